Context: an optimization exercise on an open-source flow, tuned for small area. The choices shown serve that exercise and are no tape-out recipe.
At most, simulation tests tie the RTL to the original design; equivalence was not proved.
Order is by start time. A run may have started before the one above it ended, and the first run may already hold edits.
The series may have gaps, and a smaller design here may also do less where the tests do not look.
Function not checked in run 1: the RTL went through the layout flow alone.
The clock port is modelled as an ideal driver; clocking choices that lean on that would not hold on a real chip.

`flow/run.sh`:
```
#!/bin/bash
# synth_recipe.tcl (not shown) runs the flow's synth.tcl, then flattens the netlist and writes it again
# the make line also repeats each setting of config.mk as NAME=value (left out here)
make -C /OpenROAD-flow-scripts/flow DESIGN_CONFIG=/design/flow/config.mk WORK_HOME=/design/flow/orfs CLKGATE_MAP_FILE= SYNTH_SCRIPT=/design/flow/synth_recipe.tcl finish
```
`flow/config.mk`:
```
export PLATFORM = sky130hd
export DESIGN_NAME = camera_init
export DESIGN_NICKNAME = camera_init
export VERILOG_FILES = /design/flow/design.v
export SDC_FILE = /design/flow/constraint.sdc
export NUM_CORES = 4
export LEC_CHECK = 0
export CAP_MARGIN = 20
export CELL_PAD_IN_SITES_DETAIL_PLACEMENT = 1
export CORE_MARGIN = 2
export CORE_UTILIZATION = 30
export SLEW_MARGIN = 20
```
`flow/constraint.sdc`:
```
create_clock -name core_clock -period 10.0 [get_ports {clk}]
set_input_delay 2.0000 -clock core_clock [delete_from_list [all_inputs] [get_ports {clk}]]
set_output_delay 2.0000 -clock core_clock [all_outputs]
set_load 0.01 [all_outputs]
```
`flow/design.v`:
```
module i2c_module(
	input clk,  
	input reset_n,
	output reg sda_oe,
	input wire sda_in,
	output reg sda,
	output reg scl_out,
	input[7:0] writedata,
	input write,
	input[2:0] address,
	output reg ready,
	output reg success_out
);
reg[7:0] state_next;
localparam STATE_IDLE = 0;
localparam STATE_ADDRESS_START = 1;
localparam STATE_ADDRESS_START_2 = 111;
localparam STATE_ADDRESS_START_3 = 112;
localparam STATE_ADDRESS_BIT_1 = 2;
localparam STATE_ADDRESS_BIT_2 = 3;
localparam STATE_ADDRESS_BIT_3 = 4;
localparam STATE_ADDRESS_BIT_4 = 5;
localparam STATE_ADDRESS_BIT_5 = 6;
localparam STATE_ADDRESS_BIT_6 = 7;
localparam STATE_ADDRESS_BIT_7 = 8;
localparam STATE_ADDRESS_BIT_8 = 9;
localparam STATE_ADDRESS_ACK = 10;
localparam STATE_TRANSIT_1 =	102;
localparam STATE_REG_BIT_1 = 11;
localparam STATE_REG_BIT_2 = 12;
localparam STATE_REG_BIT_3 = 13;
localparam STATE_REG_BIT_4 = 14;
localparam STATE_REG_BIT_5 = 15;
localparam STATE_REG_BIT_6 = 16;
localparam STATE_REG_BIT_7 = 17;
localparam STATE_REG_BIT_8 = 18;
localparam STATE_REG_ACK = 19;
localparam STATE_TRANSIT_2 =	192;
localparam STATE_DATA_BIT_1 = 20;
localparam STATE_DATA_BIT_2 = 21;
localparam STATE_DATA_BIT_3 = 22;
localparam STATE_DATA_BIT_4 = 23;
localparam STATE_DATA_BIT_5 = 24;
localparam STATE_DATA_BIT_6 = 25;
localparam STATE_DATA_BIT_7 = 26;
localparam STATE_DATA_BIT_8 = 27;
localparam STATE_DATA_ACK = 28;
localparam STATE_STOP = 29;
localparam STATE_STOP_1 = 30;
localparam STATE_STOP_2 = 31;
reg clk_div;
reg[7:0] divider2;
wire div_rise = (divider2 == 8'd127);
wire div_fall = (divider2 == 8'd255);
always@(posedge clk)
begin
	if(reset_n == 0)
		clk_div <= 0;
	else if(div_rise)
		clk_div <= ~clk_div;
end
always@(posedge clk)
begin
	if(reset_n == 0)
		divider2 <= 0;
	else
		divider2 <= divider2 + 8'b1;
end
reg [7:0] control_reg;
reg [7:0] slave_address;
reg [7:0] slave_reg_address;
reg [7:0] slave_data_1;
reg [7:0] slave_data_2;
always@(posedge clk)
begin
	if(reset_n == 0)
	begin
		control_reg <= 0;
		slave_address <= 0;
		slave_reg_address <= 0;
		slave_data_1 <= 0;
		slave_data_2 <= 0;
	end
	else
	begin
		if(write == 1'b1)
		begin
			case(address)
				3'b000: control_reg <= writedata;
				3'b001:	slave_address <= writedata;
				3'b010:	slave_reg_address <= writedata;
				3'b011:	slave_data_1 <= writedata;
				3'b100:	slave_data_2 <= writedata;
			endcase
		end
		if(state_next != STATE_IDLE)
			control_reg <= 0;
	end
end
reg scl_output_enable;
reg scl_output_zero;
always@(posedge clk)
begin
	if(reset_n == 0)
		scl_out <= 1'b1;
	else if(div_rise)
	if(scl_output_enable == 1)
	begin
		scl_out <= ~scl_out;
	end
	else
	begin
			if(scl_output_zero == 0)
				scl_out <= 1'b1;
			else
				scl_out <= 1'b0;
	end
end
reg success;
reg ack_ok;
always@(posedge clk)
begin
	if(reset_n == 0)
		ack_ok <= 1'b0;
	else if(div_rise)
	if( (state_next == STATE_ADDRESS_ACK || state_next == STATE_REG_ACK || state_next == STATE_DATA_ACK) && sda_in == 1'b0 && clk_div == 1)
	begin	
		ack_ok <= 1'b1;
	end
		else
		ack_ok <= 1'b0;
end
always@(posedge clk)
begin
	if(reset_n == 0)
		success_out <= 1'b0;
	else if(div_fall)
	if(clk_div == 1)
	begin
		if(state_next == STATE_STOP && success == 1'b1)
			success_out <= 1'b1;
		else
			if(state_next == STATE_ADDRESS_START)
				success_out <= 1'b0;
	end
end
always@(posedge clk)
begin
	if(reset_n == 0)
	begin
	 state_next <= STATE_IDLE;
	end
	else if(div_fall)
	begin
		case(state_next)
			STATE_IDLE:
			begin
				if(control_reg[0] == 1'b1 )
				begin
					state_next <= STATE_ADDRESS_START;
				end
			end
			STATE_ADDRESS_START:
			begin
				if(clk_div == 0)
				begin
					state_next <= STATE_ADDRESS_START_2;
				end
			end
			STATE_ADDRESS_START_2:
			begin
				if(clk_div == 1)
				begin
					state_next <= STATE_ADDRESS_START_3;
				end
			end
			STATE_ADDRESS_START_3:
			begin
				if(clk_div == 0)
				begin
					state_next <= STATE_ADDRESS_BIT_1;
				end
			end
			STATE_ADDRESS_BIT_1:
			begin
				if(clk_div == 0)
				begin
					state_next <= STATE_ADDRESS_BIT_2;
				end
			end
			STATE_ADDRESS_BIT_2:
			begin
				if(clk_div == 0)
				begin
					state_next <= STATE_ADDRESS_BIT_3;
				end
			end
			STATE_ADDRESS_BIT_3:
			begin
				if(clk_div == 0)
				begin
					state_next <= STATE_ADDRESS_BIT_4;
				end
			end
			STATE_ADDRESS_BIT_4:
			begin
				if(clk_div == 0)
				begin
					state_next <= STATE_ADDRESS_BIT_5;
				end
			end
			STATE_ADDRESS_BIT_5:
			begin
				if(clk_div == 0)
				begin
					state_next <= STATE_ADDRESS_BIT_6;
				end
			end
			STATE_ADDRESS_BIT_6:
			begin
				if(clk_div == 0)
				begin
					state_next <= STATE_ADDRESS_BIT_7;
				end
			end
			STATE_ADDRESS_BIT_7:
			begin
				if(clk_div == 0)
				begin
					state_next <= STATE_ADDRESS_BIT_8;
				end
			end
			STATE_ADDRESS_BIT_8:
			begin
				if(clk_div == 0)
				begin
					state_next <= STATE_ADDRESS_ACK;
				end
			end
			STATE_ADDRESS_ACK:
			begin
			if(clk_div == 0)
				begin
				if(ack_ok == 1'b1)
					begin
						state_next <= STATE_TRANSIT_1;
					end
					else
					begin
						state_next <= STATE_STOP;
					end
				end
			end
			STATE_TRANSIT_1:
			begin
				if(clk_div == 0)
				begin
					state_next <= STATE_REG_BIT_1;
				end
			end
			STATE_REG_BIT_1:
			begin
				if(clk_div == 0)
				begin
					state_next <= STATE_REG_BIT_2;
				end
			end
			STATE_REG_BIT_2:
			begin
				if(clk_div == 0)
				begin
					state_next <= STATE_REG_BIT_3;
				end
			end
			STATE_REG_BIT_3:
			begin
				if(clk_div == 0)
				begin
					state_next <= STATE_REG_BIT_4;
				end
			end
			STATE_REG_BIT_4:
			begin
				if(clk_div == 0)
				begin
					state_next <= STATE_REG_BIT_5;
				end
			end
			STATE_REG_BIT_5:
			begin
				if(clk_div == 0)
				begin
					state_next <= STATE_REG_BIT_6;
				end
			end
			STATE_REG_BIT_6:
			begin
				if(clk_div == 0)
				begin
					state_next <= STATE_REG_BIT_7;
				end
			end
			STATE_REG_BIT_7:
			begin
				if(clk_div == 0)
				begin
					state_next <= STATE_REG_BIT_8;
				end
			end
			STATE_REG_BIT_8:
			begin
				if(clk_div == 0)
				begin
					state_next <= STATE_REG_ACK;
				end
			end
			STATE_REG_ACK:
			begin
				if(clk_div == 0)
				begin
					if(ack_ok == 1'b1)
					begin
						state_next <= STATE_TRANSIT_2;
					end
					else
					begin
						state_next <= STATE_STOP;
					end
				end
			end
			STATE_TRANSIT_2:
			begin
				if(clk_div == 0)
				begin
					state_next <= STATE_DATA_BIT_1;
				end
			end
			STATE_DATA_BIT_1:
			begin
				if(clk_div == 0)
				begin
					state_next <= STATE_DATA_BIT_2;
				end
			end
			STATE_DATA_BIT_2:
			begin
				if(clk_div == 0)
				begin
					state_next <= STATE_DATA_BIT_3;
				end
			end
			STATE_DATA_BIT_3:
			begin
				if(clk_div == 0)
				begin
					state_next <= STATE_DATA_BIT_4;
				end
			end
			STATE_DATA_BIT_4:
			begin
				if(clk_div == 0)
				begin
					state_next <= STATE_DATA_BIT_5;
				end
			end
			STATE_DATA_BIT_5:
			begin
				if(clk_div == 0)
				begin
					state_next <= STATE_DATA_BIT_6;
				end
			end
			STATE_DATA_BIT_6:
			begin
				if(clk_div == 0)
				begin
					state_next <= STATE_DATA_BIT_7;
				end
			end
			STATE_DATA_BIT_7:
			begin
				if(clk_div == 0)
				begin
					state_next <= STATE_DATA_BIT_8;
				end
			end
			STATE_DATA_BIT_8:
			begin
				if(clk_div == 0)
				begin
					state_next <= STATE_DATA_ACK;
				end
			end
			STATE_DATA_ACK:
			begin
				if(clk_div == 0)
				begin
					state_next <= STATE_STOP;
				end
			end
			STATE_STOP:
			begin
				if(clk_div == 1)
				begin
					state_next <= STATE_STOP_1;
				end
			end
			STATE_STOP_1:
			begin
				if(clk_div == 0)
				begin
					state_next <= STATE_IDLE;
				end
			end
			STATE_STOP_2:
			begin
				if(clk_div == 1)
				begin
					state_next <= STATE_IDLE;
				end
			end
		endcase
	end
end
always@(posedge clk)
begin
	if(reset_n == 1'b0)
	begin
		sda <= 1'b1;
		sda_oe <= 1'b1;
		scl_output_enable <= 1'b0;
		scl_output_zero <= 1'b0;
		ready <= 1;
		success <= 0;
	end
	else if(div_fall)
	begin
		case(state_next)
			STATE_IDLE:
			begin
				sda <= 1'b1;
				sda_oe <= 1'b1;
				scl_output_enable <= 1'b0;
				ready <= 1;
				success <= 0;
				scl_output_zero <= 0;
			end
			STATE_ADDRESS_START:
			begin
				if(clk_div == 0)
				begin
					scl_output_zero <= 0;
					scl_output_enable <= 0;
					sda_oe <= 1;
					sda <= 0;
					ready <= 0;
					success <= 0;
				end
			end
			STATE_ADDRESS_START_2:
			begin
				if(clk_div == 1)
				begin
					scl_output_zero <= 1;
					scl_output_enable <= 0;
					sda_oe <= 1;
					sda <= 0;
					ready <= 0;
					success <= 0;
				end
			end
			STATE_ADDRESS_START_3:
			begin
				if(clk_div == 0)
				begin
					scl_output_zero <= 0;
					scl_output_enable <= 1;
					sda_oe <= 1;
					sda <= slave_address[7];
					ready <= 0;
					success <= 0;
				end
			end
			STATE_ADDRESS_BIT_1:
			begin
				if(clk_div == 0)
				begin
					scl_output_zero <= 0;
					scl_output_enable <= 1;
					sda_oe <= 1;
					sda <= slave_address[6];
					ready <= 0;
					success <= 0;
				end
			end
			STATE_ADDRESS_BIT_2:
			begin
				if(clk_div == 0)
				begin
					scl_output_zero <= 0;
					scl_output_enable <= 1;
					sda_oe <= 1;
					sda <= slave_address[5];
					ready <= 0;
					success <= 0;	
				end
			end
			STATE_ADDRESS_BIT_3:
			begin
				if(clk_div == 0)
				begin
				scl_output_zero <= 0;
					scl_output_enable <= 1;
					sda_oe <= 1;
					sda <= slave_address[4];
					ready <= 0;
					success <= 0;	
				end
			end
			STATE_ADDRESS_BIT_4:
			begin
				if(clk_div == 0)
				begin
				scl_output_zero <= 0;
					scl_output_enable <= 1;
					sda_oe <= 1;
					sda <= slave_address[3];
					ready <= 0;
					success <= 0;	
				end
			end
			STATE_ADDRESS_BIT_5:
			begin
				if(clk_div == 0)
				begin
				scl_output_zero <= 0;
					scl_output_enable <= 1;
					sda_oe <= 1;
					sda <= slave_address[2];
					ready <= 0;
					success <= 0;	
				end
			end
			STATE_ADDRESS_BIT_6:
			begin
				if(clk_div == 0)
				begin
				scl_output_zero <= 0;
					scl_output_enable <= 1;
					sda_oe <= 1;
					sda <= slave_address[1];
					ready <= 0;
					success <= 0;	
				end
			end
			STATE_ADDRESS_BIT_7:
			begin
				if(clk_div == 0)
				begin
				scl_output_zero <= 0;
					scl_output_enable <= 1;
					sda_oe <= 1;
					sda <= slave_address[0];
					ready <= 0;
					success <= 0;
				end
			end
			STATE_ADDRESS_BIT_8:
			begin
				if(clk_div == 0)
				begin
				scl_output_zero <= 0;
					ready <= 0;
					scl_output_enable <= 1;
					sda_oe <= 0;
					sda <= 0;
					success <= 0;	
				end
			end
			STATE_ADDRESS_ACK:
			begin
				if(clk_div == 0)
				begin
					if(ack_ok == 1'b1)
					begin
						scl_output_zero <= 1;
						ready <= 0;
						sda_oe <= 1'b1;
						scl_output_enable <= 0;
						sda <= 0;
						success <= 0;
					end
					else
					begin
						sda_oe <= 1'b1;
						sda <= 1'b0;
						scl_output_enable <= 1'b0;
						ready <= 0;
						success <= 0;
						scl_output_zero <= 1;
					end
				end
			end
			STATE_TRANSIT_1:
			begin
				if(clk_div == 0)
				begin
					scl_output_zero <= 0;
					scl_output_enable <= 1;
					sda_oe <= 1;
					sda <= slave_reg_address[7];
					ready <= 0;
					success <= 0;
				end
			end
			STATE_REG_BIT_1:
			begin
				if(clk_div == 0)
				begin
					scl_output_zero <= 0;
					scl_output_enable <= 1;
					sda_oe <= 1;
					sda <= slave_reg_address[6];
					ready <= 0;
					success <= 0;
				end
			end
			STATE_REG_BIT_2:
			begin
				if(clk_div == 0)
				begin
				scl_output_zero <= 0;
					scl_output_enable <= 1;
					sda_oe <= 1;
					sda <= slave_reg_address[5];
					ready <= 0;
					success <= 0;
				end
			end
			STATE_REG_BIT_3:
			begin
				if(clk_div == 0)
				begin
					scl_output_enable <= 1;
					sda_oe <= 1;
					sda <= slave_reg_address[4];
					ready <= 0;
					success <= 0;
					scl_output_zero <= 0;
				end
			end
			STATE_REG_BIT_4:
			begin
				if(clk_div == 0)
				begin
					scl_output_enable <= 1;
					sda_oe <= 1;
					sda <= slave_reg_address[3];
					ready <= 0;
					success <= 0;
					scl_output_zero <= 0;
				end
			end
			STATE_REG_BIT_5:
			begin
				if(clk_div == 0)
				begin
					scl_output_enable <= 1;
					sda_oe <= 1;
					sda <= slave_reg_address[2];
					ready <= 0;
					success <= 0;
					scl_output_zero <= 0;
				end
			end
			STATE_REG_BIT_6:
			begin
				if(clk_div == 0)
				begin
					scl_output_enable <= 1;
					sda_oe <= 1;
					sda <= slave_reg_address[1];
					ready <= 0;
					success <= 0;
					scl_output_zero <= 0;
				end
			end
			STATE_REG_BIT_7:
			begin
				if(clk_div == 0)
				begin
					scl_output_enable <= 1;
					sda_oe <= 1;
					sda <= slave_reg_address[0];
					ready <= 0;
					success <= 0;
					scl_output_zero <= 0;
				end
			end
			STATE_REG_BIT_8:
			begin
				if(clk_div == 0)
				begin
					ready <= 0;
					scl_output_enable <= 1;
					sda_oe <= 0;
					sda <= 0;
					success <= 0;
					scl_output_zero <= 0;
				end
			end
			STATE_REG_ACK:
			begin
				if(clk_div == 0)
				begin
					if(ack_ok == 1'b1)
					begin
						ready <= 0;
						sda_oe <= 1'b1;
						scl_output_enable <= 0;
						sda <= 0;
						success <= 0;
						scl_output_zero <= 1;
					end
					else
					begin
						sda_oe <= 1'b1;
						sda <= 1'b0;
						scl_output_enable <= 1'b0;
						ready <= 0;
						success <= 0;
						scl_output_zero <= 1;
					end
				end
			end
			STATE_TRANSIT_2:
			begin
				if(clk_div == 0)
				begin
					scl_output_enable <= 1;
					sda_oe <= 1;
					sda <= slave_data_1[7];
					ready <= 0;
					success <= 0;
					scl_output_zero <= 0;
				end
			end
			STATE_DATA_BIT_1:
			begin
				if(clk_div == 0)
				begin
					scl_output_enable <= 1;
					sda_oe <= 1;
					sda <= slave_data_1[6];
					ready <= 0;
					success <= 0;
					scl_output_zero <= 0;
				end
			end
			STATE_DATA_BIT_2:
			begin
				if(clk_div == 0)
				begin
					scl_output_enable <= 1;
					sda_oe <= 1;
					sda <= slave_data_1[5];
					ready <= 0;
					success <= 0;
					scl_output_zero <= 0;
				end
			end
			STATE_DATA_BIT_3:
			begin
				if(clk_div == 0)
				begin
					scl_output_enable <= 1;
					sda_oe <= 1;
					sda <= slave_data_1[4];
					ready <= 0;
					success <= 0;
					scl_output_zero <= 0;
				end
			end
			STATE_DATA_BIT_4:
			begin
				if(clk_div == 0)
				begin
					scl_output_enable <= 1;
					sda_oe <= 1;
					sda <= slave_data_1[3];
					ready <= 0;
					success <= 0;
					scl_output_zero <= 0;
				end
			end
			STATE_DATA_BIT_5:
			begin
				if(clk_div == 0)
				begin
					scl_output_enable <= 1;
					sda_oe <= 1;
					sda <= slave_data_1[2];
					ready <= 0;
					success <= 0;
					scl_output_zero <= 0;
				end
			end
			STATE_DATA_BIT_6:
			begin
				if(clk_div == 0)
				begin
					scl_output_enable <= 1;
					sda_oe <= 1;
					sda <= slave_data_1[1];
					ready <= 0;
					success <= 0;
					scl_output_zero <= 0;
				end
			end
			STATE_DATA_BIT_7:
			begin
				if(clk_div == 0)
				begin
					scl_output_enable <= 1;
					sda_oe <= 1;
					sda <= slave_data_1[0];
					ready <= 0;
					success <= 0;
					scl_output_zero <= 0;
				end
			end
			STATE_DATA_BIT_8:
			begin
				if(clk_div == 0)
				begin
					ready <= 0;
					scl_output_enable <= 1;
					sda_oe <= 0;
					sda <= 0;
					success <= 0;
					scl_output_zero <= 0;
				end
			end
			STATE_DATA_ACK:
			begin
				if(clk_div == 0)
				begin
					if(ack_ok == 1'b1)
					begin
						sda_oe <= 1'b1;
						sda <= 1'b0;
						scl_output_enable <= 1'b1;
						ready <= 0;
						scl_output_zero <= 1;
						success <= 1;
					end
					else
					begin
						sda_oe <= 1'b1;
						sda <= 1'b0;
						scl_output_enable <= 1'b0;
						ready <= 0;
						success <= 0;
						scl_output_zero <= 1;
					end
				end
			end
			STATE_STOP:
			begin
				if(clk_div == 1)
				begin
					ready <= 0;
					sda_oe <= 1'b1;
					sda <= 1'b0;
					scl_output_enable <= 1'b0;
					success <= 0;
					scl_output_zero <= 0;
				end
			end
			STATE_STOP_1:
			begin
				if(clk_div == 0)
				begin
					ready <= 0;
					sda <= 1'b1;
					sda_oe <= 1'b1;
					scl_output_enable <= 1'b0;
					success <= 0;
					scl_output_zero <= 0;
				end
			end
			STATE_STOP_2:
				begin
					if(clk_div == 1)
					begin
					end
				end
			default:
			begin
				sda <= 1'b1;
				sda_oe <= 1'b1;
				scl_output_enable <= 1'b0;
				ready <= 1;
				scl_output_zero <= 0;
				success <= 0;
			end
		endcase
	end
end
endmodule
module camera_init (
	input clk,
	input reset_n,
	output reg ready,
	output wire sda_oe,
	output wire sda,
	input wire sda_in,
	output scl
);
parameter REGS_TO_INIT = 73;
localparam CAMERA_INIT_1 = 11;
localparam CAMERA_INIT_2 = 12;
localparam CAMERA_INIT_3 = 13;
localparam CAMERA_INIT_4 = 14;
localparam CAMERA_INIT_5 = 15;
localparam CAMERA_INIT_6 = 16;
localparam CAMERA_INIT_7 = 17;
localparam CAMERA_IDLE = 18;
localparam CONTROL_REG = 3'b000;
localparam SLAVE_ADDRESS = 3'b001;
localparam SLAVE_REG_ADDRESS = 3'b010;
localparam SLAVE_DATA_1 = 3'b011;
localparam SLAVE_DATA_2 = 3'b100;
reg[7:0] data_in_bus;
reg [2:0] reg_address;
reg bus_write;
wire ready_out;
wire success_out;
i2c_module i2c_write_module(.clk(clk), .reset_n(reset_n), .scl_out(scl), 
						.writedata(data_in_bus), .address(reg_address),
						.write(bus_write), .ready(ready_out), .success_out(success_out), .sda_in(sda_in), .sda(sda), .sda_oe(sda_oe)  );
wire[7:0] regs_addr;
wire[7:0] data_to_write;
reg[7:0] counter;
reg[7:0] state_next;
wire [15:0] regs_data = 
counter == 0 ? 16'h12_80 :  
counter == 1 ? 16'hFF_F0 :  
counter == 2 ? 16'h12_04 :  
counter == 3 ? 16'h11_80 :  
counter == 4 ? 16'h0C_00 :  
counter == 5 ? 16'h3E_00 :  
counter == 6 ? 16'h04_00 :  
counter == 7 ? 16'h40_d0 :  
counter == 8 ? 16'h3a_04 :  
counter == 9 ? 16'h14_18 :  
counter == 10 ? 16'h4F_B3 :  
counter == 11 ? 16'h50_B3 :  
counter == 12 ? 16'h51_00 :  
counter == 13 ? 16'h52_3d :  
counter == 14 ? 16'h53_A7 :  
counter == 15 ? 16'h54_E4 :  
counter == 16 ? 16'h58_9E :  
counter == 17 ? 16'h3D_C0 :  
counter == 18 ? 16'h17_14 :  
counter == 19 ? 16'h18_02 :  
counter == 20 ? 16'h32_80 :  
counter == 21 ? 16'h19_03 :  
counter == 22 ? 16'h1A_7B :  
counter == 23 ? 16'h03_0A :  
counter == 24 ? 16'h0F_41 :  
counter == 25 ? 16'h1E_00 :  
counter == 26 ? 16'h33_0B :  
counter == 27 ? 16'h3C_78 :  
counter == 28 ? 16'h69_00 :  
counter == 29 ? 16'h74_00 :  
counter == 30 ? 16'hB0_84 :  
counter == 31 ? 16'hB1_0c :  
counter == 32 ? 16'hB2_0e :  
counter == 33 ? 16'hB3_80 :  
counter == 34 ? 16'h70_3a :
counter == 35 ? 16'h71_35 :
counter == 36 ? 16'h72_11 :
counter == 37 ? 16'h73_f0 :
counter == 38 ? 16'ha2_02 :
counter == 39 ? 16'h7a_20 :
counter == 40 ? 16'h7b_10 :
counter == 41 ? 16'h7c_1e :
counter == 42 ? 16'h7d_35 :
counter == 43 ? 16'h7e_5a :
counter == 44 ? 16'h7f_69 :
counter == 45 ? 16'h80_76 :
counter == 46 ? 16'h81_80 :
counter == 47 ? 16'h82_88 :
counter == 48 ? 16'h83_8f :
counter == 49 ? 16'h84_96 :
counter == 50 ? 16'h85_a3 :
counter == 51 ? 16'h86_af :
counter == 52 ? 16'h87_c4 :
counter == 53 ? 16'h88_d7 :
counter == 54 ? 16'h89_e8 :
counter == 54 ? 16'h13_e0 :  
counter == 55 ? 16'h00_00 :  
counter == 56 ? 16'h10_00 :  
counter == 57 ? 16'h0d_40 :  
counter == 58 ? 16'h14_18 :  
counter == 59 ? 16'ha5_05 :  
counter == 60 ? 16'hab_07 :  
counter == 61 ? 16'h24_95 :  
counter == 62 ? 16'h25_33 :  
counter == 63 ? 16'h26_e3 :  
counter == 64 ? 16'h9f_78 :  
counter == 65 ? 16'ha0_68 :  
counter == 66 ? 16'ha1_03 :  
counter == 67 ? 16'ha6_d8 :  
counter == 68 ? 16'ha7_d8 :  
counter == 69 ? 16'ha8_f0 :  
counter == 70 ? 16'ha9_90 :  
counter == 71 ? 16'haa_94 :  
counter == 72 ? 16'h13_e5 :  
8'hFF;
assign regs_addr = 	counter == 0 ? 8'h12 :
							counter == 1 ? 8'h12 :
							counter == 2 ? 8'h12 :	
							counter == 3 ? 8'h40 :
							counter == 4 ? 8'h58 :
							counter == 5 ? 8'h1e :
							counter == 6 ? 8'h3c :
							8'hFF;
assign data_to_write = 	counter == 0 ? 8'h80 :
								counter == 1 ? 8'h04 :
								counter == 2 ? 8'h04 :	
								counter == 3 ? 8'hd0 :
								counter == 4 ? 8'h9e :
								counter == 5 ? 8'h01 :
								counter == 6 ? 8'h78 :
								8'hFF;
always@(posedge clk)
begin
		if(reset_n == 1'b0)
			ready <= 1'b0;
		else
		if(state_next == CAMERA_IDLE)
			ready <= 1'b1;
		else
			ready <= 1'b0;
end
always@(posedge clk)
begin
	if(reset_n == 1'b0)
	begin
		state_next <= CAMERA_INIT_1;	
	end
	else
	begin
		case(state_next)
			CAMERA_INIT_1:
				begin 
					state_next <= CAMERA_INIT_2;		
				end
			CAMERA_INIT_2:
				begin
						state_next <= CAMERA_INIT_3;
				end
			CAMERA_INIT_3:
				begin
					state_next <= CAMERA_INIT_4;
				end
			CAMERA_INIT_4:
				begin
					state_next <= CAMERA_INIT_7;
				end
			CAMERA_INIT_7:
			begin
				if(ready_out == 1'b0)
					state_next <= CAMERA_INIT_5;
			end
			CAMERA_INIT_5:
				begin
					if(ready_out == 1'b1)
					begin
						if(success_out == 1'b1)
						begin
							if(counter == REGS_TO_INIT - 1)
							begin
								state_next <= CAMERA_IDLE;
							end
							else
							state_next <= CAMERA_INIT_6;
						end
						else
						state_next <= CAMERA_INIT_2;
					end	
				end
			CAMERA_INIT_6:
				begin
					state_next <= CAMERA_INIT_2;
				end
			CAMERA_IDLE:
				begin
					state_next <= CAMERA_IDLE;
				end
		endcase
	end
end
always@(posedge clk)
begin
	if(reset_n == 1'b0)
	begin
		reg_address <= 0;
		data_in_bus <= 0;
		bus_write <= 1'b0;
		counter <= 0;
	end
	else
	begin
		case(state_next)
			CAMERA_INIT_1:
				begin
					reg_address <= SLAVE_ADDRESS;
					data_in_bus <= 8'h42;  
					bus_write <= 1'b1;
				end
			CAMERA_INIT_2:
				begin
					reg_address <= SLAVE_REG_ADDRESS;
					data_in_bus <= regs_data[15:8];
					bus_write <= 1'b1;	
				end
			CAMERA_INIT_3:
				begin
					reg_address <= SLAVE_DATA_1;
					data_in_bus <= regs_data[7:0];
					bus_write <= 1'b1;			
				end
			CAMERA_INIT_4:
				begin
					reg_address <= CONTROL_REG;
					data_in_bus <= 3'b001;
					bus_write <= 1'b1;
				end
			CAMERA_INIT_5:
				begin
					reg_address <= 0;
					data_in_bus <= 0;
					bus_write <= 1'b0;
				end
			CAMERA_INIT_6:
				begin
					bus_write <= 1'b0;
					reg_address <= 0;
					data_in_bus <= 0;
					counter <= counter + 1'b1;
				end
			CAMERA_INIT_7:
				begin
					reg_address <= 0;
					data_in_bus <= 0;
					bus_write <= 1'b0;
				end
			CAMERA_IDLE:
				begin
					reg_address <= 0;
					data_in_bus <= 0;
					bus_write <= 1'b0;
				end
			default:
				begin
					bus_write <= 1'b0;
					reg_address <= 3'd0;
					data_in_bus <= 8'd0;
				end
		endcase
	end
end
endmodule
```
==> impl_metrics.json, run 1 <==
{
  "clk_pin_slew_ns": 0.06,
  "slowest_delay_ns": 0.99,
  "drtAntennaViolNets": 0,
  "diodes": 0,
  "finalCritPeriodShare_pct": 40.6,
  "skew_ns": 0.00554,
  "postCtsHoldBufs": 0,
  "whs_path_depth": 2,
  "synth_cell_types": 81,
  "gp_congestion": 1.05,
  "seq_area_sq_mm": 0.00152,
  "synth_top_area_share_pct": 21.2,
  "cts_inserted_buffers": 9,
  "yosys_register_bits": 76,
  "tightestPinTransition_ns": 1.07,
  "antenna_found_initial": 0,
  "avgSynthCellArea_sq_um": 6.86,
  "start_kind": "input pin",
  "cp.arrival_ns": 4.32,
  "synth.cell_area_sq_mm": 0.00716,
  "outcome": "timing/DRC/antenna clean",
  "netlist_top_cells_area": "dfxtp_1 (21%), a21oi_1 (7.5%), o21ai_0 (6.5%)",
  "path_class": "in -> reg",
  "coreArea_sq_mm": 0.0235,
  "multi_input_area_sq_mm": 0.00514,
  "fin_setup_tns_ns": 0,
  "cp_slowest_cell": "clkdlybuf4s50_1",
  "cts-root-buf": "clkbuf_16",
  "synth-edff-count": 0,
  "cts_sinks": 76,
  "min_path_type": "reg -> reg",
  "die_area_sq_mm": 0.0251,
  "start_util_pct": 30.5,
  "max_cap_violations": 0,
  "post_drt_wl_per_cell_microns": 23.6,
  "drive_gt1_share_pct": 7.06,
  "grt_usage_pct": 24.1,
  "placedCellCount": 1282,
  "yosysWarningCount": 2,
  "fp.dieH_microns": 159,
  "setup_viol": 0,
  "crit_buf_inv": 3,
  "synth_nets": 1052,
  "worst_slack_ns": 5.94,
  "portBuffers": 6,
  "finalHoldViolations": 0,
  "final_cell_mix": "nor2_1 (119), a21oi_1 (108), o21ai_0 (93)",
  "synth_top_cell_by_area": "dfxtp_1",
  "io_pins": 7,
  "fin_nets": 982,
  "route.vias.total": 8497,
  "viasPerCell": 6.55,
  "drc": 0,
  "totalWireLength_mm": 30.6,
  "drt_first_pass_iters": 5,
  "die_x_microns": 159,
  "htreeDepth": 3,
  "grt_pass1_wl_mm": 47.7,
  "post-cts-setup-buffers": 0,
  "globalRouteOverflowTotal": 0,
  "fin_area_sq_mm": 0.00769,
  "clock_latency_ns": 0.34,
  "endpoint_kind": "register",
  "fin_cells": 1297,
  "fmax_mhz": 246,
  "crit_fanout": 55,
  "dp_slack_ns": 5.59,
  "period_minus_slack_ns": 4.06,
  "crit_required_ns": 10.27,
  "clockBufferDepth": 2,
  "area_growth_pct": 7.30,
  "fp-row-count": 56,
  "drt_iter0_drc": 1022,
  "hpwl_mm": 20.9,
  "nFillCells": 2948,
  "synth_cells": 1044,
  "path_cells": "clkdlybuf4s50_1 > clkinv_1 > buf_4 > or4b_1 > o21ai_0",
  "slew-limit-headroom_pct": 28.3,
  "ctsResizeCount": 0,
  "grt_max_degree": 57,
  "synth_seq_area_share_pct": 21.2,
  "critical-path-top-delay-family": "buffers and inverters",
  "slew_viol_final": 0,
  "synth_ff_type": "dfxtp_1",
  "ff2ff_path_depth": 8,
  "grt_pass1_vias": 8309,
  "synthArstFlopShare_pct": 0,
  "place_area_sq_mm": 0.00737,
  "tritoncts": "done",
  "final_common_cell": "nor2_1",
  "rsz0062_at_grt": "no",
  "worstSetupPathDepth": 5
}
==> worst reg2reg max path, stage by stage, from the launching register on <==
cell	delay, ns
dfxtp_2	0.72
buf_4	0.60
inv_1	0.61
nand2_1	0.52
nand2_1	0.19
a211oi_1	0.34
o221ai_1	0.21
a32oi_1	0.32
o221ai_1	0.14
==> path summary, 6_finish.rpt <==
check / startpoint / to / slack, ns
setup / recovery: reset_n / i2c_write_module.state_next[7] / 5.94
hold / removal: i2c_write_module.scl_output_zero / i2c_write_module.scl_output_zero / 0.46
setup reg to reg: counter[3] / data_in_bus[0] / 6.23
hold reg to reg: i2c_write_module.scl_output_zero / i2c_write_module.scl_output_zero / 0.46
==> through the flow <==
step                util (%)  hold WS (ns)
global route            32.8         0.493
CTS                     32.8         0.463
floorplan                  -         0.430
finish                  32.8         0.463
detailed placement      31.4         0.451
global placement        31.4         0.443
==> synthesized netlist by cell type, types with 12 or more instances <==
library cell and n:
inv_1 18, o21ai_0 93, clkbuf_1 86, a211oi_1 12
a31oi_1 19, nor2_1 119, nor3_1 25, nand2_1 73
o211ai_1 16, a21oi_1 108, nand2b_1 16, nand3_1 39
nor2b_1 22, mux2i_1 35, nand4_1 16, o22ai_1 16
buf_1 12, and2_1 12, dfxtp_1 76
==> kinds of logic after synthesis <==
kind of cell	synth area share (%)
muxes	5.36
DFF	21.2
buffers and inverters	7.58
and+or+nand+nor	27.8
adders and majority gates	0.873
xor gates and xnor gates	2.08
AOI/OAI and AO/OA	35.1
==> routing by layer <==
| layer | global-route usage, % | share of wire, % | up-vias |
|---|---|---|---|
| li1 | - | - | 3755 |
| met1 | 30.3 | 41 | 4064 |
| met2 | 37.9 | 44 | 534 |
| met3 | 5.53 | 9.2 | 144 |
| met4 | 14.0 | 5.9 | 0 |
| met5 | 0 | 0 | - |
==> layout make-up <==
class	instances	share of cell area, %
sequential	76	19.8
clock buffer	11	3.16
timing repair buffer	30	3.12
multi-input combinational	838	66.8
clock inverter	4	0.960
inverter	19	0.928
tap	319	5.19
Power of run 1 is not shown: the default activity estimate is doubtful for this run.
==> inputs of run 2 (changes only) <==
==> flow/design.v (replaced) <==
module i2c_module(
	input clk,
	input reset_n,
	output sda_oe,
	input  sda_in,
	output sda,
	output scl,
	input  data_bit,         
	output [1:0] pos_byte,   
	output [2:0] pos_bit,    
	input  last,             
	output inc,              
	output ready
);
localparam SP_I = 4'd0;
localparam SP_A = 4'd1;
localparam SP_S = 4'd2;
localparam SP_D = 4'd3;
reg [8:0] p;
reg [1:0] byte_r;
reg [3:0] slot;
reg ack;
wire ev     = &p;                        
wire ev_ack = p[8] & ~p[7] & (&p[6:0]);  
wire ev_rdy = p[8] & ~p[7] & (p[6:0] == 7'd1);  
wire special = (byte_r == 2'd3);
wire is_k = slot[3] & ~slot[0];
wire is_g = slot[3] & slot[0];
wire lastbyte = (byte_r == 2'd2);
assign inc = ev & is_g & lastbyte & ack & ~special;
assign pos_byte = byte_r;
assign pos_bit = slot[2:0];
assign ready = special & (slot == SP_D);
always @(posedge clk) begin
	if (!reset_n)
		p <= 9'd0;
	else
		p <= p + 9'd1;
end
always @(posedge clk) begin
	if (ev_ack && is_k)
		ack <= ~sda_in;
end
always @(posedge clk) begin
	if (!reset_n) begin
		byte_r <= 2'd3;
		slot <= SP_A;
	end else if (special) begin
		if (slot == SP_I) begin
			if (ev_rdy && last)
				slot <= SP_D;
			else if (ev)
				slot <= SP_A;
		end else if (ev) begin
			if (slot == SP_A)
				slot <= SP_S;
			else if (slot == SP_S) begin
				byte_r <= 2'd0;
				slot <= 4'd0;
			end
		end
	end else if (ev) begin
		if (is_g) begin
			if (ack && !lastbyte) begin
				byte_r <= byte_r + 2'd1;
				slot <= 4'd0;
			end else begin
				byte_r <= 2'd3;
				slot <= SP_I;
			end
		end else
			slot <= slot + 4'd1;
	end
end
wire cd = p[8] ^ p[7];
wire q3 = p[8] & p[7];
assign sda_oe = ~(is_k & ~special);
assign sda = special ? (slot != SP_S) :
             is_g ? 1'b0 :
             (byte_r == 2'd0) ? (slot[2:0] == 3'd1 || slot[2:0] == 3'd6) :
             data_bit;
assign scl = special ? ~((slot == SP_S) & q3) :
             is_g ? ((q3 & (~ack | lastbyte)) | (cd & ack & lastbyte)) :
             cd;
endmodule
module camera_init (
	input clk,
	input reset_n,
	output ready,
	output wire sda_oe,
	output wire sda,
	input wire sda_in,
	output scl
);
reg [6:0] counter;    
wire [1:0] pos_byte;
wire [2:0] pos_bit;
wire inc;
wire [15:0] entry;
assign entry =
	counter == 7'd0 ? 16'h1280 :
	counter == 7'd1 ? 16'hfff0 :
	counter == 7'd2 ? 16'h1204 :
	counter == 7'd3 ? 16'h1180 :
	counter == 7'd4 ? 16'h0c00 :
	counter == 7'd5 ? 16'h3e00 :
	counter == 7'd6 ? 16'h0400 :
	counter == 7'd7 ? 16'h40d0 :
	counter == 7'd8 ? 16'h3a04 :
	counter == 7'd9 ? 16'h1418 :
	counter == 7'd10 ? 16'h4fb3 :
	counter == 7'd11 ? 16'h50b3 :
	counter == 7'd12 ? 16'h5100 :
	counter == 7'd13 ? 16'h523d :
	counter == 7'd14 ? 16'h53a7 :
	counter == 7'd15 ? 16'h54e4 :
	counter == 7'd16 ? 16'h589e :
	counter == 7'd17 ? 16'h3dc0 :
	counter == 7'd18 ? 16'h1714 :
	counter == 7'd19 ? 16'h1802 :
	counter == 7'd20 ? 16'h3280 :
	counter == 7'd21 ? 16'h1903 :
	counter == 7'd22 ? 16'h1a7b :
	counter == 7'd23 ? 16'h030a :
	counter == 7'd24 ? 16'h0f41 :
	counter == 7'd25 ? 16'h1e00 :
	counter == 7'd26 ? 16'h330b :
	counter == 7'd27 ? 16'h3c78 :
	counter == 7'd28 ? 16'h6900 :
	counter == 7'd29 ? 16'h7400 :
	counter == 7'd30 ? 16'hb084 :
	counter == 7'd31 ? 16'hb10c :
	counter == 7'd32 ? 16'hb20e :
	counter == 7'd33 ? 16'hb380 :
	counter == 7'd34 ? 16'h703a :
	counter == 7'd35 ? 16'h7135 :
	counter == 7'd36 ? 16'h7211 :
	counter == 7'd37 ? 16'h73f0 :
	counter == 7'd38 ? 16'ha202 :
	counter == 7'd39 ? 16'h7a20 :
	counter == 7'd40 ? 16'h7b10 :
	counter == 7'd41 ? 16'h7c1e :
	counter == 7'd42 ? 16'h7d35 :
	counter == 7'd43 ? 16'h7e5a :
	counter == 7'd44 ? 16'h7f69 :
	counter == 7'd45 ? 16'h8076 :
	counter == 7'd46 ? 16'h8180 :
	counter == 7'd47 ? 16'h8288 :
	counter == 7'd48 ? 16'h838f :
	counter == 7'd49 ? 16'h8496 :
	counter == 7'd50 ? 16'h85a3 :
	counter == 7'd51 ? 16'h86af :
	counter == 7'd52 ? 16'h87c4 :
	counter == 7'd53 ? 16'h88d7 :
	counter == 7'd54 ? 16'h89e8 :
	counter == 7'd55 ? 16'h0000 :
	counter == 7'd56 ? 16'h1000 :
	counter == 7'd57 ? 16'h0d40 :
	counter == 7'd58 ? 16'h1418 :
	counter == 7'd59 ? 16'ha505 :
	counter == 7'd60 ? 16'hab07 :
	counter == 7'd61 ? 16'h2495 :
	counter == 7'd62 ? 16'h2533 :
	counter == 7'd63 ? 16'h26e3 :
	counter == 7'd64 ? 16'h9f78 :
	counter == 7'd65 ? 16'ha068 :
	counter == 7'd66 ? 16'ha103 :
	counter == 7'd67 ? 16'ha6d8 :
	counter == 7'd68 ? 16'ha7d8 :
	counter == 7'd69 ? 16'ha8f0 :
	counter == 7'd70 ? 16'ha990 :
	counter == 7'd71 ? 16'haa94 :
	counter == 7'd72 ? 16'h13e5 :
	16'h0000;
wire data_bit = entry[~{pos_byte[1], pos_bit}];
wire last = counter[6] & counter[3] & counter[0];
i2c_module i2c_write_module(.clk(clk), .reset_n(reset_n), .sda_oe(sda_oe),
	.sda_in(sda_in), .sda(sda), .scl(scl), .data_bit(data_bit),
	.pos_byte(pos_byte), .pos_bit(pos_bit), .last(last), .inc(inc),
	.ready(ready));
always @(posedge clk) begin
	if (!reset_n)
		counter <= 7'd0;
	else if (inc)
		counter <= counter + 7'd1;
end
endmodule
--- a/flow/config.mk
+++ b/flow/config.mk
@@ -7,2 +7,3 @@
 export LEC_CHECK = 0
+export ABC_AREA = 1
 export CAP_MARGIN = 20
==> run 2 against run 1 <==
- synthesized area down 48%
- synthesized cell count down 32%
- still clean on timing, DRC and antenna
- highest routed layer unchanged
- clock skew down 0.0023 ns
- cell area down 48%
- sequential share of layout area down 8.1 points
- fmax down 42%
- worst hold slack better by 0.032 ns
- worst setup slack worse by 2.9 ns
- wire length down 56%
==> impl_metrics.json, run 2 <==
{
  "skew_ns": 0.00324,
  "area_growth_pct": 8.06,
  "synth.cell_area_sq_mm": 0.00371,
  "synth_common_cells": "nor2_1 (137), nand2_1 (130), inv_1 (119)",
  "hold_ws_ns": 0.495,
  "antenna_found_initial": 0,
  "min_path_type": "reg -> reg",
  "post_drt_wl_per_cell_microns": 15.3,
  "critPathLaunch": "counter[0]",
  "netlist_top_cells_area": "nor2_1 (14%), nand2_1 (13%), inv_1 (12%)",
  "fmax_mhz": 143,
  "crit_fanout": 6,
  "setup_viol": 0,
  "synth_top_cell_by_area": "nor2_1",
  "reg_top3": "i2c_write_module.p (9), counter (7), i2c_write_module.slot (4)",
  "r2r_setup_slack_ns": 7.38,
  "finalHoldViolations": 0,
  "io_pins": 7,
  "whs_path_depth": 1,
  "clock_latency_ns": 0.26,
  "gp_congestion": 0.974,
  "htreeDepth": 1,
  "start_kind": "register",
  "path_class": "reg -> out",
  "post-cts-setup-buffers": 0,
  "synth_top_area_share_pct": 13.9,
  "die_x_microns": 115,
  "yosys_register_bits": 23,
  "grt_pass1_wl_mm": 22.5,
  "synth_ff_type": "dfxtp_1",
  "hpwl_mm": 10.9,
  "drc": 0,
  "fp.dieH_microns": 115,
  "largest_reg_flops": 9,
  "regMostFlops": "i2c_write_module.p",
  "ctsResizeCount": 0,
  "synth-edff-count": 1,
  "start_util_pct": 30.8,
  "synth_cell_types": 40,
  "worstHoldEndpoint": "i2c_write_module.p[0]",
  "grt_usage_pct": 20.7,
  "route.vias.total": 4710,
  "cp_slowest_cell": "clkdlybuf4s50_1",
  "synth_cells": 713,
  "tritoncts": "done",
  "fin_nets": 734,
  "diodes": 0,
  "finalCritPeriodShare_pct": 69.7,
  "clk_pin_slew_ns": 0.06,
  "max_cap_violations": 0,
  "fp-row-count": 40,
  "fin_setup_tns_ns": 0,
  "synth_seq_area_share_pct": 12.7,
  "tightestPinTransition_ns": 0.624,
  "drt_first_pass_iters": 5,
  "slew-limit-headroom_pct": 58.3,
  "cts_inserted_buffers": 3,
  "cts-root-buf": "clkbuf_16",
  "viasPerCell": 5.34,
  "cp.arrival_ns": 4.97,
  "drt_iter0_drc": 346,
  "slowest_delay_ns": 0.53,
  "totalWireLength_mm": 13.5,
  "grt_max_degree": 18,
  "synth_nets": 732,
  "drtAntennaViolNets": 0,
  "postCtsHoldBufs": 0,
  "die_area_sq_mm": 0.0133,
  "coreArea_sq_mm": 0.0121,
  "final_common_cell": "nor2_1",
  "clockBufferDepth": 2,
  "avgSynthCellArea_sq_um": 5.20,
  "slew_viol_final": 0,
  "synthArstFlopShare_pct": 0,
  "hp-start": "i2c_write_module.p[0]",
  "rsz0062_at_grt": "no",
  "period_minus_slack_ns": 6.97,
  "crit_required_ns": 8.00,
  "rr_startpoint": "i2c_write_module.p[0]",
  "globalRouteOverflowTotal": 0,
  "yosysWarningCount": 2,
  "drive_gt1_share_pct": 3.50,
  "r2r-end": "counter[6]",
  "final_cell_mix": "nor2_1 (137), nand2_1 (130), inv_1 (119)",
  "ff2ff_path_depth": 13,
  "yosys.cell_count.top_type": "nor2_1",
  "portBuffers": 6,
  "outcome": "timing/DRC/antenna clean",
  "nFillCells": 1727,
  "cp_common_cell": "nand2_1",
  "endpoint_kind": "output port",
  "grt_pass1_vias": 4724,
  "cts_sinks": 23
}
[run 2: worst max path at each step]
stage / slack (ns) / to / cells past startpoint
after global routing: 2.72 / sda / 51
after global placement: 3.54 / sda / 28
after detailed placement: 3.48 / sda / 28
after floorplan: 4.90 / sda / 32
after CTS: 3.17 / sda / 28
final: 3.03 / sda / 28
[run 2: stage by stage]
step	instances	cell area, sq um	setup slack (ns)	utilization, %
floorplan	713	3710	4.90	-
global placement	878	3930	3.54	32.6
detailed placement	878	3930	3.48	32.6
CTS	882	4010	3.17	33.2
global route	882	4010	2.72	33.2
finish	882	4010	3.03	33.2
[run 2: critical path: cells and delay by family, from the launching register on]
family | cells | cell delay (ns)
AO/OA/AOI/OAI | 11 | 1.97
AND/OR/NAND/NOR | 13 | 1.39
adder cells (fa/ha/maj) | 1 | 0.23
flip-flops | 1 | 0.38
buffers and inverters | 3 | 0.74
[run 2: layout make-up]
class	count	area, sq um	area share, %
Multi-Input combinational cell	550	2700	67.2
Inverter	131	494	12.3
Sequential cell	23	470	11.7
Tap cell	168	210	5.24
Clock buffer	4	78.8	1.97
Timing Repair Buffer	6	60.1	1.50
[run 2: metal layers]
metal  share of wire [%]  up-vias  wire length, microns  global-route usage [%]
li1                    -     2364                     -                       -
met1                  46     2194                  6220                    27.3
met2                  47      127                  6380                    36.0
met3                 4.5       25                   604                    1.42
met4                 1.9        0                   253                    6.18
met5                   0        -                     0                       0
[run 2: cells by family after synthesis]
kind of cell / share of synthesized area, %
adders and majority gates: 5.40
and+or+nand+nor: 44.1
buffers and inverters: 14.7
AOI/OAI and AO/OA: 23.1
DFF: 12.7
Power of run 2 is not shown: the default activity estimate is doubtful for this run.
==> inputs of run 3 (changes only) <==
--- a/flow/design.v
+++ b/flow/design.v
@@ -8,4 +8,3 @@
 	input  data_bit,         
-	output [1:0] pos_byte,   
-	output [2:0] pos_bit,    
+	output [3:0] bit_sel,    
 	input  last,             
@@ -14,6 +13,2 @@
 );
-localparam SP_I = 4'd0;
-localparam SP_A = 4'd1;
-localparam SP_S = 4'd2;
-localparam SP_D = 4'd3;
 reg [8:0] p;
@@ -22,13 +17,16 @@
 reg ack;
-wire ev     = &p;                        
-wire ev_ack = p[8] & ~p[7] & (&p[6:0]);  
-wire ev_rdy = p[8] & ~p[7] & (p[6:0] == 7'd1);  
-wire special = (byte_r == 2'd3);
-wire is_k = slot[3] & ~slot[0];
-wire is_g = slot[3] & slot[0];
-wire lastbyte = (byte_r == 2'd2);
-assign inc = ev & is_g & lastbyte & ack & ~special;
-assign pos_byte = byte_r;
-assign pos_bit = slot[2:0];
-assign ready = special & (slot == SP_D);
+wire ev     = &p;                                 
+wire ev_ack = p[8] & ~p[7] & (&p[6:0]);           
+wire ev_rdy = p[8] & ~p[7] & (p[6:0] == 7'd1);    
+wire special = &byte_r;
+wire s9 = slot[3] & slot[0];                      
+wire s8 = slot[3] & ~slot[0];
+wire is_k = s8 & ~special;
+wire is_g = s9 & ~special;
+wire is_i = special & (slot == 4'd7);
+wire done = special & slot[3] & slot[1];           
+wire lastbyte = byte_r[1] & ~byte_r[0];
+assign inc = ev & is_g & lastbyte & ack;
+assign bit_sel = {byte_r[1], slot[2:0]};
+assign ready = done;
 always @(posedge clk) begin
@@ -46,26 +44,12 @@
 		byte_r <= 2'd3;
-		slot <= SP_A;
-	end else if (special) begin
-		if (slot == SP_I) begin
-			if (ev_rdy && last)
-				slot <= SP_D;
-			else if (ev)
-				slot <= SP_A;
-		end else if (ev) begin
-			if (slot == SP_A)
-				slot <= SP_S;
-			else if (slot == SP_S) begin
-				byte_r <= 2'd0;
-				slot <= 4'd0;
-			end
-		end
-	end else if (ev) begin
-		if (is_g) begin
-			if (ack && !lastbyte) begin
-				byte_r <= byte_r + 2'd1;
-				slot <= 4'd0;
-			end else begin
-				byte_r <= 2'd3;
-				slot <= SP_I;
-			end
+		slot <= 4'd8;
+	end else if (is_i && ev_rdy && last) begin
+		slot <= 4'd10;
+	end else if (ev && !done) begin
+		if (is_g && (!ack || lastbyte)) begin
+			byte_r <= 2'd3;
+			slot <= 4'd7;
+		end else if (s9) begin
+			byte_r <= byte_r + 2'd1;
+			slot <= 4'd0;
 		end else
@@ -76,10 +60,9 @@
 wire q3 = p[8] & p[7];
-assign sda_oe = ~(is_k & ~special);
-assign sda = special ? (slot != SP_S) :
-             is_g ? 1'b0 :
-             (byte_r == 2'd0) ? (slot[2:0] == 3'd1 || slot[2:0] == 3'd6) :
-             data_bit;
-assign scl = special ? ~((slot == SP_S) & q3) :
-             is_g ? ((q3 & (~ack | lastbyte)) | (cd & ack & lastbyte)) :
-             cd;
+wire addr_bit = ~(slot[2] ^ slot[1]) & (slot[1] ^ slot[0]);    
+assign sda_oe = ~is_k;
+assign sda = s9 ? 1'b0 :
+             special ? 1'b1 :
+             (byte_r == 2'd0) ? addr_bit : data_bit;
+assign scl = s9 ? (special ? ~q3 : ((q3 & (~ack | lastbyte)) | (cd & ack & lastbyte))) :
+             special ? 1'b1 : cd;
 endmodule
@@ -95,7 +78,5 @@
 reg [6:0] counter;    
-wire [1:0] pos_byte;
-wire [2:0] pos_bit;
+wire [3:0] bit_sel;
 wire inc;
-wire [15:0] entry;
-assign entry =
+wire [15:0] entry =
 	counter == 7'd0 ? 16'h1280 :
@@ -174,3 +155,3 @@
 	16'h0000;
-wire data_bit = entry[~{pos_byte[1], pos_bit}];
+wire data_bit = entry[~bit_sel];
 wire last = counter[6] & counter[3] & counter[0];
@@ -178,4 +159,3 @@
 	.sda_in(sda_in), .sda(sda), .scl(scl), .data_bit(data_bit),
-	.pos_byte(pos_byte), .pos_bit(pos_bit), .last(last), .inc(inc),
-	.ready(ready));
+	.bit_sel(bit_sel), .last(last), .inc(inc), .ready(ready));
 always @(posedge clk) begin
==> flow/flow/run.sh (new file) <==
#!/bin/bash
# Layout flow: the standard synthesis, then the combinational logic of
# its netlist is re-mapped by ABC with an area-oriented script (the
# flip-flops are kept: same instances, names and cell types), then the standard flow's
# standard layout from floorplan to finish. Each tool writes its own log
# into the work folder.
set -euo pipefail
W=$PWD
R=$W/orfs/results/$FLOW_PLATFORM/camera_init/base
YOSYS=${YOSYS_EXE:-$FLOW_HOME/../tools/install/yosys/bin/yosys}

bash standard.sh synth > $W/log_1_standard_synth.log 2>&1

cp $R/1_2_yosys.v $W/standard_1_2_yosys.v
RS_LIB=$FLOW_HOME/platforms/$FLOW_PLATFORM/lib/sky130_fd_sc_hd__tt_025C_1v80.lib \
RS_IN=$W/standard_1_2_yosys.v RS_OUT=$W/resynth_1_2_yosys.v \
RS_SCRIPT=$W/flow/resynth.abc RS_TOP=$FLOW_TOP \
RS_STAT0=$W/resynth_stat_in.txt RS_STAT=$W/resynth_stat_out.txt \
RS_CONSTR=$W/flow/abc.constr \
  $YOSYS -c $W/flow/resynth.tcl > $W/log_2_resynth_yosys.log 2>&1
cp $W/resynth_1_2_yosys.v $R/1_2_yosys.v

bash standard.sh finish > $W/log_3_standard_finish.log 2>&1
==> flow/flow/abc.constr (new file) <==
set_driving_cell sky130_fd_sc_hd__buf_1
set_load 5
==> flow/flow/resynth.abc (new file) <==
strash
&get -n
&deepsyn -T 120
&put
dch -f
amap
==> flow/flow/resynth.tcl (new file) <==
# Re-map the combinational logic of the standard synthesis netlist with an
# area-oriented ABC script. Sequential cells (and tie cells) stay black
# boxes, so every flip-flop keeps its instance, name and cell type.
yosys -import
set lib $::env(RS_LIB)
read_liberty -ignore_miss_func $lib
foreach m {dfxtp_1 dfxtp_2 dfxtp_4 edfxtp_1 dfrtp_1 dfrtp_2 dfrtp_4 dfstp_1 dfstp_2 dfstp_4 dfxbp_1 dfxbp_2 dfrbp_1 dfrbp_2 dfbbn_1 dfbbp_1 dfsbp_1 dfsbp_2 edfxbp_1 conb_1} {
  catch { blackbox sky130_fd_sc_hd__$m }
}
read_verilog $::env(RS_IN)
hierarchy -top $::env(RS_TOP)
flatten
opt_clean -purge
tee -o $::env(RS_STAT0) stat -liberty $lib
set dont_use {}
foreach c {lpflow_bleeder_1 lpflow_clkbufkapwr_1 lpflow_clkbufkapwr_16 lpflow_clkbufkapwr_2 lpflow_clkbufkapwr_4 lpflow_clkbufkapwr_8 lpflow_clkinvkapwr_1 lpflow_clkinvkapwr_16 lpflow_clkinvkapwr_2 lpflow_clkinvkapwr_4 lpflow_clkinvkapwr_8 lpflow_decapkapwr_12 lpflow_decapkapwr_3 lpflow_decapkapwr_4 lpflow_decapkapwr_6 lpflow_decapkapwr_8 lpflow_inputiso0n_1 lpflow_inputiso0p_1 lpflow_inputiso1n_1 lpflow_inputiso1p_1 lpflow_inputisolatch_1 lpflow_isobufsrc_1 lpflow_isobufsrc_16 lpflow_isobufsrc_2 lpflow_isobufsrc_4 lpflow_isobufsrc_8 lpflow_isobufsrckapwr_16 lpflow_lsbuf_lh_hl_isowell_tap_1 lpflow_lsbuf_lh_hl_isowell_tap_2 lpflow_lsbuf_lh_hl_isowell_tap_4 lpflow_lsbuf_lh_isowell_4 lpflow_lsbuf_lh_isowell_tap_1 lpflow_lsbuf_lh_isowell_tap_2 lpflow_lsbuf_lh_isowell_tap_4 probe_p_8 probec_p_8} {
  lappend dont_use -dont_use sky130_fd_sc_hd__$c
}
abc -liberty $lib -script $::env(RS_SCRIPT) -constr $::env(RS_CONSTR) -D 10000 {*}$dont_use
opt_clean -purge
hilomap -singleton -hicell sky130_fd_sc_hd__conb_1 HI -locell sky130_fd_sc_hd__conb_1 LO
opt_clean -purge
# names left by flattening the library cells contain '.': make them private
yosys rename -hide w:*.*
read_liberty -lib -ignore_redef -ignore_miss_func $lib
tee -o $::env(RS_STAT) stat -liberty $lib
check -assert -mapped
write_verilog -noattr -nohex -nodec $::env(RS_OUT)
==> flow/standard.sh (new file) <==
#!/bin/bash
# synth_recipe.tcl (not shown) runs the flow's synth.tcl, then flattens the netlist and writes it again
# the make line also repeats each setting of config.mk as NAME=value (left out here)
make -C /OpenROAD-flow-scripts/flow DESIGN_CONFIG=/design/flow/config.mk WORK_HOME=/design/flow/orfs CLKGATE_MAP_FILE= SYNTH_SCRIPT=/design/flow/synth_recipe.tcl "${@:-finish}"
removed: flow/run.sh
==> run 3 against run 2 <==
- highest routed layer unchanged
- die area shrank 44%
- core utilization rose by 0.60 points
- synthesized area is 45% lower
- still clean on timing, DRC and antenna
- worst hold slack worse by 0.043 ns
- critical path type unchanged
- sequential share of layout area increased by 9.1 points
==> impl_metrics.json, run 3 <==
{
  "start_util_pct": 30.6,
  "final_common_cell": "nor2_1",
  "cts-root-buf": "clkbuf_8",
  "tightestPinTransition_ns": 0.924,
  "skew_ns": 0.00644,
  "hpwl_mm": 8.17,
  "drive_gt1_share_pct": 1.43,
  "die_x_microns": 86.6,
  "largest_reg_flops": 9,
  "grt_pass1_wl_mm": 15.5,
  "totalWireLength_mm": 10.0,
  "ctsResizeCount": 0,
  "drt_first_pass_iters": 5,
  "fp-row-count": 30,
  "regMostFlops": "i2c_write_module.p",
  "grt_max_degree": 15,
  "io_pins": 7,
  "route.vias.total": 2747,
  "hold_ws_ns": 0.452,
  "drt_iter0_drc": 208,
  "yosysWarningCount": 2,
  "cts_inserted_buffers": 3,
  "grt_usage_pct": 27.4,
  "drtAntennaViolNets": 0,
  "crit_fanout": 12,
  "cts_sinks": 23,
  "post_drt_wl_per_cell_microns": 23.4,
  "portBuffers": 6,
  "cp.arrival_ns": 5.63,
  "period_minus_slack_ns": 7.63,
  "coreArea_sq_mm": 0.00668,
  "finalHoldViolations": 0,
  "die_area_sq_mm": 0.00750,
  "clockBufferDepth": 2,
  "rsz0062_at_grt": "no",
  "min_path_type": "reg -> reg",
  "place_area_sq_mm": 0.00221,
  "tritoncts": "done",
  "grt_pass1_vias": 2816,
  "postLayoutCoreUtil_pct": 33.8,
  "gp_congestion": 1.01,
  "slew-limit-headroom_pct": 37.9,
  "final_cell_mix": "nor2_1 (88), clkinv_1 (44), nand2_1 (29)",
  "fin_area_sq_mm": 0.00226,
  "post-cts-setup-buffers": 0,
  "viasPerCell": 6.40,
  "antenna_found_initial": 0,
  "avgSynthCellArea_sq_um": 6.05,
  "start_kind": "register",
  "reg_top3": "i2c_write_module.p (9), counter (7), i2c_write_module.slot (4)",
  "path_class": "reg -> out",
  "clk_pin_slew_ns": 0.09,
  "max_cap_violations": 0,
  "synth_nets": 341,
  "synth_cells": 338,
  "crit_required_ns": 8.00,
  "fin_setup_tns_ns": 0,
  "setup_viol": 0,
  "area_growth_pct": 10.5,
  "synth.cell_area_sq_mm": 0.00205,
  "endpoint_kind": "output port",
  "globalRouteOverflowTotal": 0,
  "fin_nets": 353,
  "fmax_mhz": 131,
  "htreeDepth": 1,
  "slew_viol_final": 0,
  "finalCritPeriodShare_pct": 76.3,
  "postCtsHoldBufs": 0,
  "drc": 0,
  "outcome": "timing/DRC/antenna clean",
  "diodes": 0,
  "fp.dieH_microns": 86.6,
  "clock_latency_ns": 0.27
}
-- run 3: worst paths after layout --
kind	from	end	slack, ns	cells past startpoint
max	counter[1]	sda	2.37	21
min	i2c_write_module.p[0]	i2c_write_module.p[0]	0.45	1
max reg2reg	i2c_write_module.p[0]	counter[6]	6.93	13
min reg2reg	i2c_write_module.p[0]	i2c_write_module.p[0]	0.45	1
-- run 3: worst max-delay path: stages, from the launching register on --
cell	delay, ns
dfxtp_1	0.59
clkinv_1	0.43
nor2_1	0.48
nor2_1	0.15
o22ai_1	0.29
nand2_1	0.14
nor2_1	0.19
o21ai_0	0.21
o31ai_1	0.37
nor3_1	0.12
nand3_1	0.13
o21ai_0	0.19
a221oi_1	0.30
o31ai_1	0.14
or4_1	0.41
o21a_1	0.12
o32a_1	0.15
nor2_1	0.10
nor3_1	0.05
nand3b_1	0.15
nor2b_1	0.15
clkdlybuf4s50_1	0.50
-- run 3: area by class of cell --
cell class / instances / area, sq um
multi-input combinational: 271 / 1410
fill: 911 / 4420
tap: 80 / 100
clock buffer: 3 / 41.3
clock inverter: 1 / 6.26
inverter: 44 / 165
timing repair buffer: 7 / 67.6
sequential: 23 / 470
-- run 3: per-stage QoR --
step	setup slack (ns)	cells
after CTS	2.59	429
after floorplan	4.29	338
final	2.37	429
after global placement	2.99	425
after detailed placement	2.91	425
after global routing	2.02	429
-- run 3: layer usage --
| metal | global-route usage (%) | up-vias | part of all wire [%] |
|---|---|---|---|
| met2 | 47.2 | 157 | 47 |
| met1 | 31.9 | 1299 | 38 |
| met4 | 18.3 | 0 | 7.7 |
| met5 | 0 | - | 0 |
| met3 | 3.05 | 55 | 6.6 |
| li1 | - | 1236 | - |
Power of run 3 is not shown: the default activity estimate is doubtful for this run.
==> inputs of run 4 (changes only) <==
--- a/flow/flow/run.sh
+++ b/flow/flow/run.sh
@@ -22,2 +22,2 @@
 
-bash standard.sh finish > $W/log_3_standard_finish.log 2>&1
+bash standard.sh BUFFER_PORTS_ARGS="-buffer_cell sky130_fd_sc_hd__buf_1" finish > $W/log_3_standard_finish.log 2>&1
--- a/flow/config.mk
+++ b/flow/config.mk
@@ -12,2 +12,3 @@
 export CORE_UTILIZATION = 30
+export CTS_BUF_LIST = sky130_fd_sc_hd__clkbuf_2 sky130_fd_sc_hd__clkbuf_4
 export SLEW_MARGIN = 20
==> run 4 against run 3 <==
- synthesized area did not move
- non-clock buffer count fell by 1
- worst hold slack improved by 0.016 ns
- clock skew is 0.0038 ns lower
- final cell count shrank 0.23%
- global-route usage down 1.7 points
- clock-buffer cell count stayed put
- register-to-register slack gained 0.03 ns
- critical path depth is the same
- fmax increased by 7.8%
- die area is the same
- first-iteration DRC count increased by 30%
- critical path type unchanged
- critical endpoint unchanged
==> impl_metrics.json, run 4 <==
{
  "outcome": "timing/DRC/antenna clean",
  "final_common_cell": "nor2_1",
  "synth_nets": 341,
  "start_kind": "register",
  "gp_congestion": 1.06,
  "tightestPinTransition_ns": 0.914,
  "finalHoldViolations": 0,
  "multi_input_area_sq_mm": 0.00141,
  "tritoncts": "done",
  "path_class": "reg -> out",
  "cts_inserted_buffers": 3,
  "regMostFlops": "i2c_write_module.p",
  "grt_usage_pct": 25.7,
  "portBuffers": 6,
  "slowest_delay_ns": 0.59,
  "place_area_sq_mm": 0.00217,
  "slew_viol_final": 0,
  "hpwl_mm": 7.49,
  "fp-row-count": 30,
  "ctsResizeCount": 0,
  "finalCritPeriodShare_pct": 70.7,
  "cp_slowest_cell": "dfxtp_1",
  "totalWireLength_mm": 9.35,
  "cts_sinks": 23,
  "fin_nets": 352,
  "crit_fanout": 11,
  "cts-root-buf": "clkbuf_4",
  "post-cts-setup-buffers": 0,
  "postCtsHoldBufs": 0,
  "fp.dieH_microns": 86.6,
  "setup_viol": 0,
  "die_area_sq_mm": 0.00750,
  "drc": 0,
  "worst_slack_ns": 2.93,
  "drt_first_pass_iters": 5,
  "synth.cell_area_sq_mm": 0.00205,
  "coreArea_sq_mm": 0.00668,
  "synth_cells": 338,
  "avgSynthCellArea_sq_um": 6.05,
  "clockBufferDepth": 2,
  "drtAntennaViolNets": 0,
  "final_cell_mix": "nor2_1 (88), clkinv_1 (44), nand2_1 (29)",
  "post_drt_wl_per_cell_microns": 21.8,
  "min_path_type": "reg -> reg",
  "crit_buf_inv": 2,
  "clk_pin_slew_ns": 0.12,
  "max_cap_violations": 0,
  "yosysWarningCount": 2,
  "largest_reg_flops": 9,
  "fmax_mhz": 141,
  "htreeDepth": 1,
  "reg_top3": "i2c_write_module.p (9), counter (7), i2c_write_module.slot (4)",
  "die_x_microns": 86.6,
  "skew_ns": 0.00265,
  "crit_required_ns": 8.00,
  "drt_iter0_drc": 270,
  "path_cells": "clkinv_1 > nor2_1 > nor2_1 > o22ai_1 > nand2_1 > nor2_1 > o21ai_0 > o31ai_1 > nor3_1 > nand3_1 > o21ai_0 > a221oi_1 > o31ai_1 > or4_1 > o21a_1 > o32a_1 > nor2_1 > nor3_1 > nand3b_1 > nor2b_1 > buf_1",
  "rsz0062_at_grt": "no",
  "clock_latency_ns": 0.31,
  "viasPerCell": 6.56,
  "grt_max_degree": 15,
  "antenna_found_initial": 0,
  "postLayoutCoreUtil_pct": 32.9,
  "route.vias.total": 2806,
  "io_pins": 7,
  "nFillCells": 916,
  "endpoint_kind": "output port",
  "area_growth_pct": 7.34,
  "drive_gt1_share_pct": 1.15,
  "slew-limit-headroom_pct": 38.6,
  "critical-path-top-delay-family": "simple AND/OR/NAND/NOR gates",
  "start_util_pct": 30.6,
  "seq_area_sq_um": 470,
  "diodes": 0,
  "fin_area_sq_mm": 0.00220,
  "period_minus_slack_ns": 7.07,
  "fin_setup_tns_ns": 0,
  "cp.arrival_ns": 5.07,
  "grt_pass1_wl_mm": 14.9,
  "cp_common_cell": "nor2_1",
  "dp_slack_ns": 3.47,
  "globalRouteOverflowTotal": 0,
  "grt_pass1_vias": 2793
}
[run 4: through the flow]
stage / hold WS [ns] / instances
after detailed placement: 0.439 / 424
after global routing: 0.492 / 428
final: 0.468 / 428
after CTS: 0.469 / 428
after global placement: 0.428 / 424
after floorplan: 0.410 / 338
[run 4: area by class of cell]
class | instances | share of cell area, %
clock inverter | 1 | 0.228
sequential | 23 | 21.4
tap | 80 | 4.56
multi-input combinational | 271 | 64.2
inverter | 44 | 7.52
clock buffer | 3 | 1.03
timing repair buffer | 6 | 1.03
[run 4: worst reg2reg max path: cells and delay by family (launching register included)]
family,cells,cell delay (ns)
and+or+nand+nor,10,2.09
buffers and inverters,1,0.09
AOI/OAI and AO/OA,2,0.37
DFF,1,0.39
[run 4: path summary, 6_finish.rpt]
kind | startpoint | to | slack [ns] | cells past startpoint
max reg2reg | i2c_write_module.p[0] | counter[6] | 6.96 | 13
min reg2reg | i2c_write_module.p[0] | i2c_write_module.p[0] | 0.47 | 1
min | i2c_write_module.p[0] | i2c_write_module.p[0] | 0.47 | 1
max | counter[0] | sda | 2.93 | 21
[run 4: per-layer routing]
metal	wire [microns]	GRT usage, %	up-vias
li1	-	-	1253
met2	4330	42.2	164
met5	0	0	-
met3	652	2.95	63
met4	779	18.3	0
met1	3580	31.1	1326
Power of run 4 is not shown: the default activity estimate is doubtful for this run.
==> inputs of run 5 (changes only) <==
--- a/flow/config.mk
+++ b/flow/config.mk
@@ -12,3 +12,4 @@
 export CORE_UTILIZATION = 30
-export CTS_BUF_LIST = sky130_fd_sc_hd__clkbuf_2 sky130_fd_sc_hd__clkbuf_4
+export CTS_BUF_LIST = sky130_fd_sc_hd__clkbuf_4
+export CTS_CLUSTER_SIZE = 8
 export SLEW_MARGIN = 20
==> run 5 against run 4 <==
- global-route usage stayed put
- wire length stayed put
- first-iteration DRC count stayed put
- via count stayed put
- clock skew stayed put
- critical path depth stayed put
- synthesized area stayed put
- critical endpoint unchanged
- non-clock buffer count stayed put
==> impl_metrics.json, run 5 <==
{
  "outcome": "timing/DRC/antenna clean",
  "diodes": 0,
  "drt_iter0_drc": 270,
  "cp_common_cell": "nor2_1",
  "fp-row-count": 30,
  "drive_gt1_share_pct": 1.15,
  "finalCritPeriodShare_pct": 70.7,
  "placedCellCount": 424,
  "fin_nets": 352,
  "clockBufferDepth": 2,
  "viasPerCell": 6.56,
  "fin_cells": 428,
  "cp_slowest_cell": "dfxtp_1",
  "skew_ns": 0.00265,
  "start_util_pct": 30.6,
  "gp_congestion": 1.06,
  "grt_pass1_vias": 2793,
  "largest_reg_flops": 9,
  "cts_inserted_buffers": 3,
  "fp.dieH_microns": 86.6,
  "tightestPinTransition_ns": 0.914,
  "reg_top3": "i2c_write_module.p (9), counter (7), i2c_write_module.slot (4)",
  "fin_setup_tns_ns": 0,
  "grt_pass1_wl_mm": 14.9,
  "grt_max_degree": 15,
  "clock_latency_ns": 0.31,
  "rr_startpoint": "i2c_write_module.p[0]",
  "cts-root-buf": "clkbuf_4",
  "critPathLaunch": "counter[0]",
  "ctsResizeCount": 0,
  "crit_fanout": 11,
  "slew_viol_final": 0,
  "hp-start": "i2c_write_module.p[0]",
  "area_growth_pct": 7.34,
  "setup_viol": 0,
  "synth.cell_area_sq_mm": 0.00205,
  "drc": 0,
  "path_class": "reg -> out",
  "start_kind": "register",
  "drt_first_pass_iters": 5,
  "cts_sinks": 23,
  "coreArea_sq_mm": 0.00668,
  "route.vias.total": 2806,
  "clk_pin_slew_ns": 0.12,
  "place_area_sq_mm": 0.00217,
  "grt_usage_pct": 25.7,
  "htreeDepth": 1,
  "max_cap_violations": 0,
  "post-cts-setup-buffers": 0,
  "rsz0062_at_grt": "no",
  "portBuffers": 6,
  "slew-limit-headroom_pct": 38.6,
  "hpwl_mm": 7.49,
  "post_drt_wl_per_cell_microns": 21.8,
  "slowest_delay_ns": 0.59,
  "period_minus_slack_ns": 7.07,
  "io_pins": 7,
  "min_path_type": "reg -> reg",
  "path_cells": "clkinv_1 > nor2_1 > nor2_1 > o22ai_1 > nand2_1 > nor2_1 > o21ai_0 > o31ai_1 > nor3_1 > nand3_1 > o21ai_0 > a221oi_1 > o31ai_1 > or4_1 > o21a_1 > o32a_1 > nor2_1 > nor3_1 > nand3b_1 > nor2b_1 > buf_1",
  "synth_nets": 341,
  "finalHoldViolations": 0,
  "postCtsHoldBufs": 0,
  "totalWireLength_mm": 9.35,
  "die_area_sq_mm": 0.00750,
  "die_x_microns": 86.6,
  "fin_area_sq_mm": 0.00220,
  "antenna_found_initial": 0,
  "crit_required_ns": 8.00,
  "final_cell_mix": "nor2_1 (88), clkinv_1 (44), nand2_1 (29)",
  "tritoncts": "done",
  "endpoint_kind": "output port",
  "cp.arrival_ns": 5.07,
  "avgSynthCellArea_sq_um": 6.05,
  "drtAntennaViolNets": 0,
  "fmax_mhz": 141,
  "regMostFlops": "i2c_write_module.p",
  "globalRouteOverflowTotal": 0,
  "synth_cells": 338,
  "yosysWarningCount": 2,
  "final_common_cell": "nor2_1"
}
-- run 5: cell counts in the layout (fill, tap and decap cells not counted) --
Identical to the previous run, type by type.
-- run 5: routing by layer --
metal	share of wire, %	global-route usage (%)	vias to the layer above
met3	7.0	2.95	63
met5	0	0	-
met4	8.3	18.3	0
met1	38	31.1	1326
met2	46	42.2	164
li1	-	-	1253
-- run 5: path summary, 6_finish.rpt --
path | endpoint | slack [ns] | depth (start not counted)
max reg2reg | counter[6] | 6.96 | 13
min | i2c_write_module.p[0] | 0.47 | 1
max | sda | 2.93 | 21
min reg2reg | i2c_write_module.p[0] | 0.47 | 1
-- run 5: cell type report --
| class | count | area [sq um] |
|---|---|---|
| Fill cell | 916 | 4490 |
| Multi-Input combinational cell | 271 | 1410 |
| Sequential cell | 23 | 470 |
| Inverter | 44 | 165 |
| Tap cell | 80 | 100 |
| Clock buffer | 3 | 22.5 |
| Timing Repair Buffer | 6 | 22.5 |
| Clock inverter | 1 | 5.00 |
-- run 5: per-stage QoR --
step | hold slack (ns) | utilization [%] | setup slack [ns]
after floorplan | 0.410 | - | 4.29
after global routing | 0.492 | 32.9 | 2.50
after CTS | 0.469 | 32.9 | 3.06
after global placement | 0.428 | 32.5 | 3.51
final | 0.468 | 32.9 | 2.93
after detailed placement | 0.439 | 32.5 | 3.47
-- run 5: critical path: cells and delay by family, from the launching register on --
kind | cells | cell delay [ns]
buffers and inverters | 2 | 0.53
flip-flops | 1 | 0.59
AO/OA/AOI/OAI | 8 | 1.68
AND/OR/NAND/NOR | 11 | 1.96
Power of run 5 is not shown: the default activity estimate is doubtful for this run.
==> inputs of run 6 (changes only) <==
--- a/flow/config.mk
+++ b/flow/config.mk
@@ -11,5 +11,4 @@
 export CORE_MARGIN = 2
-export CORE_UTILIZATION = 30
+export CORE_UTILIZATION = 60
 export CTS_BUF_LIST = sky130_fd_sc_hd__clkbuf_4
-export CTS_CLUSTER_SIZE = 8
 export SLEW_MARGIN = 20
==> run 6 against run 5 <==
- the flow now stops in global routing (5_1_grt)
- synthesized cell count stayed put
- synthesized area unchanged
==> impl_metrics.json, run 6 <==
{
  "cts-root-buf": "clkbuf_4",
  "post-cts-setup-buffers": 0,
  "hpwl_mm": 8.31,
  "die_x_microns": 62.4,
  "htreeDepth": 1,
  "avgSynthCellArea_sq_um": 6.05,
  "stop_stage": "global routing (5_1_grt)",
  "portBuffers": 6,
  "fp-row-count": 21,
  "gp_congestion": 1.31,
  "error": "[ERROR GRT-0232] Routing congestion too high. Check the congestion heatmap in the GUI.",
  "ctsResizeCount": 0,
  "grt_max_degree": 15,
  "cts_inserted_buffers": 3,
  "start_util_pct": 61.8,
  "synth.cell_area_sq_mm": 0.00205,
  "fp.dieH_microns": 62.4,
  "outcome": "did not finish",
  "synth_nets": 341,
  "place_area_sq_mm": 0.00213,
  "yosysWarningCount": 2,
  "antenna_found_initial": 2,
  "io_pins": 7,
  "postCtsHoldBufs": 0,
  "clockBufferDepth": 2,
  "synth_cells": 338,
  "grt_usage_pct": 78.5,
  "globalRouteOverflowTotal": 46
}
==> run 6: per-layer routing <==
| metal | track usage [%] | overflow |
|---|---|---|
| met5 | 23.6 | 0 |
| met4 | 83.6 | 32 |
| met3 | 56.4 | 1 |
| met2 | 95.8 | 13 |
| met1 | 80.2 | 0 |
==> run 6: worst min-delay path by stage <==
stage | end | slack, ns
after floorplan | i2c_write_module.p[0] | 0.41
after global placement | i2c_write_module.p[0] | 0.42
after detailed placement | i2c_write_module.p[0] | 0.45
after CTS | i2c_write_module.p[0] | 0.49
==> run 6: metrics by stage <==
stage	setup slack [ns]	utilization (%)	instances
detailed placement	3.24	64.4	391
floorplan	4.29	-	338
CTS	2.42	65.3	395
global placement	3.66	64.4	391
==> inputs of run 7 (changes only) <==
--- a/flow/config.mk
+++ b/flow/config.mk
@@ -11,4 +11,4 @@
 export CORE_MARGIN = 2
-export CORE_UTILIZATION = 60
-export CTS_BUF_LIST = sky130_fd_sc_hd__clkbuf_4
+export CORE_UTILIZATION = 30
+export CTS_BUF_LIST = sky130_fd_sc_hd__clkbuf_2 sky130_fd_sc_hd__clkbuf_8
 export SLEW_MARGIN = 20
==> run 7 against run 6 <==
- now clean on timing, DRC and antenna
- synthesized cell count stayed put
- synthesized area stayed put
==> impl_metrics.json, run 7 <==
{
  "outcome": "timing/DRC/antenna clean",
  "drive_gt1_share_pct": 1.15,
  "clockBufferDepth": 2,
  "area_growth_pct": 8.26,
  "slew_viol_final": 0,
  "cts_inserted_buffers": 3,
  "start_util_pct": 30.6,
  "coreArea_sq_mm": 0.00668,
  "cp.arrival_ns": 5.05,
  "antenna_found_initial": 0,
  "skew_ns": 0.00211,
  "setup_viol": 0,
  "finalCritPeriodShare_pct": 70.5,
  "min_path_type": "reg -> reg",
  "path_class": "reg -> out",
  "endpoint_kind": "output port",
  "htreeDepth": 1,
  "final_common_cell": "nor2_1",
  "max_cap_violations": 0,
  "route.vias.total": 2775,
  "ctsResizeCount": 0,
  "period_minus_slack_ns": 7.05,
  "final_cell_mix": "nor2_1 (88), clkinv_1 (44), nand2_1 (29)",
  "crit_fanout": 11,
  "tightestPinTransition_ns": 0.872,
  "drt_iter0_drc": 263,
  "slew-limit-headroom_pct": 41.4,
  "postCtsHoldBufs": 0,
  "drt_first_pass_iters": 5,
  "grt_max_degree": 15,
  "hpwl_mm": 7.49,
  "globalRouteOverflowTotal": 0,
  "reg_top3": "i2c_write_module.p (9), counter (7), i2c_write_module.slot (4)",
  "fp.dieH_microns": 86.6,
  "post-cts-setup-buffers": 0,
  "clock_latency_ns": 0.26,
  "place_area_sq_mm": 0.00217,
  "clk_pin_slew_ns": 0.08,
  "drc": 0,
  "gp_congestion": 1.06,
  "finalHoldViolations": 0,
  "die_area_sq_mm": 0.00750,
  "cts-root-buf": "clkbuf_8",
  "nFillCells": 918,
  "synth.cell_area_sq_mm": 0.00205,
  "die_x_microns": 86.6,
  "tritoncts": "done",
  "start_kind": "register",
  "rsz0062_at_grt": "no",
  "diodes": 0,
  "synth_nets": 341,
  "synth_cells": 338,
  "largest_reg_flops": 9,
  "avgSynthCellArea_sq_um": 6.05,
  "grt_pass1_wl_mm": 14.9,
  "viasPerCell": 6.48,
  "yosysWarningCount": 2,
  "cts_sinks": 23,
  "regMostFlops": "i2c_write_module.p",
  "fmax_mhz": 142,
  "grt_pass1_vias": 2775,
  "fin_nets": 352,
  "crit_required_ns": 8.00,
  "drtAntennaViolNets": 0,
  "fin_setup_tns_ns": 0,
  "totalWireLength_mm": 9.42,
  "fp-row-count": 30,
  "io_pins": 7,
  "grt_usage_pct": 25.7,
  "post_drt_wl_per_cell_microns": 22.0,
  "fin_area_sq_mm": 0.00221,
  "portBuffers": 6
}
## run 7: worst max-delay path, stage by stage (launching register included)
cell and delay [ns]:
dfxtp_1 0.56, clkinv_1 0.39, nor2_1 0.46, nor2_1 0.14, o22ai_1 0.27, nand2_1 0.12, nor2_1 0.16, o21ai_0 0.20
o31ai_1 0.38, nor3_1 0.15, nand3_1 0.12, o21ai_0 0.16, a221oi_1 0.29, o31ai_1 0.13, or4_1 0.42, o21a_1 0.12
o32a_1 0.16, nor2_1 0.09, nor3_1 0.05, nand3b_1 0.15, nor2b_1 0.13, buf_1 0.13
## run 7: cell type report
type | count | area, sq um | share of cell area [%]
Sequential cell | 23 | 470 | 21.2
Clock buffer | 3 | 41.3 | 1.86
Timing Repair Buffer | 6 | 22.5 | 1.02
Multi-Input combinational cell | 271 | 1410 | 63.7
Inverter | 44 | 165 | 7.46
Clock inverter | 1 | 5.00 | 0.226
Tap cell | 80 | 100 | 4.52
## run 7: path summary, 6_finish.rpt
| check | startpoint | end | slack, ns | depth (start not counted) |
|---|---|---|---|---|
| worst max-delay path | counter[0] | sda | 2.95 | 21 |
| worst min-delay path | i2c_write_module.p[0] | i2c_write_module.p[0] | 0.46 | 1 |
| worst max register to register | i2c_write_module.p[0] | counter[6] | 6.95 | 13 |
| worst min register to register | i2c_write_module.p[0] | i2c_write_module.p[0] | 0.46 | 1 |
## run 7: metal layers
metal | global-route usage (%) | wire length (microns) | share of wire [%] | up-vias
met5 | 0 | 0 | 0 | -
met4 | 18.6 | 760 | 8.1 | 0
met3 | 2.57 | 627 | 6.7 | 61
met2 | 42.2 | 4350 | 46 | 169
met1 | 31.2 | 3680 | 39 | 1299
li1 | - | - | - | 1246
## run 7: stage by stage
step | cells | setup slack, ns | utilization [%] | hold slack, ns
final | 428 | 2.95 | 33.1 | 0.458
after global routing | 428 | 2.57 | 33.1 | 0.484
after CTS | 428 | 3.13 | 33.1 | 0.458
after detailed placement | 424 | 3.47 | 32.5 | 0.439
after global placement | 424 | 3.51 | 32.5 | 0.428
after floorplan | 338 | 4.29 | - | 0.410
Power of run 7 is not shown: the default activity estimate is doubtful for this run.
==> inputs of run 8 (changes only) <==
--- a/flow/config.mk
+++ b/flow/config.mk
@@ -11,4 +11,4 @@
 export CORE_MARGIN = 2
-export CORE_UTILIZATION = 30
-export CTS_BUF_LIST = sky130_fd_sc_hd__clkbuf_2 sky130_fd_sc_hd__clkbuf_8
+export CORE_UTILIZATION = 40
+export CTS_BUF_LIST = sky130_fd_sc_hd__clkbuf_4
 export SLEW_MARGIN = 20
==> run 8 against run 7 <==
- critical path depth did not move
- via count rose by 2.8%
- register-to-register slack got worse by 0.24 ns
==> impl_metrics.json, run 8 <==
{
  "synth_nets": 341,
  "grt_max_degree": 15,
  "skew_ns": 0.00266,
  "period_minus_slack_ns": 7.28,
  "slew_viol_final": 0,
  "gp_congestion": 1.07,
  "coreArea_sq_mm": 0.00501,
  "drt_iter0_drc": 340,
  "htreeDepth": 1,
  "r2r-end": "counter[6]",
  "fin_setup_tns_ns": 0,
  "crit_required_ns": 8.00,
  "grt_pass1_vias": 2954,
  "postCtsHoldBufs": 0,
  "outcome": "timing/DRC/antenna clean",
  "finalCritPeriodShare_pct": 72.8,
  "endpoint_kind": "output port",
  "clock_latency_ns": 0.31,
  "largest_reg_flops": 9,
  "io_pins": 7,
  "drive_gt1_share_pct": 1.43,
  "avgSynthCellArea_sq_um": 6.05,
  "cp.arrival_ns": 5.28,
  "path_class": "reg -> out",
  "yosysWarningCount": 2,
  "r2r_setup_slack_ns": 6.71,
  "die_x_microns": 75.5,
  "cts-root-buf": "clkbuf_4",
  "rr_startpoint": "i2c_write_module.p[0]",
  "clockBufferDepth": 2,
  "fp-row-count": 26,
  "ff2ff_path_depth": 13,
  "globalRouteOverflowTotal": 0,
  "rsz0062_at_grt": "no",
  "post-cts-setup-buffers": 0,
  "portBuffers": 6,
  "cts_inserted_buffers": 3,
  "ctsResizeCount": 0,
  "grt_usage_pct": 37.5,
  "whs_path_depth": 1,
  "finalHoldViolations": 0,
  "antenna_found_initial": 0,
  "totalWireLength_mm": 10.1,
  "crit_fanout": 12,
  "nFillCells": 697,
  "regMostFlops": "i2c_write_module.p",
  "tritoncts": "done",
  "fin_nets": 353,
  "fp.dieH_microns": 75.5,
  "clk_pin_slew_ns": 0.12,
  "min_path_type": "reg -> reg",
  "drtAntennaViolNets": 0,
  "drc": 0,
  "slew-limit-headroom_pct": 41.4,
  "max_cap_violations": 0,
  "hp-start": "i2c_write_module.p[0]",
  "start_util_pct": 40.8,
  "die_area_sq_mm": 0.00570,
  "area_growth_pct": 7.22,
  "final_common_cell": "nor2_1",
  "drt_first_pass_iters": 5,
  "synth_cells": 338,
  "post_drt_wl_per_cell_microns": 24.1,
  "cts_sinks": 23,
  "reg_top3": "i2c_write_module.p (9), counter (7), i2c_write_module.slot (4)",
  "fmax_mhz": 137,
  "diodes": 0,
  "final_cell_mix": "nor2_1 (88), clkinv_1 (44), nand2_1 (29)",
  "synth.cell_area_sq_mm": 0.00205,
  "start_kind": "register",
  "grt_pass1_wl_mm": 15.7,
  "tightestPinTransition_ns": 0.872,
  "hpwl_mm": 8.10,
  "critPathLaunch": "counter[1]",
  "worstHoldEndpoint": "i2c_write_module.p[0]",
  "viasPerCell": 6.81,
  "setup_viol": 0,
  "route.vias.total": 2853
}
-- run 8: cell types whose count changed in the layout (fill, tap and decap cells not counted) --
cell	change
buf_4	+1
clkbuf_4	+4
clkinv_2	-1
clkbuf_8	-3
-- run 8: stage by stage --
| step | utilization, % | instances | setup slack (ns) | hold WS (ns) | cell area, sq um |
|---|---|---|---|---|---|
| final | 43.8 | 419 | 2.72 | 0.464 | 2190 |
| after global placement | 43.2 | 415 | 3.46 | 0.426 | 2160 |
| after floorplan | - | 338 | 4.29 | 0.410 | 2050 |
| after global routing | 43.8 | 419 | 2.30 | 0.509 | 2190 |
| after CTS | 43.8 | 419 | 3.00 | 0.469 | 2190 |
| after detailed placement | 43.2 | 415 | 3.34 | 0.438 | 2160 |
-- run 8: final cells by class --
| type | count | area [sq um] | share of cell area [%] |
|---|---|---|---|
| clock buffer | 4 | 30.0 | 1.37 |
| timing repair buffer | 7 | 30.0 | 1.37 |
| tap | 70 | 87.6 | 3.99 |
| sequential | 23 | 470 | 21.4 |
| multi-input combinational | 271 | 1410 | 64.3 |
| inverter | 44 | 165 | 7.53 |
-- run 8: critical path, stage by stage, from the launching register on --
cell and delay (ns):
dfxtp_1 0.60, clkinv_1 0.40, nor2_1 0.47, nor2_1 0.15, o22ai_1 0.28, nand2_1 0.14
nor2_1 0.15, o21ai_0 0.23, o31ai_1 0.43, nor3_1 0.14, nand3_1 0.13, o21ai_0 0.16
a221oi_1 0.29, o31ai_1 0.14, or4_1 0.42, o21a_1 0.12, o32a_1 0.15, nor2_1 0.09
nor3_1 0.05, nand3b_1 0.16, nor2b_1 0.13, buf_1 0.14
-- run 8: worst max path at each step --
stage,to,cells past startpoint
after floorplan,sda,20
after global placement,sda,21
after detailed placement,sda,21
after CTS,sda,21
after global routing,sda,21
final,sda,21
-- run 8: routing by layer --
metal	global-route usage, %	vias up	part of all wire, %
li1	-	1251	-
met1	43.1	1316	35
met2	61.3	213	46
met3	5.03	73	9.3
met4	31.6	0	9.0
met5	0	-	0
Power of run 8 is not shown: the default activity estimate is doubtful for this run.
==> inputs of run 9 (changes only) <==
--- a/flow/config.mk
+++ b/flow/config.mk
@@ -11,4 +11,5 @@
 export CORE_MARGIN = 2
-export CORE_UTILIZATION = 40
+export CORE_UTILIZATION = 30
 export CTS_BUF_LIST = sky130_fd_sc_hd__clkbuf_4
+export CTS_CLUSTER_DIAMETER = 20
 export SLEW_MARGIN = 20
==> run 9 against run 8 <==
- synthesized cell count unchanged
- still clean
- first-iteration DRC count decreased by 21%
- critical endpoint unchanged
- sequential share of layout area about the same
- worst hold slack improved by 0.0040 ns
- non-clock buffer count decreased by 1
- fmax increased by 2.9%
- clock skew about the same
==> impl_metrics.json, run 9 <==
{
  "cp.arrival_ns": 5.07,
  "grt_max_degree": 15,
  "fmax_mhz": 141,
  "grt_usage_pct": 25.7,
  "finalCritPeriodShare_pct": 70.7,
  "diodes": 0,
  "grt_pass1_vias": 2793,
  "portBuffers": 6,
  "globalRouteOverflowTotal": 0,
  "route.vias.total": 2806,
  "path_cells": "clkinv_1 > nor2_1 > nor2_1 > o22ai_1 > nand2_1 > nor2_1 > o21ai_0 > o31ai_1 > nor3_1 > nand3_1 > o21ai_0 > a221oi_1 > o31ai_1 > or4_1 > o21a_1 > o32a_1 > nor2_1 > nor3_1 > nand3b_1 > nor2b_1 > buf_1",
  "critPathLaunch": "counter[0]",
  "viasPerCell": 6.56,
  "synth_cells": 338,
  "tritoncts": "done",
  "rsz0062_at_grt": "no",
  "cts_sinks": 23,
  "fp-row-count": 30,
  "antenna_found_initial": 0,
  "finalHoldViolations": 0,
  "clk_pin_slew_ns": 0.12,
  "worstSetupPathDepth": 21,
  "synth.cell_area_sq_mm": 0.00205,
  "clock_latency_ns": 0.31,
  "gp_congestion": 1.06,
  "drt_first_pass_iters": 5,
  "final_common_cell": "nor2_1",
  "post-cts-setup-buffers": 0,
  "fin_area_sq_mm": 0.00220,
  "fin_setup_tns_ns": 0,
  "grtUsageMet3_pct": 2.95,
  "drt_iter0_drc": 270,
  "post_drt_wl_per_cell_microns": 21.8,
  "start_kind": "register",
  "rr_startpoint": "i2c_write_module.p[0]",
  "synth_nets": 341,
  "path_class": "reg -> out",
  "slowest_delay_ns": 0.59,
  "htreeDepth": 1,
  "r2r-end": "counter[6]",
  "busiest_layer": "met2",
  "cp_common_cell": "nor2_1",
  "ff2ff_path_depth": 13,
  "endpoint_kind": "output port",
  "slew_viol_final": 0,
  "reg_top3": "i2c_write_module.p (9), counter (7), i2c_write_module.slot (4)",
  "die_area_sq_mm": 0.00750,
  "min_path_type": "reg -> reg",
  "ctsResizeCount": 0,
  "cts-root-buf": "clkbuf_4",
  "drc": 0,
  "crit_required_ns": 8.00,
  "outcome": "timing/DRC/antenna clean",
  "crit_buf_inv": 2,
  "final_cell_mix": "nor2_1 (88), clkinv_1 (44), nand2_1 (29)",
  "area_growth_pct": 7.34,
  "largest_reg_flops": 9,
  "hpwl_mm": 7.49,
  "worst_slack_ns": 2.93,
  "crit_fanout": 11,
  "yosysWarningCount": 2,
  "r2r_setup_slack_ns": 6.96,
  "cts_inserted_buffers": 3,
  "totalWireLength_mm": 9.35,
  "avgSynthCellArea_sq_um": 6.05,
  "placedCellCount": 424,
  "cp-endpoint": "sda",
  "start_util_pct": 30.6,
  "clockBufferDepth": 2,
  "setup_viol": 0,
  "coreArea_sq_mm": 0.00668,
  "place_area_sq_mm": 0.00217,
  "die_x_microns": 86.6,
  "dp_slack_ns": 3.47,
  "critical-path-top-delay-family": "simple AND/OR/NAND/NOR gates",
  "tightestPinTransition_ns": 0.914,
  "cp_slowest_cell": "dfxtp_1",
  "postCtsHoldBufs": 0,
  "skew_ns": 0.00265,
  "io_pins": 7,
  "grt_pass1_wl_mm": 14.9,
  "drive_gt1_share_pct": 1.15,
  "drtAntennaViolNets": 0,
  "use_met1_pct": 31.1,
  "fin_cells": 428,
  "fin_nets": 352,
  "nFillCells": 916,
  "gr-usage-met2_pct": 42.2,
  "max_cap_violations": 0,
  "period_minus_slack_ns": 7.07,
  "slew-limit-headroom_pct": 38.6,
  "fp.dieH_microns": 86.6,
  "regMostFlops": "i2c_write_module.p"
}
[run 9: layout make-up]
type	count	area (sq um)	area share, %
flip-flops and latches	23	470	21.4
inverters	44	165	7.52
clock buffers	3	22.5	1.03
well taps	80	100	4.56
repair buffers	6	22.5	1.03
multi-input cells	271	1410	64.2
clock inverters	1	5.00	0.228
[run 9: routing by layer]
metal | part of all wire [%] | up-vias | routed length (microns)
li1 | - | 1253 | -
met1 | 38 | 1326 | 3580
met2 | 46 | 164 | 4330
met3 | 7.0 | 63 | 652
met4 | 8.3 | 0 | 779
met5 | 0 | - | 0
[run 9: worst min path at each step]
stage | slack [ns] | endpoint | cells after the start | from
after floorplan | 0.41 | i2c_write_module.p[0] | 1 | i2c_write_module.p[0]
after global placement | 0.43 | i2c_write_module.p[0] | 1 | i2c_write_module.p[0]
after detailed placement | 0.44 | i2c_write_module.p[0] | 1 | i2c_write_module.p[0]
after CTS | 0.47 | i2c_write_module.p[0] | 1 | i2c_write_module.p[0]
after global routing | 0.49 | i2c_write_module.p[0] | 1 | i2c_write_module.p[0]
final | 0.47 | i2c_write_module.p[0] | 1 | i2c_write_module.p[0]
[run 9: stage by stage]
step                      util (%)  hold slack (ns)
final                         32.9            0.468
after global routing          32.9            0.492
after CTS                     32.9            0.469
after detailed placement      32.5            0.439
after global placement        32.5            0.428
after floorplan                  -            0.410
Power of run 9 is not shown: the default activity estimate is doubtful for this run.
==> inputs of run 10 (changes only) <==
--- a/flow/config.mk
+++ b/flow/config.mk
@@ -12,4 +12,3 @@
 export CORE_UTILIZATION = 30
-export CTS_BUF_LIST = sky130_fd_sc_hd__clkbuf_4
-export CTS_CLUSTER_DIAMETER = 20
+export CTS_BUF_LIST = sky130_fd_sc_hd__clkbuf_4 sky130_fd_sc_hd__clkbuf_8
 export SLEW_MARGIN = 20
==> run 10 against run 9 <==
- highest routed layer unchanged
- wire length rose by 0.76%
- via count fell by 1.1%
- critical endpoint unchanged
- still clean on timing, DRC and antenna
- non-clock buffer count did not move
- register-to-register slack barely moved
- clock skew fell by 0.00054 ns
==> impl_metrics.json, run 10 <==
{
  "outcome": "timing/DRC/antenna clean",
  "tightestPinTransition_ns": 0.872,
  "post_drt_wl_per_cell_microns": 22.0,
  "route.vias.total": 2775,
  "min_path_type": "reg -> reg",
  "rr_startpoint": "i2c_write_module.p[0]",
  "die_x_microns": 86.6,
  "antenna_found_initial": 0,
  "gp_congestion": 1.06,
  "setup_viol": 0,
  "r2r-end": "counter[6]",
  "final_cell_mix": "nor2_1 (88), clkinv_1 (44), nand2_1 (29)",
  "drt_iter0_drc": 263,
  "clockBufferDepth": 2,
  "totalWireLength_mm": 9.42,
  "finalCritPeriodShare_pct": 70.5,
  "synth_cells": 338,
  "diodes": 0,
  "largest_reg_flops": 9,
  "post-cts-setup-buffers": 0,
  "endpoint_kind": "output port",
  "avgSynthCellArea_sq_um": 6.05,
  "grt_pass1_vias": 2775,
  "portBuffers": 6,
  "reg_top3": "i2c_write_module.p (9), counter (7), i2c_write_module.slot (4)",
  "fmax_mhz": 142,
  "die_area_sq_mm": 0.00750,
  "regMostFlops": "i2c_write_module.p",
  "grt_usage_pct": 25.7,
  "io_pins": 7,
  "period_minus_slack_ns": 7.05,
  "placedCellCount": 424,
  "synth.cell_area_sq_mm": 0.00205,
  "postCtsHoldBufs": 0,
  "synth_nets": 341,
  "viasPerCell": 6.48,
  "worstHoldEndpoint": "i2c_write_module.p[0]",
  "fin_setup_tns_ns": 0,
  "grt_pass1_wl_mm": 14.9,
  "cp.arrival_ns": 5.05,
  "cts_inserted_buffers": 3,
  "finalHoldViolations": 0,
  "slew_viol_final": 0,
  "start_util_pct": 30.6,
  "hpwl_mm": 7.49,
  "whs_path_depth": 1,
  "drt_first_pass_iters": 5,
  "fp-row-count": 30,
  "yosysWarningCount": 2,
  "cts-root-buf": "clkbuf_8",
  "fin_cells": 428,
  "cts_sinks": 23,
  "fin_nets": 352,
  "ff2ff_path_depth": 13,
  "skew_ns": 0.00211,
  "ctsResizeCount": 0,
  "r2r_setup_slack_ns": 6.95,
  "clk_pin_slew_ns": 0.08,
  "htreeDepth": 1,
  "coreArea_sq_mm": 0.00668,
  "clock_latency_ns": 0.26,
  "crit_required_ns": 8.00,
  "drtAntennaViolNets": 0,
  "drive_gt1_share_pct": 1.15,
  "path_class": "reg -> out",
  "globalRouteOverflowTotal": 0,
  "start_kind": "register",
  "final_common_cell": "nor2_1",
  "grt_max_degree": 15,
  "drc": 0,
  "slew-limit-headroom_pct": 41.4,
  "area_growth_pct": 8.26,
  "rsz0062_at_grt": "no",
  "hp-start": "i2c_write_module.p[0]",
  "tritoncts": "done",
  "nFillCells": 918,
  "max_cap_violations": 0,
  "fp.dieH_microns": 86.6,
  "crit_fanout": 11
}
## run 10: how the worst max path moves through the flow
stage                           from   to  slack [ns]
final                     counter[0]  sda        2.95
after global routing      counter[0]  sda        2.57
after CTS                 counter[0]  sda        3.13
after detailed placement  counter[0]  sda        3.47
after global placement    counter[4]  sda        3.51
after floorplan           counter[1]  sda        4.29
## run 10: cell type report
class                           instances  area, sq um  area share, %
Clock buffer                            3         41.3           1.86
Clock inverter                          1         5.00          0.226
Inverter                               44          165           7.46
Multi-Input combinational cell        271         1410           63.7
Sequential cell                        23          470           21.2
Tap cell                               80          100           4.52
Timing Repair Buffer                    6         22.5           1.02
## run 10: layer usage
| metal | share of wire, % | vias to the layer above | track usage (%) |
|---|---|---|---|
| met3 | 6.7 | 61 | 2.57 |
| met2 | 46 | 169 | 42.2 |
| met1 | 39 | 1299 | 31.2 |
| met5 | 0 | - | 0 |
| met4 | 8.1 | 0 | 18.6 |
| li1 | - | 1246 | - |
## run 10: critical path, stage by stage (launching register included)
cell and delay (ns):
dfxtp_1 0.56, clkinv_1 0.39, nor2_1 0.46, nor2_1 0.14
o22ai_1 0.27, nand2_1 0.12, nor2_1 0.16, o21ai_0 0.20
o31ai_1 0.38, nor3_1 0.15, nand3_1 0.12, o21ai_0 0.16
a221oi_1 0.29, o31ai_1 0.13, or4_1 0.42, o21a_1 0.12
o32a_1 0.16, nor2_1 0.09, nor3_1 0.05, nand3b_1 0.15
nor2b_1 0.13, buf_1 0.13
## run 10: through the flow
| step | hold WS, ns | area (sq um) | utilization, % | worst slack [ns] |
|---|---|---|---|---|
| 3_3_place_gp | 0.428 | 2170 | 32.5 | 3.51 |
| 4_1_cts | 0.458 | 2210 | 33.1 | 3.13 |
| 6_report | 0.458 | 2210 | 33.1 | 2.95 |
| 2_1_floorplan | 0.410 | 2050 | - | 4.29 |
| 3_5_place_dp | 0.439 | 2170 | 32.5 | 3.47 |
| 5_1_grt | 0.484 | 2210 | 33.1 | 2.57 |
Power of run 10 is not shown: the default activity estimate is doubtful for this run.
==> inputs of run 11 (changes only) <==
--- a/flow/design.v
+++ b/flow/design.v
@@ -13,3 +13,8 @@
 );
-reg [8:0] p;
+localparam [6:0] POL = 7'b0101010;
+localparam [6:0] LFSR_T = 7'b1111111;    
+localparam [6:0] LFSR_R = 7'b1111110;    
+localparam [6:0] LFSR_1 = 7'b1111100;    
+reg [6:0] m;
+reg [1:0] q;
 reg [1:0] byte_r;
@@ -17,14 +22,17 @@
 reg ack;
-wire ev     = &p;                                 
-wire ev_ack = p[8] & ~p[7] & (&p[6:0]);           
-wire ev_rdy = p[8] & ~p[7] & (p[6:0] == 7'd1);    
-wire special = &byte_r;
-wire s9 = slot[3] & slot[0];                      
-wire s8 = slot[3] & ~slot[0];
+wire [6:0] lfsr = m ^ POL;
+wire fb = lfsr[6] ^ lfsr[5] ^ (lfsr[5:0] == 6'd0);
+wire q_end = (lfsr == LFSR_T);
+wire ev     = q_end & q[1] & q[0];                
+wire ev_ack = q_end & q[1] & ~q[0];               
+wire ev_rdy = (lfsr == LFSR_1) & q[1] & ~q[0];    
+wire special  = byte_r[1] & byte_r[0];
+wire lastbyte = byte_r[1] & ~byte_r[0];
+wire s9   = slot[3] & slot[0];                    
+wire s8   = slot[3] & ~slot[0];                   
 wire is_k = s8 & ~special;
 wire is_g = s9 & ~special;
-wire is_i = special & (slot == 4'd7);
-wire done = special & slot[3] & slot[1];           
-wire lastbyte = byte_r[1] & ~byte_r[0];
-assign inc = ev & is_g & lastbyte & ack;
+wire is_i = special & ~slot[3];
+wire done = special & slot[3] & slot[1];
+assign inc = ev & s9 & lastbyte & ack;
 assign bit_sel = {byte_r[1], slot[2:0]};
@@ -32,9 +40,13 @@
 always @(posedge clk) begin
-	if (!reset_n)
-		p <= 9'd0;
-	else
-		p <= p + 9'd1;
+	if (!reset_n) begin
+		m <= LFSR_R ^ POL;
+		q <= 2'd0;
+	end else begin
+		m <= {lfsr[5:0], fb} ^ POL;
+		if (q_end)
+			q <= q + 2'd1;
+	end
 end
 always @(posedge clk) begin
-	if (ev_ack && is_k)
+	if (ev_ack && s8)
 		ack <= ~sda_in;
@@ -55,7 +67,7 @@
 		end else
-			slot <= slot + 4'd1;
+			slot <= {slot[3] | (&slot[2:0]), slot[2] ^ (&slot[1:0]), slot[1] ^ slot[0], ~slot[0]};
 	end
 end
-wire cd = p[8] ^ p[7];
-wire q3 = p[8] & p[7];
+wire cd = q[1] ^ q[0];
+wire q3 = q[1] & q[0];
 wire addr_bit = ~(slot[2] ^ slot[1]) & (slot[1] ^ slot[0]);    
==> flow/flow/run.sh (replaced) <==
#!/bin/bash
# Layout flow: the standard synthesis, then the combinational logic of
# its netlist is re-mapped by ABC with an area-oriented script (the
# flip-flops are kept: same instances, names and cell types), then the standard flow's
# standard layout from floorplan to finish. The re-mapping is run with a few
# random seeds in parallel and the smallest result is used. Each tool
# writes its own log into the work folder.
set -euo pipefail
W=$PWD
R=$W/orfs/results/$FLOW_PLATFORM/camera_init/base
YOSYS=${YOSYS_EXE:-$FLOW_HOME/../tools/install/yosys/bin/yosys}
LIB=$FLOW_HOME/platforms/$FLOW_PLATFORM/lib/sky130_fd_sc_hd__tt_025C_1v80.lib

bash standard.sh synth > $W/log_1_standard_synth.log 2>&1
cp $R/1_2_yosys.v $W/standard_1_2_yosys.v

SEEDS="1 2 3 4"
for s in $SEEDS; do
  printf 'strash\n&get -n\n&deepsyn -T 120 -S %s\n&put\ndch -f\namap -F 3 -A 10\n' $s > $W/resynth_$s.abc
  RS_LIB=$LIB RS_IN=$W/standard_1_2_yosys.v RS_OUT=$W/resynth_$s.v \
  RS_SCRIPT=$W/resynth_$s.abc RS_TOP=$FLOW_TOP \
  RS_STAT0=$W/resynth_stat_in.txt RS_STAT=$W/resynth_stat_$s.txt \
  RS_CONSTR=$W/flow/abc.constr \
    $YOSYS -c $W/flow/resynth.tcl > $W/log_2_resynth_yosys_$s.log 2>&1 &
done
wait
best=""; best_area=""
for s in $SEEDS; do
  a=$(awk '/Chip area/ {print $NF}' $W/resynth_stat_$s.txt 2>/dev/null || true)
  if [[ -n "$a" ]] && { [[ -z "$best" ]] || awk -v a="$a" -v b="$best_area" 'BEGIN {exit !(a < b)}'; }; then
    best=$s; best_area=$a
  fi
done
echo "resynth: seed $best, area $best_area" > $W/resynth_choice.txt
cp $W/resynth_$best.v $R/1_2_yosys.v

bash standard.sh BUFFER_PORTS_ARGS="-buffer_cell sky130_fd_sc_hd__buf_1" finish > $W/log_3_standard_finish.log 2>&1
removed: flow/flow/resynth.abc
==> run 11 against run 10 <==
- cell area is 0.85% lower
- largest cell class unchanged
- core utilization is 0.85 points higher
- highest routed layer unchanged
- non-clock buffer count stayed put
==> impl_metrics.json, run 11 <==
{
  "die_x_microns": 86.3,
  "critical-path-top-delay-family": "compound AO/OA/AOI/OAI gates",
  "slowest_delay_ns": 0.73,
  "drt_first_pass_iters": 5,
  "tritoncts": "done",
  "tightestPinTransition_ns": 0.816,
  "area_growth_pct": 8.20,
  "cts_inserted_buffers": 3,
  "hp-start": "i2c_write_module.m[3]",
  "grt_pass1_vias": 2732,
  "cp_common_cell": "nor2_1",
  "clockBufferDepth": 2,
  "globalRouteOverflowTotal": 0,
  "fmax_mhz": 147,
  "start_util_pct": 31.4,
  "slew_viol_final": 0,
  "viasPerCell": 6.58,
  "synth_cells": 335,
  "setup_viol": 0,
  "path_cells": "clkinv_1 > nor2_1 > nor2_1 > clkinv_1 > o21ai_0 > a211oi_1 > nor2_1 > nor2_1 > clkinv_1 > o21ai_0 > a41oi_1 > a311oi_1 > a21oi_1 > nor2_1 > nor2_1 > nor3_1 > nor2_1 > buf_1",
  "die_area_sq_mm": 0.00744,
  "portBuffers": 6,
  "rr_startpoint": "i2c_write_module.slot[0]",
  "gp_congestion": 1.15,
  "r2r_setup_slack_ns": 6.62,
  "rsz0062_at_grt": "no",
  "endpoint_kind": "output port",
  "outcome": "timing/DRC/antenna clean",
  "ff2ff_path_depth": 16,
  "final_cell_mix": "nor2_1 (90), clkinv_1 (50), o21ai_0 (30)",
  "avgSynthCellArea_sq_um": 6.06,
  "grt_max_degree": 20,
  "crit_buf_inv": 4,
  "slew-limit-headroom_pct": 45.3,
  "postCtsHoldBufs": 0,
  "post_drt_wl_per_cell_microns": 20.9,
  "post-cts-setup-buffers": 0,
  "coreArea_sq_mm": 0.00646,
  "min_path_type": "reg -> reg",
  "drc": 0,
  "synth.cell_area_sq_mm": 0.00203,
  "finalHoldViolations": 0,
  "skew_ns": 0.00372,
  "antenna_found_initial": 0,
  "r2r-end": "counter[6]",
  "start_kind": "register",
  "cp.arrival_ns": 4.79,
  "worstHoldEndpoint": "i2c_write_module.m[4]",
  "max_cap_violations": 0,
  "diodes": 0,
  "fp-row-count": 29,
  "reg_top3": "counter (7), i2c_write_module.m (7), i2c_write_module.slot (4)",
  "route.vias.total": 2778,
  "io_pins": 7,
  "cts_sinks": 23,
  "crit_required_ns": 8.00,
  "whs_path_depth": 1,
  "totalWireLength_mm": 8.83,
  "htreeDepth": 1,
  "fin_nets": 349,
  "cts-root-buf": "clkbuf_8",
  "period_minus_slack_ns": 6.79,
  "clk_pin_slew_ns": 0.08,
  "synth_nets": 338,
  "drtAntennaViolNets": 0,
  "final_common_cell": "nor2_1",
  "fin_setup_tns_ns": 0,
  "crit_fanout": 14,
  "clock_latency_ns": 0.27,
  "hpwl_mm": 7.03,
  "fp.dieH_microns": 86.3,
  "ctsResizeCount": 0,
  "yosysWarningCount": 2,
  "finalCritPeriodShare_pct": 67.9,
  "cp_slowest_cell": "a211oi_1",
  "path_class": "reg -> out",
  "drive_gt1_share_pct": 1.16,
  "grt_usage_pct": 24.2,
  "drt_iter0_drc": 396,
  "grt_pass1_wl_mm": 14.2
}
run 11: worst max-delay path by stage:
stage | start | endpoint | slack (ns) | cells past startpoint
2_1_floorplan | counter[1] | sda | 4.81 | 19
3_3_place_gp | counter[1] | sda | 3.60 | 18
3_5_place_dp | counter[4] | sda | 3.73 | 19
4_1_cts | counter[4] | sda | 3.40 | 19
5_1_grt | counter[1] | sda | 2.80 | 20
6_report | counter[1] | sda | 3.21 | 18
run 11: area by class of cell:
type                       count  area [sq um]
inverter                      50           188
timing repair buffer           6          22.5
multi-input combinational    262          1370
sequential                    23           470
fill                         879          4260
clock buffer                   3          41.3
tap                           77          96.3
clock inverter                 1          6.26
run 11: routing by layer:
metal | track usage [%] | share of wire (%) | up-vias
met5 | 0 | 0 | -
met4 | 10.8 | 5.1 | 0
met3 | 3.43 | 8.5 | 58
met2 | 39.3 | 45 | 184
met1 | 31.9 | 42 | 1299
li1 | - | - | 1237
run 11: per-stage QoR:
step | instance area, sq um | setup WS, ns | hold WS, ns | instances | util (%)
floorplan | 2030 | 4.81 | 0.369 | 335 | -
global placement | 2150 | 3.60 | 0.377 | 418 | 33.3
detailed placement | 2150 | 3.73 | 0.383 | 418 | 33.3
CTS | 2200 | 3.40 | 0.406 | 422 | 34.0
global route | 2200 | 2.80 | 0.419 | 422 | 34.0
finish | 2200 | 3.21 | 0.407 | 422 | 34.0
Power of run 11 is not shown: the default activity estimate is doubtful for this run.
==> inputs of run 12 (changes only) <==
--- a/flow/design.v
+++ b/flow/design.v
@@ -21,3 +21,2 @@
 reg [3:0] slot;
-reg ack;
 wire [6:0] lfsr = m ^ POL;
@@ -32,2 +31,3 @@
 wire s8   = slot[3] & ~slot[0];                   
+wire ack  = ~slot[2];                             
 wire is_k = s8 & ~special;
@@ -50,6 +50,2 @@
 always @(posedge clk) begin
-	if (ev_ack && s8)
-		ack <= ~sda_in;
-end
-always @(posedge clk) begin
 	if (!reset_n) begin
@@ -59,2 +55,4 @@
 		slot <= 4'd10;
+	end else if (is_k && ev_ack) begin
+		slot[2] <= sda_in;
 	end else if (ev && !done) begin
==> flow/flow/run.sh (replaced) <==
#!/bin/bash
# Layout flow: the standard synthesis, then the combinational logic of
# its netlist is re-mapped by ABC with area-oriented scripts (the
# flip-flops are kept: same instances, names and cell types), then the standard flow's
# standard layout from floorplan to finish. The re-mapping is tried with
# several random seeds and mappers, four at a time, and the smallest result
# is used. Each tool writes its own log into the work folder.
set -euo pipefail
W=$PWD
R=$W/orfs/results/$FLOW_PLATFORM/camera_init/base
YOSYS=${YOSYS_EXE:-$FLOW_HOME/../tools/install/yosys/bin/yosys}
LIB=$FLOW_HOME/platforms/$FLOW_PLATFORM/lib/sky130_fd_sc_hd__tt_025C_1v80.lib
JOBS=${NUM_CORES:-4}

bash standard.sh synth > $W/log_1_standard_synth.log 2>&1
cp $R/1_2_yosys.v $W/standard_1_2_yosys.v

resynth() {  # resynth NAME : ABC script in $W/resynth_NAME.abc
  RS_LIB=$LIB RS_IN=$W/standard_1_2_yosys.v RS_OUT=$W/resynth_$1.v \
  RS_SCRIPT=$W/resynth_$1.abc RS_TOP=$FLOW_TOP \
  RS_STAT0=$W/resynth_stat_in.txt RS_STAT=$W/resynth_stat_$1.txt \
  RS_CONSTR=$W/flow/abc.constr \
    $YOSYS -c $W/flow/resynth.tcl > $W/log_2_resynth_yosys_$1.log 2>&1 || true
}

NAMES=""
for s in 1 2 3 4 5 6 7 8; do
  printf 'strash\n&get -n\n&deepsyn -T 75 -S %s\n&put\ndch -f\namap -F 3 -A 10\n' $s > $W/resynth_a$s.abc
  NAMES="$NAMES a$s"
done
n=0
for name in $NAMES; do
  resynth $name &
  n=$((n + 1))
  if (( n % JOBS == 0 )); then wait; fi
done
wait

best=""; best_area=""
for name in $NAMES; do
  a=$(awk '/Chip area/ {print $NF}' $W/resynth_stat_$name.txt 2>/dev/null || true)
  echo "$name ${a:-failed}" >> $W/resynth_choice.txt
  if [[ -n "$a" ]] && { [[ -z "$best" ]] || awk -v a="$a" -v b="$best_area" 'BEGIN {exit !(a < b)}'; }; then
    best=$name; best_area=$a
  fi
done
echo "chosen: $best, area $best_area" >> $W/resynth_choice.txt
cp $W/resynth_$best.v $R/1_2_yosys.v

bash standard.sh BUFFER_PORTS_ARGS="-buffer_cell sky130_fd_sc_hd__buf_1" finish > $W/log_3_standard_finish.log 2>&1
==> run 12 against run 11 <==
- still clean on timing, DRC and antenna
- global-route usage increased by 0.48 points
- wire length hardly changed
- worst setup slack worse by 0.14 ns
- sequential share of layout area is 1.0 points lower
- non-clock buffer count stayed put
- die area down 2.2%
- cell area down 1.8%
- critical endpoint unchanged
- highest routed layer unchanged
==> impl_metrics.json, run 12 <==
{
  "outcome": "timing/DRC/antenna clean",
  "fin_setup_tns_ns": 0,
  "path_class": "reg -> out",
  "grt_usage_pct": 24.7,
  "fmax_mhz": 144,
  "cts-root-buf": "clkbuf_8",
  "postCtsHoldBufs": 0,
  "drt_iter0_drc": 469,
  "hpwl_mm": 6.83,
  "post_drt_wl_per_cell_microns": 21.3,
  "tightestPinTransition_ns": 0.724,
  "synth_cells": 327,
  "cp_common_cell": "nor2_1",
  "io_pins": 7,
  "portBuffers": 6,
  "min_path_type": "reg -> reg",
  "rsz0062_at_grt": "no",
  "place_area_sq_mm": 0.00210,
  "antenna_found_initial": 0,
  "period_minus_slack_ns": 6.94,
  "clock_latency_ns": 0.26,
  "final_cell_mix": "nor2_1 (73), clkinv_1 (41), o21ai_0 (32)",
  "ctsResizeCount": 0,
  "die_x_microns": 85.3,
  "area_growth_pct": 8.77,
  "skew_ns": 0.00464,
  "maxUsedRoutingLayer": "met4",
  "gp_congestion": 1.10,
  "setup_viol": 0,
  "drc": 0,
  "final_common_cell": "nor2_1",
  "grt_pass1_wl_mm": 14.3,
  "crit_buf_inv": 4,
  "grt_pass1_vias": 2714,
  "finalHoldViolations": 0,
  "fp-row-count": 29,
  "post-cts-setup-buffers": 0,
  "fin_area_sq_mm": 0.00216,
  "clk_pin_slew_ns": 0.08,
  "drt_first_pass_iters": 5,
  "crit_required_ns": 8.00,
  "fin_nets": 341,
  "slowest_delay_ns": 0.64,
  "die_area_sq_mm": 0.00728,
  "wl_met2_mm": 3.88,
  "start_kind": "register",
  "route.vias.total": 2757,
  "finalCritPeriodShare_pct": 69.4,
  "postLayoutCoreUtil_pct": 33.8,
  "diodes": 0,
  "clockBufferDepth": 2,
  "totalWireLength_mm": 8.83,
  "critical-path-top-delay-family": "compound AO/OA/AOI/OAI gates",
  "drtAntennaViolNets": 0,
  "cts_inserted_buffers": 3,
  "synth_nets": 330,
  "avgSynthCellArea_sq_um": 6.06,
  "drive_gt1_share_pct": 1.19,
  "cts_sinks": 22,
  "tritoncts": "done",
  "start_util_pct": 31.1,
  "coreArea_sq_mm": 0.00639,
  "path_cells": "clkinv_1 > nor2_1 > clkinv_1 > o21ai_0 > clkinv_1 > a22oi_1 > nand2_1 > o2111ai_1 > nand3_1 > nand2_1 > nor4_1 > a31oi_1 > nor2_1 > a31oi_1 > nor2_1 > a211oi_1 > nor3_1 > o21ai_0 > o31a_1 > nor2_1 > nor2_1 > buf_1",
  "yosysWarningCount": 2,
  "crit_fanout": 11,
  "max_cap_violations": 0,
  "met3WireLength_microns": 766,
  "reg_top3": "counter (7), i2c_write_module.m (7), i2c_write_module.slot (4)",
  "slew_viol_final": 0,
  "globalRouteOverflowTotal": 0,
  "fp.dieH_microns": 85.3,
  "drt-met1-wl_mm": 3.57,
  "viasPerCell": 6.66,
  "slew-limit-headroom_pct": 51.6,
  "synth.cell_area_sq_mm": 0.00198,
  "grt_max_degree": 19,
  "cp.arrival_ns": 4.94,
  "htreeDepth": 1,
  "endpoint_kind": "output port",
  "cp_slowest_cell": "nor2_1"
}
## run 12: final timing paths
kind                          from  slack [ns]               endpoint  cells past startpoint
min          i2c_write_module.m[1]        0.40  i2c_write_module.m[2]                      1
max                     counter[5]        3.06                    sda                     22
min reg2reg  i2c_write_module.m[1]        0.40  i2c_write_module.m[2]                      1
max reg2reg  i2c_write_module.m[2]        6.63             counter[6]                     14
## run 12: metal layers
metal	vias up	GRT usage [%]
met4	0	15.6
li1	1222	-
met3	55	3.21
met5	-	0
met2	203	39.3
met1	1277	31.3
## run 12: layout make-up
class | instances | area, sq um
clock buffers | 4 | 55.1
fillers | 853 | 4230
inverters | 41 | 154
multi-input cells | 264 | 1390
flip-flops and latches | 22 | 440
well taps | 77 | 96.3
repair buffers | 6 | 22.5
## run 12: stage by stage
step / instances / hold slack [ns] / worst slack (ns)
2_1_floorplan: 327 / 0.369 / 4.80
3_3_place_gp: 410 / 0.375 / 3.51
3_5_place_dp: 410 / 0.385 / 3.63
4_1_cts: 414 / 0.407 / 3.35
5_1_grt: 414 / 0.413 / 2.78
6_report: 414 / 0.401 / 3.06
Power of run 12 is not shown: the default activity estimate is doubtful for this run.
==> inputs of run 13 (changes only) <==
--- a/flow/flow/run.sh
+++ b/flow/flow/run.sh
@@ -26,5 +26,6 @@
 NAMES=""
-for s in 1 2 3 4 5 6 7 8; do
+for s in 1 2 3 4 5 6 7 8 9 10 11 12; do
   printf 'strash\n&get -n\n&deepsyn -T 75 -S %s\n&put\ndch -f\namap -F 3 -A 10\n' $s > $W/resynth_a$s.abc
-  NAMES="$NAMES a$s"
+  printf 'strash\n&get -n\n&deepsyn -T 75 -S %s\n&dch -f\n&nf -a -p -R 1000\n&put\n' $((s + 50)) > $W/resynth_n$s.abc
+  NAMES="$NAMES a$s n$s"
 done
==> run 13 against run 12 <==
- worst setup slack improved by 0.42 ns
- sequential share of layout area about the same
- wire length is 2.8% lower
- first-iteration DRC count fell by 44%
- cell area about the same
==> impl_metrics.json, run 13 <==
{
  "outcome": "timing/DRC/antenna clean",
  "io_pins": 7,
  "htreeDepth": 1,
  "clock_latency_ns": 0.26,
  "worst_slack_ns": 3.48,
  "cts_sinks": 22,
  "route.vias.total": 2712,
  "cp.arrival_ns": 4.52,
  "synth_nets": 336,
  "start_util_pct": 31.0,
  "drtAntennaViolNets": 0,
  "finalHoldViolations": 0,
  "fin_setup_tns_ns": 0,
  "setup_viol": 0,
  "fin_nets": 347,
  "path_class": "reg -> out",
  "rr_startpoint": "i2c_write_module.slot[0]",
  "avgSynthCellArea_sq_um": 5.91,
  "tightestPinTransition_ns": 0.932,
  "fmax_mhz": 153,
  "endpoint_kind": "output port",
  "max_cap_violations": 0,
  "skew_ns": 0.00289,
  "grt_pass1_wl_mm": 14.4,
  "slew-limit-headroom_pct": 37.4,
  "yosysWarningCount": 2,
  "cts-root-buf": "clkbuf_8",
  "cp_slowest_cell": "dfxtp_1",
  "rsz0062_at_grt": "no",
  "crit_fanout": 16,
  "synth_cells": 333,
  "path_cells": "clkinv_1 > nor2_1 > clkinv_1 > o311ai_0 > o21ai_0 > nor4b_1 > o32a_1 > o311a_1 > o41ai_1 > nor2_1 > buf_1",
  "gp_congestion": 1.08,
  "drc": 0,
  "drt_first_pass_iters": 5,
  "synth.cell_area_sq_mm": 0.00197,
  "grt_pass1_vias": 2746,
  "post_drt_wl_per_cell_microns": 20.4,
  "reg_top3": "counter (7), i2c_write_module.m (7), i2c_write_module.slot (4)",
  "area_growth_pct": 9.66,
  "busiest_layer": "met2",
  "slew_viol_final": 0,
  "dp_slack_ns": 3.87,
  "grt_usage_pct": 24.8,
  "finalCritPeriodShare_pct": 65.2,
  "slowest_delay_ns": 0.74,
  "postLayoutCoreUtil_pct": 34.0,
  "clk_pin_slew_ns": 0.08,
  "tritoncts": "done",
  "coreArea_sq_mm": 0.00635,
  "drt_iter0_drc": 261,
  "crit_required_ns": 8.00,
  "fp.dieH_microns": 85.0,
  "hpwl_mm": 6.77,
  "ctsResizeCount": 0,
  "portBuffers": 6,
  "globalRouteOverflowTotal": 0,
  "period_minus_slack_ns": 6.52,
  "final_common_cell": "nor2_1",
  "totalWireLength_mm": 8.58,
  "grtUsageMet3_pct": 2.53,
  "postCtsHoldBufs": 0,
  "placedCellCount": 416,
  "fp-row-count": 29,
  "cts_inserted_buffers": 3,
  "r2r_setup_slack_ns": 6.62,
  "antenna_found_initial": 0,
  "min_path_type": "reg -> reg",
  "viasPerCell": 6.46,
  "grt_max_degree": 19,
  "ff2ff_path_depth": 9,
  "drive_gt1_share_pct": 1.17,
  "die_area_sq_mm": 0.00722,
  "r2r-end": "counter[6]",
  "critPathLaunch": "counter[0]",
  "use_met1_pct": 30.7,
  "final_cell_mix": "nor2_1 (94), clkinv_1 (48), nor3_1 (28)",
  "clockBufferDepth": 2,
  "diodes": 0,
  "gr-usage-met2_pct": 41.3,
  "post-cts-setup-buffers": 0,
  "cp-endpoint": "sda",
  "fin_cells": 420,
  "start_kind": "register",
  "die_x_microns": 85.0
}
==> run 13: layout make-up <==
type	instances	area [sq um]
inverter	48	180
timing repair buffer	6	22.5
fill	855	4190
multi-input combinational	263	1350
sequential	22	440
clock buffer	3	41.3
clock inverter	1	30.0
tap	77	96.3
==> run 13: worst min path at each step <==
stage                          start                    end  slack, ns  cells past startpoint
2_1_floorplan  i2c_write_module.m[3]  i2c_write_module.m[4]       0.37                      1
3_3_place_gp   i2c_write_module.m[3]  i2c_write_module.m[4]       0.38                      1
3_5_place_dp   i2c_write_module.m[3]  i2c_write_module.m[4]       0.39                      1
4_1_cts        i2c_write_module.m[3]  i2c_write_module.m[4]       0.41                      1
5_1_grt        i2c_write_module.m[3]  i2c_write_module.m[4]       0.43                      1
6_report       i2c_write_module.m[3]  i2c_write_module.m[4]       0.41                      1
==> run 13: routing by layer <==
metal  wire length (microns)  vias up
met2                    4040      152
met3                     501       38
li1                        -     1225
met1                    3490     1297
met5                       0        -
met4                     549        0
==> run 13: worst max-delay path, delay by kind of cell (launching register included) <==
family                 cells  cell delay [ns]
AO/OA/AOI/OAI              5             1.92
AND/OR/NAND/NOR            3             0.81
buffers and inverters      3             0.80
flip-flops                 1             0.74
==> run 13: stage by stage <==
step,hold WS (ns),cell area [sq um]
6_report,0.408,2160
5_1_grt,0.429,2160
4_1_cts,0.414,2160
3_5_place_dp,0.394,2090
3_3_place_gp,0.382,2090
2_1_floorplan,0.369,1970
Power of run 13 is not shown: the default activity estimate is doubtful for this run.
==> inputs of run 14 (changes only) <==
--- a/flow/flow/run.sh
+++ b/flow/flow/run.sh
@@ -4,5 +4,6 @@
 # flip-flops are kept: same instances, names and cell types), then the standard flow's
-# standard layout from floorplan to finish. The re-mapping is tried with
-# several random seeds and mappers, four at a time, and the smallest result
-# is used. Each tool writes its own log into the work folder.
+# standard layout from floorplan to finish (port buffers of the smallest
+# buffer cell; clock tree of clkbuf_8 without dummy loads). The re-mapping (flow/resynth.tcl) is run
+# with several random seeds, four at a time, and the smallest result is
+# used. Each tool writes its own log into the work folder.
 set -euo pipefail
@@ -17,7 +18,6 @@
 
-resynth() {  # resynth NAME : ABC script in $W/resynth_NAME.abc
+resynth() {  # resynth SEED
   RS_LIB=$LIB RS_IN=$W/standard_1_2_yosys.v RS_OUT=$W/resynth_$1.v \
-  RS_SCRIPT=$W/resynth_$1.abc RS_TOP=$FLOW_TOP \
+  RS_SEED=$1 RS_TIME=75 RS_TMP=$W/resynth_tmp_$1 RS_TOP=$FLOW_TOP \
   RS_STAT0=$W/resynth_stat_in.txt RS_STAT=$W/resynth_stat_$1.txt \
-  RS_CONSTR=$W/flow/abc.constr \
     $YOSYS -c $W/flow/resynth.tcl > $W/log_2_resynth_yosys_$1.log 2>&1 || true
@@ -25,8 +25,3 @@
 
-NAMES=""
-for s in 1 2 3 4 5 6 7 8 9 10 11 12; do
-  printf 'strash\n&get -n\n&deepsyn -T 75 -S %s\n&put\ndch -f\namap -F 3 -A 10\n' $s > $W/resynth_a$s.abc
-  printf 'strash\n&get -n\n&deepsyn -T 75 -S %s\n&dch -f\n&nf -a -p -R 1000\n&put\n' $((s + 50)) > $W/resynth_n$s.abc
-  NAMES="$NAMES a$s n$s"
-done
+NAMES="1 2 3 4 5 6 7 8 9 10 11 12"
 n=0
@@ -50,2 +45,3 @@
 
-bash standard.sh BUFFER_PORTS_ARGS="-buffer_cell sky130_fd_sc_hd__buf_1" finish > $W/log_3_standard_finish.log 2>&1
+CTS="-sink_clustering_enable -repair_clock_nets -buf_list sky130_fd_sc_hd__clkbuf_8 -dont_use_dummy_load"
+bash standard.sh BUFFER_PORTS_ARGS="-buffer_cell sky130_fd_sc_hd__buf_1" CTS_ARGS="$CTS" finish > $W/log_3_standard_finish.log 2>&1
--- a/flow/flow/resynth.tcl
+++ b/flow/flow/resynth.tcl
@@ -1,6 +1,11 @@
-# Re-map the combinational logic of the standard synthesis netlist with an
-# area-oriented ABC script. Sequential cells (and tie cells) stay black
-# boxes, so every flip-flop keeps its instance, name and cell type.
+# Re-map the combinational logic of the standard synthesis netlist for
+# area. Sequential cells (and tie cells) stay black boxes, so every
+# flip-flop keeps its instance, name and cell type.
+# Step 1: ABC's deepsyn restructures the logic (seed RS_SEED), kept as
+# simple gates. Step 2: several mapping scripts to the cell library are
+# tried on that logic and the smallest result is kept.
 yosys -import
 set lib $::env(RS_LIB)
+set seed $::env(RS_SEED)
+set tmp $::env(RS_TMP)
 read_liberty -ignore_miss_func $lib
@@ -18,4 +23,53 @@
 }
-abc -liberty $lib -script $::env(RS_SCRIPT) -constr $::env(RS_CONSTR) -D 10000 {*}$dont_use
+
+proc write_script {name text} {
+  set f [open $name w]
+  puts $f $text
+  close $f
+}
+
+# step 1
+write_script $tmp.ds.abc "strash\n&get -n\n&deepsyn -T $::env(RS_TIME) -S $seed\n&put\nmap"
+abc -script $tmp.ds.abc -g AND
 opt_clean -purge
+design -save ds
+
+# step 2
+set maps {
+  "strash\ndch -f\namap -F 3 -A 10"
+  "strash\ndch -f\namap -F 5 -A 20"
+  "strash\ndch\namap -F 3 -A 10"
+  "strash\n&get -n\n&dc2\n&put\ndch -f\namap -F 3 -A 10"
+  "strash\n&get -n\n&dc2 -l\n&put\ndch -f\namap -F 3 -A 10"
+  "strash\n&get -n\n&b\n&put\ndch -f\namap -F 3 -A 10"
+  "strash\n&get -n\n&dch -f\n&put\ndch -f\namap -F 3 -A 10"
+  "strash\ndc2\ndch -f\namap -F 3 -A 10"
+  "strash\n&get -n\n&dch -f\n&nf -a -p -R 1000\n&put"
+  "strash\n&get -n\n&dc2\n&dch -f\n&nf -a -p -R 1000\n&put"
+}
+set best ""
+set best_area 0
+set i 0
+foreach m $maps {
+  incr i
+  design -load ds
+  write_script $tmp.map$i.abc [subst -nocommands -novariables $m]
+  abc -liberty $lib -script $tmp.map$i.abc {*}$dont_use
+  opt_clean -purge
+  tee -q -o $tmp.stat$i stat -liberty $lib
+  set f [open $tmp.stat$i r]
+  set txt [read $f]
+  close $f
+  if {[regexp {Chip area for module[^:]*: ([0-9.]+)} $txt -> a]} {
+    puts "RESYNTH map $i area $a"
+    if {$best eq "" || $a < $best_area} {
+      set best $i
+      set best_area $a
+      design -save best
+    }
+  }
+}
+puts "RESYNTH chosen map $best area $best_area"
+design -load best
+
 hilomap -singleton -hicell sky130_fd_sc_hd__conb_1 HI -locell sky130_fd_sc_hd__conb_1 LO
removed: flow/flow/abc.constr
==> run 14 against run 13 <==
- synthesized cell count down 3.9%
- clock skew up 0.0051 ns
- critical path type unchanged
- worst setup slack better by 0.13 ns
- sequential share of layout area grew 0.35 points
- via count is 0.15% lower
- non-clock buffer count stayed put
- global-route usage rose by 1.6 points
- final cell count fell by 3.3%
- fmax increased by 2.1%
- cell area shrank 1.7%
- clock-buffer cell count stayed put
==> impl_metrics.json, run 14 <==
{
  "viasPerCell": 6.67,
  "gp_congestion": 1.08,
  "area_growth_pct": 8.16,
  "yosysWarningCount": 2,
  "final_common_cell": "nor2_1",
  "slowest_delay_ns": 0.79,
  "setup_viol": 0,
  "portBuffers": 6,
  "start_util_pct": 30.9,
  "hpwl_mm": 7.22,
  "slew_viol_final": 0,
  "critical-path-top-delay-family": "simple AND/OR/NAND/NOR gates",
  "ff2ff_path_depth": 14,
  "totalWireLength_mm": 9.35,
  "fin_setup_tns_ns": 0,
  "diodes": 0,
  "drt_iter0_drc": 354,
  "post-cts-setup-buffers": 0,
  "path_cells": "clkinv_1 > nor2_1 > clkinv_1 > nor4_1 > nor2_1 > o311a_1 > a21oi_1 > nor3_1 > o21ai_0 > nand3_1 > o311ai_0 > nand2_1 > nor2b_1 > buf_1",
  "worstSetupPathDepth": 14,
  "whs_path_depth": 1,
  "clockBufferDepth": 2,
  "start_kind": "register",
  "io_pins": 7,
  "grt_pass1_wl_mm": 14.9,
  "min_path_type": "reg -> reg",
  "die_x_microns": 84.9,
  "synth.cell_area_sq_mm": 0.00196,
  "postLayoutCoreUtil_pct": 33.4,
  "coreArea_sq_mm": 0.00635,
  "grt_max_degree": 17,
  "cts-root-buf": "clkbuf_8",
  "drt_first_pass_iters": 7,
  "nFillCells": 840,
  "fin_nets": 334,
  "endpoint_kind": "output port",
  "globalRouteOverflowTotal": 0,
  "finalHoldViolations": 0,
  "fp.dieH_microns": 84.9,
  "grt_pass1_vias": 2751,
  "skew_ns": 0.00799,
  "avgSynthCellArea_sq_um": 6.13,
  "crit_fanout": 14,
  "fp-row-count": 29,
  "postCtsHoldBufs": 0,
  "tritoncts": "done",
  "cts_sinks": 22,
  "grt_usage_pct": 26.4,
  "rsz0062_at_grt": "no",
  "finalCritPeriodShare_pct": 63.9,
  "crit_buf_inv": 3,
  "max_cap_violations": 0,
  "drtAntennaViolNets": 0,
  "drc": 0,
  "htreeDepth": 1,
  "antenna_found_initial": 0,
  "clock_latency_ns": 0.27,
  "outcome": "timing/DRC/antenna clean",
  "fmax_mhz": 157,
  "ctsResizeCount": 0,
  "clk_pin_slew_ns": 0.08,
  "path_class": "reg -> out",
  "cts_inserted_buffers": 3,
  "cp_slowest_cell": "nor4_1",
  "die_area_sq_mm": 0.00720,
  "tightestPinTransition_ns": 1.00,
  "cp.arrival_ns": 4.39,
  "period_minus_slack_ns": 6.39,
  "post_drt_wl_per_cell_microns": 23.0,
  "route.vias.total": 2708,
  "synth_nets": 323,
  "synth_cells": 320,
  "drive_gt1_share_pct": 0.912,
  "final_cell_mix": "nor2_1 (65), clkinv_1 (43), nand2_1 (39)",
  "reg_top3": "counter (7), i2c_write_module.m (7), i2c_write_module.slot (4)",
  "slew-limit-headroom_pct": 32.5,
  "crit_required_ns": 8.00
}
run 14: path summary, 6_finish.rpt:
| check | from | to | slack (ns) |
|---|---|---|---|
| hold reg to reg | i2c_write_module.m[3] | i2c_write_module.m[4] | 0.41 |
| hold / removal | i2c_write_module.m[3] | i2c_write_module.m[4] | 0.41 |
| setup / recovery | counter[2] | sda | 3.61 |
| setup reg to reg | i2c_write_module.m[3] | counter[5] | 6.80 |
run 14: final cells by class:
type,count,area (sq um),area share (%)
Timing Repair Buffer,6,22.5,1.06
Multi-Input combinational cell,255,1360,64.1
Sequential cell,22,440,20.8
Clock buffer,3,41.3,1.95
Inverter,43,161,7.61
Tap cell,77,96.3,4.54
run 14: layer usage:
metal  vias up  wire, microns  GRT usage [%]
li1       1201              -              -
met1      1254           3700           33.4
met2       190           4220           41.2
met3        63            831           5.16
met4         0            598           16.6
met5         -              0              0
run 14: per-stage QoR:
| step | hold WS, ns | cells | instance area [sq um] | setup slack, ns |
|---|---|---|---|---|
| 4_1_cts | 0.414 | 406 | 2120 | 3.83 |
| 5_1_grt | 0.425 | 406 | 2120 | 3.36 |
| 2_1_floorplan | 0.367 | 320 | 1960 | 5.34 |
| 3_3_place_gp | 0.381 | 403 | 2080 | 3.90 |
| 3_5_place_dp | 0.395 | 403 | 2080 | 4.15 |
| 6_report | 0.409 | 406 | 2120 | 3.61 |
Power of run 14 is not shown: the default activity estimate is doubtful for this run.
==> inputs of run 15 (changes only) <==
--- a/flow/flow/run.sh
+++ b/flow/flow/run.sh
@@ -5,3 +5,4 @@
 # standard layout from floorplan to finish (port buffers of the smallest
-# buffer cell; clock tree of clkbuf_8 without dummy loads). The re-mapping (flow/resynth.tcl) is run
+# buffer cell; clock tree of clkbuf_8 without dummy loads, then its root
+# buffer made a clkbuf_2 by flow/root_buf.tcl). The re-mapping (flow/resynth.tcl) is run
 # with several random seeds, four at a time, and the smallest result is
@@ -46,2 +47,4 @@
 CTS="-sink_clustering_enable -repair_clock_nets -buf_list sky130_fd_sc_hd__clkbuf_8 -dont_use_dummy_load"
-bash standard.sh BUFFER_PORTS_ARGS="-buffer_cell sky130_fd_sc_hd__buf_1" CTS_ARGS="$CTS" finish > $W/log_3_standard_finish.log 2>&1
+bash standard.sh BUFFER_PORTS_ARGS="-buffer_cell sky130_fd_sc_hd__buf_1" CTS_ARGS="$CTS" cts > $W/log_3_standard_cts.log 2>&1
+RB_DB=$R/4_cts.odb openroad -no_init -exit $W/flow/root_buf.tcl > $W/log_4_root_buf_openroad.log 2>&1
+bash standard.sh BUFFER_PORTS_ARGS="-buffer_cell sky130_fd_sc_hd__buf_1" CTS_ARGS="$CTS" finish > $W/log_5_standard_finish.log 2>&1
==> flow/flow/root_buf.tcl (new file) <==
# After clock tree synthesis: the root buffer of the clock tree only drives
# the inputs of the leaf buffers, so give it the small clkbuf_2 cell (the
# leaf buffers, which drive the flip-flops, keep clkbuf_8). The smaller
# cell fits in the place of the larger one, so placement stays legal.
read_db $::env(RB_DB)
set block [ord::get_db_block]
set inst [$block findInst clkbuf_0_clk]
if { $inst != "NULL" } {
  set old [[$inst getMaster] getName]
  $inst swapMaster [[ord::get_db] findMaster sky130_fd_sc_hd__clkbuf_2]
  puts "root clock buffer [$inst getName]: $old -> [[$inst getMaster] getName]"
} else {
  puts "no root clock buffer clkbuf_0_clk found; nothing changed"
}
write_db $::env(RB_DB)
--- a/flow/config.mk
+++ b/flow/config.mk
@@ -12,3 +12,3 @@
 export CORE_UTILIZATION = 30
-export CTS_BUF_LIST = sky130_fd_sc_hd__clkbuf_4 sky130_fd_sc_hd__clkbuf_8
+export GPL_TIMING_DRIVEN = 0
 export SLEW_MARGIN = 20
==> run 15 against run 14 <==
- first-iteration DRC count is 4.5% higher
- core utilization is 0.12 points lower
- critical path depth stayed put
- wire length is 9.5% lower
- global-route usage is 2.9 points lower
- worst setup slack worse by 0.82 ns
- clock skew is 0.0052 ns higher
- sequential share of layout area is 0.074 points higher
- cell area is 0.35% lower
- via count is 0.59% lower
- synthesized area hardly changed
- largest cell class unchanged
==> impl_metrics.json, run 15 <==
{
  "setup_viol": 0,
  "avgSynthCellArea_sq_um": 6.21,
  "drive_gt1_share_pct": 0.923,
  "finalCritPeriodShare_pct": 72.1,
  "critPathLaunch": "counter[5]",
  "fp-row-count": 29,
  "globalRouteOverflowTotal": 0,
  "cp_slowest_cell": "dfxtp_1",
  "start_util_pct": 30.9,
  "synth.cell_area_sq_mm": 0.00196,
  "antenna_found_initial": 0,
  "reg_top3": "counter (7), i2c_write_module.m (7), i2c_write_module.slot (4)",
  "yosysWarningCount": 2,
  "min_path_type": "reg -> reg",
  "gp_congestion": 1.12,
  "fp.dieH_microns": 84.9,
  "clockBufferDepth": 2,
  "endpoint_kind": "output port",
  "crit_fanout": 13,
  "ctsResizeCount": 0,
  "diodes": 0,
  "outcome": "timing/DRC/antenna clean",
  "hpwl_mm": 6.46,
  "post-cts-setup-buffers": 0,
  "clk_pin_slew_ns": 0.08,
  "cts_inserted_buffers": 3,
  "area_growth_pct": 7.71,
  "synth_cells": 316,
  "clock_latency_ns": 0.27,
  "slowest_delay_ns": 0.67,
  "fmax_mhz": 139,
  "start_kind": "register",
  "grt_usage_pct": 23.5,
  "portBuffers": 6,
  "die_area_sq_mm": 0.00721,
  "grt_pass1_wl_mm": 13.7,
  "max_cap_violations": 0,
  "period_minus_slack_ns": 7.21,
  "final_cell_mix": "nor2_1 (60), clkinv_1 (46), nand2_1 (30)",
  "route.vias.total": 2692,
  "fin_nets": 330,
  "path_class": "reg -> out",
  "io_pins": 7,
  "crit_required_ns": 8.00,
  "tightestPinTransition_ns": 0.744,
  "fin_area_sq_mm": 0.00211,
  "drc": 0,
  "cts_sinks": 22,
  "drt_iter0_drc": 370,
  "drt_first_pass_iters": 5,
  "post_drt_wl_per_cell_microns": 21.0,
  "coreArea_sq_mm": 0.00635,
  "cp.arrival_ns": 5.21,
  "grt_pass1_vias": 2755,
  "totalWireLength_mm": 8.46,
  "slew-limit-headroom_pct": 50.3,
  "die_x_microns": 84.9,
  "fin_cells": 402,
  "viasPerCell": 6.70,
  "slew_viol_final": 0,
  "fin_setup_tns_ns": 0,
  "final_common_cell": "nor2_1",
  "tritoncts": "done",
  "postCtsHoldBufs": 0,
  "place_area_sq_mm": 0.00208,
  "rr_startpoint": "i2c_write_module.slot[0]",
  "cts-root-buf": "clkbuf_8",
  "synth_nets": 319,
  "skew_ns": 0.0132,
  "grt_max_degree": 21,
  "finalHoldViolations": 0,
  "placedCellCount": 399,
  "hp-start": "i2c_write_module.m[5]",
  "htreeDepth": 1,
  "drtAntennaViolNets": 0,
  "path_cells": "clkinv_1 > nor2_1 > clkinv_1 > nor2_1 > nor2_1 > nor3_1 > clkinv_1 > nor3_1 > a211oi_1 > a21oi_1 > o32ai_1 > o311ai_0 > o311a_1 > buf_1",
  "rsz0062_at_grt": "no"
}
-- run 15: metal layers --
| metal | wire length, microns | part of all wire (%) | up-vias | GRT usage (%) |
|---|---|---|---|---|
| met2 | 3760 | 44 | 168 | 37.1 |
| met5 | 0 | 0 | - | 0 |
| li1 | - | - | 1207 | - |
| met3 | 750 | 8.9 | 56 | 2.43 |
| met4 | 482 | 5.7 | 0 | 13.3 |
| met1 | 3470 | 41 | 1261 | 31.4 |
-- run 15: worst paths after layout --
check | endpoint | slack, ns | cells after the start
worst max-delay path | sda | 2.79 | 14
worst min-delay path | i2c_write_module.m[6] | 0.41 | 1
worst max register to register | counter[5] | 6.49 | 12
worst min register to register | i2c_write_module.m[6] | 0.41 | 1
-- run 15: cell type report --
class	count	area (sq um)
fillers	844	4240
multi-input cells	248	1350
flip-flops and latches	22	440
inverters	46	173
well taps	77	96.3
clock buffers	3	32.5
repair buffers	6	22.5
-- run 15: metrics by stage --
| stage | setup WS (ns) | utilization (%) | hold slack [ns] |
|---|---|---|---|
| after floorplan | 4.98 | - | 0.367 |
| final | 2.79 | 33.3 | 0.412 |
| after detailed placement | 3.48 | 32.8 | 0.393 |
| after CTS | 3.16 | 33.4 | 0.413 |
| after global placement | 3.43 | 32.8 | 0.384 |
| after global routing | 2.73 | 33.3 | 0.442 |
-- run 15: critical path: cells and delay by family (launching register included) --
| family | cells | cell delay (ns) |
|---|---|---|
| flip-flops | 1 | 0.67 |
| buffers and inverters | 4 | 1.26 |
| AO/OA/AOI/OAI | 5 | 1.16 |
| AND/OR/NAND/NOR | 5 | 1.85 |
Power of run 15 is not shown: the default activity estimate is doubtful for this run.
==> inputs of run 16 (changes only) <==
--- a/flow/flow/run.sh
+++ b/flow/flow/run.sh
@@ -21,3 +21,3 @@
   RS_LIB=$LIB RS_IN=$W/standard_1_2_yosys.v RS_OUT=$W/resynth_$1.v \
-  RS_SEED=$1 RS_TIME=75 RS_TMP=$W/resynth_tmp_$1 RS_TOP=$FLOW_TOP \
+  RS_SEED=$1 RS_TIME=240 RS_TMP=$W/resynth_tmp_$1 RS_TOP=$FLOW_TOP \
   RS_STAT0=$W/resynth_stat_in.txt RS_STAT=$W/resynth_stat_$1.txt \
@@ -26,3 +26,3 @@
 
-NAMES="1 2 3 4 5 6 7 8 9 10 11 12"
+NAMES="1 2 3 4 5 6 7 8"
 n=0
==> run 16 against run 15 <==
- sequential cell count unchanged
- global-route usage about the same
- non-clock buffer count stayed put
- final cell count up 1.0%
- critical endpoint unchanged
- still clean on timing, DRC and antenna
- first-iteration DRC count is 14% lower
- synthesized cell count rose by 1.3%
- core utilization fell by 0.086 points
- register-to-register slack better by 0.54 ns
- critical path depth increased by 1
- critical path type unchanged
- worst setup slack gained 0.77 ns
- fmax is 12% higher
- synthesized area is 0.89% lower
==> impl_metrics.json, run 16 <==
{
  "outcome": "timing/DRC/antenna clean",
  "grt_usage_pct": 23.5,
  "grt_pass1_vias": 2536,
  "grt_pass1_wl_mm": 13.5,
  "synth_nets": 323,
  "postLayoutCoreUtil_pct": 33.2,
  "min_path_type": "reg -> reg",
  "avgSynthCellArea_sq_um": 6.08,
  "viasPerCell": 6.33,
  "slew-limit-headroom_pct": 38.6,
  "drt_first_pass_iters": 5,
  "start_kind": "register",
  "tightestPinTransition_ns": 0.913,
  "fp-row-count": 29,
  "post-cts-setup-buffers": 0,
  "worst_slack_ns": 3.56,
  "fmax_mhz": 155,
  "setup_viol": 0,
  "totalWireLength_mm": 8.21,
  "final_cell_mix": "nor2_1 (66), clkinv_1 (46), nand2_1 (29)",
  "route.vias.total": 2570,
  "maxUsedRoutingLayer": "met4",
  "fin_cells": 406,
  "finalCritPeriodShare_pct": 64.4,
  "antenna_found_initial": 0,
  "fp.dieH_microns": 84.5,
  "nFillCells": 859,
  "skew_ns": 0.0127,
  "coreArea_sq_mm": 0.00631,
  "max_cap_violations": 0,
  "post_drt_wl_per_cell_microns": 20.2,
  "drive_gt1_share_pct": 0.912,
  "path_class": "reg -> out",
  "crit_fanout": 8,
  "period_minus_slack_ns": 6.44,
  "io_pins": 7,
  "finalHoldViolations": 0,
  "tritoncts": "done",
  "endpoint_kind": "output port",
  "drt_iter0_drc": 319,
  "portBuffers": 6,
  "slew_viol_final": 0,
  "clock_latency_ns": 0.29,
  "die_area_sq_mm": 0.00715,
  "fin_nets": 334,
  "met3WireLength_microns": 501,
  "drt-met1-wl_mm": 3.56,
  "cp.arrival_ns": 4.44,
  "globalRouteOverflowTotal": 0,
  "yosysWarningCount": 2,
  "fin_setup_tns_ns": 0,
  "rsz0062_at_grt": "no",
  "grt_max_degree": 22,
  "cts_inserted_buffers": 3,
  "synth.cell_area_sq_mm": 0.00195,
  "die_x_microns": 84.5,
  "reg_top3": "counter (7), i2c_write_module.m (7), i2c_write_module.slot (4)",
  "hpwl_mm": 6.40,
  "final_common_cell": "nor2_1",
  "crit_required_ns": 8.00,
  "ctsResizeCount": 0,
  "placedCellCount": 403,
  "dp_slack_ns": 4.04,
  "gp_congestion": 0.968,
  "area_growth_pct": 7.78,
  "cts_sinks": 22,
  "drtAntennaViolNets": 0,
  "synth_cells": 320,
  "clockBufferDepth": 2,
  "diodes": 0,
  "postCtsHoldBufs": 0,
  "clk_pin_slew_ns": 0.08,
  "drc": 0,
  "cts-root-buf": "clkbuf_8",
  "htreeDepth": 1,
  "start_util_pct": 30.8,
  "wl_met2_mm": 3.76
}
## run 16: critical path: stages, from the launching register on
cell and delay (ns):
dfxtp_1 0.52, clkinv_1 0.30, nor4_1 0.85, clkinv_1 0.30, nor2_1 0.24, clkinv_1 0.18, o22ai_1 0.36, a21oi_1 0.12
o41ai_1 0.13, a311oi_1 0.09, a22oi_1 0.25, o221a_1 0.22, o32ai_1 0.07, a21boi_0 0.13, nor3b_1 0.21, buf_1 0.17
## run 16: routing by layer
layer	up-vias	GRT usage, %
met2	123	37.6
li1	1195	-
met5	-	0
met4	0	11.0
met1	1224	31.9
met3	28	2.36
## run 16: stage by stage
step	area [sq um]	hold slack [ns]
after floorplan	1950	0.367
after global placement	2060	0.383
after detailed placement	2060	0.389
after CTS	2110	0.406
after global routing	2100	0.414
final	2100	0.400
## run 16: cell type report
| type | instances | area, sq um | share of cell area [%] |
|---|---|---|---|
| timing repair buffer | 6 | 22.5 | 1.07 |
| inverter | 46 | 173 | 8.23 |
| tap | 77 | 96.3 | 4.59 |
| multi-input combinational | 252 | 1330 | 63.5 |
| sequential | 22 | 440 | 21.0 |
| clock buffer | 3 | 32.5 | 1.55 |
## run 16: path summary, 6_finish.rpt
check / slack [ns] / startpoint / to / cells after the start
max: 3.56 / counter[6] / sda / 15
min: 0.40 / i2c_write_module.m[5] / i2c_write_module.m[6] / 1
max reg2reg: 7.03 / i2c_write_module.slot[0] / counter[5] / 12
min reg2reg: 0.40 / i2c_write_module.m[5] / i2c_write_module.m[6] / 1
Power of run 16 is not shown: the default activity estimate is doubtful for this run.
==> inputs of run 17 (changes only) <==
--- a/flow/flow/run.sh
+++ b/flow/flow/run.sh
@@ -21,3 +21,3 @@
   RS_LIB=$LIB RS_IN=$W/standard_1_2_yosys.v RS_OUT=$W/resynth_$1.v \
-  RS_SEED=$1 RS_TIME=240 RS_TMP=$W/resynth_tmp_$1 RS_TOP=$FLOW_TOP \
+  RS_SEED=$1 RS_TIME=75 RS_TMP=$W/resynth_tmp_$1 RS_TOP=$FLOW_TOP \
   RS_STAT0=$W/resynth_stat_in.txt RS_STAT=$W/resynth_stat_$1.txt \
@@ -26,3 +26,3 @@
 
-NAMES="1 2 3 4 5 6 7 8"
+NAMES="1 2 3 4 5 6 7 8 9 10 11 12 13 14 15 16 17 18 19 20"
 n=0
==> run 17 against run 16 <==
- clock-buffer cell count stayed put
- largest cell class unchanged
- critical path depth rose by 4
- non-clock buffer count is the same
- critical endpoint unchanged
- still clean on timing, DRC and antenna
- fmax is 5.8% lower
==> impl_metrics.json, run 17 <==
{
  "rsz0062_at_grt": "no",
  "finalHoldViolations": 0,
  "synth_nets": 325,
  "portBuffers": 6,
  "drtAntennaViolNets": 0,
  "critPathLaunch": "counter[4]",
  "ctsResizeCount": 0,
  "fin_setup_tns_ns": 0,
  "cts_sinks": 22,
  "globalRouteOverflowTotal": 0,
  "path_class": "reg -> out",
  "use_met1_pct": 30.8,
  "slew_viol_final": 0,
  "clk_pin_slew_ns": 0.07,
  "grtUsageMet3_pct": 3.05,
  "fin_area_sq_mm": 0.00209,
  "max_cap_violations": 0,
  "totalWireLength_mm": 8.27,
  "drt_iter0_drc": 352,
  "slew-limit-headroom_pct": 30.4,
  "busiest_layer": "met2",
  "drt_first_pass_iters": 5,
  "drc": 0,
  "diodes": 0,
  "antenna_found_initial": 0,
  "io_pins": 7,
  "cts_inserted_buffers": 3,
  "coreArea_sq_mm": 0.00631,
  "clock_latency_ns": 0.30,
  "start_kind": "register",
  "area_growth_pct": 7.80,
  "grt_pass1_vias": 2677,
  "cp.arrival_ns": 4.83,
  "grt_usage_pct": 24.0,
  "synth.cell_area_sq_mm": 0.00194,
  "start_util_pct": 30.8,
  "final_cell_mix": "nor2_1 (81), clkinv_1 (41), o21ai_0 (30)",
  "gp_congestion": 1.05,
  "finalCritPeriodShare_pct": 68.3,
  "rr_startpoint": "i2c_write_module.slot[0]",
  "postCtsHoldBufs": 0,
  "die_area_sq_mm": 0.00713,
  "fmax_mhz": 146,
  "htreeDepth": 1,
  "hold_ws_ns": 0.391,
  "place_area_sq_mm": 0.00206,
  "grt_max_degree": 17,
  "crit_required_ns": 8.00,
  "die_x_microns": 84.5,
  "drive_gt1_share_pct": 0.906,
  "final_common_cell": "nor2_1",
  "route.vias.total": 2602,
  "fp-row-count": 29,
  "avgSynthCellArea_sq_um": 6.03,
  "hp-start": "i2c_write_module.m[1]",
  "grt_pass1_wl_mm": 13.8,
  "period_minus_slack_ns": 6.83,
  "viasPerCell": 6.38,
  "crit_fanout": 9,
  "cts-root-buf": "clkbuf_8",
  "synth_cells": 322,
  "min_path_type": "reg -> reg",
  "reg_top3": "counter (7), i2c_write_module.m (7), i2c_write_module.slot (4)",
  "clockBufferDepth": 2,
  "endpoint_kind": "output port",
  "tritoncts": "done",
  "skew_ns": 0.00661,
  "fin_nets": 336,
  "nFillCells": 888,
  "tightestPinTransition_ns": 1.04,
  "placedCellCount": 405,
  "post-cts-setup-buffers": 0,
  "outcome": "timing/DRC/antenna clean",
  "hpwl_mm": 6.44,
  "yosysWarningCount": 2,
  "gr-usage-met2_pct": 38.7,
  "setup_viol": 0,
  "fp.dieH_microns": 84.5,
  "fin_cells": 408,
  "post_drt_wl_per_cell_microns": 20.3
}
==> run 17: area by class of cell <==
class / count / area, sq um / area share, %
Multi-Input combinational cell: 259 / 1350 / 64.4
Sequential cell: 22 / 440 / 21.0
Inverter: 41 / 154 / 7.35
Tap cell: 77 / 96.3 / 4.60
Clock buffer: 3 / 32.5 / 1.55
Timing Repair Buffer: 6 / 22.5 / 1.08
==> run 17: final timing paths <==
kind                           endpoint  slack [ns]  cells past startpoint
setup / recovery                    sda        3.17                     19
hold / removal    i2c_write_module.m[2]        0.39                      1
setup reg to reg             counter[6]        6.87                     11
hold reg to reg   i2c_write_module.m[2]        0.39                      1
==> run 17: through the flow <==
step / utilization [%] / setup slack [ns]
floorplan: - / 5.00
global placement: 32.6 / 3.72
detailed placement: 32.6 / 3.72
CTS: 33.3 / 3.39
global route: 33.2 / 2.77
finish: 33.2 / 3.17
==> run 17: critical path, cell delays in order (launching register included) <==
cell	delay, ns
dfxtp_1	0.49
clkinv_1	0.32
nor2_1	0.40
clkinv_1	0.39
nor2_1	0.61
a21oi_1	0.14
o32ai_1	0.19
a21oi_1	0.16
nor3_1	0.39
nor2_1	0.12
o21ai_0	0.32
nor3_1	0.10
a31oi_1	0.19
nor3_1	0.06
a21oi_1	0.14
nor2_1	0.06
o22ai_1	0.14
nor2_1	0.06
nor2_1	0.10
buf_1	0.16
==> run 17: routing by layer <==
metal	wire, microns	up-vias
li1	-	1204
met5	0	-
met4	473	0
met3	577	50
met2	3670	143
met1	3540	1205
Power of run 17 is not shown: the default activity estimate is doubtful for this run.
==> inputs of run 18 (changes only) <==
--- a/flow/flow/run.sh
+++ b/flow/flow/run.sh
@@ -7,3 +7,3 @@
 # buffer made a clkbuf_2 by flow/root_buf.tcl). The re-mapping (flow/resynth.tcl) is run
-# with several random seeds, four at a time, and the smallest result is
+# with several random seeds, eight at a time, and the smallest result is
 # used. Each tool writes its own log into the work folder.
@@ -14,3 +14,3 @@
 LIB=$FLOW_HOME/platforms/$FLOW_PLATFORM/lib/sky130_fd_sc_hd__tt_025C_1v80.lib
-JOBS=${NUM_CORES:-4}
+JOBS=8
 
@@ -21,3 +21,3 @@
   RS_LIB=$LIB RS_IN=$W/standard_1_2_yosys.v RS_OUT=$W/resynth_$1.v \
-  RS_SEED=$1 RS_TIME=75 RS_TMP=$W/resynth_tmp_$1 RS_TOP=$FLOW_TOP \
+  RS_SEED=$1 RS_TIME=120 RS_TMP=$W/resynth_tmp_$1 RS_TOP=$FLOW_TOP \
   RS_STAT0=$W/resynth_stat_in.txt RS_STAT=$W/resynth_stat_$1.txt \
@@ -26,3 +26,3 @@
 
-NAMES="1 2 3 4 5 6 7 8 9 10 11 12 13 14 15 16 17 18 19 20"
+NAMES="1 2 3 4 5 6 7 8 9 10 11 12 13 14 15 16 17 18 19 20 21 22 23 24"
 n=0
==> run 18 against run 17 <==
- synthesized area down 2.6%
- die area down 2.5%
- sequential cell count did not move
- worst hold slack better by 0.012 ns
- synthesized cell count down 5.3%
- sequential share of layout area increased by 0.56 points
- core utilization up 0.89 points
- non-clock buffer count unchanged
- via count decreased by 0.85%
- register-to-register slack worse by 0.38 ns
- worst setup slack gained 0.17 ns
- still clean
==> impl_metrics.json, run 18 <==
{
  "tightestPinTransition_ns": 0.684,
  "die_x_microns": 83.4,
  "drt_first_pass_iters": 5,
  "grt_usage_pct": 23.2,
  "slowest_delay_ns": 0.54,
  "start_kind": "register",
  "synth.cell_area_sq_mm": 0.00189,
  "grt_max_degree": 17,
  "fp.dieH_microns": 83.4,
  "cts_inserted_buffers": 3,
  "max_cap_violations": 0,
  "clockBufferDepth": 2,
  "finalCritPeriodShare_pct": 66.6,
  "finalHoldViolations": 0,
  "drive_gt1_share_pct": 0.955,
  "min_path_type": "reg -> reg",
  "io_pins": 7,
  "post-cts-setup-buffers": 0,
  "slew_viol_final": 0,
  "antenna_found_initial": 0,
  "avgSynthCellArea_sq_um": 6.20,
  "cp_slowest_cell": "dfxtp_1",
  "postCtsHoldBufs": 0,
  "fin_nets": 319,
  "fmax_mhz": 150,
  "cts_sinks": 22,
  "diodes": 0,
  "viasPerCell": 6.63,
  "coreArea_sq_mm": 0.00599,
  "globalRouteOverflowTotal": 0,
  "grt_pass1_vias": 2654,
  "gp_congestion": 1.06,
  "final_common_cell": "nor2_1",
  "setup_viol": 0,
  "drtAntennaViolNets": 0,
  "hpwl_mm": 6.17,
  "fp-row-count": 28,
  "start_util_pct": 31.6,
  "path_class": "reg -> out",
  "cp.arrival_ns": 4.66,
  "period_minus_slack_ns": 6.66,
  "crit_fanout": 9,
  "tritoncts": "done",
  "drt_iter0_drc": 337,
  "route.vias.total": 2580,
  "outcome": "timing/DRC/antenna clean",
  "ctsResizeCount": 0,
  "cts-root-buf": "clkbuf_8",
  "clock_latency_ns": 0.28,
  "post_drt_wl_per_cell_microns": 20.6,
  "synth_cells": 305,
  "reg_top3": "counter (7), i2c_write_module.m (7), i2c_write_module.slot (4)",
  "totalWireLength_mm": 8.00,
  "grt_pass1_wl_mm": 13.3,
  "synth_nets": 308,
  "clk_pin_slew_ns": 0.07,
  "portBuffers": 6,
  "cp_common_cell": "clkinv_1",
  "path_cells": "clkinv_1 > nor2_1 > clkinv_1 > nor2_1 > clkinv_1 > nor3_1 > o21ai_0 > o21ai_0 > clkinv_1 > o21ai_0 > o22ai_1 > o2111a_1 > a32oi_1 > o22ai_1 > a21oi_1 > buf_1",
  "yosysWarningCount": 2,
  "rsz0062_at_grt": "no",
  "slew-limit-headroom_pct": 54.3,
  "skew_ns": 0.00712,
  "final_cell_mix": "nor2_1 (66), clkinv_1 (44), nor3_1 (29)",
  "die_area_sq_mm": 0.00695,
  "area_growth_pct": 7.88,
  "endpoint_kind": "output port",
  "fin_setup_tns_ns": 0,
  "htreeDepth": 1,
  "crit_required_ns": 8.00,
  "drc": 0
}
-- run 18: cell count changes in the layout (fill, tap and decap cells not counted), moves of 3 or more --
| cell | delta |
|---|---|
| o32ai_1 | +3 |
| nor4_1 | -6 |
| a21oi_1 | -10 |
| o21ai_0 | -6 |
| nand3_1 | +4 |
| nor3_1 | +8 |
| nor2_1 | -15 |
| clkinv_1 | +3 |
-- run 18: per-layer routing --
layer / up-vias / routed length [microns] / part of all wire [%] / GRT usage [%]
met2: 161 / 3630 / 45 / 38.0
met4: 0 / 430 / 5.4 / 11.8
met1: 1216 / 3220 / 40 / 29.6
met5: - / 0 / 0 / 0
li1: 1156 / - / - / -
met3: 47 / 720 / 9.0 / 3.18
-- run 18: layout make-up --
| class | instances | area (sq um) |
|---|---|---|
| tap | 75 | 93.8 |
| timing repair buffer | 6 | 22.5 |
| multi-input combinational | 239 | 1280 |
| sequential | 22 | 440 |
| inverter | 44 | 165 |
| clock buffer | 3 | 32.5 |
| fill | 819 | 3950 |
-- run 18: worst paths after layout --
path,slack (ns),depth (start not counted),to,start
worst max register to register,6.49,12,counter[6],i2c_write_module.slot[0]
worst min register to register,0.40,1,i2c_write_module.m[6],i2c_write_module.m[5]
worst min-delay path,0.40,1,i2c_write_module.m[6],i2c_write_module.m[5]
worst max-delay path,3.34,16,sda,counter[4]
-- run 18: worst max-delay path: cells and delay by family (launching register included) --
kind | cells | cell delay (ns)
buffers and inverters | 5 | 1.11
AND/OR/NAND/NOR | 3 | 0.98
AO/OA/AOI/OAI | 8 | 1.74
flip-flops | 1 | 0.54
-- run 18: metrics by stage --
step	cells	utilization, %	worst slack [ns]	instance area [sq um]	hold slack, ns
2_1_floorplan	305	-	5.17	1890	0.367
3_3_place_gp	386	33.5	3.82	2010	0.387
3_5_place_dp	386	33.5	3.86	2010	0.393
4_1_cts	389	34.2	3.56	2050	0.409
5_1_grt	389	34.0	3.00	2040	0.419
6_report	389	34.0	3.34	2040	0.404
Power of run 18 is not shown: the default activity estimate is doubtful for this run.
==> inputs of run 19 (changes only) <==
--- a/flow/flow/run.sh
+++ b/flow/flow/run.sh
@@ -26,3 +26,3 @@
 
-NAMES="1 2 3 4 5 6 7 8 9 10 11 12 13 14 15 16 17 18 19 20 21 22 23 24"
+NAMES="$(seq -s " " 1 40)"
 n=0
==> run 19 against run 18 <==
- cell area unchanged
- synthesized area did not move
- still clean
- final cell count stayed put
- sequential share of layout area is the same
- worst hold slack unchanged
- critical path type unchanged
- die area is the same
- wire length is the same
- clock-buffer cell count is the same
- first-iteration DRC count unchanged
- register-to-register slack about the same
==> impl_metrics.json, run 19 <==
{
  "drt_iter0_drc": 337,
  "placedCellCount": 386,
  "diodes": 0,
  "r2r_setup_slack_ns": 6.49,
  "start_kind": "register",
  "finalHoldViolations": 0,
  "final_common_cell": "nor2_1",
  "hp-start": "i2c_write_module.m[5]",
  "rsz0062_at_grt": "no",
  "fin_setup_tns_ns": 0,
  "cp_slowest_cell": "dfxtp_1",
  "die_x_microns": 83.4,
  "tightestPinTransition_ns": 0.684,
  "period_minus_slack_ns": 6.66,
  "path_class": "reg -> out",
  "post-cts-setup-buffers": 0,
  "avgSynthCellArea_sq_um": 6.20,
  "tritoncts": "done",
  "drive_gt1_share_pct": 0.955,
  "totalWireLength_mm": 8.00,
  "postLayoutCoreUtil_pct": 34.0,
  "whs_path_depth": 1,
  "synth_nets": 308,
  "ff2ff_path_depth": 12,
  "r2r-end": "counter[6]",
  "ctsResizeCount": 0,
  "min_path_type": "reg -> reg",
  "area_growth_pct": 7.88,
  "skew_ns": 0.00712,
  "globalRouteOverflowTotal": 0,
  "finalCritPeriodShare_pct": 66.6,
  "reg_top3": "counter (7), i2c_write_module.m (7), i2c_write_module.slot (4)",
  "synth_cells": 305,
  "crit_fanout": 9,
  "grt_pass1_vias": 2654,
  "grt_max_degree": 17,
  "slew-limit-headroom_pct": 54.3,
  "synth.cell_area_sq_mm": 0.00189,
  "cp_common_cell": "clkinv_1",
  "drc": 0,
  "start_util_pct": 31.6,
  "crit_buf_inv": 5,
  "setup_viol": 0,
  "hold_ws_ns": 0.404,
  "fin_nets": 319,
  "critical-path-top-delay-family": "compound AO/OA/AOI/OAI gates",
  "fmax_mhz": 150,
  "fp.dieH_microns": 83.4,
  "viasPerCell": 6.63,
  "grt_pass1_wl_mm": 13.3,
  "gp_congestion": 1.06,
  "drt_first_pass_iters": 5,
  "grt_usage_pct": 23.2,
  "htreeDepth": 1,
  "slew_viol_final": 0,
  "slowest_delay_ns": 0.54,
  "io_pins": 7,
  "outcome": "timing/DRC/antenna clean",
  "final_cell_mix": "nor2_1 (66), clkinv_1 (44), nor3_1 (29)",
  "clock_latency_ns": 0.28,
  "antenna_found_initial": 0,
  "postCtsHoldBufs": 0,
  "portBuffers": 6,
  "crit_required_ns": 8.00,
  "cts_inserted_buffers": 3,
  "cp.arrival_ns": 4.66,
  "worstHoldEndpoint": "i2c_write_module.m[6]",
  "hpwl_mm": 6.17,
  "coreArea_sq_mm": 0.00599,
  "path_cells": "clkinv_1 > nor2_1 > clkinv_1 > nor2_1 > clkinv_1 > nor3_1 > o21ai_0 > o21ai_0 > clkinv_1 > o21ai_0 > o22ai_1 > o2111a_1 > a32oi_1 > o22ai_1 > a21oi_1 > buf_1",
  "drtAntennaViolNets": 0,
  "cts-root-buf": "clkbuf_8",
  "die_area_sq_mm": 0.00695,
  "max_cap_violations": 0,
  "rr_startpoint": "i2c_write_module.slot[0]",
  "endpoint_kind": "output port",
  "fp-row-count": 28,
  "fin_cells": 389,
  "route.vias.total": 2580,
  "clockBufferDepth": 2,
  "cts_sinks": 22,
  "post_drt_wl_per_cell_microns": 20.6,
  "yosysWarningCount": 2,
  "clk_pin_slew_ns": 0.07
}
-- run 19: worst max path at each step --
stage	startpoint	endpoint	slack (ns)	depth (start not counted)
after detailed placement	counter[4]	sda	3.86	16
after global placement	counter[4]	sda	3.82	16
after global routing	counter[4]	sda	3.00	16
after CTS	counter[4]	sda	3.56	16
final	counter[4]	sda	3.34	16
after floorplan	counter[5]	sda	5.17	17
-- run 19: layout make-up --
type | instances | area (sq um)
sequential | 22 | 440
timing repair buffer | 6 | 22.5
fill | 819 | 3950
clock buffer | 3 | 32.5
multi-input combinational | 239 | 1280
tap | 75 | 93.8
inverter | 44 | 165
-- run 19: per-stage QoR --
stage / instance area, sq um / setup slack [ns]
after detailed placement: 2010 / 3.86
after floorplan: 1890 / 5.17
after global routing: 2040 / 3.00
after CTS: 2050 / 3.56
final: 2040 / 3.34
after global placement: 2010 / 3.82
-- run 19: layer usage --
| layer | vias to the layer above | track usage, % | wire [microns] |
|---|---|---|---|
| met3 | 47 | 3.18 | 720 |
| met5 | - | 0 | 0 |
| met2 | 161 | 38.0 | 3630 |
| li1 | 1156 | - | - |
| met4 | 0 | 11.8 | 430 |
| met1 | 1216 | 29.6 | 3220 |
-- run 19: worst reg2reg max path, cell delays in order, from the launching register on --
cell and delay, ns:
dfxtp_1 0.65, clkinv_1 0.38, nor2_1 0.37, clkinv_1 0.14, nor3_1 0.23, clkinv_1 0.18, nor3_1 0.36, nand2_1 0.17
nor3_1 0.32, clkinv_1 0.14, nor2_1 0.18, nor2_1 0.06, a211oi_1 0.22
Power of run 19 is not shown: the default activity estimate is doubtful for this run.
==> inputs of run 20 (changes only) <==
--- a/flow/flow/run.sh
+++ b/flow/flow/run.sh
@@ -26,3 +26,3 @@
 
-NAMES="$(seq -s " " 1 40)"
+NAMES="21 $(seq -s " " 41 87)"
 n=0
==> run 20 against run 19 <==
- still clean
- cell area is 1.3% higher
- wire length rose by 4.0%
- final cell count stayed put
- core utilization is 1.1 points lower
- global-route usage increased by 0.66 points
- first-iteration DRC count fell by 28%
- clock-buffer cell count is the same
- clock skew up 0.0033 ns
- via count decreased by 1.9%
- synthesized cell count fell by 0.66%
- critical endpoint unchanged
- highest routed layer unchanged
==> impl_metrics.json, run 20 <==
{
  "globalRouteOverflowTotal": 0,
  "worstHoldEndpoint": "i2c_write_module.m[4]",
  "fin_setup_tns_ns": 0,
  "final_cell_mix": "nor2_1 (63), clkinv_1 (44), o21ai_0 (24)",
  "tightestPinTransition_ns": 0.806,
  "fp-row-count": 29,
  "coreArea_sq_mm": 0.00628,
  "postCtsHoldBufs": 0,
  "area_growth_pct": 7.90,
  "clockBufferDepth": 2,
  "r2r_setup_slack_ns": 6.37,
  "cts-root-buf": "clkbuf_8",
  "post-cts-setup-buffers": 0,
  "antenna_found_initial": 0,
  "htreeDepth": 1,
  "clock_latency_ns": 0.30,
  "slew-limit-headroom_pct": 44.9,
  "min_path_type": "reg -> reg",
  "outcome": "timing/DRC/antenna clean",
  "slowest_delay_ns": 0.68,
  "totalWireLength_mm": 8.31,
  "gp_congestion": 1.03,
  "synth_nets": 306,
  "hpwl_mm": 6.45,
  "die_x_microns": 83.9,
  "drt_iter0_drc": 244,
  "ff2ff_path_depth": 15,
  "fmax_mhz": 146,
  "start_util_pct": 30.5,
  "drtAntennaViolNets": 0,
  "yosysWarningCount": 2,
  "cts_inserted_buffers": 3,
  "drive_gt1_share_pct": 0.962,
  "reg_top3": "counter (7), i2c_write_module.m (7), i2c_write_module.slot (4)",
  "fin_nets": 317,
  "placedCellCount": 386,
  "cts_sinks": 22,
  "avgSynthCellArea_sq_um": 6.32,
  "path_cells": "clkinv_1 > nor2_1 > clkinv_1 > o22ai_1 > a21o_1 > o21ai_0 > and3_1 > o21ai_0 > a21oi_1 > o22a_1 > nor3_1 > o32ai_1 > or2_0 > nor2b_1 > buf_1",
  "finalHoldViolations": 0,
  "tritoncts": "done",
  "io_pins": 7,
  "whs_path_depth": 1,
  "nFillCells": 840,
  "crit_required_ns": 8.00,
  "grt_pass1_wl_mm": 13.5,
  "slew_viol_final": 0,
  "synth_cells": 303,
  "grt_usage_pct": 23.9,
  "drt_first_pass_iters": 5,
  "r2r-end": "counter[6]",
  "max_cap_violations": 0,
  "post_drt_wl_per_cell_microns": 21.4,
  "start_kind": "register",
  "seq_area_sq_um": 440,
  "grt_pass1_vias": 2514,
  "ctsResizeCount": 0,
  "final_common_cell": "nor2_1",
  "clk_pin_slew_ns": 0.08,
  "viasPerCell": 6.50,
  "grt_max_degree": 16,
  "hp-start": "i2c_write_module.m[3]",
  "fp.dieH_microns": 83.9,
  "cp.arrival_ns": 4.83,
  "route.vias.total": 2530,
  "synth.cell_area_sq_mm": 0.00192,
  "crit_fanout": 14,
  "fin_cells": 389,
  "skew_ns": 0.0104,
  "rr_startpoint": "i2c_write_module.slot[0]",
  "diodes": 0,
  "cp_slowest_cell": "dfxtp_1",
  "hold_ws_ns": 0.410,
  "endpoint_kind": "output port",
  "portBuffers": 6,
  "drc": 0,
  "die_area_sq_mm": 0.00704,
  "multi_input_area_sq_mm": 0.00131,
  "rsz0062_at_grt": "no",
  "path_class": "reg -> out",
  "finalCritPeriodShare_pct": 68.3,
  "period_minus_slack_ns": 6.83,
  "setup_viol": 0
}
run 20: per-layer routing:
layer	vias to the layer above	routed length, microns	track usage (%)
met5	-	0	0
met3	33	479	2.37
met1	1201	3630	31.1
met2	136	3780	38.7
li1	1160	-	-
met4	0	423	12.6
run 20: metrics by stage:
| step | utilization, % | setup WS, ns | cell area [sq um] |
|---|---|---|---|
| floorplan | - | 4.98 | 1920 |
| global placement | 32.4 | 3.59 | 2030 |
| detailed placement | 32.4 | 3.74 | 2030 |
| CTS | 33.1 | 3.44 | 2080 |
| global route | 32.9 | 2.95 | 2070 |
| finish | 32.9 | 3.17 | 2070 |
run 20: worst max path at each step:
stage                from  end  slack (ns)  cells past startpoint
2_1_floorplan  counter[3]  sda        4.98                     15
3_3_place_gp   counter[2]  sda        3.59                     15
3_5_place_dp   counter[2]  sda        3.74                     15
4_1_cts        counter[2]  sda        3.44                     15
5_1_grt        counter[3]  sda        2.95                     16
6_report       counter[2]  sda        3.17                     15
run 20: layout make-up:
cell class / instances / area share (%)
Multi-Input combinational cell: 237 / 63.4
Sequential cell: 22 / 21.3
Inverter: 44 / 7.99
Tap cell: 77 / 4.66
Clock buffer: 3 / 1.57
Timing Repair Buffer: 6 / 1.09
run 20: critical path: cells and delay by family (launching register included):
kind / cells / cell delay, ns
compound gates: 7 / 1.64
simple gates: 5 / 1.29
buf+inv: 3 / 0.91
flops: 1 / 0.68
Power of run 20 is not shown: the default activity estimate is doubtful for this run.

port drivers added, routing unchanged:
The flow's constraints put no driver on any port. The routed layouts listed below were extracted and timed again, unchanged, in two steps. Step 1, drivers: a clkbuf_16 drives clk and a buf_2 each remaining input, both assumed. Step 2, shift: input delay + t, output delay - t, t = (earliest + latest rising clock arrival at the registers) / 2. This alone moves slack from input paths to output paths. Three values: no drivers, after step 1, after step 2; two values: the first two.
run | t (ns) | setup WS [ns] | clock arrival spread, ns
run 1 | 0.378 | 5.943 / 5.953 / 5.575 | 0.006 / 0.006
run 2 | 0.291 | 3.030 / 2.999 / 3.290 | 0.003 / 0.003
run 3 | 0.291 | 2.373 / 2.348 / 2.640 | 0.007 / 0.007
run 4 | 0.328 | 2.928 / 2.905 / 3.233 | 0.002 / 0.002
run 5 | 0.328 | 2.928 / 2.905 / 3.233 | 0.002 / 0.002
run 7 | 0.285 | 2.950 / 2.925 / 3.210 | 0.002 / 0.002
run 8 | 0.329 | 2.719 / 2.695 / 3.024 | 0.003 / 0.002
run 9 | 0.328 | 2.928 / 2.905 / 3.233 | 0.002 / 0.002
run 10 | 0.285 | 2.950 / 2.925 / 3.210 | 0.002 / 0.002
run 11 | 0.291 | 3.205 / 3.181 / 3.472 | 0.004 / 0.004
run 12 | 0.285 | 3.061 / 3.038 / 3.324 | 0.005 / 0.005
run 13 | 0.283 | 3.478 / 3.455 / 3.739 | 0.003 / 0.003
run 14 | 0.291 | 3.612 / 3.586 / 3.877 | 0.008 / 0.008
run 15 | 0.283 | 2.792 / 2.772 / 3.055 | 0.013 / 0.014
run 16 | 0.310 | 3.562 / 3.540 / 3.850 | 0.013 / 0.012
run 17 | 0.320 | 3.168 / 3.145 / 3.465 | 0.007 / 0.006
run 18 | 0.300 | 3.341 / 3.321 / 3.622 | 0.007 / 0.007
run 19 | 0.300 | 3.341 / 3.321 / 3.622 | 0.007 / 0.007
run 20 | 0.315 | 3.173 / 3.153 / 3.468 | 0.011 / 0.010
After both steps every run listed still meets setup and hold. The setup slack of run 1, which loses most, moves by +0.010 ns with the drivers and by -0.368 ns with both steps.
